Background: an optimization exercise with open tools, aiming at small area, a short achievable clock period and few clock cycles per item. Do not read the settings as production practice. RTL that was checked went through simulation tests only; none was proved equivalent to the original. Runs are listed by start time; runs that overlapped did not see each other's results, and the first one shown may already differ from the original design. Some runs may be left out. An edit can pass the tests and still lose a function that they never use. For runs 2 and 3, only the layout was checked, not whether the RTL still works.

==> flow/run.sh <==
#!/bin/bash
# synth_recipe.tcl (not shown) runs the flow's synth.tcl, then flattens the netlist and writes it again
# the make line also repeats each setting of config.mk as NAME=value (left out here)
make -C /OpenROAD-flow-scripts/flow DESIGN_CONFIG=/design/flow/config.mk WORK_HOME=/design/flow/orfs CLKGATE_MAP_FILE= SYNTH_SCRIPT=/design/flow/synth_recipe.tcl finish
==> flow/config.mk <==
export PLATFORM = sky130hd
export DESIGN_NAME = chacha20_poly1305_core
export DESIGN_NICKNAME = chacha20_poly1305_core
export VERILOG_FILES = /design/flow/design.v
export SDC_FILE = /design/flow/constraint.sdc
export NUM_CORES = 8
export LEC_CHECK = 0
export CAP_MARGIN = 35
export CORE_MARGIN = 2
export CORE_UTILIZATION = 40
export SLEW_MARGIN = 35
==> flow/constraint.sdc <==
create_clock -name core_clock -period 22.0 [get_ports {clk}]
set_input_delay 4.4000 -clock core_clock [delete_from_list [all_inputs] [get_ports {clk}]]
set_output_delay 4.4000 -clock core_clock [all_outputs]
set_load 0.01 [all_outputs]
==> flow/design.v <==
`timescale 1ns/1ps
module chacha_block(
    input  wire        clk,
    input  wire        rst_n,
    input  wire        start,         
    input  wire [511:0] state_in,
    output reg  [511:0] state_out,
    output reg         done           
);
    reg [31:0] w0,w1,w2,w3,w4,w5,w6,w7,w8,w9,w10,w11,w12,w13,w14,w15;
    reg [31:0] w_orig0,w_orig1,w_orig2,w_orig3,w_orig4,w_orig5,w_orig6,w_orig7;
    reg [31:0] w_orig8,w_orig9,w_orig10,w_orig11,w_orig12,w_orig13,w_orig14,w_orig15;
    reg [4:0] round_cnt;  
    reg running;
    integer r;
    function [127:0] qr_func;
        input [31:0] a_in, b_in, c_in, d_in;
        reg [31:0] a1,b1,c1,d1;
        reg [31:0] a2,b2,c2,d2;
    begin
        a1 = a_in + b_in;
        d1 = ((d_in ^ a1) << 16) | ((d_in ^ a1) >> 16);
        c1 = c_in + d1;
        b1 = ((b_in ^ c1) << 12) | ((b_in ^ c1) >> 20);
        a2 = a1 + b1;
        d2 = ((d1 ^ a2) << 8) | ((d1 ^ a2) >> 24);
        c2 = c1 + d2;
        b2 = ((b1 ^ c2) << 7) | ((b1 ^ c2) >> 25);
        qr_func = {a2, b2, c2, d2};
    end
    endfunction
    reg [31:0] na0, na1, na2, na3, na4, na5, na6, na7, na8, na9, na10, na11, na12, na13, na14, na15;
    always @(posedge clk or negedge rst_n) begin
        if(!rst_n) begin
            state_out <= 512'h0;
            done <= 1'b0;
            running <= 1'b0;
            round_cnt <= 5'd0;
            w0<=0;w1<=0;w2<=0;w3<=0;w4<=0;w5<=0;w6<=0;w7<=0;
            w8<=0;w9<=0;w10<=0;w11<=0;w12<=0;w13<=0;w14<=0;w15<=0;
            w_orig0<=0; w_orig1<=0; w_orig2<=0; w_orig3<=0;
            w_orig4<=0; w_orig5<=0; w_orig6<=0; w_orig7<=0;
            w_orig8<=0; w_orig9<=0; w_orig10<=0; w_orig11<=0;
            w_orig12<=0; w_orig13<=0; w_orig14<=0; w_orig15<=0;
        end else begin
            done <= 1'b0;
            if(start && !running) begin
                w0  <= state_in[511:480]; w1  <= state_in[479:448];
                w2  <= state_in[447:416]; w3  <= state_in[415:384];
                w4  <= state_in[383:352]; w5  <= state_in[351:320];
                w6  <= state_in[319:288]; w7  <= state_in[287:256];
                w8  <= state_in[255:224]; w9  <= state_in[223:192];
                w10 <= state_in[191:160]; w11 <= state_in[159:128];
                w12 <= state_in[127:96];  w13 <= state_in[95:64];
                w14 <= state_in[63:32];   w15 <= state_in[31:0];
                w_orig0  <= state_in[511:480]; w_orig1  <= state_in[479:448];
                w_orig2  <= state_in[447:416]; w_orig3  <= state_in[415:384];
                w_orig4  <= state_in[383:352]; w_orig5  <= state_in[351:320];
                w_orig6  <= state_in[319:288]; w_orig7  <= state_in[287:256];
                w_orig8  <= state_in[255:224]; w_orig9  <= state_in[223:192];
                w_orig10 <= state_in[191:160]; w_orig11 <= state_in[159:128];
                w_orig12 <= state_in[127:96];  w_orig13 <= state_in[95:64];
                w_orig14 <= state_in[63:32];   w_orig15 <= state_in[31:0];
                round_cnt <= 5'd0;
                running <= 1'b1;
            end else if(running) begin
                if(round_cnt[0] == 1'b0) begin
                    {na0, na4, na8, na12} = qr_func(w0, w4, w8, w12);
                    {na1, na5, na9, na13} = qr_func(w1, w5, w9, w13);
                    {na2, na6, na10, na14} = qr_func(w2, w6, w10, w14);
                    {na3, na7, na11, na15} = qr_func(w3, w7, w11, w15);
                end else begin
                    {na0, na5, na10, na15} = qr_func(w0, w5, w10, w15);
                    {na1, na6, na11, na12} = qr_func(w1, w6, w11, w12);
                    {na2, na7, na8, na13}  = qr_func(w2, w7, w8,  w13);
                    {na3, na4, na9, na14}  = qr_func(w3, w4, w9,  w14);
                end
                w0  <= na0;  w1  <= na1;  w2  <= na2;  w3  <= na3;
                w4  <= na4;  w5  <= na5;  w6  <= na6;  w7  <= na7;
                w8  <= na8;  w9  <= na9;  w10 <= na10; w11 <= na11;
                w12 <= na12; w13 <= na13; w14 <= na14; w15 <= na15;
                if(round_cnt == 5'd19) begin
                    state_out[511:480] <= w_orig0 + na0;
                    state_out[479:448] <= w_orig1 + na1;
                    state_out[447:416] <= w_orig2 + na2;
                    state_out[415:384] <= w_orig3 + na3;
                    state_out[383:352] <= w_orig4 + na4;
                    state_out[351:320] <= w_orig5 + na5;
                    state_out[319:288] <= w_orig6 + na6;
                    state_out[287:256] <= w_orig7 + na7;
                    state_out[255:224] <= w_orig8 + na8;
                    state_out[223:192] <= w_orig9 + na9;
                    state_out[191:160] <= w_orig10 + na10;
                    state_out[159:128] <= w_orig11 + na11;
                    state_out[127:96]  <= w_orig12 + na12;
                    state_out[95:64]   <= w_orig13 + na13;
                    state_out[63:32]   <= w_orig14 + na14;
                    state_out[31:0]    <= w_orig15 + na15;
                    running <= 1'b0;
                    round_cnt <= 5'd0;
                    done <= 1'b1;
                end else begin
                    round_cnt <= round_cnt + 1'b1;
                end
            end
        end
    end
endmodule
`timescale 1ns/1ps
module chacha_core(
    input  wire clk,
    input  wire reset_n,
    input  wire init,
    input  wire next,
    input  wire [255:0] key,
    input  wire [63:0] ctr,
    input  wire [63:0] iv,
    input  wire [511:0] data_in,
    output reg  ready,
    output reg  data_out_valid,
    output reg [511:0] data_out
);
    reg [511:0] state;
    reg request_pending;
    wire [511:0] chacha_out;
    wire block_done;
    reg start_block;
    wire [511:0] init_state = {
        32'h61707865,32'h3320646e,32'h79622d32,32'h6b206574,
        key[255:224], key[223:192], key[191:160], key[159:128],
        key[127:96], key[95:64], key[63:32], key[31:0],
        ctr, iv
    };
    chacha_block BLOCK(
        .clk(clk),
        .rst_n(reset_n),
        .start(start_block),
        .state_in(state),
        .state_out(chacha_out),
        .done(block_done)
    );
    reg pending_start;
    always @(posedge clk or negedge reset_n) begin
        if(!reset_n) begin
            state <= 512'h0;
            ready <= 1'b1;
            data_out_valid <= 1'b0;
            request_pending <= 1'b0;
            data_out <= 512'h0;
            start_block <= 1'b0;
            pending_start <= 1'b0;
        end else begin
            data_out_valid <= 1'b0;
            start_block <= 1'b0;
            if((init || next) && ready) begin
                state <= init_state;
                start_block <= 1'b1;
                pending_start <= 1'b1;
                ready <= 1'b0;
            end else if(pending_start && block_done) begin
                data_out <= data_in ^ chacha_out;
                data_out_valid <= 1'b1;
                pending_start <= 1'b0;
                ready <= 1'b1;
            end
        end
    end
endmodule
`timescale 1ns/1ps
module mult_130x128_limb(
    input  wire clk,
    input  wire reset_n,
    input  wire start,
    input  wire [129:0] a_in,
    input  wire [127:0] b_in,
    output reg [257:0] product_out,
    output reg busy,
    output reg done
);
    reg [257:0] acc;
    reg [257:0] a_shift;
    reg [127:0] b_reg;
    reg [7:0] bit_idx;
    always @(posedge clk or negedge reset_n) begin
        if(!reset_n) begin
            product_out <= 258'b0;
            acc <= 258'b0;
            a_shift <= 258'b0;
            b_reg <= 128'b0;
            bit_idx <= 8'd0;
            busy <= 1'b0;
            done <= 1'b0;
        end else begin
            done <= 1'b0;
            if(start && !busy) begin
                a_shift <= {128'b0, a_in};
                b_reg <= b_in;
                acc <= 258'b0;
                bit_idx <= 8'd0;
                busy <= 1'b1;
            end else if(busy) begin
                if(b_reg[0]) acc <= acc + a_shift;
                a_shift <= a_shift << 1;
                b_reg <= b_reg >> 1;
                bit_idx <= bit_idx + 1'b1;
                if(bit_idx == 127) begin
                    product_out <= b_reg[0] ? acc + a_shift : acc;
                    busy <= 1'b0;
                    done <= 1'b1;
                end
            end
        end
    end
endmodule
`timescale 1ns/1ps
module reduce_mod_poly1305(
    input wire clk,
    input wire reset_n,
    input wire start,
    input wire [257:0] value_in,
    output reg [129:0] value_out,
    output reg busy,
    output reg done
);
    reg [257:0] val_reg;
    reg [129:0] lo;
    reg [127:0] hi;
    reg [131:0] tmp;
    reg [130:0] tmp2;
    localparam [130:0] P1305 = {1'b0, 2'b11, {31{4'hf}}, 4'hb};  
    reg state;
    always @(posedge clk or negedge reset_n) begin
        if(!reset_n) begin
            value_out <= 130'b0;
            busy <= 1'b0;
            done <= 1'b0;
            val_reg <= 258'b0;
            state <= 1'b0;
            lo <= 0;
            hi <= 0;
            tmp <= 0;
        end else begin
            done <= 1'b0;
            if(start && !busy) begin
                busy <= 1'b1;
                val_reg <= value_in;
                state <= 1'b1;
            end else if(busy && state) begin
                lo = val_reg[129:0];
                hi = val_reg[257:130];
                tmp = lo + (hi * 5);
                tmp2 = tmp[129:0] + (tmp[131:130] * 5);
                if(tmp2 >= P1305)
                    value_out <= tmp2 - P1305;
                else
                    value_out <= tmp2[129:0];
                busy <= 1'b0;
                done <= 1'b1;
                state <= 1'b0;
            end
        end
    end
endmodule
`timescale 1ns/1ps
module chacha20_poly1305_core(
    input  wire clk,
    input  wire reset_n,
    input  wire init,
    input  wire encdec,
    input  wire [255:0] key,
    input  wire [95:0] nonce,
    input  wire [511:0] data_in,
    output reg  ready,
    output reg  valid,
    output reg  tag_ok,
    output wire [511:0] data_out,
    output wire [127:0] tag
);
    reg [127:0] r_reg, s_reg;
    reg [129:0] acc_reg;
    wire [511:0] chacha_data_out;
    wire chacha_valid;
    reg chacha_start;
    chacha_core cha_inst(
        .clk(clk),
        .reset_n(reset_n),
        .init(chacha_start),
        .next(1'b0),
        .key(key),
        .ctr({32'h0, nonce[31:0]}),
        .iv(nonce[95:32]),
        .data_in(data_in),
        .ready(),
        .data_out_valid(chacha_valid),
        .data_out(chacha_data_out)
    );
    reg mul_start, red_start;
    reg [129:0] mul_a;
    reg [127:0] mul_b;
    wire [257:0] mul_product;
    wire mul_done;
    wire [129:0] red_out;
    wire red_done;
    mult_130x128_limb mult_inst(
        .clk(clk),
        .reset_n(reset_n),
        .start(mul_start),
        .a_in(mul_a),
        .b_in(mul_b),
        .product_out(mul_product),
        .busy(),
        .done(mul_done)
    );
    reduce_mod_poly1305 red_inst(
        .clk(clk),
        .reset_n(reset_n),
        .start(red_start),
        .value_in(mul_product),
        .value_out(red_out),
        .busy(),
        .done(red_done)
    );
    reg chacha_valid_d;
    wire chacha_valid_rise;
    always @(posedge clk or negedge reset_n) begin
        if(!reset_n)
            chacha_valid_d <= 1'b0;
        else
            chacha_valid_d <= chacha_valid;
    end
    assign chacha_valid_rise = chacha_valid & ~chacha_valid_d;
    parameter IDLE = 3'd0;
    parameter CHACHA = 3'd1;
    parameter MUL = 3'd2;
    parameter RED = 3'd3;
    parameter DONE = 3'd4;
    reg [2:0] state, next_state;
    always @(posedge clk or negedge reset_n) begin
        if(!reset_n)
            state <= IDLE;
        else
            state <= next_state;
    end
    always @(*) begin
        next_state = state;
        case(state)
            IDLE: if(init) next_state = CHACHA;
            CHACHA: if(chacha_valid_rise) next_state = MUL;
            MUL: if(mul_done) next_state = RED;
            RED: if(red_done) next_state = DONE;
            DONE: next_state = IDLE;
        endcase
    end
    always @(posedge clk or negedge reset_n) begin
        if(!reset_n) begin
            ready <= 1'b1;
            valid <= 1'b0;
            tag_ok <= 1'b0;
            chacha_start <= 1'b0;
            mul_start <= 1'b0;
            red_start <= 1'b0;
            r_reg <= 128'b0;
            s_reg <= 128'b0;
            acc_reg <= 130'b0;
            mul_a <= 130'b0;
            mul_b <= 128'b0;
        end else begin
            ready <= 1'b0;
            valid <= 1'b0;
            tag_ok <= 1'b0;
            chacha_start <= 1'b0;
            mul_start <= 1'b0;
            red_start <= 1'b0;
            case(state)
                IDLE: begin
                    ready <= 1'b1;
                    if(init) chacha_start <= 1'b1;
                end
                CHACHA: if(chacha_valid_rise) begin
                    r_reg <= chacha_data_out[127:0];
                    s_reg <= chacha_data_out[255:128];
                    mul_a <= {2'b0, acc_reg} + {2'b0, data_in[127:0]};
                    mul_b <= chacha_data_out[127:0];
                    mul_start <= 1'b1;
                end
                MUL: if(mul_done) red_start <= 1'b1;
                RED: ;
                DONE: begin
                    acc_reg <= red_out;
                    valid <= 1'b1;
                    tag_ok <= 1'b1;
                    ready <= 1'b1;
                end
            endcase
        end
    end
    assign data_out = chacha_data_out;
    assign tag = acc_reg[127:0] + s_reg;
endmodule
==> run notes, run 1 <==
outcome = complete, no violations
WP buf/inv = 18
CP peak stage delay = 580 ps
Clock Path Buffers = 4
Reg2Reg Setup Slack = 660 ps
syn_nets = 34700
DRT iter0 DRCs = 29800
Initial Util = 40.1%
startpoint types = flop
vias in the first global route = 251000
nets@finish = 37500
fin. max-slew vios = 0
Root Buffer = clkbuf_16
Regs by FF count = cha_inst.BLOCK.state_out (512), cha_inst.data_out (512), cha_inst.state (353)
netlist area before placement = 285000 um2
Total Routing Usage GR = 44.2%
TNS Setup = 0 ps
first-pass GRT wire length = 2170 mm
CTS H-Tree Depth = 5
DIE AREA = 719000 um2
setup ws final = 657 ps
hpwl dp = 1390 mm
share of layout cells above drive strength 1 = 14.4%
input/output buffers = 1509
Num CTS Buffers = 463
ANT nets after route = 0
Slew Limit Headroom = 24.0%
Async SR Flop Fraction = 100%
synth warn = 5
Mapped Cells = 31400
initial antenna violation count = 386
CTS tree = yes
GP Congestion = 1.16
Setup-failing EPs final = 0
Critical Path Most Common Cell = buf_4
IO Count = 1511
fmax = 0.0469 GHz
cell family with most CP delay = compound AO/OA/AOI/OAI gates
HP Class = flop to flop
# hold bufs at CTS = 0
Netlist cell types = 106
Critical Path AT = 22280 ps
Sink Count = 4080
Final Cell Area = 346000 um2
Tcrit/Tclk final = 97.0%
Synth Flop Type = dfrtp_1
Syn Area/Cell = 9.06 um2
post-DR vias/cell = 6.02
Final Hold Fails = 0
clock-pin slew on the worst setup and hold paths = 60 ps
Worst Setup Path Type = flop to flop
row count = 310
largest net degree at the start of global routing = 196
drt wl/cell = 37.0 um
CP endpoint kind = flop
Syn-to-layout area delta = 21.4%
filler cell count = 68000
worst-path cell with the longest stage delay = dfrtp_1
DRC Markers = 0
area post-placement = 326000 um2
Req. time, crit path = 22940 ps
number of synthesized flops with an enable pin = 0
DR vias = 267000
Tmin final = 21340 ps
hold_ws = 383 ps
gr ovfl total = 0
total core area = 711000 um2
Worst-Skew Late Latency = 1200 ps
synthesis-stage register bit count = 4080
Total Wirelength = 1640 mm
crit-path max FO = 3
maxcap violations = 0
Worst Skew = 151 ps
post-synthesis sequential area ratio = 35.8%
Slew @ Worst Pin = 1140 ps
die height = 848 um
dpl ws = -603 ps
Die X = 848 um
DRT Pass-1 Iters = 10
## worst reg2reg max path: cells and delay by family, from the launching register on
family	cells	cell delay (ps)
buf+inv	18	2880
xor+xnor	10	1850
fa+ha+maj	5	1360
simple gates	14	2370
compound gates	63	12110
flops	1	580
## worst paths after layout
| path | endpoint | cells after the start | from |
|---|---|---|---|
| worst max-delay path | cha_inst.BLOCK.state_out[287] | 110 | cha_inst.BLOCK.w2[1] |
| worst max register to register | cha_inst.BLOCK.state_out[287] | 110 | cha_inst.BLOCK.w2[1] |
| max in group asynchronous | cha_inst.BLOCK.w4[15] | 6 | reset_n |
| worst min register to register | chacha_valid_d | 0 | cha_inst.data_out_valid |
| min in group asynchronous | mult_inst.acc[32] | 1 | reset_n |
| worst min-delay path | chacha_valid_d | 0 | cha_inst.data_out_valid |
## synthesized netlist by cell type, drive strengths merged (685+ instances only)
master / count / area share [%]
mux2: 1275 / 5.0
inv: 685 / 0.90
clkbuf: 1192 / 1.6
dfrtp: 4078 / 36
ha: 2323 / 10
nand2: 4117 / 5.4
mux2i: 885 / 3.1
a21oi: 2547 / 4.5
xor2: 1488 / 4.6
a21o: 801 / 2.1
o21ai: 2707 / 4.8
xnor2: 2150 / 6.6
nor2: 2022 / 2.7
## area by class of cell
| cell class | count | area [um2] | share of cell area, % |
|---|---|---|---|
| sequential | 4080 | 102000 | 29.5 |
| tap | 9516 | 11900 | 3.44 |
| multi-input combinational | 25400 | 180000 | 51.9 |
| clock buffer | 654 | 13300 | 3.85 |
| clock inverter | 211 | 3200 | 0.924 |
| antenna | 253 | 633 | 0.183 |
| timing repair buffer | 3640 | 32400 | 9.37 |
| inverter | 688 | 2630 | 0.761 |
## logic make-up after synthesis
group	share of synthesized area [%]
simple gates	13.7
compound gates	17.9
flops	35.8
xor+xnor	11.2
fa+ha+maj	10.6
mux	8.15
buf+inv	2.65
## metal layers
layer / track usage [%] / up-vias / share of wire, %
li1: - / 117000 / -
met4: 37.6 / 164 / 10
met1: 53.6 / 133000 / 38
met2: 65.0 / 13100 / 42
met3: 12.3 / 3663 / 9.1
met5: 0.615 / - / 0.080
## per-stage QoR
step	instances	util (%)
6_report	44400	48.6
5_1_grt	44200	48.6
4_1_cts	44100	48.2
3_5_place_dp	43200	45.9
3_3_place_gp	43200	45.6
2_1_floorplan	31400	-
## placed cells by master, fill, tap and decap left out, drive strengths merged, types with 303 or more instances in the layout
master and n:
mux2 1275, a21o 801, nor2 2022, ha 2323
nor3 492, nand3 483, o21bai 388, buf 2133
o21ai 2707, clkbuf 654, o21a 303, xor2 1488
mux2i 885, dfrtp 4078, nand4 316, inv 698
nand2 4117, a21oi 2547, xnor2 2150, clkdlybuf4s50 1507
## what timing repair did
| action | CTS | global route |
|---|---|---|
| setup buffers | 2 | 16 |
| gates resized for setup | 17 | 235 |
| pin swaps | 5 | 46 |
| setup endpoints to repair | 9 | 165 |
Testbench counts, summed over its fixed seeds: cycles 40,712, items 256.
Power of run 1 is not shown: the default activity estimate is doubtful for this run.
## Run 2: large edit since run 1, in outline
flow/design.v: 399 -> 3478 lines; modules unchanged: 0
  chacha_block: edited, 107 -> 41 lines
  chacha_core: edited, 59 -> 23 lines
  mac_csa_step: new, 2697 lines, shown in part
  mac_csa_fold: new, 591 lines
  reduce_mod_poly1305: edited, 48 -> 9 lines
  chacha20_poly1305_core: edited, 135 -> 112 lines
  removed: mult_130x128_limb
==> module chacha_block as of run 2 <==
module chacha_block(
    input  wire [1:0]   ph,
    input  wire [511:0] st,
    output wire [511:0] nx
);
    function [31:0] rotl16(input [31:0] x); rotl16 = {x[15:0], x[31:16]}; endfunction
    function [31:0] rotl12(input [31:0] x); rotl12 = {x[19:0], x[31:20]}; endfunction
    function [31:0] rotl8 (input [31:0] x); rotl8  = {x[23:0], x[31:24]}; endfunction
    function [31:0] rotl7 (input [31:0] x); rotl7  = {x[24:0], x[31:25]}; endfunction
    wire [31:0] a [0:3];
    wire [31:0] b [0:3];
    wire [31:0] c [0:3];
    wire [31:0] d [0:3];
    wire [31:0] a1 [0:3];
    wire [31:0] d1 [0:3];
    wire [31:0] c1 [0:3];
    wire [31:0] u  [0:3];
    genvar j;
    generate
        for (j = 0; j < 4; j = j + 1) begin : g_unit
            assign a[j] = st[511 - 32*j      -: 32];
            assign b[j] = st[511 - 32*(4+j)  -: 32];
            assign c[j] = st[511 - 32*(8+j)  -: 32];
            assign d[j] = st[511 - 32*(12+j) -: 32];
            assign a1[j] = a[j] + b[j];
            assign d1[j] = ph[0] ? rotl8(d[j] ^ a1[j]) : rotl16(d[j] ^ a1[j]);
            assign c1[j] = c[j] + d1[j];
            assign u[j]  = b[j] ^ c1[j];
        end
        for (j = 0; j < 4; j = j + 1) begin : g_wb
            assign nx[511 - 32*j -: 32] = a1[j];
            assign nx[511 - 32*(4+j) -: 32] =
                (ph == 2'd0 || ph == 2'd2) ? rotl12(u[j]) :
                (ph == 2'd1) ? rotl7(u[(j+1)%4]) : rotl7(u[(j+3)%4]);
            assign nx[511 - 32*(8+j) -: 32] = ph[0] ? c1[(j+2)%4] : c1[j];
            assign nx[511 - 32*(12+j) -: 32] =
                (ph == 2'd0 || ph == 2'd2) ? d1[j] :
                (ph == 2'd1) ? d1[(j+3)%4] : d1[(j+1)%4];
        end
    endgenerate
endmodule
==> module chacha_core as of run 2 <==
module chacha_core(
    input  wire [255:0] key,
    input  wire [95:0]  nonce,
    input  wire [511:0] data_in,
    input  wire [511:0] st,
    output wire [511:0] init_state,
    output wire [511:0] ff_out
);
    assign init_state = {
        32'h61707865, 32'h3320646e, 32'h79622d32, 32'h6b206574,
        key, 32'h0, nonce[31:0], nonce[95:64], nonce[63:32]
    };
    genvar i;
    generate
        for (i = 0; i < 16; i = i + 1) begin : g_ff
            if (i == 12)
                assign ff_out[511 - 32*i -: 32] = st[511 - 32*i -: 32] ^ data_in[511 - 32*i -: 32];
            else
                assign ff_out[511 - 32*i -: 32] =
                    (st[511 - 32*i -: 32] + init_state[511 - 32*i -: 32]) ^ data_in[511 - 32*i -: 32];
        end
    endgenerate
endmodule
==> module mac_csa_step as of run 2, first 42 of 2697 lines <==
module mac_csa_step(
    input  wire [137:0] s,
    input  wire [137:0] c,
    input  wire [129:0] a,
    input  wire [7:0] d,
    output wire [137:0] so,
    output wire [137:0] co
);
  wire [129:0] pp0 = a & {130{d[0]}};
  wire [129:0] pp1 = a & {130{d[1]}};
  wire [129:0] pp2 = a & {130{d[2]}};
  wire [129:0] pp3 = a & {130{d[3]}};
  wire [129:0] pp4 = a & {130{d[4]}};
  wire [129:0] pp5 = a & {130{d[5]}};
  wire [129:0] pp6 = a & {130{d[6]}};
  wire [129:0] pp7 = a & {130{d[7]}};
  wire t_s1 = s[0] ^ s[128];
  wire t_c2 = s[0] & s[128];
  wire t_s3 = s[1] ^ s[129] ^ s[131];
  wire t_c4 = (s[1] & s[129]) | (s[1] & s[131]) | (s[129] & s[131]);
  wire t_s5 = s[2] ^ s[130] ^ s[132];
  wire t_c6 = (s[2] & s[130]) | (s[2] & s[132]) | (s[130] & s[132]);
  wire t_s7 = s[3] ^ s[131] ^ s[133];
  wire t_c8 = (s[3] & s[131]) | (s[3] & s[133]) | (s[131] & s[133]);
  wire t_s9 = s[4] ^ s[132] ^ s[134];
  wire t_c10 = (s[4] & s[132]) | (s[4] & s[134]) | (s[132] & s[134]);
  wire t_s11 = s[5] ^ s[133] ^ s[135];
  wire t_c12 = (s[5] & s[133]) | (s[5] & s[135]) | (s[133] & s[135]);
  wire t_s13 = s[6] ^ s[134] ^ s[136];
  wire t_c14 = (s[6] & s[134]) | (s[6] & s[136]) | (s[134] & s[136]);
  wire t_s15 = s[7] ^ s[135] ^ s[137];
  wire t_c16 = (s[7] & s[135]) | (s[7] & s[137]) | (s[135] & s[137]);
  wire t_s17 = s[125] ^ s[127];
  wire t_c18 = s[125] & s[127];
  wire t_s19 = s[126] ^ s[128] ^ c[126];
  wire t_c20 = (s[126] & s[128]) | (s[126] & c[126]) | (s[128] & c[126]);
  wire t_s21 = c[128] ^ pp0[6];
  wire t_c22 = c[128] & pp0[6];
  wire t_s23 = s[127] ^ s[129] ^ c[127];
  wire t_c24 = (s[127] & s[129]) | (s[127] & c[127]) | (s[129] & c[127]);
  wire t_s25 = c[129] ^ pp0[7] ^ pp1[6];
  wire t_c26 = (c[129] & pp0[7]) | (c[129] & pp1[6]) | (pp0[7] & pp1[6]);
==> module mac_csa_fold as of run 2 <==
module mac_csa_fold(
    input  wire [137:0] s,
    input  wire [137:0] c,
    output wire [137:0] so,
    output wire [137:0] co
);
  wire t_s1 = s[2] ^ s[130] ^ s[132];
  wire t_c2 = (s[2] & s[130]) | (s[2] & s[132]) | (s[130] & s[132]);
  wire t_s3 = s[3] ^ s[131] ^ s[133];
  wire t_c4 = (s[3] & s[131]) | (s[3] & s[133]) | (s[131] & s[133]);
  wire t_s5 = c[3] ^ c[131];
  wire t_c6 = c[3] & c[131];
  wire t_s7 = s[4] ^ s[132] ^ s[134];
  wire t_c8 = (s[4] & s[132]) | (s[4] & s[134]) | (s[132] & s[134]);
  wire t_s9 = c[4] ^ c[132] ^ c[134];
  wire t_c10 = (c[4] & c[132]) | (c[4] & c[134]) | (c[132] & c[134]);
  wire t_s11 = s[5] ^ s[133] ^ s[135];
  wire t_c12 = (s[5] & s[133]) | (s[5] & s[135]) | (s[133] & s[135]);
  wire t_s13 = c[5] ^ c[133] ^ c[135];
  wire t_c14 = (c[5] & c[133]) | (c[5] & c[135]) | (c[133] & c[135]);
  wire t_s15 = s[6] ^ s[134] ^ s[136];
  wire t_c16 = (s[6] & s[134]) | (s[6] & s[136]) | (s[134] & s[136]);
  wire t_s17 = c[6] ^ c[134] ^ c[136];
  wire t_c18 = (c[6] & c[134]) | (c[6] & c[136]) | (c[134] & c[136]);
  wire t_s19 = s[7] ^ s[135] ^ s[137];
  wire t_c20 = (s[7] & s[135]) | (s[7] & s[137]) | (s[135] & s[137]);
  wire t_s21 = c[7] ^ c[135] ^ c[137];
  wire t_c22 = (c[7] & c[135]) | (c[7] & c[137]) | (c[135] & c[137]);
  wire t_s23 = s[8] ^ s[136] ^ c[8];
  wire t_c24 = (s[8] & s[136]) | (s[8] & c[8]) | (s[136] & c[8]);
  wire t_s25 = s[9] ^ s[137];
  wire t_c26 = s[9] & s[137];
  wire t_s27 = s[0] ^ s[130];
  wire t_c28 = s[0] & s[130];
  wire t_s29 = s[1] ^ s[131] ^ c[1];
  wire t_c30 = (s[1] & s[131]) | (s[1] & c[1]) | (s[131] & c[1]);
  wire t_s31 = t_s1 ^ c[2] ^ c[130];
  wire t_c32 = (t_s1 & c[2]) | (t_s1 & c[130]) | (c[2] & c[130]);
  wire t_s33 = t_c2 ^ t_s3 ^ t_s5;
  wire t_c34 = (t_c2 & t_s3) | (t_c2 & t_s5) | (t_s3 & t_s5);
  wire t_s35 = t_c4 ^ t_c6 ^ t_s7;
  wire t_c36 = (t_c4 & t_c6) | (t_c4 & t_s7) | (t_c6 & t_s7);
  wire t_s37 = t_c8 ^ t_c10 ^ t_s11;
  wire t_c38 = (t_c8 & t_c10) | (t_c8 & t_s11) | (t_c10 & t_s11);
  wire t_s39 = t_c12 ^ t_c14 ^ t_s15;
  wire t_c40 = (t_c12 & t_c14) | (t_c12 & t_s15) | (t_c14 & t_s15);
  wire t_s41 = t_c16 ^ t_c18 ^ t_s19;
  wire t_c42 = (t_c16 & t_c18) | (t_c16 & t_s19) | (t_c18 & t_s19);
  wire t_s43 = t_c20 ^ t_c22 ^ t_s23;
  wire t_c44 = (t_c20 & t_c22) | (t_c20 & t_s23) | (t_c22 & t_s23);
  wire t_s45 = t_c24 ^ t_s25 ^ c[9];
  wire t_c46 = (t_c24 & t_s25) | (t_c24 & c[9]) | (t_s25 & c[9]);
  wire t_s47 = t_c26 ^ s[10];
  wire t_c48 = t_c26 & s[10];
  wire t_s49 = t_s27 ^ c[0];
  wire t_c50 = t_s27 & c[0];
  wire t_s51 = t_c28 ^ t_s29 ^ c[131];
  wire t_c52 = (t_c28 & t_s29) | (t_c28 & c[131]) | (t_s29 & c[131]);
  wire t_s53 = t_c30 ^ t_s31 ^ c[132];
  wire t_c54 = (t_c30 & t_s31) | (t_c30 & c[132]) | (t_s31 & c[132]);
  wire t_s55 = t_c32 ^ t_s33 ^ c[133];
  wire t_c56 = (t_c32 & t_s33) | (t_c32 & c[133]) | (t_s33 & c[133]);
  wire t_s57 = t_c34 ^ t_s35 ^ t_s9;
  wire t_c58 = (t_c34 & t_s35) | (t_c34 & t_s9) | (t_s35 & t_s9);
  wire t_s59 = t_c36 ^ t_s37 ^ t_s13;
  wire t_c60 = (t_c36 & t_s37) | (t_c36 & t_s13) | (t_s37 & t_s13);
  wire t_s61 = t_c38 ^ t_s39 ^ t_s17;
  wire t_c62 = (t_c38 & t_s39) | (t_c38 & t_s17) | (t_s39 & t_s17);
  wire t_s63 = t_c40 ^ t_s41 ^ t_s21;
  wire t_c64 = (t_c40 & t_s41) | (t_c40 & t_s21) | (t_s41 & t_s21);
  wire t_s65 = t_c42 ^ t_s43 ^ c[136];
  wire t_c66 = (t_c42 & t_s43) | (t_c42 & c[136]) | (t_s43 & c[136]);
  wire t_s67 = t_c44 ^ t_s45 ^ c[137];
  wire t_c68 = (t_c44 & t_s45) | (t_c44 & c[137]) | (t_s45 & c[137]);
  wire t_s69 = t_c46 ^ t_s47 ^ c[10];
  wire t_c70 = (t_c46 & t_s47) | (t_c46 & c[10]) | (t_s47 & c[10]);
  wire t_s71 = t_c48 ^ s[11] ^ c[11];
  wire t_c72 = (t_c48 & s[11]) | (t_c48 & c[11]) | (s[11] & c[11]);
  wire t_s73 = s[12] ^ c[12];
  wire t_c74 = s[12] & c[12];
  wire t_s75 = s[13] ^ c[13];
  wire t_c76 = s[13] & c[13];
  wire t_s77 = s[14] ^ c[14];
  wire t_c78 = s[14] & c[14];
  wire t_s79 = s[15] ^ c[15];
  wire t_c80 = s[15] & c[15];
  wire t_s81 = s[16] ^ c[16];
  wire t_c82 = s[16] & c[16];
  wire t_s83 = s[17] ^ c[17];
  wire t_c84 = s[17] & c[17];
  wire t_s85 = s[18] ^ c[18];
  wire t_c86 = s[18] & c[18];
  wire t_s87 = s[19] ^ c[19];
  wire t_c88 = s[19] & c[19];
  wire t_s89 = s[20] ^ c[20];
  wire t_c90 = s[20] & c[20];
  wire t_s91 = s[21] ^ c[21];
  wire t_c92 = s[21] & c[21];
  wire t_s93 = s[22] ^ c[22];
  wire t_c94 = s[22] & c[22];
  wire t_s95 = s[23] ^ c[23];
  wire t_c96 = s[23] & c[23];
  wire t_s97 = s[24] ^ c[24];
  wire t_c98 = s[24] & c[24];
  wire t_s99 = s[25] ^ c[25];
  wire t_c100 = s[25] & c[25];
  wire t_s101 = s[26] ^ c[26];
  wire t_c102 = s[26] & c[26];
  wire t_s103 = s[27] ^ c[27];
  wire t_c104 = s[27] & c[27];
  wire t_s105 = s[28] ^ c[28];
  wire t_c106 = s[28] & c[28];
  wire t_s107 = s[29] ^ c[29];
  wire t_c108 = s[29] & c[29];
  wire t_s109 = s[30] ^ c[30];
  wire t_c110 = s[30] & c[30];
  wire t_s111 = s[31] ^ c[31];
  wire t_c112 = s[31] & c[31];
  wire t_s113 = s[32] ^ c[32];
  wire t_c114 = s[32] & c[32];
  wire t_s115 = s[33] ^ c[33];
  wire t_c116 = s[33] & c[33];
  wire t_s117 = s[34] ^ c[34];
  wire t_c118 = s[34] & c[34];
  wire t_s119 = s[35] ^ c[35];
  wire t_c120 = s[35] & c[35];
  wire t_s121 = s[36] ^ c[36];
  wire t_c122 = s[36] & c[36];
  wire t_s123 = s[37] ^ c[37];
  wire t_c124 = s[37] & c[37];
  wire t_s125 = s[38] ^ c[38];
  wire t_c126 = s[38] & c[38];
  wire t_s127 = s[39] ^ c[39];
  wire t_c128 = s[39] & c[39];
  wire t_s129 = s[40] ^ c[40];
  wire t_c130 = s[40] & c[40];
  wire t_s131 = s[41] ^ c[41];
  wire t_c132 = s[41] & c[41];
  wire t_s133 = s[42] ^ c[42];
  wire t_c134 = s[42] & c[42];
  wire t_s135 = s[43] ^ c[43];
  wire t_c136 = s[43] & c[43];
  wire t_s137 = s[44] ^ c[44];
  wire t_c138 = s[44] & c[44];
  wire t_s139 = s[45] ^ c[45];
  wire t_c140 = s[45] & c[45];
  wire t_s141 = s[46] ^ c[46];
  wire t_c142 = s[46] & c[46];
  wire t_s143 = s[47] ^ c[47];
  wire t_c144 = s[47] & c[47];
  wire t_s145 = s[48] ^ c[48];
  wire t_c146 = s[48] & c[48];
  wire t_s147 = s[49] ^ c[49];
  wire t_c148 = s[49] & c[49];
  wire t_s149 = s[50] ^ c[50];
  wire t_c150 = s[50] & c[50];
  wire t_s151 = s[51] ^ c[51];
  wire t_c152 = s[51] & c[51];
  wire t_s153 = s[52] ^ c[52];
  wire t_c154 = s[52] & c[52];
  wire t_s155 = s[53] ^ c[53];
  wire t_c156 = s[53] & c[53];
  wire t_s157 = s[54] ^ c[54];
  wire t_c158 = s[54] & c[54];
  wire t_s159 = s[55] ^ c[55];
  wire t_c160 = s[55] & c[55];
  wire t_s161 = s[56] ^ c[56];
  wire t_c162 = s[56] & c[56];
  wire t_s163 = s[57] ^ c[57];
  wire t_c164 = s[57] & c[57];
  wire t_s165 = s[58] ^ c[58];
  wire t_c166 = s[58] & c[58];
  wire t_s167 = s[59] ^ c[59];
  wire t_c168 = s[59] & c[59];
  wire t_s169 = s[60] ^ c[60];
  wire t_c170 = s[60] & c[60];
  wire t_s171 = s[61] ^ c[61];
  wire t_c172 = s[61] & c[61];
  wire t_s173 = s[62] ^ c[62];
  wire t_c174 = s[62] & c[62];
  wire t_s175 = s[63] ^ c[63];
  wire t_c176 = s[63] & c[63];
  wire t_s177 = s[64] ^ c[64];
  wire t_c178 = s[64] & c[64];
  wire t_s179 = s[65] ^ c[65];
  wire t_c180 = s[65] & c[65];
  wire t_s181 = s[66] ^ c[66];
  wire t_c182 = s[66] & c[66];
  wire t_s183 = s[67] ^ c[67];
  wire t_c184 = s[67] & c[67];
  wire t_s185 = s[68] ^ c[68];
  wire t_c186 = s[68] & c[68];
  wire t_s187 = s[69] ^ c[69];
  wire t_c188 = s[69] & c[69];
  wire t_s189 = s[70] ^ c[70];
  wire t_c190 = s[70] & c[70];
  wire t_s191 = s[71] ^ c[71];
  wire t_c192 = s[71] & c[71];
  wire t_s193 = s[72] ^ c[72];
  wire t_c194 = s[72] & c[72];
  wire t_s195 = s[73] ^ c[73];
  wire t_c196 = s[73] & c[73];
  wire t_s197 = s[74] ^ c[74];
  wire t_c198 = s[74] & c[74];
  wire t_s199 = s[75] ^ c[75];
  wire t_c200 = s[75] & c[75];
  wire t_s201 = s[76] ^ c[76];
  wire t_c202 = s[76] & c[76];
  wire t_s203 = s[77] ^ c[77];
  wire t_c204 = s[77] & c[77];
  wire t_s205 = s[78] ^ c[78];
  wire t_c206 = s[78] & c[78];
  wire t_s207 = s[79] ^ c[79];
  wire t_c208 = s[79] & c[79];
  wire t_s209 = s[80] ^ c[80];
  wire t_c210 = s[80] & c[80];
  wire t_s211 = s[81] ^ c[81];
  wire t_c212 = s[81] & c[81];
  wire t_s213 = s[82] ^ c[82];
  wire t_c214 = s[82] & c[82];
  wire t_s215 = s[83] ^ c[83];
  wire t_c216 = s[83] & c[83];
  wire t_s217 = s[84] ^ c[84];
  wire t_c218 = s[84] & c[84];
  wire t_s219 = s[85] ^ c[85];
  wire t_c220 = s[85] & c[85];
  wire t_s221 = s[86] ^ c[86];
  wire t_c222 = s[86] & c[86];
  wire t_s223 = s[87] ^ c[87];
  wire t_c224 = s[87] & c[87];
  wire t_s225 = s[88] ^ c[88];
  wire t_c226 = s[88] & c[88];
  wire t_s227 = s[89] ^ c[89];
  wire t_c228 = s[89] & c[89];
  wire t_s229 = s[90] ^ c[90];
  wire t_c230 = s[90] & c[90];
  wire t_s231 = s[91] ^ c[91];
  wire t_c232 = s[91] & c[91];
  wire t_s233 = s[92] ^ c[92];
  wire t_c234 = s[92] & c[92];
  wire t_s235 = s[93] ^ c[93];
  wire t_c236 = s[93] & c[93];
  wire t_s237 = s[94] ^ c[94];
  wire t_c238 = s[94] & c[94];
  wire t_s239 = s[95] ^ c[95];
  wire t_c240 = s[95] & c[95];
  wire t_s241 = s[96] ^ c[96];
  wire t_c242 = s[96] & c[96];
  wire t_s243 = s[97] ^ c[97];
  wire t_c244 = s[97] & c[97];
  wire t_s245 = s[98] ^ c[98];
  wire t_c246 = s[98] & c[98];
  wire t_s247 = s[99] ^ c[99];
  wire t_c248 = s[99] & c[99];
  wire t_s249 = s[100] ^ c[100];
  wire t_c250 = s[100] & c[100];
  wire t_s251 = s[101] ^ c[101];
  wire t_c252 = s[101] & c[101];
  wire t_s253 = s[102] ^ c[102];
  wire t_c254 = s[102] & c[102];
  wire t_s255 = s[103] ^ c[103];
  wire t_c256 = s[103] & c[103];
  wire t_s257 = s[104] ^ c[104];
  wire t_c258 = s[104] & c[104];
  wire t_s259 = s[105] ^ c[105];
  wire t_c260 = s[105] & c[105];
  wire t_s261 = s[106] ^ c[106];
  wire t_c262 = s[106] & c[106];
  wire t_s263 = s[107] ^ c[107];
  wire t_c264 = s[107] & c[107];
  wire t_s265 = s[108] ^ c[108];
  wire t_c266 = s[108] & c[108];
  wire t_s267 = s[109] ^ c[109];
  wire t_c268 = s[109] & c[109];
  wire t_s269 = s[110] ^ c[110];
  wire t_c270 = s[110] & c[110];
  wire t_s271 = s[111] ^ c[111];
  wire t_c272 = s[111] & c[111];
  wire t_s273 = s[112] ^ c[112];
  wire t_c274 = s[112] & c[112];
  wire t_s275 = s[113] ^ c[113];
  wire t_c276 = s[113] & c[113];
  wire t_s277 = s[114] ^ c[114];
  wire t_c278 = s[114] & c[114];
  wire t_s279 = s[115] ^ c[115];
  wire t_c280 = s[115] & c[115];
  wire t_s281 = s[116] ^ c[116];
  wire t_c282 = s[116] & c[116];
  wire t_s283 = s[117] ^ c[117];
  wire t_c284 = s[117] & c[117];
  wire t_s285 = s[118] ^ c[118];
  wire t_c286 = s[118] & c[118];
  wire t_s287 = s[119] ^ c[119];
  wire t_c288 = s[119] & c[119];
  wire t_s289 = s[120] ^ c[120];
  wire t_c290 = s[120] & c[120];
  wire t_s291 = s[121] ^ c[121];
  wire t_c292 = s[121] & c[121];
  wire t_s293 = s[122] ^ c[122];
  wire t_c294 = s[122] & c[122];
  wire t_s295 = s[123] ^ c[123];
  wire t_c296 = s[123] & c[123];
  wire t_s297 = s[124] ^ c[124];
  wire t_c298 = s[124] & c[124];
  wire t_s299 = s[125] ^ c[125];
  wire t_c300 = s[125] & c[125];
  wire t_s301 = s[126] ^ c[126];
  wire t_c302 = s[126] & c[126];
  wire t_s303 = s[127] ^ c[127];
  wire t_c304 = s[127] & c[127];
  wire t_s305 = s[128] ^ c[128];
  wire t_c306 = s[128] & c[128];
  wire t_s307 = s[129] ^ c[129];
  wire t_c308 = s[129] & c[129];
  assign so[0] = t_s49;
  assign co[0] = c[130];
  assign so[1] = t_c50;
  assign co[1] = t_s51;
  assign so[2] = t_c52;
  assign co[2] = t_s53;
  assign so[3] = t_c54;
  assign co[3] = t_s55;
  assign so[4] = t_c56;
  assign co[4] = t_s57;
  assign so[5] = t_c58;
  assign co[5] = t_s59;
  assign so[6] = t_c60;
  assign co[6] = t_s61;
  assign so[7] = t_c62;
  assign co[7] = t_s63;
  assign so[8] = t_c64;
  assign co[8] = t_s65;
  assign so[9] = t_c66;
  assign co[9] = t_s67;
  assign so[10] = t_c68;
  assign co[10] = t_s69;
  assign so[11] = t_c70;
  assign co[11] = t_s71;
  assign so[12] = t_c72;
  assign co[12] = t_s73;
  assign so[13] = t_c74;
  assign co[13] = t_s75;
  assign so[14] = t_c76;
  assign co[14] = t_s77;
  assign so[15] = t_c78;
  assign co[15] = t_s79;
  assign so[16] = t_c80;
  assign co[16] = t_s81;
  assign so[17] = t_c82;
  assign co[17] = t_s83;
  assign so[18] = t_c84;
  assign co[18] = t_s85;
  assign so[19] = t_c86;
  assign co[19] = t_s87;
  assign so[20] = t_c88;
  assign co[20] = t_s89;
  assign so[21] = t_c90;
  assign co[21] = t_s91;
  assign so[22] = t_c92;
  assign co[22] = t_s93;
  assign so[23] = t_c94;
  assign co[23] = t_s95;
  assign so[24] = t_c96;
  assign co[24] = t_s97;
  assign so[25] = t_c98;
  assign co[25] = t_s99;
  assign so[26] = t_c100;
  assign co[26] = t_s101;
  assign so[27] = t_c102;
  assign co[27] = t_s103;
  assign so[28] = t_c104;
  assign co[28] = t_s105;
  assign so[29] = t_c106;
  assign co[29] = t_s107;
  assign so[30] = t_c108;
  assign co[30] = t_s109;
  assign so[31] = t_c110;
  assign co[31] = t_s111;
  assign so[32] = t_c112;
  assign co[32] = t_s113;
  assign so[33] = t_c114;
  assign co[33] = t_s115;
  assign so[34] = t_c116;
  assign co[34] = t_s117;
  assign so[35] = t_c118;
  assign co[35] = t_s119;
  assign so[36] = t_c120;
  assign co[36] = t_s121;
  assign so[37] = t_c122;
  assign co[37] = t_s123;
  assign so[38] = t_c124;
  assign co[38] = t_s125;
  assign so[39] = t_c126;
  assign co[39] = t_s127;
  assign so[40] = t_c128;
  assign co[40] = t_s129;
  assign so[41] = t_c130;
  assign co[41] = t_s131;
  assign so[42] = t_c132;
  assign co[42] = t_s133;
  assign so[43] = t_c134;
  assign co[43] = t_s135;
  assign so[44] = t_c136;
  assign co[44] = t_s137;
  assign so[45] = t_c138;
  assign co[45] = t_s139;
  assign so[46] = t_c140;
  assign co[46] = t_s141;
  assign so[47] = t_c142;
  assign co[47] = t_s143;
  assign so[48] = t_c144;
  assign co[48] = t_s145;
  assign so[49] = t_c146;
  assign co[49] = t_s147;
  assign so[50] = t_c148;
  assign co[50] = t_s149;
  assign so[51] = t_c150;
  assign co[51] = t_s151;
  assign so[52] = t_c152;
  assign co[52] = t_s153;
  assign so[53] = t_c154;
  assign co[53] = t_s155;
  assign so[54] = t_c156;
  assign co[54] = t_s157;
  assign so[55] = t_c158;
  assign co[55] = t_s159;
  assign so[56] = t_c160;
  assign co[56] = t_s161;
  assign so[57] = t_c162;
  assign co[57] = t_s163;
  assign so[58] = t_c164;
  assign co[58] = t_s165;
  assign so[59] = t_c166;
  assign co[59] = t_s167;
  assign so[60] = t_c168;
  assign co[60] = t_s169;
  assign so[61] = t_c170;
  assign co[61] = t_s171;
  assign so[62] = t_c172;
  assign co[62] = t_s173;
  assign so[63] = t_c174;
  assign co[63] = t_s175;
  assign so[64] = t_c176;
  assign co[64] = t_s177;
  assign so[65] = t_c178;
  assign co[65] = t_s179;
  assign so[66] = t_c180;
  assign co[66] = t_s181;
  assign so[67] = t_c182;
  assign co[67] = t_s183;
  assign so[68] = t_c184;
  assign co[68] = t_s185;
  assign so[69] = t_c186;
  assign co[69] = t_s187;
  assign so[70] = t_c188;
  assign co[70] = t_s189;
  assign so[71] = t_c190;
  assign co[71] = t_s191;
  assign so[72] = t_c192;
  assign co[72] = t_s193;
  assign so[73] = t_c194;
  assign co[73] = t_s195;
  assign so[74] = t_c196;
  assign co[74] = t_s197;
  assign so[75] = t_c198;
  assign co[75] = t_s199;
  assign so[76] = t_c200;
  assign co[76] = t_s201;
  assign so[77] = t_c202;
  assign co[77] = t_s203;
  assign so[78] = t_c204;
  assign co[78] = t_s205;
  assign so[79] = t_c206;
  assign co[79] = t_s207;
  assign so[80] = t_c208;
  assign co[80] = t_s209;
  assign so[81] = t_c210;
  assign co[81] = t_s211;
  assign so[82] = t_c212;
  assign co[82] = t_s213;
  assign so[83] = t_c214;
  assign co[83] = t_s215;
  assign so[84] = t_c216;
  assign co[84] = t_s217;
  assign so[85] = t_c218;
  assign co[85] = t_s219;
  assign so[86] = t_c220;
  assign co[86] = t_s221;
  assign so[87] = t_c222;
  assign co[87] = t_s223;
  assign so[88] = t_c224;
  assign co[88] = t_s225;
  assign so[89] = t_c226;
  assign co[89] = t_s227;
  assign so[90] = t_c228;
  assign co[90] = t_s229;
  assign so[91] = t_c230;
  assign co[91] = t_s231;
  assign so[92] = t_c232;
  assign co[92] = t_s233;
  assign so[93] = t_c234;
  assign co[93] = t_s235;
  assign so[94] = t_c236;
  assign co[94] = t_s237;
  assign so[95] = t_c238;
  assign co[95] = t_s239;
  assign so[96] = t_c240;
  assign co[96] = t_s241;
  assign so[97] = t_c242;
  assign co[97] = t_s243;
  assign so[98] = t_c244;
  assign co[98] = t_s245;
  assign so[99] = t_c246;
  assign co[99] = t_s247;
  assign so[100] = t_c248;
  assign co[100] = t_s249;
  assign so[101] = t_c250;
  assign co[101] = t_s251;
  assign so[102] = t_c252;
  assign co[102] = t_s253;
  assign so[103] = t_c254;
  assign co[103] = t_s255;
  assign so[104] = t_c256;
  assign co[104] = t_s257;
  assign so[105] = t_c258;
  assign co[105] = t_s259;
  assign so[106] = t_c260;
  assign co[106] = t_s261;
  assign so[107] = t_c262;
  assign co[107] = t_s263;
  assign so[108] = t_c264;
  assign co[108] = t_s265;
  assign so[109] = t_c266;
  assign co[109] = t_s267;
  assign so[110] = t_c268;
  assign co[110] = t_s269;
  assign so[111] = t_c270;
  assign co[111] = t_s271;
  assign so[112] = t_c272;
  assign co[112] = t_s273;
  assign so[113] = t_c274;
  assign co[113] = t_s275;
  assign so[114] = t_c276;
  assign co[114] = t_s277;
  assign so[115] = t_c278;
  assign co[115] = t_s279;
  assign so[116] = t_c280;
  assign co[116] = t_s281;
  assign so[117] = t_c282;
  assign co[117] = t_s283;
  assign so[118] = t_c284;
  assign co[118] = t_s285;
  assign so[119] = t_c286;
  assign co[119] = t_s287;
  assign so[120] = t_c288;
  assign co[120] = t_s289;
  assign so[121] = t_c290;
  assign co[121] = t_s291;
  assign so[122] = t_c292;
  assign co[122] = t_s293;
  assign so[123] = t_c294;
  assign co[123] = t_s295;
  assign so[124] = t_c296;
  assign co[124] = t_s297;
  assign so[125] = t_c298;
  assign co[125] = t_s299;
  assign so[126] = t_c300;
  assign co[126] = t_s301;
  assign so[127] = t_c302;
  assign co[127] = t_s303;
  assign so[128] = t_c304;
  assign co[128] = t_s305;
  assign so[129] = t_c306;
  assign co[129] = t_s307;
  assign so[130] = t_c308;
  assign co[130] = 1'b0;
  assign so[131] = 1'b0;
  assign co[131] = 1'b0;
  assign so[132] = 1'b0;
  assign co[132] = 1'b0;
  assign so[133] = 1'b0;
  assign co[133] = 1'b0;
  assign so[134] = 1'b0;
  assign co[134] = 1'b0;
  assign so[135] = 1'b0;
  assign co[135] = 1'b0;
  assign so[136] = 1'b0;
  assign co[136] = 1'b0;
  assign so[137] = 1'b0;
  assign co[137] = 1'b0;
endmodule
==> module reduce_mod_poly1305 as of run 2 <==
module reduce_mod_poly1305(
    input  wire [131:0] y,
    output wire [129:0] r
);
    wire [3:0]   e  = {y[131:130], 2'b00} + {2'b00, y[131:130]};    
    wire [130:0] z  = {1'b0, y[129:0]} + {127'b0, e};                
    wire [130:0] z5 = {1'b0, y[129:0]} + {127'b0, e} + 131'd5;       
    assign r = z5[130] ? z5[129:0] : z[129:0];
endmodule
==> module chacha20_poly1305_core as of run 2 <==
module chacha20_poly1305_core(
    input  wire clk,
    input  wire reset_n,
    input  wire init,
    input  wire encdec,
    input  wire [255:0] key,
    input  wire [95:0] nonce,
    input  wire [511:0] data_in,
    output reg  ready,
    output reg  valid,
    output reg  tag_ok,
    output wire [511:0] data_out,
    output wire [127:0] tag
);
    localparam K = 8;
    localparam W = 130 + K;
    localparam [2:0] S_IDLE = 3'd0, S_RND = 3'd1, S_FF = 3'd2, S_MUL = 3'd3,
                     S_F1 = 3'd4, S_F2 = 3'd5, S_F3 = 3'd6, S_F4 = 3'd7;
    reg [2:0]   state;
    reg [5:0]   cnt;
    reg [511:0] st;
    reg [129:0] acc;
    reg         acc_cy;
    reg [W-1:0] ms, mc;
    wire [511:0] init_state, ff_out, rnd_out;
    chacha_core u_core(.key(key), .nonce(nonce), .data_in(data_in), .st(st),
                       .init_state(init_state), .ff_out(ff_out));
    chacha_block u_blk(.ph(cnt[1:0]), .st(st), .nx(rnd_out));
    wire [K-1:0] digit = st[127 - K*cnt[3:0] -: K];
    wire [W-1:0] step_s, step_c, fold_s, fold_c;
    mac_csa_step u_step(.s(ms), .c(mc), .a(acc), .d(digit), .so(step_s), .co(step_c));
    mac_csa_fold u_fold(.s(ms), .c(mc), .so(fold_s), .co(fold_c));
    wire [131:0] ysum = ms[131:0] + mc[131:0];
    wire [129:0] red;
    reduce_mod_poly1305 u_red(.y(ms[131:0]), .r(red));
    wire [127:0] tag_sum = acc[127:0] + st[255:128];
    wire [65:0] acc_lo_sum = {1'b0, acc[64:0]} + {1'b0, data_in[64:0]};
    wire [64:0] acc_hi_sum = acc[129:65] + {2'b00, data_in[127:65]} + {64'b0, acc_cy};
    always @(posedge clk or negedge reset_n) begin
        if (!reset_n) begin
            state  <= S_IDLE;
            cnt    <= 6'd0;
            ready  <= 1'b1;
            valid  <= 1'b0;
            tag_ok <= 1'b0;
        end else begin
            valid  <= 1'b0;
            tag_ok <= 1'b0;
            case (state)
                S_IDLE: if (init) begin
                    state <= S_RND;
                    cnt   <= 6'd0;
                    ready <= 1'b0;
                end
                S_RND: begin
                    cnt <= cnt + 6'd1;
                    if (cnt == 6'd39) state <= S_FF;
                end
                S_FF: begin
                    cnt   <= 6'd0;
                    state <= S_MUL;
                end
                S_MUL: begin
                    cnt <= cnt + 6'd1;
                    if (cnt[3:0] == 4'd15) state <= S_F1;
                end
                S_F1: state <= S_F2;
                S_F2: state <= S_F3;
                S_F3: state <= S_F4;
                S_F4: begin
                    state  <= S_IDLE;
                    valid  <= 1'b1;
                    tag_ok <= 1'b1;
                    ready  <= 1'b1;
                end
            endcase
        end
    end
    always @(posedge clk or negedge reset_n) begin
        if (!reset_n) begin
            acc    <= 130'b0;
            acc_cy <= 1'b0;
        end else begin
            if (state == S_IDLE && init) begin
                acc[64:0] <= acc_lo_sum[64:0];
                acc_cy    <= acc_lo_sum[65];
            end else if (state == S_RND && cnt == 6'd0) begin
                acc[129:65] <= acc_hi_sum;
            end else if (state == S_F3) begin
                acc <= red;
            end
        end
    end
    always @(posedge clk) begin
        case (state)
            S_IDLE: if (init) st <= init_state;
            S_RND:  st <= rnd_out;
            S_FF:   st <= ff_out;
            default: ;
        endcase
        case (state)
            S_FF:  begin ms <= {W{1'b0}}; mc <= {W{1'b0}}; end
            S_MUL: begin ms <= step_s; mc <= step_c; end
            S_F1:  begin ms <= fold_s; mc <= fold_c; end
            S_F2:  ms[131:0] <= ysum;
            S_F4:  ms[127:0] <= tag_sum;
            default: ;
        endcase
    end
    assign data_out = st;
    assign tag = ms[127:0];
endmodule
==> run notes, run 2 <==
outcome = complete, no violations
die height = 610 um
Slew Limit Headroom = 21.1%
most common cell after layout, fill and taps aside = clkdlybuf4s50_1
Syn-to-layout area delta = 19.3%
Worst Setup Path Type = flop to flop
cell family with most CP delay = compound AO/OA/AOI/OAI gates
netlist area before placement = 147000 um2
Worst Skew = 60.9 ps
Netlist cell types = 101
post-DR vias/cell = 6.75
Clock Path Buffers = 4
Critical Path AT = 11240 ps
Worst-Skew Late Latency = 990 ps
CTS H-Tree Depth = 4
vias in the first global route = 147000
DRT Pass-1 Iters = 12
post-synthesis sequential area ratio = 18.5%
Final Util = 48.0%
CP endpoint kind = flop
Num CTS Buffers = 148
total core area = 366000 um2
drt wl/cell = 44.6 um
Req. time, crit path = 22690 ps
Regs by FF count = st (512), ms (138), mc (137)
synth cell count leaders = inv_1 (1404), nand2_1 (1319), xnor2_1 (1216)
DRT iter0 DRCs = 24500
top-area cell type share of the netlist area = 16.1%
Area contributors post-synth = edfxtp_1 (16%), fa_1 (15%), ha_1 (9.7%), xnor2_1 (7.2%), a21oi_1 (4.1%)
synth warn = 2
clock-pin slew on the worst setup and hold paths = 60 ps
startpoint types = flop
synthesis-stage register bit count = 929
share of layout cells above drive strength 1 = 6.12%
Async SR Flop Fraction = 15.3%
CTS tree = yes
Tmin final = 10560 ps
Syn Area/Cell = 8.68 um2
Root Buffer = clkbuf_16
hpwl dp = 856 mm
maxcap violations = 0
max FFs per register = 512
unrepaired setup endpoints after global routing = false
first-pass GRT wire length = 1360 mm
setup ws final = 11440 ps
gr ovfl total = 0
Synth Flop Type = edfxtp_1
largest net degree at the start of global routing = 152
nets@finish = 21300
Total Wirelength = 1050 mm
# hold bufs at CTS = 0
Slew @ Worst Pin = 1150 ps
Final Hold Fails = 0
worst-path cell with the longest stage delay = a21oi_1
WP buf/inv = 0
row count = 222
Setup-failing EPs final = 0
crit-path max FO = 5
dpl ws = 11570 ps
Mapped Cells = 17000
input/output buffers = 1509
most frequent cells in the layout = clkdlybuf4s50_1 (1508), inv_1 (1403), nand2_1 (1308), a21oi_1 (1199), xnor2_1 (1163)
ANT nets after route = 0
fmax = 0.0947 GHz
GP Congestion = 1.13
syn_nets = 20100
DRC Markers = 0
Synth area leader = edfxtp_1
DIE AREA = 373000 um2
Total Routing Usage GR = 54.6%
post-CTS setup buffer count = 0
Die X = 610 um
Post-CTS Resized = 0
number of synthesized flops with an enable pin = 787
HP Class = flop to flop
IO Count = 1511
Initial Util = 40.2%
Sink Count = 929
fin. max-slew vios = 0
TNS Setup = 0 ps
Biggest register = st
CP peak stage delay = 970 ps
most common cell in the netlist = inv_1
Tcrit/Tclk final = 48.0%
initial antenna violation count = 375
DR vias = 158000
[run 2: final cells by class]
class                   count  area, um2
fillers                 35900     190000
multi-input cells       13700     112000
flip-flops and latches    929      27200
repair buffers           1986      19000
well taps                4816       6030
inverters                1408       5300
clock buffers             183       3940
clock inverters            85        906
diodes                    343        858
[run 2: kinds of logic after synthesis]
family	count (synthesis)	synth area share, %
compound gates	4752	21.2
xor+xnor	1889	11.4
flops	929	18.5
simple gates	4495	15.1
mux	302	2.57
fa+ha+maj	2254	24.9
buf+inv	2337	6.30
[run 2: path summary, 6_finish.rpt]
path | startpoint | end | slack, ps | cells after the start
setup / recovery | st[352] | st[257] | 11440 | 27
hold / removal | ready | ready | 480 | 2
setup reg to reg | st[352] | st[257] | 11440 | 27
hold reg to reg | ready | ready | 480 | 2
max in group asynchronous | reset_n | acc[94] | 16810 | 3
min in group asynchronous | reset_n | acc[25] | 3430 | 1
[run 2: worst reg2reg max path: stages (launching register included)]
cell and delay (ps):
edfxtp_1 670, ha_1 370, a211oi_1 340, o21ai_0 300, a211o_1 360, and3_1 220, a21o_1 240, a31oi_1 490
o221ai_1 290, a31o_2 290, a31oi_1 280, xnor2_2 440, xnor2_1 440, a21oi_1 970, ha_1 500, o21ai_0 120
nand2b_1 90, and2_1 190, a2111oi_1 780, o31ai_1 280, a31o_2 340, a211oi_1 260, o21bai_1 150, xor2_1 710
xnor2_2 360, nor2_1 100, a21oi_1 470, o221ai_1 220
[run 2: layer usage]
metal	global-route usage (%)	wire (um)	up-vias	share of wire [%]
met3	21.6	135000	3530	13
met5	0.0387	665	-	0.064
met4	56.4	129000	100	12
li1	-	-	63200	-
met1	60.6	353000	78500	34
met2	77.2	428000	12800	41
[run 2: per-stage QoR]
step / cells / instance area [um2] / hold slack (ps)
after global routing: 23300 / 175000 / 506
after global placement: 22800 / 168000 / 469
after floorplan: 17000 / 147000 / 465
final: 23400 / 175000 / 479
after detailed placement: 22800 / 169000 / 480
after CTS: 23100 / 174000 / 486
Power of run 2 is not shown: the default activity estimate is doubtful for this run.
==> inputs of run 3 (changes only) <==
--- a/flow/design.v
+++ b/flow/design.v
@@ -45,24 +45,18 @@
     input  wire [255:0] key,
     input  wire [95:0]  nonce,
     input  wire [511:0] data_in,
-    input  wire [511:0] st,
+    input  wire [31:0]  x,
+    input  wire [3:0]   k,
     output wire [511:0] init_state,
-    output wire [511:0] ff_out
+    output wire [31:0]  y
 );
     assign init_state = {
         32'h61707865, 32'h3320646e, 32'h79622d32, 32'h6b206574,
         key, 32'h0, nonce[31:0], nonce[95:64], nonce[63:32]
     };
-    genvar i;
-    generate
-        for (i = 0; i < 16; i = i + 1) begin : g_ff
-            if (i == 12)
-                assign ff_out[511 - 32*i -: 32] = st[511 - 32*i -: 32] ^ data_in[511 - 32*i -: 32];
-            else
-                assign ff_out[511 - 32*i -: 32] =
-                    (st[511 - 32*i -: 32] + init_state[511 - 32*i -: 32]) ^ data_in[511 - 32*i -: 32];
-        end
-    endgenerate
+    wire [31:0] iw = init_state[511 - 32*k -: 32];
+    wire [31:0] dw = data_in[511 - 32*k -: 32];
+    assign y = (x + iw) ^ dw;
 endmodule
 `timescale 1ns/1ps
 module mac_csa_step(
@@ -3355,13 +3349,54 @@
 endmodule
 `timescale 1ns/1ps
 module reduce_mod_poly1305(
-    input  wire [131:0] y,
+    input  wire [137:0] s,
+    input  wire [137:0] c,
     output wire [129:0] r
 );
-    wire [3:0]   e  = {y[131:130], 2'b00} + {2'b00, y[131:130]};    
-    wire [130:0] z  = {1'b0, y[129:0]} + {127'b0, e};                
-    wire [130:0] z5 = {1'b0, y[129:0]} + {127'b0, e} + 131'd5;       
-    assign r = z5[130] ? z5[129:0] : z[129:0];
+    wire [137:0] ys;
+    wire         yc;
+    bk_add #(.N(138)) u_add(.a(s), .b(c), .ci(1'b0), .s(ys), .co(yc));
+    wire [138:0] y  = {yc, ys};
+    wire [8:0]   yh = y[138:130];
+    wire [11:0]  e  = {1'b0, yh, 2'b00} + {3'b000, yh};       
+    wire [11:0]  e5 = e + 12'd5;
+    wire [12:0]  lo  = {1'b0, y[11:0]} + {1'b0, e};
+    wire [12:0]  lo5 = {1'b0, y[11:0]} + {1'b0, e5};
+    wire [117:0] hi  = y[129:12];
+    wire [117:0] inc;
+    wire         all1;
+    bk_add #(.N(118)) u_inc(.a(hi), .b(118'b0), .ci(1'b1), .s(inc), .co(all1));
+    wire over = lo5[12] & all1;                                 
+    assign r = over ? {118'b0, lo5[11:0]} : {(lo[12] ? inc : hi), lo[11:0]};
+endmodule
+module bk_add #(parameter N = 128) (
+    input  wire [N-1:0] a,
+    input  wire [N-1:0] b,
+    input  wire         ci,
+    output wire [N-1:0] s,
+    output wire         co
+);
+    reg [N-1:0] g, p, gg, pp;
+    integer d, i;
+    always @* begin
+        g = a & b;
+        p = a ^ b;
+        gg = g;
+        gg[0] = g[0] | (p[0] & ci);
+        pp = p;
+        for (d = 1; d < N; d = d * 2)
+            for (i = 2 * d - 1; i < N; i = i + 2 * d) begin
+                gg[i] = gg[i] | (pp[i] & gg[i - d]);
+                pp[i] = pp[i] & pp[i - d];
+            end
+        for (d = 64; d >= 1; d = d / 2)
+            for (i = 3 * d - 1; i < N; i = i + 2 * d) begin
+                gg[i] = gg[i] | (pp[i] & gg[i - d]);
+                pp[i] = pp[i] & pp[i - d];
+            end
+    end
+    assign s  = p ^ {gg[N-2:0], ci};
+    assign co = gg[N-1];
 endmodule
 `timescale 1ns/1ps
 module chacha20_poly1305_core(
@@ -3380,26 +3415,34 @@
 );
     localparam K = 8;
     localparam W = 130 + K;
-    localparam [2:0] S_IDLE = 3'd0, S_RND = 3'd1, S_FF = 3'd2, S_MUL = 3'd3,
-                     S_F1 = 3'd4, S_F2 = 3'd5, S_F3 = 3'd6, S_F4 = 3'd7;
+    localparam [2:0] S_IDLE = 3'd0, S_RND = 3'd1, S_MUL = 3'd2, S_FIN = 3'd3, S_TAG = 3'd4;
     reg [2:0]   state;
     reg [5:0]   cnt;
     reg [511:0] st;
     reg [129:0] acc;
     reg         acc_cy;
     reg [W-1:0] ms, mc;
-    wire [511:0] init_state, ff_out, rnd_out;
-    chacha_core u_core(.key(key), .nonce(nonce), .data_in(data_in), .st(st),
-                       .init_state(init_state), .ff_out(ff_out));
+    wire rnd  = (state == S_RND);
+    wire mul  = (state == S_MUL);
+    wire last = rnd && (cnt == 6'd39);
+    wire [511:0] rnd_out;
     chacha_block u_blk(.ph(cnt[1:0]), .st(st), .nx(rnd_out));
-    wire [K-1:0] digit = st[127 - K*cnt[3:0] -: K];
-    wire [W-1:0] step_s, step_c, fold_s, fold_c;
+    wire [3:0]  t   = cnt[3:0];
+    wire        ring = mul && (t >= 4'd3) && (t <= 4'd14);
+    wire [3:0]  ffk = (t < 4'd3) ? (4'd13 + t) : (t - 4'd3);
+    wire [31:0] ffx = (t == 4'd0) ? st[95:64] : (t == 4'd1) ? st[63:32] :
+                      (t == 4'd2) ? st[31:0]  : st[511:480];
+    wire [511:0] init_state;
+    wire [31:0]  ffy;
+    chacha_core u_core(.key(key), .nonce(nonce), .data_in(data_in), .x(ffx), .k(ffk),
+                       .init_state(init_state), .y(ffy));
+    wire [K-1:0] digit = st[127 - K*t -: K];
+    wire [W-1:0] step_s, step_c;
     mac_csa_step u_step(.s(ms), .c(mc), .a(acc), .d(digit), .so(step_s), .co(step_c));
-    mac_csa_fold u_fold(.s(ms), .c(mc), .so(fold_s), .co(fold_c));
-    wire [131:0] ysum = ms[131:0] + mc[131:0];
     wire [129:0] red;
-    reduce_mod_poly1305 u_red(.y(ms[131:0]), .r(red));
-    wire [127:0] tag_sum = acc[127:0] + st[255:128];
+    reduce_mod_poly1305 u_red(.s(ms), .c(mc), .r(red));
+    wire [127:0] tag_sum;
+    bk_add #(.N(128)) u_tag(.a(acc[127:0]), .b(st[255:128]), .ci(1'b0), .s(tag_sum), .co());
     wire [65:0] acc_lo_sum = {1'b0, acc[64:0]} + {1'b0, data_in[64:0]};
     wire [64:0] acc_hi_sum = acc[129:65] + {2'b00, data_in[127:65]} + {64'b0, acc_cy};
     always @(posedge clk or negedge reset_n) begin
@@ -3419,26 +3462,21 @@
                     ready <= 1'b0;
                 end
                 S_RND: begin
-                    cnt <= cnt + 6'd1;
-                    if (cnt == 6'd39) state <= S_FF;
-                end
-                S_FF: begin
-                    cnt   <= 6'd0;
-                    state <= S_MUL;
+                    cnt <= (cnt == 6'd39) ? 6'd0 : cnt + 6'd1;
+                    if (cnt == 6'd39) state <= S_MUL;
                 end
                 S_MUL: begin
                     cnt <= cnt + 6'd1;
-                    if (cnt[3:0] == 4'd15) state <= S_F1;
+                    if (t == 4'd15) state <= S_FIN;
                 end
-                S_F1: state <= S_F2;
-                S_F2: state <= S_F3;
-                S_F3: state <= S_F4;
-                S_F4: begin
+                S_FIN: state <= S_TAG;
+                S_TAG: begin
                     state  <= S_IDLE;
                     valid  <= 1'b1;
                     tag_ok <= 1'b1;
                     ready  <= 1'b1;
                 end
+                default: state <= S_IDLE;
             endcase
         end
     end
@@ -3450,28 +3488,46 @@
             if (state == S_IDLE && init) begin
                 acc[64:0] <= acc_lo_sum[64:0];
                 acc_cy    <= acc_lo_sum[65];
-            end else if (state == S_RND && cnt == 6'd0) begin
+            end else if (rnd && cnt == 6'd0) begin
                 acc[129:65] <= acc_hi_sum;
-            end else if (state == S_F3) begin
+            end else if (state == S_FIN) begin
                 acc <= red;
             end
         end
     end
+    genvar i;
+    generate
+        for (i = 0; i < 16; i = i + 1) begin : g_st
+            always @(posedge clk) begin
+                if (state == S_IDLE)
+                    st[511 - 32*i -: 32] <= init_state[511 - 32*i -: 32];
+                else if (rnd) begin
+                    if (i == 12)
+                        st[511 - 32*i -: 32] <= rnd_out[511 - 32*i -: 32] ^
+                                                (data_in[511 - 32*i -: 32] & {32{last}});
+                    else
+                        st[511 - 32*i -: 32] <= rnd_out[511 - 32*i -: 32];
+                end else if (mul) begin
+                    if (i >= 13) begin
+                        if (t == i - 13) st[511 - 32*i -: 32] <= ffy;
+                    end else if (i == 11) begin
+                        if (ring) st[511 - 32*i -: 32] <= ffy;
+                    end else if (i < 11) begin
+                        if (ring) st[511 - 32*i -: 32] <= st[511 - 32*(i+1) -: 32];
+                    end
+                end
+            end
+        end
+    endgenerate
     always @(posedge clk) begin
-        case (state)
-            S_IDLE: if (init) st <= init_state;
-            S_RND:  st <= rnd_out;
-            S_FF:   st <= ff_out;
-            default: ;
-        endcase
-        case (state)
-            S_FF:  begin ms <= {W{1'b0}}; mc <= {W{1'b0}}; end
-            S_MUL: begin ms <= step_s; mc <= step_c; end
-            S_F1:  begin ms <= fold_s; mc <= fold_c; end
-            S_F2:  ms[131:0] <= ysum;
-            S_F4:  ms[127:0] <= tag_sum;
-            default: ;
-        endcase
+        if (rnd) begin
+            ms <= {W{1'b0}};
+            mc <= {W{1'b0}};
+        end else begin
+            ms <= step_s;
+            mc <= step_c;
+            if (state == S_TAG) ms[127:0] <= tag_sum;
+        end
     end
     assign data_out = st;
     assign tag = ms[127:0];
==> run notes, run 3 <==
area post-placement = 151000 um2
Mapped Cells = 14600
synthesis-stage register bit count = 929
DRT iter0 DRCs = 23900
Req. time, crit path = 22720 ps
Final Hold Fails = 0
startpoint types = flop
CP peak stage delay = 1000 ps
row count = 207
netlist area before placement = 128000 um2
fin. max-slew vios = 0
Syn-to-layout area delta = 22.4%
WP buf/inv = 3
Slew Limit Headroom = 18.6%
Critical Path AT = 11310 ps
Post-CTS Resized = 0
largest net degree at the start of global routing = 131
Root Buffer = clkbuf_16
clock-pin slew on the worst setup and hold paths = 70 ps
ANT nets after route = 0
Setup-failing EPs final = 0
HP Class = flop to flop
gr ovfl total = 0
max FFs per register = 512
Clock Path Buffers = 4
Tcrit/Tclk final = 48.1%
DIE AREA = 325000 um2
Initial Util = 40.3%
# hold bufs at CTS = 0
post-CTS setup buffer count = 0
synth warn = 5
synth cell count leaders = inv_1 (1697), nand2_1 (1232), fa_1 (1219)
die height = 570 um
Area contributors post-synth = fa_1 (19%), ha_1 (8.7%), edfxtp_1 (8.2%), dfxtp_1 (6.8%), inv_1 (5.0%)
Synth area leader = fa_1
Total Routing Usage GR = 59.7%
drt wl/cell = 48.4 um
Worst Setup Path Type = flop to flop
DRT Pass-1 Iters = 9
share of layout cells above drive strength 1 = 8.98%
Num CTS Buffers = 142
Tmin final = 10590 ps
GP Congestion = 1.18
syn_nets = 17500
initial antenna violation count = 325
worst-path cell with the longest stage delay = a311o_1
IO Count = 1511
number of synthesized flops with an enable pin = 352
Biggest register = st
total core area = 319000 um2
DR vias = 143000
unrepaired setup endpoints after global routing = false
maxcap violations = 0
DRC Markers = 0
Regs by FF count = st (512), ms (138), mc (137)
most common cell after layout, fill and taps aside = inv_1
Async SR Flop Fraction = 15.3%
post-DR vias/cell = 6.92
post-synthesis sequential area ratio = 17.8%
crit-path max FO = 7
vias in the first global route = 127000
CTS H-Tree Depth = 4
most frequent cells in the layout = inv_1 (1694), clkdlybuf4s50_1 (1502), nand2_1 (1229), fa_1 (1219), a21oi_1 (1016)
Total Wirelength = 996 mm
TNS Setup = 0 ps
top-area cell type share of the netlist area = 19.0%
Worst Skew = 70.1 ps
CP endpoint kind = flop
first-pass GRT wire length = 1270 mm
cell family with most CP delay = compound AO/OA/AOI/OAI gates
nets@finish = 18900
filler cell count = 30600
Critical Path, Cell by Cell = ha_1 > nand4_1 > nor3_1 > o211ai_1 > a311oi_1 > nor4_1 > nor3b_2 > xor2_1 > mux2_2 > inv_1 > ha_1 > a211oi_1 > o21ai_0 > buf_4 > o41a_1 > o21ai_0 > o41ai_1 > buf_4 > a2111oi_0 > a311o_1 > mux2i_1 > a211oi_1 > a21o_1
most common cell in the netlist = inv_1
fmax = 0.0944 GHz
CTS tree = yes
input/output buffers = 1509
Synth Flop Type = dfxtp_1
Slew @ Worst Pin = 1220 ps
outcome = complete, no violations
Syn Area/Cell = 8.81 um2
Sink Count = 929
hpwl dp = 806 mm
Die X = 570 um
Final Cell Area = 157000 um2
Worst-Skew Late Latency = 930 ps
Netlist cell types = 93
[run 3: changes by cell type after synthesis, moves of 184 or more]
cell and delta:
xnor2_1 -771, nor2b_1 +667, and2_1 -592, dfxtp_1 +435, edfxtp_1 -435, inv_1 +293, ha_1 -244, mux4_2 +207
xor2_1 -198, o21ai_0 -184
[run 3: metrics by stage]
stage / std cells / util (%) / worst slack, ps / hold slack (ps)
floorplan: 14600 / - / 10210 / 478
global placement: 19900 / 47.1 / 10840 / 493
detailed placement: 20000 / 47.3 / 11280 / 495
CTS: 20200 / 48.9 / 12090 / 510
global route: 20300 / 49.1 / 11450 / 531
finish: 20600 / 49.3 / 11410 / 513
[run 3: area by class of cell]
class | instances | area (um2) | share of cell area, %
Timing Repair Buffer | 2095 | 19900 | 12.6
Multi-Input combinational cell | 11100 | 96900 | 61.7
Clock inverter | 66 | 798 | 0.508
Inverter | 1701 | 6410 | 4.08
Clock buffer | 186 | 4040 | 2.57
Sequential cell | 929 | 22800 | 14.5
Antenna cell | 371 | 928 | 0.591
Tap cell | 4180 | 5230 | 3.33
[run 3: routing by layer]
| metal | track usage (%) | share of wire, % | up-vias |
|---|---|---|---|
| li1 | - | - | 53300 |
| met1 | 64.5 | 33 | 70700 |
| met2 | 79.0 | 38 | 14200 |
| met3 | 33.6 | 16 | 4274 |
| met4 | 61.5 | 13 | 90 |
| met5 | 1.70 | 0.12 | - |
[run 3: worst paths after layout]
path | start | endpoint | slack (ps) | cells past startpoint
min in group asynchronous | reset_n | acc[33] | 3490 | 1
worst min-delay path | acc_cy | acc_cy | 510 | 1
worst min register to register | acc_cy | acc_cy | 510 | 1
max in group asynchronous | reset_n | state[0] | 17120 | 2
worst max-delay path | st[363] | st[243] | 11410 | 23
worst max register to register | st[363] | st[243] | 11410 | 23
[run 3: logic make-up (layout without fill, tap and decap cells)]
logic type | count (synthesis) | in the layout | synth area share, %
AOI/OAI and AO/OA | 3640 | 3640 | 18.2
xor gates and xnor gates | 934 | 934 | 6.72
buffers and inverters | 2562 | 4048 | 7.90
muxes | 575 | 575 | 7.12
other | 0 | 371 | 0
adders and majority gates | 2114 | 2114 | 27.8
and+or+nand+nor | 3807 | 3807 | 14.5
DFF | 929 | 929 | 17.8
[run 3: worst register-to-register path: cells and delay by family, from the launching register on]
family | cells | cell delay [ps]
simple gates | 4 | 1490
fa+ha+maj | 2 | 1020
buf+inv | 3 | 520
mux | 2 | 710
compound gates | 11 | 5490
xor+xnor | 1 | 420
flops | 1 | 770
Power of run 3 is not shown: the default activity estimate is doubtful for this run.
==> inputs of run 4 (changes only) <==
--- a/flow/design.v
+++ b/flow/design.v
@@ -16,6 +16,11 @@
     wire [31:0] d1 [0:3];
     wire [31:0] c1 [0:3];
     wire [31:0] u  [0:3];
+    wire [31:0] p1 [0:3];
+    wire [31:0] k1 [0:3];
+    wire [31:0] t1 [0:3];
+    wire [31:0] p2 [0:3];
+    wire [31:0] k2 [0:3];
     genvar j;
     generate
         for (j = 0; j < 4; j = j + 1) begin : g_unit
@@ -23,10 +28,15 @@
             assign b[j] = st[511 - 32*(4+j)  -: 32];
             assign c[j] = st[511 - 32*(8+j)  -: 32];
             assign d[j] = st[511 - 32*(12+j) -: 32];
-            assign a1[j] = a[j] + b[j];
-            assign d1[j] = ph[0] ? rotl8(d[j] ^ a1[j]) : rotl16(d[j] ^ a1[j]);
-            assign c1[j] = c[j] + d1[j];
-            assign u[j]  = b[j] ^ c1[j];
+            ks_carry u_k1(.a(a[j]), .b(b[j]), .c(k1[j]));
+            assign p1[j] = a[j] ^ b[j];
+            assign a1[j] = p1[j] ^ k1[j];
+            assign t1[j] = (d[j] ^ p1[j]) ^ k1[j];
+            assign d1[j] = ph[0] ? rotl8(t1[j]) : rotl16(t1[j]);
+            ks_carry u_k2(.a(c[j]), .b(d1[j]), .c(k2[j]));
+            assign p2[j] = c[j] ^ d1[j];
+            assign c1[j] = p2[j] ^ k2[j];
+            assign u[j]  = (b[j] ^ p2[j]) ^ k2[j];
         end
         for (j = 0; j < 4; j = j + 1) begin : g_wb
             assign nx[511 - 32*j -: 32] = a1[j];
@@ -40,23 +50,45 @@
         end
     endgenerate
 endmodule
+module ks_carry(
+    input  wire [31:0] a,
+    input  wire [31:0] b,
+    output wire [31:0] c
+);
+    reg [31:0] g, p, gn, pn;
+    integer d, i;
+    always @* begin
+        g = a & b;
+        p = a ^ b;
+        for (d = 1; d < 32; d = d * 2) begin
+            gn = g;
+            pn = p;
+            for (i = d; i < 32; i = i + 1) begin
+                gn[i] = g[i] | (p[i] & g[i - d]);
+                pn[i] = p[i] & p[i - d];
+            end
+            g = gn;
+            p = pn;
+        end
+    end
+    assign c = {g[30:0], 1'b0};
+endmodule
 `timescale 1ns/1ps
 module chacha_core(
     input  wire [255:0] key,
     input  wire [95:0]  nonce,
     input  wire [511:0] data_in,
-    input  wire [31:0]  x,
     input  wire [3:0]   k,
     output wire [511:0] init_state,
-    output wire [31:0]  y
+    output wire [31:0]  iw,
+    output wire [31:0]  dw
 );
     assign init_state = {
         32'h61707865, 32'h3320646e, 32'h79622d32, 32'h6b206574,
         key, 32'h0, nonce[31:0], nonce[95:64], nonce[63:32]
     };
-    wire [31:0] iw = init_state[511 - 32*k -: 32];
-    wire [31:0] dw = data_in[511 - 32*k -: 32];
-    assign y = (x + iw) ^ dw;
+    assign iw = init_state[511 - 32*k -: 32];
+    assign dw = data_in[511 - 32*k -: 32];
 endmodule
 `timescale 1ns/1ps
 module mac_csa_step(
@@ -2756,618 +2788,44 @@
   assign so[137] = t_c2404;
   assign co[137] = 1'b0;
 endmodule
-module mac_csa_fold(
-    input  wire [137:0] s,
-    input  wire [137:0] c,
-    output wire [137:0] so,
-    output wire [137:0] co
-);
-  wire t_s1 = s[2] ^ s[130] ^ s[132];
-  wire t_c2 = (s[2] & s[130]) | (s[2] & s[132]) | (s[130] & s[132]);
-  wire t_s3 = s[3] ^ s[131] ^ s[133];
-  wire t_c4 = (s[3] & s[131]) | (s[3] & s[133]) | (s[131] & s[133]);
-  wire t_s5 = c[3] ^ c[131];
-  wire t_c6 = c[3] & c[131];
-  wire t_s7 = s[4] ^ s[132] ^ s[134];
-  wire t_c8 = (s[4] & s[132]) | (s[4] & s[134]) | (s[132] & s[134]);
-  wire t_s9 = c[4] ^ c[132] ^ c[134];
-  wire t_c10 = (c[4] & c[132]) | (c[4] & c[134]) | (c[132] & c[134]);
-  wire t_s11 = s[5] ^ s[133] ^ s[135];
-  wire t_c12 = (s[5] & s[133]) | (s[5] & s[135]) | (s[133] & s[135]);
-  wire t_s13 = c[5] ^ c[133] ^ c[135];
-  wire t_c14 = (c[5] & c[133]) | (c[5] & c[135]) | (c[133] & c[135]);
-  wire t_s15 = s[6] ^ s[134] ^ s[136];
-  wire t_c16 = (s[6] & s[134]) | (s[6] & s[136]) | (s[134] & s[136]);
-  wire t_s17 = c[6] ^ c[134] ^ c[136];
-  wire t_c18 = (c[6] & c[134]) | (c[6] & c[136]) | (c[134] & c[136]);
-  wire t_s19 = s[7] ^ s[135] ^ s[137];
-  wire t_c20 = (s[7] & s[135]) | (s[7] & s[137]) | (s[135] & s[137]);
-  wire t_s21 = c[7] ^ c[135] ^ c[137];
-  wire t_c22 = (c[7] & c[135]) | (c[7] & c[137]) | (c[135] & c[137]);
-  wire t_s23 = s[8] ^ s[136] ^ c[8];
-  wire t_c24 = (s[8] & s[136]) | (s[8] & c[8]) | (s[136] & c[8]);
-  wire t_s25 = s[9] ^ s[137];
-  wire t_c26 = s[9] & s[137];
-  wire t_s27 = s[0] ^ s[130];
-  wire t_c28 = s[0] & s[130];
-  wire t_s29 = s[1] ^ s[131] ^ c[1];
-  wire t_c30 = (s[1] & s[131]) | (s[1] & c[1]) | (s[131] & c[1]);
-  wire t_s31 = t_s1 ^ c[2] ^ c[130];
-  wire t_c32 = (t_s1 & c[2]) | (t_s1 & c[130]) | (c[2] & c[130]);
-  wire t_s33 = t_c2 ^ t_s3 ^ t_s5;
-  wire t_c34 = (t_c2 & t_s3) | (t_c2 & t_s5) | (t_s3 & t_s5);
-  wire t_s35 = t_c4 ^ t_c6 ^ t_s7;
-  wire t_c36 = (t_c4 & t_c6) | (t_c4 & t_s7) | (t_c6 & t_s7);
-  wire t_s37 = t_c8 ^ t_c10 ^ t_s11;
-  wire t_c38 = (t_c8 & t_c10) | (t_c8 & t_s11) | (t_c10 & t_s11);
-  wire t_s39 = t_c12 ^ t_c14 ^ t_s15;
-  wire t_c40 = (t_c12 & t_c14) | (t_c12 & t_s15) | (t_c14 & t_s15);
-  wire t_s41 = t_c16 ^ t_c18 ^ t_s19;
-  wire t_c42 = (t_c16 & t_c18) | (t_c16 & t_s19) | (t_c18 & t_s19);
-  wire t_s43 = t_c20 ^ t_c22 ^ t_s23;
-  wire t_c44 = (t_c20 & t_c22) | (t_c20 & t_s23) | (t_c22 & t_s23);
-  wire t_s45 = t_c24 ^ t_s25 ^ c[9];
-  wire t_c46 = (t_c24 & t_s25) | (t_c24 & c[9]) | (t_s25 & c[9]);
-  wire t_s47 = t_c26 ^ s[10];
-  wire t_c48 = t_c26 & s[10];
-  wire t_s49 = t_s27 ^ c[0];
-  wire t_c50 = t_s27 & c[0];
-  wire t_s51 = t_c28 ^ t_s29 ^ c[131];
-  wire t_c52 = (t_c28 & t_s29) | (t_c28 & c[131]) | (t_s29 & c[131]);
-  wire t_s53 = t_c30 ^ t_s31 ^ c[132];
-  wire t_c54 = (t_c30 & t_s31) | (t_c30 & c[132]) | (t_s31 & c[132]);
-  wire t_s55 = t_c32 ^ t_s33 ^ c[133];
-  wire t_c56 = (t_c32 & t_s33) | (t_c32 & c[133]) | (t_s33 & c[133]);
-  wire t_s57 = t_c34 ^ t_s35 ^ t_s9;
-  wire t_c58 = (t_c34 & t_s35) | (t_c34 & t_s9) | (t_s35 & t_s9);
-  wire t_s59 = t_c36 ^ t_s37 ^ t_s13;
-  wire t_c60 = (t_c36 & t_s37) | (t_c36 & t_s13) | (t_s37 & t_s13);
-  wire t_s61 = t_c38 ^ t_s39 ^ t_s17;
-  wire t_c62 = (t_c38 & t_s39) | (t_c38 & t_s17) | (t_s39 & t_s17);
-  wire t_s63 = t_c40 ^ t_s41 ^ t_s21;
-  wire t_c64 = (t_c40 & t_s41) | (t_c40 & t_s21) | (t_s41 & t_s21);
-  wire t_s65 = t_c42 ^ t_s43 ^ c[136];
-  wire t_c66 = (t_c42 & t_s43) | (t_c42 & c[136]) | (t_s43 & c[136]);
-  wire t_s67 = t_c44 ^ t_s45 ^ c[137];
-  wire t_c68 = (t_c44 & t_s45) | (t_c44 & c[137]) | (t_s45 & c[137]);
-  wire t_s69 = t_c46 ^ t_s47 ^ c[10];
-  wire t_c70 = (t_c46 & t_s47) | (t_c46 & c[10]) | (t_s47 & c[10]);
-  wire t_s71 = t_c48 ^ s[11] ^ c[11];
-  wire t_c72 = (t_c48 & s[11]) | (t_c48 & c[11]) | (s[11] & c[11]);
-  wire t_s73 = s[12] ^ c[12];
-  wire t_c74 = s[12] & c[12];
-  wire t_s75 = s[13] ^ c[13];
-  wire t_c76 = s[13] & c[13];
-  wire t_s77 = s[14] ^ c[14];
-  wire t_c78 = s[14] & c[14];
-  wire t_s79 = s[15] ^ c[15];
-  wire t_c80 = s[15] & c[15];
-  wire t_s81 = s[16] ^ c[16];
-  wire t_c82 = s[16] & c[16];
-  wire t_s83 = s[17] ^ c[17];
-  wire t_c84 = s[17] & c[17];
-  wire t_s85 = s[18] ^ c[18];
-  wire t_c86 = s[18] & c[18];
-  wire t_s87 = s[19] ^ c[19];
-  wire t_c88 = s[19] & c[19];
-  wire t_s89 = s[20] ^ c[20];
-  wire t_c90 = s[20] & c[20];
-  wire t_s91 = s[21] ^ c[21];
-  wire t_c92 = s[21] & c[21];
-  wire t_s93 = s[22] ^ c[22];
-  wire t_c94 = s[22] & c[22];
-  wire t_s95 = s[23] ^ c[23];
-  wire t_c96 = s[23] & c[23];
-  wire t_s97 = s[24] ^ c[24];
-  wire t_c98 = s[24] & c[24];
-  wire t_s99 = s[25] ^ c[25];
-  wire t_c100 = s[25] & c[25];
-  wire t_s101 = s[26] ^ c[26];
-  wire t_c102 = s[26] & c[26];
-  wire t_s103 = s[27] ^ c[27];
-  wire t_c104 = s[27] & c[27];
-  wire t_s105 = s[28] ^ c[28];
-  wire t_c106 = s[28] & c[28];
-  wire t_s107 = s[29] ^ c[29];
-  wire t_c108 = s[29] & c[29];
-  wire t_s109 = s[30] ^ c[30];
-  wire t_c110 = s[30] & c[30];
-  wire t_s111 = s[31] ^ c[31];
-  wire t_c112 = s[31] & c[31];
-  wire t_s113 = s[32] ^ c[32];
-  wire t_c114 = s[32] & c[32];
-  wire t_s115 = s[33] ^ c[33];
-  wire t_c116 = s[33] & c[33];
-  wire t_s117 = s[34] ^ c[34];
-  wire t_c118 = s[34] & c[34];
-  wire t_s119 = s[35] ^ c[35];
-  wire t_c120 = s[35] & c[35];
-  wire t_s121 = s[36] ^ c[36];
-  wire t_c122 = s[36] & c[36];
-  wire t_s123 = s[37] ^ c[37];
-  wire t_c124 = s[37] & c[37];
-  wire t_s125 = s[38] ^ c[38];
-  wire t_c126 = s[38] & c[38];
-  wire t_s127 = s[39] ^ c[39];
-  wire t_c128 = s[39] & c[39];
-  wire t_s129 = s[40] ^ c[40];
-  wire t_c130 = s[40] & c[40];
-  wire t_s131 = s[41] ^ c[41];
-  wire t_c132 = s[41] & c[41];
-  wire t_s133 = s[42] ^ c[42];
-  wire t_c134 = s[42] & c[42];
-  wire t_s135 = s[43] ^ c[43];
-  wire t_c136 = s[43] & c[43];
-  wire t_s137 = s[44] ^ c[44];
-  wire t_c138 = s[44] & c[44];
-  wire t_s139 = s[45] ^ c[45];
-  wire t_c140 = s[45] & c[45];
-  wire t_s141 = s[46] ^ c[46];
-  wire t_c142 = s[46] & c[46];
-  wire t_s143 = s[47] ^ c[47];
-  wire t_c144 = s[47] & c[47];
-  wire t_s145 = s[48] ^ c[48];
-  wire t_c146 = s[48] & c[48];
-  wire t_s147 = s[49] ^ c[49];
-  wire t_c148 = s[49] & c[49];
-  wire t_s149 = s[50] ^ c[50];
-  wire t_c150 = s[50] & c[50];
-  wire t_s151 = s[51] ^ c[51];
-  wire t_c152 = s[51] & c[51];
-  wire t_s153 = s[52] ^ c[52];
-  wire t_c154 = s[52] & c[52];
-  wire t_s155 = s[53] ^ c[53];
-  wire t_c156 = s[53] & c[53];
-  wire t_s157 = s[54] ^ c[54];
-  wire t_c158 = s[54] & c[54];
-  wire t_s159 = s[55] ^ c[55];
-  wire t_c160 = s[55] & c[55];
-  wire t_s161 = s[56] ^ c[56];
-  wire t_c162 = s[56] & c[56];
-  wire t_s163 = s[57] ^ c[57];
-  wire t_c164 = s[57] & c[57];
-  wire t_s165 = s[58] ^ c[58];
-  wire t_c166 = s[58] & c[58];
-  wire t_s167 = s[59] ^ c[59];
-  wire t_c168 = s[59] & c[59];
-  wire t_s169 = s[60] ^ c[60];
-  wire t_c170 = s[60] & c[60];
-  wire t_s171 = s[61] ^ c[61];
-  wire t_c172 = s[61] & c[61];
-  wire t_s173 = s[62] ^ c[62];
-  wire t_c174 = s[62] & c[62];
-  wire t_s175 = s[63] ^ c[63];
-  wire t_c176 = s[63] & c[63];
-  wire t_s177 = s[64] ^ c[64];
-  wire t_c178 = s[64] & c[64];
-  wire t_s179 = s[65] ^ c[65];
-  wire t_c180 = s[65] & c[65];
-  wire t_s181 = s[66] ^ c[66];
-  wire t_c182 = s[66] & c[66];
-  wire t_s183 = s[67] ^ c[67];
-  wire t_c184 = s[67] & c[67];
-  wire t_s185 = s[68] ^ c[68];
-  wire t_c186 = s[68] & c[68];
-  wire t_s187 = s[69] ^ c[69];
-  wire t_c188 = s[69] & c[69];
-  wire t_s189 = s[70] ^ c[70];
-  wire t_c190 = s[70] & c[70];
-  wire t_s191 = s[71] ^ c[71];
-  wire t_c192 = s[71] & c[71];
-  wire t_s193 = s[72] ^ c[72];
-  wire t_c194 = s[72] & c[72];
-  wire t_s195 = s[73] ^ c[73];
-  wire t_c196 = s[73] & c[73];
-  wire t_s197 = s[74] ^ c[74];
-  wire t_c198 = s[74] & c[74];
-  wire t_s199 = s[75] ^ c[75];
-  wire t_c200 = s[75] & c[75];
-  wire t_s201 = s[76] ^ c[76];
-  wire t_c202 = s[76] & c[76];
-  wire t_s203 = s[77] ^ c[77];
-  wire t_c204 = s[77] & c[77];
-  wire t_s205 = s[78] ^ c[78];
-  wire t_c206 = s[78] & c[78];
-  wire t_s207 = s[79] ^ c[79];
-  wire t_c208 = s[79] & c[79];
-  wire t_s209 = s[80] ^ c[80];
-  wire t_c210 = s[80] & c[80];
-  wire t_s211 = s[81] ^ c[81];
-  wire t_c212 = s[81] & c[81];
-  wire t_s213 = s[82] ^ c[82];
-  wire t_c214 = s[82] & c[82];
-  wire t_s215 = s[83] ^ c[83];
-  wire t_c216 = s[83] & c[83];
-  wire t_s217 = s[84] ^ c[84];
-  wire t_c218 = s[84] & c[84];
-  wire t_s219 = s[85] ^ c[85];
-  wire t_c220 = s[85] & c[85];
-  wire t_s221 = s[86] ^ c[86];
-  wire t_c222 = s[86] & c[86];
-  wire t_s223 = s[87] ^ c[87];
-  wire t_c224 = s[87] & c[87];
-  wire t_s225 = s[88] ^ c[88];
-  wire t_c226 = s[88] & c[88];
-  wire t_s227 = s[89] ^ c[89];
-  wire t_c228 = s[89] & c[89];
-  wire t_s229 = s[90] ^ c[90];
-  wire t_c230 = s[90] & c[90];
-  wire t_s231 = s[91] ^ c[91];
-  wire t_c232 = s[91] & c[91];
-  wire t_s233 = s[92] ^ c[92];
-  wire t_c234 = s[92] & c[92];
-  wire t_s235 = s[93] ^ c[93];
-  wire t_c236 = s[93] & c[93];
-  wire t_s237 = s[94] ^ c[94];
-  wire t_c238 = s[94] & c[94];
-  wire t_s239 = s[95] ^ c[95];
-  wire t_c240 = s[95] & c[95];
-  wire t_s241 = s[96] ^ c[96];
-  wire t_c242 = s[96] & c[96];
-  wire t_s243 = s[97] ^ c[97];
-  wire t_c244 = s[97] & c[97];
-  wire t_s245 = s[98] ^ c[98];
-  wire t_c246 = s[98] & c[98];
-  wire t_s247 = s[99] ^ c[99];
-  wire t_c248 = s[99] & c[99];
-  wire t_s249 = s[100] ^ c[100];
-  wire t_c250 = s[100] & c[100];
-  wire t_s251 = s[101] ^ c[101];
-  wire t_c252 = s[101] & c[101];
-  wire t_s253 = s[102] ^ c[102];
-  wire t_c254 = s[102] & c[102];
-  wire t_s255 = s[103] ^ c[103];
-  wire t_c256 = s[103] & c[103];
-  wire t_s257 = s[104] ^ c[104];
-  wire t_c258 = s[104] & c[104];
-  wire t_s259 = s[105] ^ c[105];
-  wire t_c260 = s[105] & c[105];
-  wire t_s261 = s[106] ^ c[106];
-  wire t_c262 = s[106] & c[106];
-  wire t_s263 = s[107] ^ c[107];
-  wire t_c264 = s[107] & c[107];
-  wire t_s265 = s[108] ^ c[108];
-  wire t_c266 = s[108] & c[108];
-  wire t_s267 = s[109] ^ c[109];
-  wire t_c268 = s[109] & c[109];
-  wire t_s269 = s[110] ^ c[110];
-  wire t_c270 = s[110] & c[110];
-  wire t_s271 = s[111] ^ c[111];
-  wire t_c272 = s[111] & c[111];
-  wire t_s273 = s[112] ^ c[112];
-  wire t_c274 = s[112] & c[112];
-  wire t_s275 = s[113] ^ c[113];
-  wire t_c276 = s[113] & c[113];
-  wire t_s277 = s[114] ^ c[114];
-  wire t_c278 = s[114] & c[114];
-  wire t_s279 = s[115] ^ c[115];
-  wire t_c280 = s[115] & c[115];
-  wire t_s281 = s[116] ^ c[116];
-  wire t_c282 = s[116] & c[116];
-  wire t_s283 = s[117] ^ c[117];
-  wire t_c284 = s[117] & c[117];
-  wire t_s285 = s[118] ^ c[118];
-  wire t_c286 = s[118] & c[118];
-  wire t_s287 = s[119] ^ c[119];
-  wire t_c288 = s[119] & c[119];
-  wire t_s289 = s[120] ^ c[120];
-  wire t_c290 = s[120] & c[120];
-  wire t_s291 = s[121] ^ c[121];
-  wire t_c292 = s[121] & c[121];
-  wire t_s293 = s[122] ^ c[122];
-  wire t_c294 = s[122] & c[122];
-  wire t_s295 = s[123] ^ c[123];
-  wire t_c296 = s[123] & c[123];
-  wire t_s297 = s[124] ^ c[124];
-  wire t_c298 = s[124] & c[124];
-  wire t_s299 = s[125] ^ c[125];
-  wire t_c300 = s[125] & c[125];
-  wire t_s301 = s[126] ^ c[126];
-  wire t_c302 = s[126] & c[126];
-  wire t_s303 = s[127] ^ c[127];
-  wire t_c304 = s[127] & c[127];
-  wire t_s305 = s[128] ^ c[128];
-  wire t_c306 = s[128] & c[128];
-  wire t_s307 = s[129] ^ c[129];
-  wire t_c308 = s[129] & c[129];
-  assign so[0] = t_s49;
-  assign co[0] = c[130];
-  assign so[1] = t_c50;
-  assign co[1] = t_s51;
-  assign so[2] = t_c52;
-  assign co[2] = t_s53;
-  assign so[3] = t_c54;
-  assign co[3] = t_s55;
-  assign so[4] = t_c56;
-  assign co[4] = t_s57;
-  assign so[5] = t_c58;
-  assign co[5] = t_s59;
-  assign so[6] = t_c60;
-  assign co[6] = t_s61;
-  assign so[7] = t_c62;
-  assign co[7] = t_s63;
-  assign so[8] = t_c64;
-  assign co[8] = t_s65;
-  assign so[9] = t_c66;
-  assign co[9] = t_s67;
-  assign so[10] = t_c68;
-  assign co[10] = t_s69;
-  assign so[11] = t_c70;
-  assign co[11] = t_s71;
-  assign so[12] = t_c72;
-  assign co[12] = t_s73;
-  assign so[13] = t_c74;
-  assign co[13] = t_s75;
-  assign so[14] = t_c76;
-  assign co[14] = t_s77;
-  assign so[15] = t_c78;
-  assign co[15] = t_s79;
-  assign so[16] = t_c80;
-  assign co[16] = t_s81;
-  assign so[17] = t_c82;
-  assign co[17] = t_s83;
-  assign so[18] = t_c84;
-  assign co[18] = t_s85;
-  assign so[19] = t_c86;
-  assign co[19] = t_s87;
-  assign so[20] = t_c88;
-  assign co[20] = t_s89;
-  assign so[21] = t_c90;
-  assign co[21] = t_s91;
-  assign so[22] = t_c92;
-  assign co[22] = t_s93;
-  assign so[23] = t_c94;
-  assign co[23] = t_s95;
-  assign so[24] = t_c96;
-  assign co[24] = t_s97;
-  assign so[25] = t_c98;
-  assign co[25] = t_s99;
-  assign so[26] = t_c100;
-  assign co[26] = t_s101;
-  assign so[27] = t_c102;
-  assign co[27] = t_s103;
-  assign so[28] = t_c104;
-  assign co[28] = t_s105;
-  assign so[29] = t_c106;
-  assign co[29] = t_s107;
-  assign so[30] = t_c108;
-  assign co[30] = t_s109;
-  assign so[31] = t_c110;
-  assign co[31] = t_s111;
-  assign so[32] = t_c112;
-  assign co[32] = t_s113;
-  assign so[33] = t_c114;
-  assign co[33] = t_s115;
-  assign so[34] = t_c116;
-  assign co[34] = t_s117;
-  assign so[35] = t_c118;
-  assign co[35] = t_s119;
-  assign so[36] = t_c120;
-  assign co[36] = t_s121;
-  assign so[37] = t_c122;
-  assign co[37] = t_s123;
-  assign so[38] = t_c124;
-  assign co[38] = t_s125;
-  assign so[39] = t_c126;
-  assign co[39] = t_s127;
-  assign so[40] = t_c128;
-  assign co[40] = t_s129;
-  assign so[41] = t_c130;
-  assign co[41] = t_s131;
-  assign so[42] = t_c132;
-  assign co[42] = t_s133;
-  assign so[43] = t_c134;
-  assign co[43] = t_s135;
-  assign so[44] = t_c136;
-  assign co[44] = t_s137;
-  assign so[45] = t_c138;
-  assign co[45] = t_s139;
-  assign so[46] = t_c140;
-  assign co[46] = t_s141;
-  assign so[47] = t_c142;
-  assign co[47] = t_s143;
-  assign so[48] = t_c144;
-  assign co[48] = t_s145;
-  assign so[49] = t_c146;
-  assign co[49] = t_s147;
-  assign so[50] = t_c148;
-  assign co[50] = t_s149;
-  assign so[51] = t_c150;
-  assign co[51] = t_s151;
-  assign so[52] = t_c152;
-  assign co[52] = t_s153;
-  assign so[53] = t_c154;
-  assign co[53] = t_s155;
-  assign so[54] = t_c156;
-  assign co[54] = t_s157;
-  assign so[55] = t_c158;
-  assign co[55] = t_s159;
-  assign so[56] = t_c160;
-  assign co[56] = t_s161;
-  assign so[57] = t_c162;
-  assign co[57] = t_s163;
-  assign so[58] = t_c164;
-  assign co[58] = t_s165;
-  assign so[59] = t_c166;
-  assign co[59] = t_s167;
-  assign so[60] = t_c168;
-  assign co[60] = t_s169;
-  assign so[61] = t_c170;
-  assign co[61] = t_s171;
-  assign so[62] = t_c172;
-  assign co[62] = t_s173;
-  assign so[63] = t_c174;
-  assign co[63] = t_s175;
-  assign so[64] = t_c176;
-  assign co[64] = t_s177;
-  assign so[65] = t_c178;
-  assign co[65] = t_s179;
-  assign so[66] = t_c180;
-  assign co[66] = t_s181;
-  assign so[67] = t_c182;
-  assign co[67] = t_s183;
-  assign so[68] = t_c184;
-  assign co[68] = t_s185;
-  assign so[69] = t_c186;
-  assign co[69] = t_s187;
-  assign so[70] = t_c188;
-  assign co[70] = t_s189;
-  assign so[71] = t_c190;
-  assign co[71] = t_s191;
-  assign so[72] = t_c192;
-  assign co[72] = t_s193;
-  assign so[73] = t_c194;
-  assign co[73] = t_s195;
-  assign so[74] = t_c196;
-  assign co[74] = t_s197;
-  assign so[75] = t_c198;
-  assign co[75] = t_s199;
-  assign so[76] = t_c200;
-  assign co[76] = t_s201;
-  assign so[77] = t_c202;
-  assign co[77] = t_s203;
-  assign so[78] = t_c204;
-  assign co[78] = t_s205;
-  assign so[79] = t_c206;
-  assign co[79] = t_s207;
-  assign so[80] = t_c208;
-  assign co[80] = t_s209;
-  assign so[81] = t_c210;
-  assign co[81] = t_s211;
-  assign so[82] = t_c212;
-  assign co[82] = t_s213;
-  assign so[83] = t_c214;
-  assign co[83] = t_s215;
-  assign so[84] = t_c216;
-  assign co[84] = t_s217;
-  assign so[85] = t_c218;
-  assign co[85] = t_s219;
-  assign so[86] = t_c220;
-  assign co[86] = t_s221;
-  assign so[87] = t_c222;
-  assign co[87] = t_s223;
-  assign so[88] = t_c224;
-  assign co[88] = t_s225;
-  assign so[89] = t_c226;
-  assign co[89] = t_s227;
-  assign so[90] = t_c228;
-  assign co[90] = t_s229;
-  assign so[91] = t_c230;
-  assign co[91] = t_s231;
-  assign so[92] = t_c232;
-  assign co[92] = t_s233;
-  assign so[93] = t_c234;
-  assign co[93] = t_s235;
-  assign so[94] = t_c236;
-  assign co[94] = t_s237;
-  assign so[95] = t_c238;
-  assign co[95] = t_s239;
-  assign so[96] = t_c240;
-  assign co[96] = t_s241;
-  assign so[97] = t_c242;
-  assign co[97] = t_s243;
-  assign so[98] = t_c244;
-  assign co[98] = t_s245;
-  assign so[99] = t_c246;
-  assign co[99] = t_s247;
-  assign so[100] = t_c248;
-  assign co[100] = t_s249;
-  assign so[101] = t_c250;
-  assign co[101] = t_s251;
-  assign so[102] = t_c252;
-  assign co[102] = t_s253;
-  assign so[103] = t_c254;
-  assign co[103] = t_s255;
-  assign so[104] = t_c256;
-  assign co[104] = t_s257;
-  assign so[105] = t_c258;
-  assign co[105] = t_s259;
-  assign so[106] = t_c260;
-  assign co[106] = t_s261;
-  assign so[107] = t_c262;
-  assign co[107] = t_s263;
-  assign so[108] = t_c264;
-  assign co[108] = t_s265;
-  assign so[109] = t_c266;
-  assign co[109] = t_s267;
-  assign so[110] = t_c268;
-  assign co[110] = t_s269;
-  assign so[111] = t_c270;
-  assign co[111] = t_s271;
-  assign so[112] = t_c272;
-  assign co[112] = t_s273;
-  assign so[113] = t_c274;
-  assign co[113] = t_s275;
-  assign so[114] = t_c276;
-  assign co[114] = t_s277;
-  assign so[115] = t_c278;
-  assign co[115] = t_s279;
-  assign so[116] = t_c280;
-  assign co[116] = t_s281;
-  assign so[117] = t_c282;
-  assign co[117] = t_s283;
-  assign so[118] = t_c284;
-  assign co[118] = t_s285;
-  assign so[119] = t_c286;
-  assign co[119] = t_s287;
-  assign so[120] = t_c288;
-  assign co[120] = t_s289;
-  assign so[121] = t_c290;
-  assign co[121] = t_s291;
-  assign so[122] = t_c292;
-  assign co[122] = t_s293;
-  assign so[123] = t_c294;
-  assign co[123] = t_s295;
-  assign so[124] = t_c296;
-  assign co[124] = t_s297;
-  assign so[125] = t_c298;
-  assign co[125] = t_s299;
-  assign so[126] = t_c300;
-  assign co[126] = t_s301;
-  assign so[127] = t_c302;
-  assign co[127] = t_s303;
-  assign so[128] = t_c304;
-  assign co[128] = t_s305;
-  assign so[129] = t_c306;
-  assign co[129] = t_s307;
-  assign so[130] = t_c308;
-  assign co[130] = 1'b0;
-  assign so[131] = 1'b0;
-  assign co[131] = 1'b0;
-  assign so[132] = 1'b0;
-  assign co[132] = 1'b0;
-  assign so[133] = 1'b0;
-  assign co[133] = 1'b0;
-  assign so[134] = 1'b0;
-  assign co[134] = 1'b0;
-  assign so[135] = 1'b0;
-  assign co[135] = 1'b0;
-  assign so[136] = 1'b0;
-  assign co[136] = 1'b0;
-  assign so[137] = 1'b0;
-  assign co[137] = 1'b0;
-endmodule
 `timescale 1ns/1ps
 module reduce_mod_poly1305(
     input  wire [137:0] s,
     input  wire [137:0] c,
-    output wire [129:0] r
+    output wire [131:0] y
 );
-    wire [137:0] ys;
+    wire [8:0]   hs = {1'b0, s[137:130]} + {1'b0, c[137:130]};
+    wire [11:0]  f  = {1'b0, hs, 2'b00} + {3'b000, hs};        
+    wire [129:0] r3 = {118'b0, f};
+    wire [129:0] t1 = s[129:0] ^ c[129:0] ^ r3;
+    wire [130:0] t2 = {(s[129:0] & c[129:0]) | (s[129:0] & r3) | (c[129:0] & r3), 1'b0};
+    wire [130:0] ys;
     wire         yc;
-    bk_add #(.N(138)) u_add(.a(s), .b(c), .ci(1'b0), .s(ys), .co(yc));
-    wire [138:0] y  = {yc, ys};
-    wire [8:0]   yh = y[138:130];
-    wire [11:0]  e  = {1'b0, yh, 2'b00} + {3'b000, yh};       
-    wire [11:0]  e5 = e + 12'd5;
-    wire [12:0]  lo  = {1'b0, y[11:0]} + {1'b0, e};
-    wire [12:0]  lo5 = {1'b0, y[11:0]} + {1'b0, e5};
-    wire [117:0] hi  = y[129:12];
-    wire [117:0] inc;
-    wire         all1;
-    bk_add #(.N(118)) u_inc(.a(hi), .b(118'b0), .ci(1'b1), .s(inc), .co(all1));
-    wire over = lo5[12] & all1;                                 
-    assign r = over ? {118'b0, lo5[11:0]} : {(lo[12] ? inc : hi), lo[11:0]};
+    bk_add #(.N(131)) u_add(.a({1'b0, t1}), .b(t2), .ci(1'b0), .s(ys), .co(yc));
+    assign y = {yc, ys};
+endmodule
+module mac_acc_sel(
+    input  wire [131:0] y,
+    output wire         sel
+);
+    wire [1:0] h = y[131:130];
+    wire [4:0] thr = (h == 2'd0) ? 5'd27 : (h == 2'd1) ? 5'd22 : 5'd17;
+    assign sel = (&y[129:5]) & (y[4:0] >= thr);
+endmodule
+module mac_acc_add(
+    input  wire [131:0] y,
+    input  wire         sel,
+    input  wire [127:0] x,
+    output wire [129:0] sum
+);
+    wire [1:0] h = y[131:130];
+    wire [2:0] hs  = {1'b0, h} + {2'b00, sel};
+    wire [3:0] fix = {hs, 2'b00} + {1'b0, hs};                
+    wire [129:0] r2 = {2'b00, x};
+    wire [129:0] r3 = {126'b0, fix};
+    wire [129:0] t1 = y[129:0] ^ r2 ^ r3;
+    wire [129:0] t2 = {(y[128:0] & r2[128:0]) | (y[128:0] & r3[128:0]) | (r2[128:0] & r3[128:0]), 1'b0};
+    bk_add #(.N(130)) u_add(.a(t1), .b(t2), .ci(1'b0), .s(sum), .co());
 endmodule
 module bk_add #(parameter N = 128) (
     input  wire [N-1:0] a,
@@ -3415,36 +2873,42 @@
 );
     localparam K = 8;
     localparam W = 130 + K;
-    localparam [2:0] S_IDLE = 3'd0, S_RND = 3'd1, S_MUL = 3'd2, S_FIN = 3'd3, S_TAG = 3'd4;
+    localparam [2:0] S_IDLE = 3'd0, S_RND = 3'd1, S_MUL = 3'd2, S_FIN = 3'd3, S_TAG = 3'd4,
+                     S_TAG2 = 3'd5;
     reg [2:0]   state;
     reg [5:0]   cnt;
     reg [511:0] st;
-    reg [129:0] acc;
-    reg         acc_cy;
+    reg [131:0] acc;
     reg [W-1:0] ms, mc;
+    reg [31:0]  ffi, ffd;
+    reg         selr;
+    wire idle = (state == S_IDLE);
     wire rnd  = (state == S_RND);
     wire mul  = (state == S_MUL);
     wire last = rnd && (cnt == 6'd39);
     wire [511:0] rnd_out;
     chacha_block u_blk(.ph(cnt[1:0]), .st(st), .nx(rnd_out));
-    wire [3:0]  t   = cnt[3:0];
+    wire [3:0]  t    = cnt[3:0];
     wire        ring = mul && (t >= 4'd3) && (t <= 4'd14);
-    wire [3:0]  ffk = (t < 4'd3) ? (4'd13 + t) : (t - 4'd3);
+    wire [3:0]  knext = !mul ? 4'd13 : (t == 4'd0) ? 4'd14 : (t == 4'd1) ? 4'd15 : (t - 4'd2);
     wire [31:0] ffx = (t == 4'd0) ? st[95:64] : (t == 4'd1) ? st[63:32] :
                       (t == 4'd2) ? st[31:0]  : st[511:480];
+    wire [31:0] ffy = (ffx + ffi) ^ ffd;
     wire [511:0] init_state;
-    wire [31:0]  ffy;
-    chacha_core u_core(.key(key), .nonce(nonce), .data_in(data_in), .x(ffx), .k(ffk),
-                       .init_state(init_state), .y(ffy));
+    wire [31:0]  iw, dw;
+    chacha_core u_core(.key(key), .nonce(nonce), .data_in(data_in), .k(knext),
+                       .init_state(init_state), .iw(iw), .dw(dw));
     wire [K-1:0] digit = st[127 - K*t -: K];
     wire [W-1:0] step_s, step_c;
-    mac_csa_step u_step(.s(ms), .c(mc), .a(acc), .d(digit), .so(step_s), .co(step_c));
-    wire [129:0] red;
-    reduce_mod_poly1305 u_red(.s(ms), .c(mc), .r(red));
-    wire [127:0] tag_sum;
-    bk_add #(.N(128)) u_tag(.a(acc[127:0]), .b(st[255:128]), .ci(1'b0), .s(tag_sum), .co());
-    wire [65:0] acc_lo_sum = {1'b0, acc[64:0]} + {1'b0, data_in[64:0]};
-    wire [64:0] acc_hi_sum = acc[129:65] + {2'b00, data_in[127:65]} + {64'b0, acc_cy};
+    mac_csa_step u_step(.s(ms), .c(mc), .a(acc[129:0]), .d(digit), .so(step_s), .co(step_c));
+    wire [131:0] fold_y;
+    reduce_mod_poly1305 u_red(.s(ms), .c(mc), .y(fold_y));
+    wire tagc = (state == S_TAG) || (state == S_TAG2);
+    wire sel_now;
+    mac_acc_sel u_asel(.y(acc), .sel(sel_now));
+    wire [129:0] acc_sum;
+    mac_acc_add u_aadd(.y(acc), .sel(selr & (state != S_TAG)), .x(tagc ? st[255:128] : mc[127:0]),
+                       .sum(acc_sum));
     always @(posedge clk or negedge reset_n) begin
         if (!reset_n) begin
             state  <= S_IDLE;
@@ -3471,6 +2935,16 @@
                 end
                 S_FIN: state <= S_TAG;
                 S_TAG: begin
+                    if (sel_now)
+                        state <= S_TAG2;
+                    else begin
+                        state  <= S_IDLE;
+                        valid  <= 1'b1;
+                        tag_ok <= 1'b1;
+                        ready  <= 1'b1;
+                    end
+                end
+                S_TAG2: begin
                     state  <= S_IDLE;
                     valid  <= 1'b1;
                     tag_ok <= 1'b1;
@@ -3481,33 +2955,32 @@
         end
     end
     always @(posedge clk or negedge reset_n) begin
-        if (!reset_n) begin
-            acc    <= 130'b0;
-            acc_cy <= 1'b0;
-        end else begin
-            if (state == S_IDLE && init) begin
-                acc[64:0] <= acc_lo_sum[64:0];
-                acc_cy    <= acc_lo_sum[65];
-            end else if (rnd && cnt == 6'd0) begin
-                acc[129:65] <= acc_hi_sum;
-            end else if (state == S_FIN) begin
-                acc <= red;
-            end
-        end
+        if (!reset_n)
+            selr <= 1'b0;
+        else if (state == S_TAG)
+            selr <= sel_now;
+    end
+    always @(posedge clk or negedge reset_n) begin
+        if (!reset_n)
+            acc <= 132'b0;
+        else if (rnd && cnt == 6'd0)
+            acc <= {2'b00, acc_sum};
+        else if (state == S_FIN)
+            acc <= fold_y;
     end
     genvar i;
     generate
         for (i = 0; i < 16; i = i + 1) begin : g_st
             always @(posedge clk) begin
-                if (state == S_IDLE)
-                    st[511 - 32*i -: 32] <= init_state[511 - 32*i -: 32];
-                else if (rnd) begin
+                if (rnd) begin
                     if (i == 12)
                         st[511 - 32*i -: 32] <= rnd_out[511 - 32*i -: 32] ^
                                                 (data_in[511 - 32*i -: 32] & {32{last}});
                     else
                         st[511 - 32*i -: 32] <= rnd_out[511 - 32*i -: 32];
-                end else if (mul) begin
+                end else if (idle)
+                    st[511 - 32*i -: 32] <= init_state[511 - 32*i -: 32];
+                else if (mul) begin
                     if (i >= 13) begin
                         if (t == i - 13) st[511 - 32*i -: 32] <= ffy;
                     end else if (i == 11) begin
@@ -3520,13 +2993,20 @@
         end
     endgenerate
     always @(posedge clk) begin
+        ffi <= iw;
+        ffd <= dw;
+    end
+    always @(posedge clk) begin
         if (rnd) begin
             ms <= {W{1'b0}};
             mc <= {W{1'b0}};
+        end else if (idle) begin
+            ms <= step_s;
+            mc <= {{(W-128){1'b0}}, data_in[127:0]};
         end else begin
             ms <= step_s;
             mc <= step_c;
-            if (state == S_TAG) ms[127:0] <= tag_sum;
+            if (tagc) ms[127:0] <= acc_sum[127:0];
         end
     end
     assign data_out = st;
==> flow/flow/run.sh (new file) <==
#!/bin/bash
# Layout flow: the standard ORFS flow (standard.sh, unchanged synthesis,
# floorplan, placement, CTS and routing), with its timing repair aiming for
# extra setup slack (SETUP_SLACK_MARGIN) so that the layout reaches a shorter
# clock period than the constraint's.  The full make output goes to
# standard_flow.log; each ORFS step's own log is under orfs/logs/.
set -euo pipefail
MARGIN=15
bash standard.sh SETUP_SLACK_MARGIN=$MARGIN finish > standard_flow.log 2>&1
tail -n 40 standard_flow.log
==> flow/standard.sh (new file) <==
#!/bin/bash
# synth_recipe.tcl (not shown) runs the flow's synth.tcl, then flattens the netlist and writes it again
# the make line also repeats each setting of config.mk as NAME=value (left out here)
make -C /OpenROAD-flow-scripts/flow DESIGN_CONFIG=/design/flow/config.mk WORK_HOME=/design/flow/orfs CLKGATE_MAP_FILE= SYNTH_SCRIPT=/design/flow/synth_recipe.tcl "${@:-finish}"
removed: flow/run.sh
==> run notes, run 4 <==
Setup-failing EPs final = 0
Worst Skew = 110 ps
GP Congestion = 1.16
Total Routing Usage GR = 58.3%
most common cell in the netlist = nand2_1
Die X = 569 um
synth cell count leaders = nand2_1 (2399), inv_1 (1792), fa_1 (1226)
largest net degree at the start of global routing = 151
Mapped Cells = 15400
outcome = complete, no violations
max FFs per register = 512
synthesis-stage register bit count = 995
DRT iter0 DRCs = 22300
simple-gate portion of the synthesized area = 18.1%
fmax = 0.139 GHz
Slew Limit Headroom = 8.77%
Reg2Reg Setup Slack = 14820 ps
hpwl dp = 761 mm
Regs by FF count = st (512), ms (138), mc (137)
IO Count = 1511
Clock Path Buffers = 4
XOR/XNOR Fraction of Synth Area = 5.23%
cell family with most CP delay = compound AO/OA/AOI/OAI gates
Num CTS Buffers = 149
TNS Setup = 0 ps
gr ovfl total = 0
netlist area before placement = 127000 um2
CP peak stage delay = 970 ps
DRT Pass-1 Iters = 10
Synth area leader = fa_1
clock-pin slew on the worst setup and hold paths = 60 ps
first-pass GRT wire length = 1240 mm
input/output buffers = 1509
DIE AREA = 323000 um2
share of layout cells above drive strength 1 = 11.4%
CTS tree = yes
Tmin final = 7180 ps
Area contributors post-synth = fa_1 (19%), edfxtp_1 (12%), ha_1 (9.2%), nand2_1 (7.1%), dfxtp_1 (5.3%)
Sink Count = 995
Worst Setup Path Type = flop to flop
nets@finish = 19800
syn_nets = 18400
CP endpoint kind = flop
Synth Flop Type = edfxtp_1
Netlist cell types = 96
post-synthesis mux area share = 2.99%
Total Wirelength = 964 mm
Worst-Skew Late Latency = 980 ps
CTS H-Tree Depth = 4
most common cell after layout, fill and taps aside = nand2_1
Critical Path AT = 7820 ps
Biggest register = st
vias in the first global route = 127000
adder-cell area share of the yosys netlist = 28.5%
most frequent cells in the layout = nand2_1 (2379), inv_1 (1772), clkdlybuf4s50_1 (1502), fa_1 (1216), a21oi_1 (1045)
Initial Util = 40.2%
startpoint types = flop
die height = 569 um
post-synthesis sequential area ratio = 20.2%
Tcrit/Tclk final = 32.7%
fin. max-slew vios = 0
Root Buffer = clkbuf_16
Syn Area/Cell = 8.27 um2
# hold bufs at CTS = 0
post-DR vias/cell = 6.62
initial antenna violation count = 261
total core area = 318000 um2
HP Class = flop to flop
DR vias = 141000
synth warn = 5
Async SR Flop Fraction = 14.5%
WP buf/inv = 2
Final Hold Fails = 0
top-area cell type share of the netlist area = 19.3%
Req. time, crit path = 22630 ps
unrepaired setup endpoints after global routing = true
maxcap violations = 0
number of synthesized flops with an enable pin = 512
Compound-Gate Fraction of Synth Area = 16.0%
combinational family with the most area after synthesis = adder cells
ANT nets after route = 0
Critical Path, Cell by Cell = ha_2 > and3_1 > nand2_1 > a21oi_1 > and3_1 > a211oi_4 > xnor2_4 > xor2_2 > nor2_2 > a21oi_4 > ha_4 > a211oi_2 > o21ai_1 > a21oi_2 > buf_4 > buf_4 > nand2_1 > xor2_4 > xor2_1 > o21ai_0 > a2bb2oi_1 > a21oi_1
Syn-to-layout area delta = 27.4%
DRC Markers = 0
crit-path max FO = 6
Slew @ Worst Pin = 1360 ps
worst-path cell with the longest stage delay = edfxtp_1
drt wl/cell = 45.1 um
row count = 207
==> run 4: path summary, 6_finish.rpt <==
path                               from       end  cells past startpoint
worst max-delay path            st[279]   st[306]                     22
worst min-delay path              ready     ready                      2
worst max register to register  st[279]   st[306]                     22
worst min register to register    ready     ready                      2
max in group asynchronous       reset_n  acc[109]                      3
min in group asynchronous       reset_n   acc[27]                      1
==> run 4: metal layers <==
metal | vias up | part of all wire [%] | GRT usage [%]
li1 | 54500 | - | -
met3 | 3695 | 16 | 31.1
met1 | 70000 | 33 | 64.6
met2 | 13200 | 39 | 77.9
met5 | - | 0.15 | 3.41
met4 | 100 | 12 | 56.2
==> run 4: what timing repair did <==
item,4_1_cts,5_1_grt
pin swaps,154,227
endpoints found under the setup margin,617,398
buffers inserted,218,144
gates resized for setup,566,354
gates cloned,3,2
==> run 4: cell type report <==
class                   count  area [um2]
diodes                    287         718
clock buffers             202        4200
clock inverters            69         666
fillers                 30600      155000
inverters                1799        6850
multi-input cells       11500       96400
flip-flops and latches    995       25800
well taps                4180        5230
repair buffers           2298       22600
==> run 4: tightest hold or removal path: stages, from the launching register on <==
cell and delay (ps):
dfstp_2 370, a21oi_1 110, nor2_1 50
==> run 4: metrics by stage <==
step           std cells  util [%]  setup slack (ps)  instance area (um2)  hold slack [ps]
2_1_floorplan      15400         -             13810               128000              470
3_3_place_gp       20400      46.4             11490               147000              511
3_5_place_dp       20400      46.6             12190               148000              526
4_1_cts            20900      49.8             14890               158000              536
5_1_grt            21100      51.0             14790               162000              574
6_report           21400      51.1             14820               162000              538
==> run 4: kinds of logic after synthesis <==
group	Yosys count
compound gates	3222
buf+inv	2876
simple gates	5129
fa+ha+maj	2168
xor+xnor	724
mux	296
flops	995
Testbench counts for the RTL of run 4, summed over its fixed seeds: cycles 15,112, items 256.
Power of run 4 is not shown: default switching activity piles up to over one toggle a cycle in this logic, so the estimate is an artifact.
==> inputs of run 5 (changes only) <==
--- a/flow/design.v
+++ b/flow/design.v
@@ -2792,39 +2792,32 @@
 module reduce_mod_poly1305(
     input  wire [137:0] s,
     input  wire [137:0] c,
-    output wire [131:0] y
+    output wire [138:0] v
 );
-    wire [8:0]   hs = {1'b0, s[137:130]} + {1'b0, c[137:130]};
-    wire [11:0]  f  = {1'b0, hs, 2'b00} + {3'b000, hs};        
-    wire [129:0] r3 = {118'b0, f};
-    wire [129:0] t1 = s[129:0] ^ c[129:0] ^ r3;
-    wire [130:0] t2 = {(s[129:0] & c[129:0]) | (s[129:0] & r3) | (c[129:0] & r3), 1'b0};
-    wire [130:0] ys;
-    wire         yc;
-    bk_add #(.N(131)) u_add(.a({1'b0, t1}), .b(t2), .ci(1'b0), .s(ys), .co(yc));
-    assign y = {yc, ys};
+    wire [137:0] vs;
+    wire         vc;
+    bk_add #(.N(138)) u_add(.a(s), .b(c), .ci(1'b0), .s(vs), .co(vc));
+    assign v = {vc, vs};
 endmodule
 module mac_acc_sel(
-    input  wire [131:0] y,
+    input  wire [138:0] v,
     output wire         sel
 );
-    wire [1:0] h = y[131:130];
-    wire [4:0] thr = (h == 2'd0) ? 5'd27 : (h == 2'd1) ? 5'd22 : 5'd17;
-    assign sel = (&y[129:5]) & (y[4:0] >= thr);
+    wire [11:0] thr = 12'd4091 - ({1'b0, v[138:130], 2'b00} + {3'b000, v[138:130]});    
+    assign sel = (&v[129:12]) & (v[11:0] >= thr);
 endmodule
 module mac_acc_add(
-    input  wire [131:0] y,
+    input  wire [138:0] v,
     input  wire         sel,
     input  wire [127:0] x,
     output wire [129:0] sum
 );
-    wire [1:0] h = y[131:130];
-    wire [2:0] hs  = {1'b0, h} + {2'b00, sel};
-    wire [3:0] fix = {hs, 2'b00} + {1'b0, hs};                
+    wire [8:0]  vh  = v[138:130];
+    wire [11:0] fix = {1'b0, vh, 2'b00} + {3'b000, vh} + {9'b0, sel, 1'b0, sel};    
     wire [129:0] r2 = {2'b00, x};
-    wire [129:0] r3 = {126'b0, fix};
-    wire [129:0] t1 = y[129:0] ^ r2 ^ r3;
-    wire [129:0] t2 = {(y[128:0] & r2[128:0]) | (y[128:0] & r3[128:0]) | (r2[128:0] & r3[128:0]), 1'b0};
+    wire [129:0] r3 = {118'b0, fix};
+    wire [129:0] t1 = v[129:0] ^ r2 ^ r3;
+    wire [129:0] t2 = {(v[128:0] & r2[128:0]) | (v[128:0] & r3[128:0]) | (r2[128:0] & r3[128:0]), 1'b0};
     bk_add #(.N(130)) u_add(.a(t1), .b(t2), .ci(1'b0), .s(sum), .co());
 endmodule
 module bk_add #(parameter N = 128) (
@@ -2878,7 +2871,7 @@
     reg [2:0]   state;
     reg [5:0]   cnt;
     reg [511:0] st;
-    reg [131:0] acc;
+    reg [138:0] acc;
     reg [W-1:0] ms, mc;
     reg [31:0]  ffi, ffd;
     reg         selr;
@@ -2901,13 +2894,13 @@
     wire [K-1:0] digit = st[127 - K*t -: K];
     wire [W-1:0] step_s, step_c;
     mac_csa_step u_step(.s(ms), .c(mc), .a(acc[129:0]), .d(digit), .so(step_s), .co(step_c));
-    wire [131:0] fold_y;
-    reduce_mod_poly1305 u_red(.s(ms), .c(mc), .y(fold_y));
+    wire [138:0] fold_v;
+    reduce_mod_poly1305 u_red(.s(ms), .c(mc), .v(fold_v));
     wire tagc = (state == S_TAG) || (state == S_TAG2);
     wire sel_now;
-    mac_acc_sel u_asel(.y(acc), .sel(sel_now));
+    mac_acc_sel u_asel(.v(acc), .sel(sel_now));
     wire [129:0] acc_sum;
-    mac_acc_add u_aadd(.y(acc), .sel(selr & (state != S_TAG)), .x(tagc ? st[255:128] : mc[127:0]),
+    mac_acc_add u_aadd(.v(acc), .sel(selr & (state != S_TAG)), .x(tagc ? st[255:128] : mc[127:0]),
                        .sum(acc_sum));
     always @(posedge clk or negedge reset_n) begin
         if (!reset_n) begin
@@ -2962,11 +2955,11 @@
     end
     always @(posedge clk or negedge reset_n) begin
         if (!reset_n)
-            acc <= 132'b0;
+            acc <= 139'b0;
         else if (rnd && cnt == 6'd0)
-            acc <= {2'b00, acc_sum};
+            acc <= {9'b0, acc_sum};
         else if (state == S_FIN)
-            acc <= fold_y;
+            acc <= fold_v;
     end
     genvar i;
     generate
==> flow/flow/run.sh (replaced) <==
#!/bin/bash
# Layout flow: the standard ORFS flow (standard.sh: unchanged synthesis,
# floorplan, placement, CTS and routing) with two changes:
#  - timing repair aims for extra setup slack (SETUP_SLACK_MARGIN), so that the
#    layout reaches a shorter clock period than the constraint's;
#  - the buffers that buffer_ports puts on every input and output port are
#    buf_2 cells instead of the tool's default choice (a 10 um2 delay buffer).
# The full make output goes to standard_flow.log; each ORFS step's own log is
# under orfs/logs/.
set -euo pipefail
MARGIN=15
bash standard.sh "SETUP_SLACK_MARGIN=$MARGIN" \
    "BUFFER_PORTS_ARGS=-buffer_cell sky130_fd_sc_hd__buf_2" finish > standard_flow.log 2>&1
tail -n 40 standard_flow.log
--- a/flow/config.mk
+++ b/flow/config.mk
@@ -7,5 +7,5 @@
 export LEC_CHECK = 0
 export CAP_MARGIN = 35
 export CORE_MARGIN = 2
-export CORE_UTILIZATION = 40
+export CORE_UTILIZATION = 55
 export SLEW_MARGIN = 35
==> run notes, run 5 <==
largest net degree at the start of global routing = 158
Cells after DPL = 18800
Area contributors post-synth = fa_1 (19%), edfxtp_1 (12%), ha_1 (8.2%), nand2_1 (6.4%), dfxtp_1 (5.4%)
Synth Flop Type = edfxtp_1
Log Error = [ERROR GRT-0116] Global routing finished with congestion. Check the congestion regions in the DRC Viewer.
netlist area before placement = 126000 um2
Async SR Flop Fraction = 15.1%
synth warn = 5
top-area cell type share of the netlist area = 19.4%
Clock Path Buffers = 3
most common cell in the netlist = nand2_1
row count = 175
Sink Count = 1002
Mapped Cells = 15000
number of synthesized flops with an enable pin = 512
Num CTS Buffers = 138
CTS H-Tree Depth = 4
Die X = 483 um
GP Congestion = 1.31
syn_nets = 17900
hpwl dp = 711 mm
die height = 483 um
outcome = aborted with a tool error
Netlist cell types = 105
area post-placement = 137000 um2
IO Count = 1511
Syn Area/Cell = 8.42 um2
dpl ws = 12580 ps
synthesis-stage register bit count = 1002
Initial Util = 55.4%
# hold bufs at CTS = 0
last stage reached = global routing (5_1_grt)
post-synthesis sequential area ratio = 20.6%
Root Buffer = clkbuf_16
Synth area leader = fa_1
synth cell count leaders = nand2_1 (2158), inv_1 (1677), fa_1 (1226)
input/output buffers = 1509
## run 5: cell types whose count changed after synthesis, sizes merged, moves of 94 or more
cell	change
a21oi	-192
o22ai	+148
xnor2	+94
nand2	-241
xor2	-101
ha	-118
inv	-116
## run 5: timing repair
action	4_1_cts
pin swaps	143
buffers inserted	190
gates cloned	7
gates resized for setup	519
endpoints found under the setup margin	585
hold endpoints to repair	0
## run 5: worst max path at each step
stage | startpoint | endpoint | slack [ps]
2_1_floorplan | cnt[0] | st[128] | 13650
3_3_place_gp | st[310] | st[257] | 12560
3_5_place_dp | st[352] | st[347] | 12580
4_1_cts | st[295] | st[311] | 14890
## run 5: through the flow
step | utilization [%] | hold WS, ps
after floorplan | - | 503
after global placement | 59.7 | 536
after detailed placement | 60.0 | 550
after CTS | 64.2 | 564
## run 5: cells by family after synthesis
kind of cell	after synthesis	share of synthesized area [%]
muxes	349	3.27
and+or+nand+nor	4755	17.1
adders and majority gates	2050	27.6
DFF	1002	20.6
xor gates and xnor gates	727	5.42
buffers and inverters	2758	8.65
AOI/OAI and AO/OA	3356	17.4
Testbench counts for the RTL of run 5, summed over its fixed seeds: cycles 15,112, items 256.
==> inputs of run 6 (changes only) <==
--- a/flow/config.mk
+++ b/flow/config.mk
@@ -7,5 +7,5 @@
 export LEC_CHECK = 0
 export CAP_MARGIN = 35
 export CORE_MARGIN = 2
-export CORE_UTILIZATION = 55
+export CORE_UTILIZATION = 40
 export SLEW_MARGIN = 35
==> run notes, run 6 <==
outcome = complete, no violations
most common cell after layout, fill and taps aside = nand2_1
Synth Flop Type = edfxtp_1
DRT Pass-1 Iters = 9
top-area cell type share of the netlist area = 19.4%
Final Hold Fails = 0
largest net degree at the start of global routing = 131
Total Wirelength = 1010 mm
row count = 206
input/output buffers = 1509
crit-path max FO = 4
unrepaired setup endpoints after global routing = true
DR vias = 147000
filler cell count = 30500
share of layout cells above drive strength 1 = 23.2%
Setup-failing EPs final = 0
Regs by FF count = st (512), acc (139), ms (138)
Area contributors post-synth = fa_1 (19%), edfxtp_1 (12%), ha_1 (8.2%), nand2_1 (6.4%), dfxtp_1 (5.4%)
most frequent cells in the layout = nand2_1 (2131), inv_1 (1650), buf_2 (1508), fa_1 (1208), nor2_1 (870)
Worst Setup Path Type = flop to flop
gr ovfl total = 0
DRT iter0 DRCs = 26900
TNS Setup = 0 ps
Netlist cell types = 105
Tcrit/Tclk final = 34.8%
IO Count = 1511
Mapped Cells = 15000
Final Cell Area = 158000 um2
Tmin final = 7650 ps
first-pass GRT wire length = 1270 mm
max FFs per register = 512
Clock Path Buffers = 4
syn_nets = 17900
total core area = 314000 um2
DIE AREA = 320000 um2
fin. max-slew vios = 0
Req. time, crit path = 22770 ps
synth warn = 5
Worst-Skew Late Latency = 990 ps
synthesis-stage register bit count = 1002
HP Class = flop to flop
maxcap violations = 0
Initial Util = 40.1%
most common cell in the netlist = nand2_1
number of synthesized flops with an enable pin = 512
initial antenna violation count = 370
startpoint types = flop
post-DR vias/cell = 6.90
Async SR Flop Fraction = 15.1%
synth cell count leaders = nand2_1 (2158), inv_1 (1677), fa_1 (1226)
CTS H-Tree Depth = 4
Die X = 566 um
area post-placement = 140000 um2
Critical Path AT = 8430 ps
DRC Markers = 0
Slew @ Worst Pin = 1200 ps
Biggest register = st
Reg2Reg Setup Slack = 14350 ps
Syn Area/Cell = 8.42 um2
Sink Count = 1002
clock-pin slew on the worst setup and hold paths = 70 ps
fmax = 0.131 GHz
Num CTS Buffers = 149
nets@finish = 19500
CTS tree = yes
CP peak stage delay = 520 ps
post-synthesis sequential area ratio = 20.6%
Syn-to-layout area delta = 24.8%
vias in the first global route = 127000
netlist area before placement = 126000 um2
Root Buffer = clkbuf_16
GP Congestion = 1.16
Total Routing Usage GR = 61.0%
drt wl/cell = 47.8 um
hpwl dp = 807 mm
Slew Limit Headroom = 19.9%
ANT nets after route = 0
worst-path cell with the longest stage delay = xnor3_4
Worst Skew = 81.7 ps
# hold bufs at CTS = 0
Synth area leader = fa_1
die height = 566 um
CP endpoint kind = flop
run 6: cell counts after synthesis:
No cell type changed its count.
run 6: cell families after synthesis:
family,synth area share (%)
and+or+nand+nor,17.1
AOI/OAI and AO/OA,17.4
buffers and inverters,8.65
adders and majority gates,27.6
DFF,20.6
xor gates and xnor gates,5.42
muxes,3.27
run 6: critical path: cells and delay by family, from the launching register on:
family,cells,cell delay [ps]
xor+xnor,2,700
simple gates,3,360
flops,1,410
compound gates,15,3460
mux,1,190
fa+ha+maj,2,750
buf+inv,7,1480
run 6: per-layer routing:
metal	up-vias	track usage, %	wire, um
li1	54200	-	-
met1	72600	72.0	353000
met2	15600	74.2	360000
met3	3977	38.7	190000
met4	138	52.1	107000
met5	-	8.99	3910
run 6: timing repair:
action / 4_1_cts / 5_1_grt
pin swaps: 264 / 315
cloned: 1 / 3
setup endpoints to repair: 626 / 412
gates resized for setup: 817 / 482
setup buffers: 332 / 153
run 6: per-stage QoR:
stage / utilization (%) / hold WS, ps / setup slack (ps) / std cells
floorplan: - / 503 / 13650 / 15000
global placement: 44.2 / 534 / 12050 / 20100
detailed placement: 44.5 / 544 / 12110 / 20100
CTS: 48.5 / 556 / 14730 / 20700
global route: 49.9 / 577 / 14550 / 21000
finish: 50.1 / 553 / 14350 / 21200
run 6: final timing paths:
| kind | end | cells after the start | start |
|---|---|---|---|
| worst max-delay path | st[328] | 30 | st[321] |
| worst min-delay path | st[235] | 2 | st[203] |
| worst max register to register | st[328] | 30 | st[321] |
| worst min register to register | st[235] | 2 | st[203] |
| max in group asynchronous | cnt[1] | 3 | reset_n |
| min in group asynchronous | acc[71] | 1 | reset_n |
run 6: final cells by class:
type / count / area (um2) / share of cell area, %
Multi-Input combinational cell: 11200 / 97200 / 61.7
Sequential cell: 1002 / 26000 / 16.5
Timing Repair Buffer: 2505 / 16900 / 10.7
Inverter: 1680 / 6390 / 4.05
Tap cell: 4160 / 5200 / 3.30
Clock buffer: 192 / 4170 / 2.65
Antenna cell: 396 / 991 / 0.629
Clock inverter: 73 / 679 / 0.431
Power of run 6 is left out for the same reason.
==> inputs of run 7 (changes only) <==
==> flow/flow/run.sh (replaced) <==
#!/bin/bash
# Layout flow: the standard ORFS flow (standard.sh) with these changes:
#  - synthesis: the standard synthesis script, except that Yosys's quick ABC
#    pass before full-adder extraction is skipped (synth -noabc for the fine
#    stage), so that extract_fa finds the carry-save adders' full adders
#    without inverters between them; the registers keep the standard
#    synthesis's names and cell types (rename_regs.py checks both and renames
#    the flip-flops to the standard names, which the standard synthesis run
#    first provides);
#  - timing repair aims for extra setup slack (SETUP_SLACK_MARGIN), so that the
#    layout reaches a shorter clock period than the constraint's;
#  - the buffers that buffer_ports puts on every input and output port are
#    buf_2 cells instead of the tool's default choice (a 10 um2 delay buffer).
# Logs: std_synth.log (standard synthesis), own_synth.log and standard_flow.log
# (make output); each ORFS step's own log is under orfs/logs/.
set -euo pipefail
MARGIN=15
TARGET=${OWN_FLOW_TARGET:-finish}
R=orfs/results/$FLOW_PLATFORM/chacha20_poly1305_core/base
export OWN_FLOW_DIR=$PWD/flow
export OWN_STD_NETLIST=$PWD/std_1_2_yosys.v
ARGS=("SYNTH_SCRIPT=$PWD/flow/synth_noabc.tcl" "SETUP_SLACK_MARGIN=$MARGIN"
      "BUFFER_PORTS_ARGS=-buffer_cell sky130_fd_sc_hd__buf_2")

# 1. the standard synthesis, for the register names
bash standard.sh synth > std_synth.log 2>&1
cp "$R/1_2_yosys.v" "$OWN_STD_NETLIST"
rm -f "$R/1_2_yosys.v" "$R/1_2_yosys.sdc" "$R/1_synth.odb" "$R/1_synth.sdc"

# 2. own synthesis, then the rest of the flow
bash standard.sh "${ARGS[@]}" synth > own_synth.log 2>&1
bash standard.sh "${ARGS[@]}" "$TARGET" > standard_flow.log 2>&1
tail -n 40 standard_flow.log
==> flow/flow/rename_regs.py (new file) <==
#!/usr/bin/env python3
"""rename_regs.py STD_NETLIST NETLIST

Renames the flip-flop instances of NETLIST (in place) to the names that the
standard synthesis (STD_NETLIST) gives the same registers.  Both netlists name
a register bit as <register name>$_<Yosys flip-flop type>_; the register name
part must match one to one, and so must each register's cell type."""
import re
import sys

FF = re.compile(r'^(\s*)(sky130_fd_sc_hd__(?:dfxtp|dfrtp|dfstp|dfrbp|dfbbp|dfbbn|dfsbp|dfxbp|edfxtp|edfxbp|dfrtn|sdf\w*|sedf\w*|dlx\w*|dlr\w*)_\d+)\s+(\S+)(\s*\()', re.M)


def base(name):
    i = name.find('$_')
    return name[:i] if i >= 0 else name


def regs(text):
    out = {}
    for m in FF.finditer(text):
        b = base(m.group(3))
        if b in out:
            sys.exit(f"rename_regs: two registers named {b}")
        out[b] = (m.group(2), m.group(3))
    return out


std = regs(open(sys.argv[1]).read())
text = open(sys.argv[2]).read()
own = regs(text)
if set(std) != set(own):
    sys.exit(f"rename_regs: register sets differ: {sorted(set(std) ^ set(own))[:10]}")
for b, (cell, name) in own.items():
    if std[b][0] != cell:
        sys.exit(f"rename_regs: {b} is {cell} here but {std[b][0]} in the standard synthesis")


def sub(m):
    return f"{m.group(1)}{m.group(2)} {std[base(m.group(3))][1]}{m.group(4)}"


text = FF.sub(sub, text)
open(sys.argv[2], 'w').write(text)
changed = sum(1 for b in own if own[b][1] != std[b][1])
print(f"rename_regs: {len(own)} registers, {changed} renamed")
==> flow/flow/synth_noabc.tcl (new file) <==
proc synth {args} { if {[lsearch -exact $args "fine:"] >= 0} { yosys synth -nofsm -noshare -noabc {*}$args } else { yosys synth -nofsm -noshare {*}$args } }
source $::env(SCRIPTS_DIR)/synth.tcl
# left out here: clear keep_hierarchy, flatten, clean up, hide names made inside functions, write 1_2_yosys.v
# Give each register the name the standard synthesis gives it (the names carry
# Yosys's internal flip-flop type, whose polarity letters can differ here).
exec python3 $::env(OWN_FLOW_DIR)/rename_regs.py $::env(OWN_STD_NETLIST) $::env(RESULTS_DIR)/1_2_yosys.v
==> run notes, run 7 <==
outcome = complete, no violations
ANT nets after route = 0
DR vias = 132000
Slew Limit Headroom = 15.2%
post-synthesis sequential area ratio = 21.8%
Worst Setup Path Type = flop to flop
Req. time, crit path = 22600 ps
Num CTS Buffers = 150
Syn-to-layout area delta = 22.1%
initial antenna violation count = 363
Worst Skew = 67.4 ps
HP Class = flop to flop
total core area = 297000 um2
Sink Count = 1002
Slew @ Worst Pin = 1240 ps
DIE AREA = 302000 um2
DRC Markers = 0
startpoint types = flop
Syn Area/Cell = 9.19 um2
first-pass GRT wire length = 1160 mm
fmax = 0.138 GHz
syn_nets = 15900
max FFs per register = 512
Area contributors post-synth = fa_1 (21%), edfxtp_1 (13%), ha_1 (8.6%), nand2_1 (6.0%), and2_1 (5.7%)
unrepaired setup endpoints after global routing = true
synthesis-stage register bit count = 1002
Root Buffer = clkbuf_16
netlist area before placement = 119000 um2
Final Hold Fails = 0
Tcrit/Tclk final = 33.0%
Final Util = 49.0%
TNS Setup = 0 ps
input/output buffers = 1509
hpwl dp = 716 mm
clock-pin slew on the worst setup and hold paths = 60 ps
GP Congestion = 1.16
DRT iter0 DRCs = 24800
Biggest register = st
crit-path max FO = 6
drt wl/cell = 48.3 um
Synth area leader = fa_1
largest net degree at the start of global routing = 157
maxcap violations = 0
die height = 550 um
Synth Flop Type = edfxtp_1
Worst-Skew Late Latency = 950 ps
synth cell count leaders = nand2_1 (1894), fa_1 (1226), and2_1 (1088)
Tmin final = 7260 ps
Regs by FF count = st (512), acc (139), ms (138)
share of layout cells above drive strength 1 = 22.8%
CTS H-Tree Depth = 4
synth warn = 5
Async SR Flop Fraction = 15.1%
Setup-failing EPs final = 0
Die X = 550 um
fin. max-slew vios = 0
Mapped Cells = 13000
Total Routing Usage GR = 58.2%
Netlist cell types = 125
Clock Path Buffers = 4
DRT Pass-1 Iters = 15
top-area cell type share of the netlist area = 20.6%
# hold bufs at CTS = 0
Critical Path AT = 7860 ps
nets@finish = 17400
number of synthesized flops with an enable pin = 512
CTS tree = yes
gr ovfl total = 0
vias in the first global route = 117000
post-DR vias/cell = 6.99
filler cell count = 28900
CP endpoint kind = flop
most frequent cells in the layout = nand2_1 (1882), buf_2 (1511), fa_1 (1218), and2_1 (1085), a21oi_1 (826)
IO Count = 1511
most common cell after layout, fill and taps aside = nand2_1
most common cell in the netlist = nand2_1
Initial Util = 40.2%
row count = 200
Total Wirelength = 912 mm
run 7: path summary, 6_finish.rpt:
path	startpoint	end	slack (ps)	depth (start not counted)
hold / removal	acc[134]	acc[134]	570	2
setup / recovery	st[290]	st[261]	14740	21
max in group asynchronous	reset_n	acc[107]	16200	3
min in group asynchronous	reset_n	acc[35]	3520	1
hold reg to reg	acc[134]	acc[134]	570	2
setup reg to reg	st[290]	st[261]	14740	21
run 7: logic make-up (layout without fill, tap and decap cells):
logic type | count (synthesis) | after routing | share of synthesized area, %
AND/OR/NAND/NOR | 4347 | 4349 | 17.1
AO/OA/AOI/OAI | 3375 | 3375 | 18.5
adder cells (fa/ha/maj) | 2048 | 2048 | 29.3
buffers and inverters | 1064 | 2686 | 3.86
flip-flops | 1002 | 1002 | 21.8
XOR/XNOR | 743 | 743 | 5.75
multiplexers | 375 | 375 | 3.74
other | 0 | 355 | 0
run 7: through the flow:
stage,cells,instance area [um2],worst slack (ps),hold slack [ps]
after detailed placement,18000,133000,12900,559
final,18900,145000,14740,571
after floorplan,13000,119000,13610,493
after CTS,18400,141000,14930,569
after global placement,17900,132000,12730,550
after global routing,18700,145000,14920,588
run 7: cell type report:
type / count / area (um2) / share of cell area [%]
antenna: 355 / 888 / 0.611
clock buffer: 211 / 4340 / 2.99
clock inverter: 55 / 589 / 0.405
inverter: 158 / 637 / 0.438
multi-input combinational: 10900 / 93700 / 64.5
sequential: 1002 / 26000 / 17.9
tap: 3939 / 4930 / 3.39
timing repair buffer: 2261 / 14300 / 9.82
timing repair inverter: 1 / 8.76 / 0.00603
run 7: layer usage:
layer | wire length (um) | part of all wire [%] | vias to the layer above | global-route usage, %
met3 | 155000 | 17 | 3730 | 33.5
li1 | - | - | 49300 | -
met2 | 337000 | 37 | 13500 | 73.4
met4 | 108000 | 12 | 126 | 56.5
met1 | 309000 | 34 | 65300 | 66.4
met5 | 2700 | 0.30 | - | 6.55
run 7: worst max-delay path, stage by stage, from the launching register on:
cell      delay (ps)
edfxtp_1         580
ha_1             480
o21ai_0          170
o21ai_2          290
and2_1           240
nand2_1           70
nand2_1          100
xor2_2           660
xor2_1           210
mux2i_1          770
inv_1            440
ha_1             600
o21a_1           210
o32ai_4          100
or3_4            430
a311oi_4         290
a21o_1           160
a21oi_1           80
xor2_1           290
buf_4            260
xor2_4           300
a211oi_4         140
run 7: timing repair:
item | CTS | global route
buffers inserted | 140 | 140
endpoints found under the hold margin | 0 | 0
pin swaps | 77 | 139
resized for setup | 404 | 275
setup endpoints to repair | 604 | 351
gates cloned | 5 | 3
Power of run 7 is left out for the same reason.
==> inputs of run 8 (changes only) <==
--- a/flow/design.v
+++ b/flow/design.v
@@ -39,14 +39,10 @@
             assign u[j]  = (b[j] ^ p2[j]) ^ k2[j];
         end
         for (j = 0; j < 4; j = j + 1) begin : g_wb
-            assign nx[511 - 32*j -: 32] = a1[j];
-            assign nx[511 - 32*(4+j) -: 32] =
-                (ph == 2'd0 || ph == 2'd2) ? rotl12(u[j]) :
-                (ph == 2'd1) ? rotl7(u[(j+1)%4]) : rotl7(u[(j+3)%4]);
-            assign nx[511 - 32*(8+j) -: 32] = ph[0] ? c1[(j+2)%4] : c1[j];
-            assign nx[511 - 32*(12+j) -: 32] =
-                (ph == 2'd0 || ph == 2'd2) ? d1[j] :
-                (ph == 2'd1) ? d1[(j+3)%4] : d1[(j+1)%4];
+            assign nx[511 - 32*j -: 32] = (ph == 2'd3) ? a1[(j+2)%4] : a1[j];
+            assign nx[511 - 32*(4+j) -: 32] = ph[0] ? rotl7(u[(j+1)%4]) : rotl12(u[j]);
+            assign nx[511 - 32*(8+j) -: 32] = (ph == 2'd1) ? c1[(j+2)%4] : c1[j];
+            assign nx[511 - 32*(12+j) -: 32] = ph[0] ? d1[(j+3)%4] : d1[j];
         end
     endgenerate
 endmodule
==> run notes, run 8 <==
Regs by FF count = st (512), acc (139), ms (138)
post-DR vias/cell = 7.19
IO Count = 1511
Critical Path Source = st[365]
Critical Path AT = 8200 ps
total core area = 291000 um2
Area contributors post-synth = fa_1 (21%), edfxtp_1 (13%), ha_1 (8.8%), and2_1 (5.9%), dfxtp_1 (5.8%)
crit-path max FO = 5
clock-pin slew on the worst setup and hold paths = 70 ps
Worst Setup Path Type = flop to flop
syn_nets = 15400
maxcap violations = 2
initial antenna violation count = 341
Mapped Cells = 12500
synth cell count leaders = nand2_1 (1564), fa_1 (1226), and2_1 (1096)
nets@finish = 17100
Clock Path Buffers = 4
TNS Setup = 0 ps
# hold bufs at CTS = 0
Final Cell Area = 146000 um2
post-synthesis sequential area ratio = 22.2%
DIE AREA = 296000 um2
Sink Count = 1002
Syn Area/Cell = 9.35 um2
outcome = finished with violations
DRT iter0 DRCs = 26100
Synth Flop Type = edfxtp_1
worst-path cell with the longest stage delay = o41a_1
fin. max-slew vios = 13
cell family with most CP delay = compound AO/OA/AOI/OAI gates
drt wl/cell = 52.3 um
Num CTS Buffers = 148
hpwl dp = 785 mm
top-area cell type share of the netlist area = 21.0%
Worst-Skew Late Latency = 930 ps
top layer in use = met5
die height = 544 um
reg2reg end = st[261]
Biggest register = st
violated checks = max-capacitance violations, max-slew violations
WP buf/inv = 4
Tmin final = 7570 ps
Slew @ Worst Pin = 1840 ps
Netlist cell types = 110
Levels on crit path = 28
share of layout cells above drive strength 1 = 24.4%
fmax = 0.132 GHz
Reg2Reg Launch Point = st[365]
hold path start = st[150]
DRT Pass-1 Iters = 14
first-pass GRT wire length = 1230 mm
most common cell in the netlist = nand2_1
startpoint types = flop
DR vias = 135000
CP endpoint kind = flop
worst reg2reg path depth = 28
most frequent cells in the layout = nand2_1 (1547), buf_2 (1515), fa_1 (1215), and2_1 (1092), nor2_1 (824)
most common cell after layout, fill and taps aside = nand2_1
HP Class = flop to flop
Total Routing Usage GR = 64.3%
Final Hold Fails = 0
Initial Util = 40.2%
row count = 198
area post-placement = 131000 um2
Syn-to-layout area delta = 25.3%
Final Util = 50.3%
max FFs per register = 512
GP Congestion = 1.17
ANT nets after route = 0
CP peak stage delay = 500 ps
Total Wirelength = 983 mm
Slew Limit Headroom = -23.6%
synthesis-stage register bit count = 1002
DRC Markers = 0
met1 WL = 314 mm
Setup-failing EPs final = 0
Tcrit/Tclk final = 34.4%
filler cell count = 27500
Die X = 544 um
number of synthesized flops with an enable pin = 512
Req. time, crit path = 22620 ps
CTS H-Tree Depth = 4
vias in the first global route = 118000
unrepaired setup endpoints after global routing = true
CTS tree = yes
netlist area before placement = 117000 um2
met2 wire length = 366 mm
Async SR Flop Fraction = 15.1%
largest net degree at the start of global routing = 139
Worst Skew = 64.5 ps
Synth area leader = fa_1
synth warn = 5
Root Buffer = clkbuf_16
worst setup path endpoint = st[261]
input/output buffers = 1509
Met3 Routed Length = 167 mm
gr ovfl total = 0
Reg2Reg Setup Slack = 14430 ps
run 8: cell types whose count changed after synthesis, moves of 52 or more:
cell | previous run | this run
o21ai_0 | 844 | 781
clkbuf_1 | 665 | 613
a221oi_1 | 235 | 135
a211oi_1 | 160 | 69
o221ai_1 | 131 | 20
a222oi_1 | 9 | 91
a221o_1 | 52 | 195
a22o_1 | 73 | 145
nand2_1 | 1894 | 1564
nor2_1 | 775 | 885
run 8: layer usage:
layer	up-vias	track usage, %
met5	-	5.89
met4	72	69.3
met3	4405	38.8
met2	15100	82.7
met1	67200	68.1
li1	48400	-
run 8: how the worst min path moves through the flow:
stage	endpoint	slack, ps	cells after the start
CTS	st[182]	560	2
global route	st[167]	580	2
floorplan	cnt[4]	500	1
global placement	st[163]	540	2
finish	st[182]	560	2
detailed placement	st[180]	550	2
run 8: worst reg2reg max path: cells and delay by family, from the launching register on:
kind | cells | cell delay (ps)
compound gates | 13 | 3040
buf+inv | 4 | 760
fa+ha+maj | 2 | 720
xor+xnor | 3 | 860
simple gates | 6 | 1530
flops | 1 | 360
run 8: logic make-up (layout without fill, tap and decap cells):
kind of cell             count (synthesis)  after routing  share of synthesized area [%]
buffers and inverters                  984           2769                           3.61
adder cells (fa/ha/maj)               2047           2047                           29.8
AO/OA/AOI/OAI                         3196           3196                           18.2
multiplexers                           308            308                           3.17
flip-flops                            1002           1002                           22.2
other                                    0            621                              0
AND/OR/NAND/NOR                       4205           4205                           17.2
XOR/XNOR                               736            736                           5.71
run 8: what timing repair did:
action / in CTS / in global routing
gates cloned: 1 / 0
endpoints found under the setup margin: 625 / 402
gates resized for setup: 625 / 308
pin swaps: 168 / 164
setup buffers: 196 / 126
run 8: metrics by stage:
| stage | hold WS, ps | std cells | setup WS (ps) |
|---|---|---|---|
| after floorplan | 495 | 12500 | 13810 |
| after global placement | 539 | 17500 | 11560 |
| after detailed placement | 548 | 17600 | 11770 |
| after CTS | 560 | 18000 | 14760 |
| after global routing | 578 | 18500 | 14580 |
| final | 556 | 18800 | 14430 |
run 8: area by class of cell:
cell class                 count  area (um2)  area share (%)
timing repair buffer        2374       15600            10.7
multi-input combinational  10500       92600            63.4
inverter                     130         538           0.368
antenna                      621        1550            1.06
clock buffer                 195        4140            2.83
sequential                  1002       26000            17.7
clock inverter                70         932           0.637
tap                         3900        4880            3.34
Testbench counts for the RTL of run 8, summed over its fixed seeds: cycles 15,112, items 256.
Power of run 8 is left out for the same reason.
==> inputs of run 9 (changes only) <==
--- a/flow/design.v
+++ b/flow/design.v
@@ -2785,16 +2785,6 @@
   assign co[137] = 1'b0;
 endmodule
 `timescale 1ns/1ps
-module reduce_mod_poly1305(
-    input  wire [137:0] s,
-    input  wire [137:0] c,
-    output wire [138:0] v
-);
-    wire [137:0] vs;
-    wire         vc;
-    bk_add #(.N(138)) u_add(.a(s), .b(c), .ci(1'b0), .s(vs), .co(vc));
-    assign v = {vc, vs};
-endmodule
 module mac_acc_sel(
     input  wire [138:0] v,
     output wire         sel
@@ -2802,11 +2792,14 @@
     wire [11:0] thr = 12'd4091 - ({1'b0, v[138:130], 2'b00} + {3'b000, v[138:130]});    
     assign sel = (&v[129:12]) & (v[11:0] >= thr);
 endmodule
-module mac_acc_add(
+module reduce_mod_poly1305(
+    input  wire [137:0] s,
+    input  wire [137:0] c,
     input  wire [138:0] v,
     input  wire         sel,
     input  wire [127:0] x,
-    output wire [129:0] sum
+    input  wire         fin,
+    output wire [138:0] y
 );
     wire [8:0]  vh  = v[138:130];
     wire [11:0] fix = {1'b0, vh, 2'b00} + {3'b000, vh} + {9'b0, sel, 1'b0, sel};    
@@ -2814,7 +2807,11 @@
     wire [129:0] r3 = {118'b0, fix};
     wire [129:0] t1 = v[129:0] ^ r2 ^ r3;
     wire [129:0] t2 = {(v[128:0] & r2[128:0]) | (v[128:0] & r3[128:0]) | (r2[128:0] & r3[128:0]), 1'b0};
-    bk_add #(.N(130)) u_add(.a(t1), .b(t2), .ci(1'b0), .s(sum), .co());
+    wire [137:0] ys;
+    wire         yc;
+    bk_add #(.N(138)) u_add(.a(fin ? s : {8'b0, t1}), .b(fin ? c : {8'b0, t2}), .ci(1'b0),
+                            .s(ys), .co(yc));
+    assign y = {yc, ys};
 endmodule
 module bk_add #(parameter N = 128) (
     input  wire [N-1:0] a,
@@ -2890,14 +2887,13 @@
     wire [K-1:0] digit = st[127 - K*t -: K];
     wire [W-1:0] step_s, step_c;
     mac_csa_step u_step(.s(ms), .c(mc), .a(acc[129:0]), .d(digit), .so(step_s), .co(step_c));
-    wire [138:0] fold_v;
-    reduce_mod_poly1305 u_red(.s(ms), .c(mc), .v(fold_v));
     wire tagc = (state == S_TAG) || (state == S_TAG2);
     wire sel_now;
     mac_acc_sel u_asel(.v(acc), .sel(sel_now));
-    wire [129:0] acc_sum;
-    mac_acc_add u_aadd(.v(acc), .sel(selr & (state != S_TAG)), .x(tagc ? st[255:128] : mc[127:0]),
-                       .sum(acc_sum));
+    wire [138:0] ared;
+    reduce_mod_poly1305 u_red(.s(ms), .c(mc), .v(acc), .sel(selr & (state != S_TAG)),
+                              .x(tagc ? st[255:128] : mc[127:0]), .fin(state == S_FIN), .y(ared));
+    wire [129:0] acc_sum = ared[129:0];
     always @(posedge clk or negedge reset_n) begin
         if (!reset_n) begin
             state  <= S_IDLE;
@@ -2955,7 +2951,7 @@
         else if (rnd && cnt == 6'd0)
             acc <= {9'b0, acc_sum};
         else if (state == S_FIN)
-            acc <= fold_v;
+            acc <= ared;
     end
     genvar i;
     generate
==> run notes, run 9 <==
row count = 196
setup ws final = 14140 ps
DRT iter0 DRCs = 24000
Syn-to-layout area delta = 26.4%
Syn Area/Cell = 8.85 um2
hpwl dp = 739 mm
Sink Count = 1002
Worst-Skew Late Latency = 940 ps
Die X = 538 um
XOR/XNOR Fraction of Synth Area = 5.31%
IO Count = 1511
nets@finish = 17300
share of layout cells above drive strength 1 = 24.8%
TNS Setup = 0 ps
reg2reg end = st[156]
max FFs per register = 512
number of synthesized flops with an enable pin = 512
Biggest register = st
maxcap violations = 1
startpoint types = flop
Compound-Gate Fraction of Synth Area = 16.2%
GP Congestion = 1.18
Critical Path AT = 8510 ps
post-synthesis sequential area ratio = 22.7%
CP endpoint kind = flop
Total Routing Usage GR = 63.4%
most common cell after layout, fill and taps aside = nand2_1
CTS tree = yes
Hold Path Depth = 2
simple-gate portion of the synthesized area = 20.9%
most common cell in the netlist = nand2_1
Total Wirelength = 941 mm
unrepaired setup endpoints after global routing = true
die height = 538 um
vias in the first global route = 116000
Setup-failing EPs final = 0
Final Hold Fails = 0
violated checks = max-capacitance violations, max-slew violations
Synth Flop Type = edfxtp_1
Mapped Cells = 12900
dpl ws = 11650 ps
DR vias = 132000
CTS H-Tree Depth = 4
syn_nets = 15600
largest net degree at the start of global routing = 155
Worst Skew = 60.1 ps
hold path start = selr
Area contributors post-synth = fa_1 (20%), edfxtp_1 (13%), nand2_1 (8.9%), ha_1 (7.6%), and2_1 (6.3%)
worst reg2reg path depth = 30
DRT Pass-1 Iters = 13
Worst Setup Path Type = flop to flop
combinational family with the most area after synthesis = adder cells
HP Class = flop to flop
Req. time, crit path = 22650 ps
clock-pin slew on the worst setup and hold paths = 60 ps
total core area = 284000 um2
Regs by FF count = st (512), acc (139), ms (138)
post-DR vias/cell = 6.98
outcome = finished with violations
CP peak stage delay = 680 ps
gr ovfl total = 0
Reg2Reg Launch Point = st[321]
crit-path max FO = 6
fmax = 0.127 GHz
first-pass GRT wire length = 1190 mm
Slew Limit Headroom = -6.73%
synth warn = 4
Async SR Flop Fraction = 15.1%
synth cell count leaders = nand2_1 (2694), fa_1 (1162), and2_1 (1140)
DRC Markers = 0
Netlist cell types = 113
ANT nets after route = 0
Slew @ Worst Pin = 1590 ps
initial antenna violation count = 341
most frequent cells in the layout = nand2_1 (2670), buf_2 (1515), fa_1 (1145), and2_1 (1125), a21oi_1 (734)
Tcrit/Tclk final = 35.7%
Initial Util = 40.1%
top-area cell type share of the netlist area = 20.4%
Synth area leader = fa_1
Tmin final = 7860 ps
fin. max-slew vios = 3
DIE AREA = 289000 um2
worst-path cell with the longest stage delay = mux2i_2
Root Buffer = clkbuf_16
post-synthesis mux area share = 2.97%
Worst Hold Path EP = selr
Num CTS Buffers = 148
netlist area before placement = 114000 um2
input/output buffers = 1509
Reg2Reg Setup Slack = 14140 ps
synthesis-stage register bit count = 1002
Clock Path Buffers = 4
adder-cell area share of the yosys netlist = 28.0%
drt wl/cell = 49.7 um
run 9: worst max-delay path: cells and delay by family, from the launching register on:
kind,cells,cell delay (ps)
DFF,1,420
buffers and inverters,5,840
AOI/OAI and AO/OA,17,3770
and+or+nand+nor,2,320
muxes,2,930
xor gates and xnor gates,2,430
adders and majority gates,2,830
run 9: through the flow:
| step | instances | hold slack (ps) | instance area (um2) | util (%) |
|---|---|---|---|---|
| 3_3_place_gp | 17700 | 507 | 126000 | 44.5 |
| 6_report | 18900 | 487 | 144000 | 50.7 |
| 3_5_place_dp | 17700 | 502 | 128000 | 44.8 |
| 5_1_grt | 18500 | 529 | 143000 | 50.4 |
| 4_1_cts | 18300 | 514 | 139000 | 48.9 |
| 2_1_floorplan | 12900 | 482 | 114000 | - |
run 9: timing repair:
item / 4_1_cts / 5_1_grt
cloned: 4 / 0
resized for setup: 777 / 404
endpoints found under the hold margin: 0 / 0
setup buffers: 290 / 125
hold buffers: 0 / 0
pin swaps: 282 / 233
setup endpoints to repair: 640 / 372
run 9: routing by layer:
metal	vias to the layer above	wire length, um	global-route usage (%)
met4	111	122000	64.4
met3	4448	164000	43.1
li1	48600	-	-
met2	14000	355000	81.7
met1	64900	298000	65.4
met5	-	1910	6.40
run 9: how the worst max path moves through the flow:
stage / start / end / slack, ps / depth (start not counted)
final: st[321] / st[156] / 14140 / 30
after global routing: st[321] / st[330] / 14350 / 34
after CTS: st[321] / st[328] / 14610 / 31
after detailed placement: st[289] / st[326] / 11650 / 29
after global placement: st[289] / st[326] / 10860 / 28
after floorplan: cnt[0] / st[128] / 13540 / 12
run 9: area by class of cell:
type / instances / area (um2)
Tap cell: 3762 / 4710
Clock buffer: 194 / 4060
Timing Repair Buffer: 2398 / 15800
Sequential cell: 1002 / 26000
Inverter: 122 / 479
Multi-Input combinational cell: 10900 / 91100
Fill cell: 27500 / 140000
Antenna cell: 517 / 1290
Clock inverter: 69 / 778
run 9: cells by family (layout without fill, tap and decap cells):
kind of cell,after synthesis,after routing
AND/OR/NAND/NOR,5240,5243
XOR/XNOR,675,675
multiplexers,278,278
other,0,517
buffers and inverters,1030,2783
flip-flops,1002,1002
adder cells (fa/ha/maj),1858,1858
AO/OA/AOI/OAI,2803,2804
Testbench counts for the RTL of run 9, summed over its fixed seeds: cycles 15,112, items 256.
Power of run 9 is left out for the same reason.
==> inputs of run 10 (changes only) <==
--- a/flow/config.mk
+++ b/flow/config.mk
@@ -5,7 +5,7 @@
 export SDC_FILE = /design/flow/constraint.sdc
 export NUM_CORES = 8
 export LEC_CHECK = 0
-export CAP_MARGIN = 35
+export CAP_MARGIN = 50
 export CORE_MARGIN = 2
 export CORE_UTILIZATION = 40
-export SLEW_MARGIN = 35
+export SLEW_MARGIN = 50
==> run notes, run 10 <==
outcome = complete, no violations
maxcap violations = 0
Root Buffer = clkbuf_16
input/output buffers = 1509
synth warn = 4
row count = 196
synthesis-stage register bit count = 1002
crit-path max FO = 4
vias in the first global route = 116000
Reg2Reg Setup Slack = 14310 ps
clock-pin slew on the worst setup and hold paths = 70 ps
hold_ws = 510 ps
DRC Markers = 0
Slew Limit Headroom = 30.5%
number of synthesized flops with an enable pin = 512
Final Hold Fails = 0
Biggest register = st
Worst Hold Path EP = selr
DR vias = 132000
Die X = 538 um
GP Congestion = 1.18
nets@finish = 17300
Setup-failing EPs final = 0
Worst-Skew Late Latency = 930 ps
most common cell in the netlist = nand2_1
Syn-to-layout area delta = 28.1%
worst-path cell with the longest stage delay = edfxtp_1
Slew @ Worst Pin = 1040 ps
die height = 538 um
most frequent cells in the layout = nand2_1 (2672), buf_2 (1518), fa_1 (1140), and2_1 (1127), a21oi_1 (724)
Req. time, crit path = 22650 ps
DRT Pass-1 Iters = 14
Worst Skew = 46.4 ps
worst reg2reg path depth = 28
Tmin final = 7690 ps
CP peak stage delay = 530 ps
first-pass GRT wire length = 1190 mm
dpl ws = 11910 ps
Sink Count = 1002
Worst Setup Path Type = flop to flop
max FFs per register = 512
Critical Path AT = 8330 ps
Tcrit/Tclk final = 34.9%
share of layout cells above drive strength 1 = 25.7%
Synth area leader = fa_1
CTS tree = yes
Total Routing Usage GR = 63.2%
netlist area before placement = 114000 um2
Critical Path Most Common Cell = a21oi_2
Total Wirelength = 943 mm
post-synthesis sequential area ratio = 22.7%
startpoint types = flop
total core area = 284000 um2
Num CTS Buffers = 150
Hold Path Depth = 2
DRT iter0 DRCs = 24300
Area contributors post-synth = fa_1 (20%), edfxtp_1 (13%), nand2_1 (8.9%), ha_1 (7.6%), and2_1 (6.3%)
post-DR vias/cell = 6.94
Synth Flop Type = edfxtp_1
reg2reg end = st[156]
most common cell after layout, fill and taps aside = nand2_1
DIE AREA = 289000 um2
CTS H-Tree Depth = 4
initial antenna violation count = 331
Async SR Flop Fraction = 15.1%
Syn Area/Cell = 8.85 um2
IO Count = 1511
Clock Path Buffers = 4
Mapped Cells = 12900
hpwl dp = 743 mm
CP endpoint kind = flop
Netlist cell types = 113
fmax = 0.130 GHz
drt wl/cell = 49.6 um
syn_nets = 15600
hold path start = selr
gr ovfl total = 0
largest net degree at the start of global routing = 115
HP Class = flop to flop
Reg2Reg Launch Point = st[321]
unrepaired setup endpoints after global routing = true
setup ws final = 14310 ps
Initial Util = 40.1%
synth cell count leaders = nand2_1 (2694), fa_1 (1162), and2_1 (1140)
Regs by FF count = st (512), acc (139), ms (138)
top-area cell type share of the netlist area = 20.4%
fin. max-slew vios = 0
ANT nets after route = 0
TNS Setup = 0 ps
run 10: critical path: cells and delay by family, from the launching register on:
| kind | cells | cell delay, ps |
|---|---|---|
| muxes | 1 | 310 |
| buffers and inverters | 4 | 760 |
| DFF | 1 | 530 |
| and+or+nand+nor | 2 | 390 |
| AOI/OAI and AO/OA | 17 | 4050 |
| adders and majority gates | 2 | 850 |
| xor gates and xnor gates | 2 | 500 |
run 10: worst max-delay path by stage:
stage	from	endpoint	slack [ps]	depth (start not counted)
floorplan	cnt[0]	st[128]	13540	12
global placement	st[289]	st[326]	10860	28
detailed placement	st[289]	st[326]	11910	29
CTS	st[321]	st[358]	14580	32
global route	st[320]	st[328]	14410	34
finish	st[321]	st[156]	14310	28
run 10: cells by family after synthesis:
| logic type | count (synthesis) | synth area share, % |
|---|---|---|
| xor+xnor | 675 | 5.31 |
| mux | 278 | 2.97 |
| flops | 1002 | 22.7 |
| simple gates | 5240 | 20.9 |
| fa+ha+maj | 1858 | 28.0 |
| buf+inv | 1030 | 3.83 |
| compound gates | 2803 | 16.2 |
run 10: metal layers:
layer	vias up	track usage [%]	wire (um)
li1	48700	-	-
met1	65100	65.5	299000
met2	13700	81.4	353000
met3	4372	42.6	168000
met4	104	64.6	122000
met5	-	6.22	1400
run 10: layout make-up:
type,count,area [um2]
clock buffers,190,4130
well taps,3762,4710
repair buffers,2477,16800
diodes,528,1320
clock inverters,72,946
flip-flops and latches,1002,26000
multi-input cells,10900,91800
inverters,122,484
fillers,27200,138000
run 10: metrics by stage:
stage / utilization (%) / cell area [um2] / cells
after floorplan: - / 114000 / 12900
after global placement: 44.5 / 126000 / 17700
after detailed placement: 45.5 / 129000 / 17800
after CTS: 49.3 / 140000 / 18300
after global routing: 51.0 / 145000 / 18600
final: 51.4 / 146000 / 19000
run 10: repair_timing:
item / 4_1_cts / 5_1_grt
gates resized for setup: 666 / 418
pin swaps: 285 / 278
endpoints found under the setup margin: 579 / 390
hold buffers: 0 / 0
endpoints found under the hold margin: 0 / 0
gates cloned: 2 / 0
setup buffers: 234 / 158
Power of run 10 is left out for the same reason.
==> inputs of run 11 (changes only) <==
==> flow/design.v: back to that of run 5 <==
--- a/flow/flow/run.sh
+++ b/flow/flow/run.sh
@@ -14,7 +14,7 @@
 # Logs: std_synth.log (standard synthesis), own_synth.log and standard_flow.log
 # (make output); each ORFS step's own log is under orfs/logs/.
 set -euo pipefail
-MARGIN=15
+MARGIN=15.3
 TARGET=${OWN_FLOW_TARGET:-finish}
 R=orfs/results/$FLOW_PLATFORM/chacha20_poly1305_core/base
 export OWN_FLOW_DIR=$PWD/flow
--- a/flow/config.mk
+++ b/flow/config.mk
@@ -5,7 +5,7 @@
 export SDC_FILE = /design/flow/constraint.sdc
 export NUM_CORES = 8
 export LEC_CHECK = 0
-export CAP_MARGIN = 50
+export CAP_MARGIN = 35
 export CORE_MARGIN = 2
 export CORE_UTILIZATION = 40
-export SLEW_MARGIN = 50
+export SLEW_MARGIN = 35
==> run notes, run 11 <==
Die X = 550 um
top-area cell type share of the netlist area = 20.6%
FF/Latch Area = 26000 um2
drt wl/cell = 48.3 um
Critical Path Most Common Cell = buf_4
post-DR vias/cell = 6.96
TNS Setup = 0 ps
nets@finish = 17500
input/output buffers = 1509
post-synthesis sequential area ratio = 21.8%
Netlist cell types = 125
Sink Count = 1002
synth warn = 5
Biggest register = st
IO Count = 1511
area of the multi-input gates = 95300 um2
Mapped Cells = 13000
hold_ws = 561 ps
HP Class = flop to flop
CP endpoint kind = flop
DRT Pass-1 Iters = 14
Synth Flop Type = edfxtp_1
Setup-failing EPs final = 0
Final Cell Area = 148000 um2
maxcap violations = 0
Worst Skew = 118 ps
Num CTS Buffers = 150
row count = 200
Worst Setup Path Type = flop to flop
Total Wirelength = 917 mm
Reg2Reg Setup Slack = 15030 ps
gr ovfl total = 0
Critical Path AT = 7770 ps
unrepaired setup endpoints after global routing = true
DIE AREA = 302000 um2
filler cell count = 28700
fmax = 0.143 GHz
Req. time, crit path = 22800 ps
Final Util = 49.9%
CP peak stage delay = 550 ps
die height = 550 um
Tcrit/Tclk final = 31.7%
vias in the first global route = 118000
Slew Limit Headroom = 15.5%
CTS tree = yes
worst-path cell with the longest stage delay = edfxtp_1
post-synthesis mux area share = 3.74%
initial antenna violation count = 343
largest net degree at the start of global routing = 162
hpwl dp = 720 mm
Initial Util = 40.2%
most common cell in the netlist = nand2_1
DRT iter0 DRCs = 24400
crit-path max FO = 4
adder-cell area share of the yosys netlist = 29.3%
synth cell count leaders = nand2_1 (1894), fa_1 (1226), and2_1 (1088)
fin. max-slew vios = 0
most frequent cells in the layout = nand2_1 (1875), buf_2 (1510), fa_1 (1207), and2_1 (1083), a21oi_1 (798)
# hold bufs at CTS = 0
Tmin final = 6970 ps
max FFs per register = 512
ANT nets after route = 0
synthesis-stage register bit count = 1002
Final Hold Fails = 0
number of synthesized flops with an enable pin = 512
CTS H-Tree Depth = 4
Area contributors post-synth = fa_1 (21%), edfxtp_1 (13%), ha_1 (8.6%), nand2_1 (6.0%), and2_1 (5.7%)
total core area = 297000 um2
netlist area before placement = 119000 um2
Async SR Flop Fraction = 15.1%
XOR/XNOR Fraction of Synth Area = 5.75%
startpoint types = flop
area post-placement = 133000 um2
Clock Path Buffers = 4
outcome = complete, no violations
Regs by FF count = st (512), acc (139), ms (138)
clock-pin slew on the worst setup and hold paths = 60 ps
simple-gate portion of the synthesized area = 17.1%
first-pass GRT wire length = 1160 mm
Synth area leader = fa_1
Total Routing Usage GR = 58.6%
Root Buffer = clkbuf_16
GP Congestion = 1.14
combinational family with the most area after synthesis = adder cells
Worst-Skew Late Latency = 990 ps
most common cell after layout, fill and taps aside = nand2_1
DR vias = 132000
share of layout cells above drive strength 1 = 24.7%
Syn Area/Cell = 9.19 um2
Syn-to-layout area delta = 24.3%
Compound-Gate Fraction of Synth Area = 18.5%
DRC Markers = 0
syn_nets = 15900
Slew @ Worst Pin = 1250 ps
[run 11: cell families (layout without fill, tap and decap cells)]
kind of cell | count (synthesis) | count (layout)
xor+xnor | 743 | 743
compound gates | 3375 | 3376
buf+inv | 1064 | 2784
mux | 375 | 375
flops | 1002 | 1002
other cells | 0 | 391
fa+ha+maj | 2048 | 2048
simple gates | 4347 | 4347
[run 11: worst paths after layout]
kind                       startpoint       end  depth (start not counted)
max                           st[288]   st[350]                         28
min reg2reg                  acc[135]  acc[135]                          2
max in group asynchronous     reset_n   acc[97]                          2
max reg2reg                   st[288]   st[350]                         28
min                          acc[135]  acc[135]                          2
min in group asynchronous     reset_n   acc[28]                          1
[run 11: what timing repair did]
action	CTS	global route
cloned	3	2
buffers inserted	251	146
endpoints found under the setup margin	631	437
gates resized for setup	582	426
pin swaps	157	216
[run 11: worst max-delay path: cells and delay by family (launching register included)]
family	cells	cell delay [ps]
AO/OA/AOI/OAI	13	2850
AND/OR/NAND/NOR	4	510
multiplexers	1	310
adder cells (fa/ha/maj)	3	850
flip-flops	1	550
buffers and inverters	3	480
XOR/XNOR	4	1210
[run 11: layer usage]
layer  up-vias  track usage, %  routed length (um)
met5         -            6.11                2520
met4       114            58.5              112000
met3      3788            34.5              155000
met2     13200            73.4              338000
met1     65700            66.3              310000
li1      49500               -                   -
[run 11: cell type report]
cell class                 instances  area share, %
clock inverter                    74          0.540
multi-input combinational      10900           64.4
timing repair buffer            2356           10.3
sequential                      1002           17.5
antenna                          391          0.661
tap                             3939           3.33
clock buffer                     195           2.78
inverter                         158          0.452
timing repair inverter             1        0.00761
[run 11: stage by stage]
stage,setup slack (ps),std cells
floorplan,13610,13000
detailed placement,12560,17900
global route,15100,18800
CTS,15220,18500
global placement,12360,17900
finish,15030,19000
Testbench counts for the RTL of run 11, summed over its fixed seeds: cycles 15,112, items 256.
Power of run 11 is left out for the same reason.
==> inputs of run 12 (changes only) <==
--- a/flow/design.v
+++ b/flow/design.v
@@ -2964,25 +2964,16 @@
     genvar i;
     generate
         for (i = 0; i < 16; i = i + 1) begin : g_st
-            always @(posedge clk) begin
-                if (rnd) begin
-                    if (i == 12)
-                        st[511 - 32*i -: 32] <= rnd_out[511 - 32*i -: 32] ^
-                                                (data_in[511 - 32*i -: 32] & {32{last}});
-                    else
-                        st[511 - 32*i -: 32] <= rnd_out[511 - 32*i -: 32];
-                end else if (idle)
-                    st[511 - 32*i -: 32] <= init_state[511 - 32*i -: 32];
-                else if (mul) begin
-                    if (i >= 13) begin
-                        if (t == i - 13) st[511 - 32*i -: 32] <= ffy;
-                    end else if (i == 11) begin
-                        if (ring) st[511 - 32*i -: 32] <= ffy;
-                    end else if (i < 11) begin
-                        if (ring) st[511 - 32*i -: 32] <= st[511 - 32*(i+1) -: 32];
-                    end
-                end
-            end
+            wire [31:0] cur = st[511 - 32*i -: 32];
+            wire [31:0] r   = (i == 12) ? (rnd_out[511 - 32*i -: 32] ^ (data_in[511 - 32*i -: 32] & {32{last}}))
+                                        : rnd_out[511 - 32*i -: 32];
+            wire        ld  = (i >= 13) ? (mul && t == i - 13) : (i == 11) ? ring : 1'b0;
+            wire        sh  = (i < 11) ? ring : 1'b0;
+            wire [31:0] src = (i < 11) ? st[511 - 32*((i+1)%16) -: 32] : ffy;
+            wire        hold = !(rnd || idle || ld || sh);
+            always @(posedge clk)
+                st[511 - 32*i -: 32] <= ({32{rnd}} & r) | ({32{idle}} & init_state[511 - 32*i -: 32]) |
+                                        ({32{ld || sh}} & src) | ({32{hold}} & cur);
         end
     endgenerate
     always @(posedge clk) begin
--- a/flow/flow/run.sh
+++ b/flow/flow/run.sh
@@ -14,7 +14,7 @@
 # Logs: std_synth.log (standard synthesis), own_synth.log and standard_flow.log
 # (make output); each ORFS step's own log is under orfs/logs/.
 set -euo pipefail
-MARGIN=15.3
+MARGIN=15
 TARGET=${OWN_FLOW_TARGET:-finish}
 R=orfs/results/$FLOW_PLATFORM/chacha20_poly1305_core/base
 export OWN_FLOW_DIR=$PWD/flow
==> run notes, run 12 <==
netlist area before placement = 116000 um2
cell family with most CP delay = compound AO/OA/AOI/OAI gates
row count = 197
hpwl dp = 744 mm
Req. time, crit path = 22850 ps
TNS Setup = 0 ps
Setup-failing EPs final = 0
Syn Area/Cell = 8.98 um2
post-synthesis sequential area ratio = 17.9%
GP Congestion = 1.15
unrepaired setup endpoints after global routing = true
fmax = 0.139 GHz
CTS tree = yes
Syn-to-layout area delta = 20.1%
Total Wirelength = 950 mm
syn_nets = 15900
largest net degree at the start of global routing = 149
maxcap violations = 0
gr ovfl total = 0
Root Buffer = clkbuf_16
Slew @ Worst Pin = 1240 ps
nets@finish = 17100
number of synthesized flops with an enable pin = 0
Final Cell Area = 139000 um2
Netlist cell types = 106
area post-placement = 130000 um2
Tcrit/Tclk final = 32.7%
ANT nets after route = 0
Async SR Flop Fraction = 15.1%
IO Count = 1511
DIE AREA = 295000 um2
Area contributors post-synth = fa_1 (21%), dfxtp_1 (15%), ha_1 (8.9%), and2_1 (5.8%), nand2_1 (5.2%)
worst-path cell with the longest stage delay = xnor2_2
post-DR vias/cell = 7.29
synth cell count leaders = nand2_1 (1619), fa_1 (1226), and2_1 (1077)
DR vias = 135000
CP peak stage delay = 620 ps
outcome = complete, no violations
Final Hold Fails = 0
fin. max-slew vios = 0
CP endpoint kind = flop
Critical Path, Cell by Cell = ha_2 > fa_1 > a211oi_2 > nor2_1 > a21oi_2 > o2bb2ai_1 > o311ai_0 > a21oi_1 > xnor2_2 > xnor2_2 > a21oi_2 > ha_1 > inv_1 > o21ai_1 > and4_2 > o21ai_1 > a21boi_1 > o2111ai_1 > a22oi_1 > xor2_2 > xor2_1 > nand2_1 > nand4_1
Tmin final = 7190 ps
most common cell after layout, fill and taps aside = nand2_1
CTS H-Tree Depth = 4
input/output buffers = 1509
Worst-Skew Late Latency = 940 ps
WP buf/inv = 1
vias in the first global route = 119000
Synth area leader = fa_1
Critical Path AT = 8040 ps
max FFs per register = 512
first-pass GRT wire length = 1210 mm
Synth Flop Type = dfxtp_1
Initial Util = 40.3%
top-area cell type share of the netlist area = 21.1%
Total Routing Usage GR = 62.5%
Regs by FF count = st (512), acc (139), ms (138)
Biggest register = st
share of layout cells above drive strength 1 = 21.8%
Die X = 543 um
Slew Limit Headroom = 17.2%
startpoint types = flop
DRC Markers = 0
initial antenna violation count = 372
drt wl/cell = 51.4 um
HP Class = flop to flop
clock-pin slew on the worst setup and hold paths = 60 ps
Clock Path Buffers = 4
synth warn = 5
die height = 543 um
most common cell in the netlist = nand2_1
Worst Skew = 63.2 ps
most frequent cells in the layout = nand2_1 (1605), buf_2 (1530), fa_1 (1222), and2_1 (1070), a21oi_1 (867)
DRT iter0 DRCs = 24100
Sink Count = 1002
setup ws final = 14810 ps
crit-path max FO = 5
total core area = 288000 um2
synthesis-stage register bit count = 1002
Num CTS Buffers = 151
DRT Pass-1 Iters = 14
dpl ws = 12870 ps
Mapped Cells = 12900
Worst Setup Path Type = flop to flop
[run 12: stage by stage]
stage          hold WS (ps)  utilization, %  std cells
3_3_place_gp            470            44.6      17700
5_1_grt                 535            48.2      18200
6_report                513            48.4      18500
3_5_place_dp            483            44.9      17700
2_1_floorplan           493               -      12900
4_1_cts                 496            47.4      18000
[run 12: kinds of logic (layout without fill, tap and decap cells)]
kind of cell / count (synthesis) / after routing / share of synthesized area [%]
AND/OR/NAND/NOR: 4127 / 4129 / 17.2
AO/OA/AOI/OAI: 3540 / 3540 / 21.2
adder cells (fa/ha/maj): 2048 / 2048 / 30.0
buffers and inverters: 1145 / 2526 / 4.15
flip-flops: 1002 / 1002 / 17.9
XOR/XNOR: 763 / 763 / 6.04
multiplexers: 309 / 315 / 3.50
other: 0 / 367 / 0
[run 12: cell type report]
class	instances	area, um2
diodes	367	918
clock buffers	216	4390
clock inverters	45	589
fillers	28200	149000
inverters	158	616
multi-input cells	10800	94600
flip-flops and latches	1002	20900
well taps	3781	4730
repair buffers	2107	12700
[run 12: worst paths after layout]
| kind | from | endpoint | slack [ps] | depth (start not counted) |
|---|---|---|---|---|
| setup / recovery | st[256] | st[264] | 14810 | 23 |
| hold / removal | st[480] | st[480] | 510 | 2 |
| hold reg to reg | st[480] | st[480] | 510 | 2 |
| max in group asynchronous | reset_n | acc[58] | 16390 | 3 |
| min in group asynchronous | reset_n | acc[9] | 3530 | 1 |
| setup reg to reg | st[256] | st[264] | 14810 | 23 |
[run 12: worst register-to-register path: cells and delay by family (launching register included)]
| family | cells | cell delay (ps) |
|---|---|---|
| compound gates | 11 | 3070 |
| fa+ha+maj | 3 | 890 |
| buf+inv | 1 | 90 |
| flops | 1 | 520 |
| simple gates | 4 | 990 |
| xor+xnor | 4 | 1560 |
[run 12: timing repair]
action | 4_1_cts | 5_1_grt
endpoints found under the setup margin | 581 | 390
cloned | 2 | 7
resized for setup | 306 | 213
hold buffers | 0 | 0
buffers inserted | 54 | 44
pin swaps | 48 | 60
[run 12: metal layers]
| metal | routed length (um) | part of all wire, % | vias up | GRT usage [%] |
|---|---|---|---|---|
| met3 | 152000 | 16 | 4514 | 37.7 |
| met5 | 1990 | 0.21 | - | 2.15 |
| met4 | 130000 | 14 | 138 | 68.3 |
| met1 | 303000 | 32 | 66600 | 65.1 |
| li1 | - | - | 49600 | - |
| met2 | 363000 | 38 | 13800 | 81.9 |
Testbench counts for the RTL of run 12, summed over its fixed seeds: cycles 15,112, items 256.
Power of run 12 is not shown: the default activity estimate is doubtful for this run.
## Run 13: large edit since run 12, in outline
flow/design.v: 2998 -> 1975 lines; modules unchanged: 7
  mac_csa_step: edited, 2697 -> 1668 lines, shown in part
  chacha20_poly1305_core: edited, 146 -> 152 lines
==> module mac_csa_step, changes in run 13, first 44 of 4328 lines <==
@@ -2,18 +2,27 @@
     input  wire [137:0] s,
     input  wire [137:0] c,
     input  wire [129:0] a,
+    input  wire [131:0] a3,
     input  wire [7:0] d,
     output wire [137:0] so,
     output wire [137:0] co
 );
-  wire [129:0] pp0 = a & {130{d[0]}};
-  wire [129:0] pp1 = a & {130{d[1]}};
-  wire [129:0] pp2 = a & {130{d[2]}};
-  wire [129:0] pp3 = a & {130{d[3]}};
-  wire [129:0] pp4 = a & {130{d[4]}};
-  wire [129:0] pp5 = a & {130{d[5]}};
-  wire [129:0] pp6 = a & {130{d[6]}};
-  wire [129:0] pp7 = a & {130{d[7]}};
+  wire s1_0 = d[0] & ~d[1];
+  wire s2_0 = ~d[0] & d[1];
+  wire s3_0 = d[0] & d[1];
+  wire [131:0] m0 = ({132{s1_0}} & {2'b00, a}) | ({132{s2_0}} & {1'b0, a, 1'b0}) | ({132{s3_0}} & a3);
+  wire s1_1 = d[2] & ~d[3];
+  wire s2_1 = ~d[2] & d[3];
+  wire s3_1 = d[2] & d[3];
+  wire [131:0] m1 = ({132{s1_1}} & {2'b00, a}) | ({132{s2_1}} & {1'b0, a, 1'b0}) | ({132{s3_1}} & a3);
+  wire s1_2 = d[4] & ~d[5];
+  wire s2_2 = ~d[4] & d[5];
+  wire s3_2 = d[4] & d[5];
+  wire [131:0] m2 = ({132{s1_2}} & {2'b00, a}) | ({132{s2_2}} & {1'b0, a, 1'b0}) | ({132{s3_2}} & a3);
+  wire s1_3 = d[6] & ~d[7];
+  wire s2_3 = ~d[6] & d[7];
+  wire s3_3 = d[6] & d[7];
+  wire [131:0] m3 = ({132{s1_3}} & {2'b00, a}) | ({132{s2_3}} & {1'b0, a, 1'b0}) | ({132{s3_3}} & a3);
   wire t_s1 = s[0] ^ s[128];
   wire t_c2 = s[0] & s[128];
   wire t_s3 = s[1] ^ s[129] ^ s[131];
@@ -30,2668 +39,1630 @@
   wire t_c14 = (s[6] & s[134]) | (s[6] & s[136]) | (s[134] & s[136]);
   wire t_s15 = s[7] ^ s[135] ^ s[137];
   wire t_c16 = (s[7] & s[135]) | (s[7] & s[137]) | (s[135] & s[137]);
-  wire t_s17 = s[125] ^ s[127];
-  wire t_c18 = s[125] & s[127];
-  wire t_s19 = s[126] ^ s[128] ^ c[126];
-  wire t_c20 = (s[126] & s[128]) | (s[126] & c[126]) | (s[128] & c[126]);
==> module chacha20_poly1305_core, changes in run 13 <==
@@ -21,6 +21,7 @@
     reg [511:0] st;
     reg [138:0] acc;
     reg [W-1:0] ms, mc;
+    reg [131:0] a3;                  
     reg [31:0]  ffi, ffd;
     reg         selr;
     wire idle = (state == S_IDLE);
@@ -41,7 +42,7 @@
                        .init_state(init_state), .iw(iw), .dw(dw));
     wire [K-1:0] digit = st[127 - K*t -: K];
     wire [W-1:0] step_s, step_c;
-    mac_csa_step u_step(.s(ms), .c(mc), .a(acc[129:0]), .d(digit), .so(step_s), .co(step_c));
+    mac_csa_step u_step(.s(ms), .c(mc), .a(acc[129:0]), .a3(a3), .d(digit), .so(step_s), .co(step_c));
     wire [138:0] fold_v;
     reduce_mod_poly1305 u_red(.s(ms), .c(mc), .v(fold_v));
     wire tagc = (state == S_TAG) || (state == S_TAG2);
@@ -124,12 +125,17 @@
                                         ({32{ld || sh}} & src) | ({32{hold}} & cur);
         end
     endgenerate
+    always @(posedge clk)
+        if (rnd && cnt == 6'd2) a3 <= fold_v[131:0];
     always @(posedge clk) begin
         ffi <= iw;
         ffd <= dw;
     end
     always @(posedge clk) begin
-        if (rnd) begin
+        if (rnd && cnt == 6'd1) begin
+            ms <= {{(W-130){1'b0}}, acc[129:0]};
+            mc <= {{(W-131){1'b0}}, acc[129:0], 1'b0};
+        end else if (rnd) begin
             ms <= {W{1'b0}};
             mc <= {W{1'b0}};
         end else if (idle) begin
==> run notes, run 13 <==
unrepaired setup endpoints after global routing = true
GP Congestion = 1.27
Syn Area/Cell = 8.87 um2
post-synthesis mux area share = 10.3%
most common cell in the netlist = nand2_1
Synth Flop Type = dfxtp_1
Slew @ Worst Pin = 1240 ps
adder-cell area share of the yosys netlist = 21.0%
share of layout cells above drive strength 1 = 23.8%
first-pass GRT wire length = 1250 mm
clock-pin slew on the worst setup and hold paths = 70 ps
synth warn = 5
HP Class = flop to flop
nets@finish = 16600
Synth area leader = dfxtp_1
Critical Path Source = st[256]
Sink Count = 1134
reg2reg end = st[382]
total core area = 287000 um2
Root Buffer = clkbuf_16
Clock Path Buffers = 4
met1 WL = 344 mm
synthesis-stage register bit count = 1134
drt wl/cell = 53.2 um
top layer in use = met5
Total Wirelength = 1000 mm
fin. max-slew vios = 0
CP endpoint kind = flop
worst reg2reg path depth = 20
DRT Pass-1 Iters = 22
post-synthesis sequential area ratio = 21.5%
top-area cell type share of the netlist area = 14.8%
Reg2Reg Setup Slack = 14600 ps
setup ws final = 14600 ps
syn_nets = 15300
vias in the first global route = 121000
Tmin final = 7400 ps
gr ovfl total = 0
Area contributors post-synth = dfxtp_1 (15%), fa_1 (13%), ha_1 (7.7%), mux2i_1 (7.2%), o21ai_0 (5.9%)
Initial Util = 40.1%
DR vias = 144000
Die X = 541 um
combinational family with the most area after synthesis = compound AO/OA/AOI/OAI gates
Cell Count, Final, Fillers Out = 18800
netlist area before placement = 115000 um2
die height = 541 um
worst setup path endpoint = st[382]
Reg2Reg Launch Point = st[256]
Setup-failing EPs final = 0
post-DR vias/cell = 7.68
number of synthesized flops with an enable pin = 132
max FFs per register = 512
simple-gate portion of the synthesized area = 11.2%
crit-path max FO = 5
Tcrit/Tclk final = 33.6%
Mapped Cells = 13000
hpwl dp = 794 mm
input/output buffers = 1509
Worst Skew = 52.6 ps
outcome = finished with violations
Final Hold Fails = 0
met2 wire length = 343 mm
Async SR Flop Fraction = 13.3%
XOR/XNOR Fraction of Synth Area = 6.18%
CTS tree = yes
DRC Markers = 0
most common cell after layout, fill and taps aside = buf_2
fmax = 0.135 GHz
maxcap violations = 0
Critical Path AT = 8160 ps
startpoint types = flop
Cells after DPL = 17700
Slew Limit Headroom = 16.8%
Syn-to-layout area delta = 21.5%
row count = 197
DIE AREA = 292000 um2
initial antenna violation count = 395
Num CTS Buffers = 157
Regs by FF count = st (512), acc (139), ms (138)
IO Count = 1511
dpl ws = 12670 ps
violated checks = antenna violations
most frequent cells in the layout = buf_2 (1530), nand2_1 (1427), o21ai_0 (1291), dfxtp_1 (807), mux2i_1 (805)
Total Routing Usage GR = 65.1%
TNS Setup = 0 ps
DRT iter0 DRCs = 33200
Met3 Routed Length = 195 mm
Biggest register = st
Compound-Gate Fraction of Synth Area = 24.5%
Final Util = 48.7%
CTS H-Tree Depth = 4
Worst Setup Path Type = flop to flop
Worst-Skew Late Latency = 970 ps
largest net degree at the start of global routing = 133
Netlist cell types = 112
synth cell count leaders = nand2_1 (1437), o21ai_0 (1355), dfxtp_1 (851)
ANT nets after route = 1
# hold bufs at CTS = 0
Req. time, crit path = 22760 ps
run 13: cell types whose count changed in the layout (fill, tap and decap cells not counted), sizes merged, moves of 143 or more:
cell and change:
a21oi -153, a221oi -199, a222oi +143, and2 -1029
and3 -168, buf +148, diode +290, fa -457
mux2i +636, nand2 -182, o21ai +792
run 13: cells by family after synthesis:
family / Yosys count
adders and majority gates: 1475
DFF: 1134
AOI/OAI and AO/OA: 4199
xor gates and xnor gates: 749
buffers and inverters: 1383
muxes: 1071
and+or+nand+nor: 2975
run 13: worst min path at each step:
stage          slack (ps)  startpoint       end  depth (start not counted)
6_report              500     st[271]   st[271]                          2
5_1_grt               510       ready     ready                          1
4_1_cts               490     st[373]   st[373]                          2
3_5_place_dp          470     st[373]   st[373]                          2
3_3_place_gp          460     st[373]   st[373]                          2
2_1_floorplan         500    acc[135]  acc[135]                          2
run 13: what timing repair did:
item | 4_1_cts | 5_1_grt
cloned | 6 | 2
setup endpoints to repair | 594 | 344
setup buffers | 80 | 57
gates resized for setup | 376 | 256
pin swaps | 61 | 82
run 13: worst max-delay path: stages (launching register included):
cell	delay (ps)
dfxtp_2	470
ha_1	340
fa_1	430
a21o_1	210
and3_1	210
o21ai_0	290
o21bai_1	120
xnor2_1	450
xor2_1	170
a21oi_1	590
inv_1	390
ha_1	510
and4_1	240
and2_1	180
nand4_1	210
a211oi_4	390
nor3_1	150
xnor2_2	740
xor2_2	230
mux2i_1	130
o211ai_1	710
run 13: per-stage QoR:
step                      area (um2)  hold WS [ps]
final                         140000           503
after floorplan               115000           503
after detailed placement      128000           471
after global placement        128000           458
after global routing          139000           513
after CTS                     136000           485
run 13: final cells by class:
class	instances	area [um2]
Clock buffer	227	4580
Multi-Input combinational cell	10500	88400
Fill cell	28000	147000
Inverter	221	878
Sequential cell	1134	24900
Clock inverter	55	609
Timing Repair Buffer	2258	14300
Tap cell	3781	4730
Antenna cell	657	1640
run 13: layer usage:
layer	GRT usage (%)	up-vias
li1	-	51500
met5	14.7	-
met1	73.8	70800
met3	47.0	4592
met2	76.6	17400
met4	58.3	154
Testbench counts for the RTL of run 13, summed over its fixed seeds: cycles 15,112, items 256.
Power of run 13 is not shown: default switching activity piles up to over one toggle a cycle in this logic, so the estimate is an artifact.

==> static timing again, ports no longer ideal <==
The flow's constraints put no driver on any port. The routed layouts listed below were extracted and timed again, unchanged, in two steps. Step 1: set_driving_cell puts a clkbuf_16 on clk and a buf_2 on each other input, an assumption about the parent block. Step 2 times the ports against the registers' clock, not the clock port: input delays grow and output delays shrink by t, the midpoint of the rising clock arrivals with the driver on. a / b / c = no drivers / after step 1 / after step 2; a / b = the first two.
run	shift t [ns]	slack for setup (ns)	worst hold slack (ns)	worst register clock-pin slew, ns	worst data-port slew with drivers (ns)
run 1	1.306	0.657 / 0.657 / 0.657	0.383 / 0.383 / 0.383	0.09 / 0.09	0.39
run 2	1.102	11.443 / 11.443 / 11.025	0.479 / 0.479 / 0.479	0.07 / 0.07	0.47
run 3	1.029	11.411 / 11.411 / 10.804	0.513 / 0.513 / 0.513	0.07 / 0.07	0.74
run 4	1.046	14.816 / 14.697 / 14.591	0.538 / 0.538 / 0.538	0.07 / 0.07	0.64
run 6	1.062	14.346 / 14.346 / 14.346	0.553 / 0.553 / 0.553	0.07 / 0.07	0.47
run 7	1.043	14.739 / 14.739 / 14.739	0.571 / 0.571 / 0.571	0.07 / 0.07	0.51
run 8	1.024	14.426 / 14.426 / 14.426	0.556 / 0.556 / 0.556	0.07 / 0.07	0.65
run 9	1.036	14.145 / 14.145 / 14.145	0.487 / 0.487 / 0.487	0.07 / 0.07	0.61
run 10	1.030	14.312 / 14.312 / 14.312	0.510 / 0.510 / 0.510	0.07 / 0.07	0.61
run 11	1.034	15.028 / 15.028 / 14.870	0.561 / 0.561 / 0.561	0.07 / 0.07	0.59
run 12	1.046	14.806 / 14.806 / 14.806	0.513 / 0.513 / 0.513	0.07 / 0.07	0.69
run 13	1.078	14.604 / 14.604 / 14.604	0.503 / 0.503 / 0.503	0.08 / 0.08	0.62
The setup slack of run 3, which loses most, moves by 0.000 ns with the drivers and by -0.607 ns with both steps.
